From an optimization exercise on the open Yosys and OpenROAD flow, aimed at small area and a short achievable clock period; shortcuts taken in it are not production practice. Function was checked by simulation only, so behaviour that the tests miss may differ from the original. Runs are listed by start time; runs that overlapped did not see each other's results, and the first one shown may already differ from the original design. Not every run is shown, and edits may drop behaviour that the tests do not exercise.

$ cat flow/run.sh
#!/bin/bash
# synth_recipe.tcl (not shown) runs the flow's synth.tcl, then flattens the netlist and writes it again
# the make line also repeats each setting of config.mk as NAME=value (left out here)
make -C /OpenROAD-flow-scripts/flow DESIGN_CONFIG=/design/flow/config.mk WORK_HOME=/design/flow/orfs CLKGATE_MAP_FILE= SYNTH_SCRIPT=/design/flow/synth_recipe.tcl finish
$ cat flow/config.mk
export PLATFORM = sky130hd
export DESIGN_NAME = singlecycle
export DESIGN_NICKNAME = singlecycle
export VERILOG_FILES = /design/flow/design.v
export SDC_FILE = /design/flow/constraint.sdc
export NUM_CORES = 8
export LEC_CHECK = 0
export CAP_MARGIN = 20
export CORE_MARGIN = 2
export CORE_UTILIZATION = 30
export PLACE_DENSITY = 0.5
export SLEW_MARGIN = 20
$ cat flow/constraint.sdc
create_clock -name core_clock -period 30.0 [get_ports {i_clk}]
set_input_delay 6.0000 -clock core_clock [delete_from_list [all_inputs] [get_ports {i_clk}]]
set_output_delay 6.0000 -clock core_clock [all_outputs]
set_load 0.01 [all_outputs]
$ cat flow/design.v
module full_adder(
	input logic x,y,z,
	output logic s,c);
	assign s = x ^ y ^ z;
	assign c = x&y | x&z | y&z;
endmodule 
module ADD_SUB(
	input logic [31:0] x,y,
	input logic c_in,
	output logic [31:0] s,
	output logic c_out
	);
	reg [30:0] tmp;
  full_adder bit_0(.x(x[0]), .y(y[0]^c_in), .z(c_in), .s(s[0]), .c(tmp[0]));
  full_adder bit_1(.x(x[1]), .y(y[1]^c_in), .z(tmp[0]), .s(s[1]), .c(tmp[1]));
  full_adder bit_2(.x(x[2]), .y(y[2]^c_in), .z(tmp[1]), .s(s[2]), .c(tmp[2]));
  full_adder bit_3(.x(x[3]), .y(y[3]^c_in), .z(tmp[2]), .s(s[3]), .c(tmp[3]));
  full_adder bit_4(.x(x[4]), .y(y[4]^c_in), .z(tmp[3]), .s(s[4]), .c(tmp[4]));
  full_adder bit_5(.x(x[5]), .y(y[5]^c_in), .z(tmp[4]), .s(s[5]), .c(tmp[5]));
  full_adder bit_6(.x(x[6]), .y(y[6]^c_in), .z(tmp[5]), .s(s[6]), .c(tmp[6]));
  full_adder bit_7(.x(x[7]), .y(y[7]^c_in), .z(tmp[6]), .s(s[7]), .c(tmp[7]));
  full_adder bit_8(.x(x[8]), .y(y[8]^c_in), .z(tmp[7]), .s(s[8]), .c(tmp[8]));
  full_adder bit_9(.x(x[9]), .y(y[9]^c_in), .z(tmp[8]), .s(s[9]), .c(tmp[9]));
  full_adder bit_10(.x(x[10]), .y(y[10]^c_in), .z(tmp[9]), .s(s[10]), .c(tmp[10]));
  full_adder bit_11(.x(x[11]), .y(y[11]^c_in), .z(tmp[10]), .s(s[11]), .c(tmp[11]));
  full_adder bit_12(.x(x[12]), .y(y[12]^c_in), .z(tmp[11]), .s(s[12]), .c(tmp[12]));
  full_adder bit_13(.x(x[13]), .y(y[13]^c_in), .z(tmp[12]), .s(s[13]), .c(tmp[13]));
  full_adder bit_14(.x(x[14]), .y(y[14]^c_in), .z(tmp[13]), .s(s[14]), .c(tmp[14]));
  full_adder bit_15(.x(x[15]), .y(y[15]^c_in), .z(tmp[14]), .s(s[15]), .c(tmp[15]));
  full_adder bit_16(.x(x[16]), .y(y[16]^c_in), .z(tmp[15]), .s(s[16]), .c(tmp[16]));
  full_adder bit_17(.x(x[17]), .y(y[17]^c_in), .z(tmp[16]), .s(s[17]), .c(tmp[17]));
  full_adder bit_18(.x(x[18]), .y(y[18]^c_in), .z(tmp[17]), .s(s[18]), .c(tmp[18]));
  full_adder bit_19(.x(x[19]), .y(y[19]^c_in), .z(tmp[18]), .s(s[19]), .c(tmp[19]));
  full_adder bit_20(.x(x[20]), .y(y[20]^c_in), .z(tmp[19]), .s(s[20]), .c(tmp[20]));
  full_adder bit_21(.x(x[21]), .y(y[21]^c_in), .z(tmp[20]), .s(s[21]), .c(tmp[21]));
  full_adder bit_22(.x(x[22]), .y(y[22]^c_in), .z(tmp[21]), .s(s[22]), .c(tmp[22]));
  full_adder bit_23(.x(x[23]), .y(y[23]^c_in), .z(tmp[22]), .s(s[23]), .c(tmp[23]));
  full_adder bit_24(.x(x[24]), .y(y[24]^c_in), .z(tmp[23]), .s(s[24]), .c(tmp[24]));
  full_adder bit_25(.x(x[25]), .y(y[25]^c_in), .z(tmp[24]), .s(s[25]), .c(tmp[25]));
  full_adder bit_26(.x(x[26]), .y(y[26]^c_in), .z(tmp[25]), .s(s[26]), .c(tmp[26]));
  full_adder bit_27(.x(x[27]), .y(y[27]^c_in), .z(tmp[26]), .s(s[27]), .c(tmp[27]));
  full_adder bit_28(.x(x[28]), .y(y[28]^c_in), .z(tmp[27]), .s(s[28]), .c(tmp[28]));
  full_adder bit_29(.x(x[29]), .y(y[29]^c_in), .z(tmp[28]), .s(s[29]), .c(tmp[29]));
  full_adder bit_30(.x(x[30]), .y(y[30]^c_in), .z(tmp[29]), .s(s[30]), .c(tmp[30]));
  full_adder bit_31(.x(x[31]), .y(y[31]^c_in), .z(tmp[30]), .s(s[31]), .c(c_out));
endmodule
module alu(
	input logic [31:0] i_op_a, i_op_b,
	input logic [3:0] i_alu_op,
	output logic [31:0] o_alu_data);
	parameter ADD  = 4'b0000;
	parameter SUB  = 4'b0001;
	parameter SLT  = 4'b0010;
	parameter SLTU = 4'b0011;
	parameter XOR  = 4'b0100;
	parameter OR   = 4'b0101;
	parameter AND  = 4'b0110;
	parameter SLL  = 4'b0111;
	parameter SRL  = 4'b1000;
	parameter SRA  = 4'b1001;
	parameter LUI  = 4'b1010;
	logic [31:0] add_result, sub_result;
	reg tmp0,tmp1;
	ADD_SUB dut(.x(i_op_a),.y(i_op_b),.c_in(1'b0),.s(add_result),.c_out(tmp0));
   ADD_SUB dut1(.x(i_op_a),.y(i_op_b),.c_in(1'b1),.s(sub_result),.c_out(tmp1));
		reg [31:0] check_slt;
		reg [31:0] slt_result;
	always @(*) begin
		if (~i_op_a[31] & i_op_b[31]) slt_result = 32'h0000_0000;  
		else if (i_op_a[31] & ~i_op_b[31]) slt_result = 32'h0000_0001; 
		else slt_result = {{31{1'b0}}, sub_result[31]};  
	end  
		logic [31:0] eq;
	   logic [31:0] eq_so_far;
	   logic [31:0] lt_i;
		logic [31:0] sltu_result;
	  assign eq = ~(i_op_a ^ i_op_b);  
	  assign eq_so_far[31] = 1'b1;
	  genvar i;
	  generate 
		 for (i = 30; i >= 0; i--) begin:step_1
			 assign eq_so_far[i] = eq[i+1] & eq_so_far[i+1];  
		 end
	  endgenerate
	  genvar j;
	  generate
		 for (j = 0; j <32; j++) begin:step_2
			 assign lt_i[j] = eq_so_far[j] & (~i_op_a[j] & i_op_b[j]);  
		 end
	  endgenerate
	  assign sltu_result = {31'b0,|lt_i[31:0]};
	function logic [31:0] sll_fc;
		input logic [31:0] r1;
		input logic [4:0] r2;
		logic [31:0] tmp0, tmp1, tmp2, tmp3, tmp4;
		begin
			tmp0 = (r2[0]==1'b1)?{r1[30:0], 1'b0}: r1;
		   tmp1 = (r2[1]==1'b1)?{tmp0[29:0], 2'b00}: tmp0;
		   tmp2 = (r2[2]==1'b1)?{tmp1[27:0], {4{1'b0}}}: tmp1;
		   tmp3 = (r2[3]==1'b1)?{tmp2[23:0], {8{1'b0}}}: tmp2;
		   sll_fc = (r2[4]==1'b1)?{tmp3[15:0], {16{1'b0}}}: tmp3;
		end
	endfunction
	function logic [31:0] srl_fc;
		input logic [31:0] r1;
		input logic [4:0] r2;
		logic [31:0] tmp0, tmp1, tmp2, tmp3, tmp4;
		begin
			tmp0 = (r2[0]==1'b1)?{1'b0, r1[31:1]}: r1;
		   tmp1 = (r2[1]==1'b1)?{2'b00, tmp0[31:2]}: tmp0;
		   tmp2 = (r2[2]==1'b1)?{{4{1'b0}}, tmp1[31:4]}: tmp1;
		   tmp3 = (r2[3]==1'b1)?{{8{1'b0}}, tmp2[31:8]}: tmp2;
		   srl_fc = (r2[4]==1'b1)?{{16{1'b0}}, tmp3[31:16]}: tmp3;
		end
	endfunction
	function logic [31:0] sra_fc;
		input logic [31:0] r1;
		input logic [4:0] r2;
		logic [31:0] tmp0, tmp1, tmp2, tmp3, tmp4;
		begin
			tmp0 = (r2[0]==1'b1)?{r1[31], r1[31:1]}: r1;
		   tmp1 = (r2[1]==1'b1)?{{2{tmp0[31]}}, tmp0[31:2]}: tmp0;
		   tmp2 = (r2[2]==1'b1)?{{4{tmp0[31]}}, tmp1[31:4]}: tmp1;
		   tmp3 = (r2[3]==1'b1)?{{8{tmp0[31]}}, tmp2[31:8]}: tmp2;
		   sra_fc = (r2[4]==1'b1)?{{16{tmp0[31]}}, tmp3[31:16]}: tmp3;
		end
	endfunction
	logic [31:0] lui_result;
	reg tmp3;
	ADD_SUB dut3(.x(32'h0000_0000), .y(i_op_b), .c_in(1'b0), .s(lui_result), .c_out(tmp3));
	always @(*) begin
		case (i_alu_op) 
			ADD:  o_alu_data = add_result;
			SUB:  o_alu_data = sub_result;
			SLT:  o_alu_data = slt_result;
			SLTU: o_alu_data = sltu_result;
			XOR:  o_alu_data = i_op_a ^ i_op_b;
			OR:   o_alu_data = i_op_a | i_op_b;
			AND:  o_alu_data = i_op_a & i_op_b;
			SLL:  o_alu_data = sll_fc(i_op_a, i_op_b[4:0]);
			SRL:  o_alu_data = srl_fc(i_op_a, i_op_b[4:0]);
			SRA:  o_alu_data = sra_fc(i_op_a, i_op_b[4:0]);
			LUI:  o_alu_data = lui_result;
			default: o_alu_data = 32'h0000_0000;
		endcase
   end
endmodule 
module brc(
	input logic [31:0] i_rs1_data,
	input logic [31:0] i_rs2_data,
	input logic i_br_un,
	output logic o_br_less,
	output logic o_br_equal);
	reg [31:0] tmp;
	assign tmp = ~(i_rs1_data ^ i_rs2_data);
	assign o_br_equal = &tmp;  
		logic [31:0] eq;
	   logic [31:0] eq_so_far;
	   logic [31:0] lt_i;
		logic [31:0] cltu_result;
	  assign eq = ~(i_rs1_data ^ i_rs2_data);  
	  assign eq_so_far[31] = 1'b1;
	  genvar i;
	  generate 
		 for (i = 30; i >= 0; i--) begin:step_1
			 assign eq_so_far[i] = eq[i+1] & eq_so_far[i+1];  
		 end
	  endgenerate
	  genvar j;
	  generate
		 for (j = 0; j <32; j++) begin:step_2
			 assign lt_i[j] = eq_so_far[j] & (~i_rs1_data[j] & i_rs2_data[j]);  
		 end
	  endgenerate
	  assign cltu_result = |lt_i[31:0];
   reg [31:0] sub_result;
	reg [31:0] clt_result;	
	reg tmp0;
	ADD_SUB dut(.x(i_rs1_data),.y(i_rs2_data),.c_in(1'b1),.s(sub_result),.c_out(tmp0));
	always @(*) begin
		if (~i_rs1_data[31] & i_rs2_data[31]) clt_result = 32'h0000_0000;  
		else if (i_rs1_data[31] & ~i_rs2_data[31]) clt_result = 32'h0000_0001; 
		else clt_result = sub_result[31];  
	end  
	assign o_br_less = (i_br_un)? clt_result : cltu_result;  
endmodule 
module regfile(
	input logic i_clk, i_reset, i_rd_wren,
	input logic [4:0] i_rs1_addr, i_rs2_addr, i_rd_addr,
	input logic [31:0] i_rd_data,
	output logic [31:0] o_rs1_data, o_rs2_data);
	reg [31:0] reg31_0 [31:0];
	reg check_rd_addr;
	always @(posedge i_clk or posedge i_reset) begin
		if (i_reset) begin
			for (int i = 0; i < 32; i++) begin
				reg31_0[i] <= 32'h0000_0000;
			end
		end else if (i_rd_wren) begin
			if (i_rd_addr == 5'b0000_0) reg31_0[i_rd_addr] <= 32'h0000_0000;
			else reg31_0[i_rd_addr] <= i_rd_data;
		end else begin
		end
	end
	assign o_rs1_data = reg31_0[i_rs1_addr];
	assign o_rs2_data = reg31_0[i_rs2_addr];
endmodule
module imm_gen(
    input logic [2:0] i_immsel,
    input logic [31:0] i_inst,
    output logic [31:0] o_imm
);
    parameter I_type = 3'b000;
    parameter S_type = 3'b001;
    parameter B_type = 3'b010;
    parameter J_type = 3'b011;
    always @(*) begin
        case (i_immsel)
            I_type: begin
                o_imm[0]      = i_inst[20];
                o_imm[4:1]    = i_inst[24:21];
                o_imm[10:5]   = i_inst[30:25];
                o_imm[11]     = i_inst[31];
                o_imm[19:12]  = {8{i_inst[31]}};
                o_imm[31:20]  = {12{i_inst[31]}};
            end
            S_type: begin
                o_imm[0]      = i_inst[7];
                o_imm[4:1]    = i_inst[11:8];
                o_imm[10:5]   = i_inst[30:25];
                o_imm[11]     = i_inst[31];
                o_imm[19:12]  = {8{i_inst[31]}};
                o_imm[31:20]  = {12{i_inst[31]}};
            end
            B_type: begin
                o_imm[0]      = 1'b0;
                o_imm[4:1]    = i_inst[11:8];
                o_imm[10:5]   = i_inst[30:25];
                o_imm[11]     = i_inst[7];
                o_imm[19:12]  = {8{i_inst[31]}};
                o_imm[31:20]  = {12{i_inst[31]}};
            end
            J_type: begin
                o_imm[0]      = 1'b0;
                o_imm[4:1]    = i_inst[24:21];
                o_imm[10:5]   = i_inst[30:25];
                o_imm[11]     = i_inst[20];
                o_imm[19:12]  = i_inst[19:12];
                o_imm[31:20]  = {12{i_inst[31]}};
            end
            default: begin  
                o_imm[0]      = 1'b0;
                o_imm[4:1]    = 4'b0000;
                o_imm[10:5]   = 6'b0000_00;
                o_imm[11]     = 1'b0;
                o_imm[19:12]  = i_inst[19:12];
                o_imm[31:20]  = i_inst[31:20];
            end
        endcase
    end
endmodule
module control_unit(
	input logic [31:0] i_inst,
	input logic i_BrEq, i_BrLT,
	output logic o_PCSel,o_RegWEn, o_BrUn, o_Bsel, o_Asel, o_MemRW, o_insn_vld,
	output logic [2:0] o_ImmSel,
	output logic [1:0] o_WBSel,
	output logic [3:0] o_ALUSel,
	output logic [2:0] o_lsu_sel);
	parameter add_sub = 3'b000;
	parameter sll = 3'b001;
	parameter slt = 3'b010;
	parameter sltu = 3'b011;
	parameter xorr = 3'b100;
	parameter srl_sra = 3'b101;
	parameter orr = 3'b110;
	parameter andd = 3'b111;
	always @(*) begin
		if (i_inst[6:0] == 7'b0110_011) begin  
			o_insn_vld = 1'b0;
			if (i_inst[31:25] == 7'b0000_000) begin  
				{o_PCSel, o_ImmSel, o_RegWEn, o_BrUn, o_Bsel, o_Asel, o_MemRW, o_WBSel} = {1'b0, 3'bxxx, 1'b1, 1'bx, 1'b0,1'b0, 1'b0, 2'b01};
				o_lsu_sel = 3'bxxx;
				case (i_inst[14:12])  
					add_sub: begin
									o_ALUSel = 4'b0000;	 
									o_insn_vld = 1'b1;
								end
					sll:		begin 
									o_ALUSel = 4'b0111;
									o_insn_vld = 1'b1;
								end
					slt: 		begin
									o_ALUSel = 4'b0010;
									o_insn_vld = 1'b1;
								end
					sltu: 	begin 
									o_ALUSel = 4'b0011;
									o_insn_vld = 1'b1;
								end
					xorr: 	begin 
									o_ALUSel = 4'b0100;
									o_insn_vld = 1'b1;
								end
					srl_sra:	begin
									o_ALUSel = 4'b1000;  
									o_insn_vld = 1'b1;
								end
					orr: 		begin 
									o_ALUSel = 4'b0101;
									o_insn_vld = 1'b1;
								end
					default:	begin
									o_ALUSel = 4'b0110;  
									o_insn_vld = 1'b0;
								end
				endcase
			end else if (i_inst[31:25] == 7'b0100_000) begin  
				{o_PCSel, o_ImmSel, o_RegWEn, o_BrUn, o_Bsel, o_Asel, o_MemRW, o_WBSel} = {1'b0, 3'bxxx, 1'b1, 1'bx, 1'b0,1'b0, 1'b0, 2'b01};
				 o_lsu_sel = 3'bxxx;
				 case (i_inst[14:12])
					add_sub: begin
									o_ALUSel = 4'b0001;	 
									o_insn_vld = 1'b1;
								end
					srl_sra:	begin
									o_ALUSel = 4'b1001;  
									o_insn_vld = 1'b1;
								end
					default:	begin
                                                        o_insn_vld = 1'b0;
				{o_PCSel, o_ImmSel, o_RegWEn, o_BrUn, o_Bsel, o_Asel, o_MemRW, o_WBSel} = {1'b0, 3'b000, 1'b0, 1'b0, 1'b0,1'b0, 1'b0, 2'b00};
							o_lsu_sel = 3'bxxx;
							o_ALUSel = 4'b1111;  
								end
				 endcase
			end else begin
				o_insn_vld = 1'b0;
				{o_PCSel, o_ImmSel, o_RegWEn, o_BrUn, o_Bsel, o_Asel, o_MemRW, o_WBSel} = {1'b0, 3'b000, 1'b0, 1'b0, 1'b0,1'b0, 1'b0, 2'b00};
				o_lsu_sel = 3'bxxx;
				o_ALUSel = 4'b1111;  
			end
end else if (i_inst[6:0] == 7'b001_0011) begin  
    o_insn_vld = 1'b1;
    if (i_inst[31:25] == 7'b0000_000) begin  
        if (i_inst[14:12] == sll) begin  
            {o_PCSel, o_ImmSel, o_RegWEn, o_BrUn, o_Bsel, o_Asel, o_MemRW, o_WBSel} = {1'b0, 3'b000, 1'b1, 1'bx, 1'b1, 1'b0, 1'b0, 2'b01};
            o_lsu_sel = 3'bxxx;
            o_ALUSel = 4'b0111;
        end else if (i_inst[14:12] == srl_sra) begin
            {o_PCSel, o_ImmSel, o_RegWEn, o_BrUn, o_Bsel, o_Asel, o_MemRW, o_WBSel} = {1'b0, 3'b000, 1'b1, 1'bx, 1'b1, 1'b0, 1'b0, 2'b01};
            o_lsu_sel = 3'bxxx;
            o_ALUSel = 4'b1000;  
        end else begin
            {o_PCSel, o_ImmSel, o_RegWEn, o_BrUn, o_Bsel, o_Asel, o_MemRW, o_WBSel} = {1'b0, 3'b000, 1'b1, 1'bx, 1'b1, 1'b0, 1'b0, 2'b01};
            o_lsu_sel = 3'bxxx;
            case (i_inst[14:12])
                add_sub: o_ALUSel = 4'b0000;  
                slt:     o_ALUSel = 4'b0010;  
                sltu:    o_ALUSel = 4'b0011;  
                xorr:    o_ALUSel = 4'b0100;  
                orr:     o_ALUSel = 4'b0101;  
                andd:    o_ALUSel = 4'b0110;  
                default: begin
                    o_insn_vld = 1'b0;
                    {o_PCSel, o_ImmSel, o_RegWEn, o_BrUn, o_Bsel, o_Asel, o_MemRW, o_WBSel} = {1'b0, 3'b000, 1'b0, 1'b0, 1'b0,1'b0, 1'b0, 2'b00};
                    o_ALUSel = 4'b0000;
                end
            endcase
        end
    end else if (i_inst[31:25] == 7'b0100_000) begin
        if (i_inst[14:12] == srl_sra) begin
            {o_PCSel, o_ImmSel, o_RegWEn, o_BrUn, o_Bsel, o_Asel, o_MemRW, o_WBSel} = {1'b0, 3'b000, 1'b1, 1'bx, 1'b1, 1'b0, 1'b0, 2'b01};
            o_lsu_sel = 3'bxxx;
            o_ALUSel = 4'b1001;  
        end else begin
            {o_PCSel, o_ImmSel, o_RegWEn, o_BrUn, o_Bsel, o_Asel, o_MemRW, o_WBSel} = {1'b0, 3'b000, 1'b1, 1'bx, 1'b1, 1'b0, 1'b0, 2'b01};
            o_lsu_sel = 3'bxxx;
            case (i_inst[14:12])
                add_sub: o_ALUSel = 4'b0000;
                slt:     o_ALUSel = 4'b0010;
                sltu:    o_ALUSel = 4'b0011;
                xorr:    o_ALUSel = 4'b0100;
                orr:     o_ALUSel = 4'b0101;
                andd:    o_ALUSel = 4'b0110;
                default: begin
                    o_insn_vld = 1'b0;
                    {o_PCSel, o_ImmSel, o_RegWEn, o_BrUn, o_Bsel, o_Asel, o_MemRW, o_WBSel} = {1'b0, 3'b000, 1'b0, 1'b0, 1'b0,1'b0, 1'b0, 2'b00};
                    o_lsu_sel = 3'bxxx;
                    o_ALUSel = 4'b0000;
                end
            endcase
        end
    end else begin
        {o_PCSel, o_ImmSel, o_RegWEn, o_BrUn, o_Bsel, o_Asel, o_MemRW, o_WBSel} = {1'b0, 3'b000, 1'b1, 1'bx, 1'b1, 1'b0, 1'b0, 2'b01};
        o_lsu_sel = 3'bxxx;
        case (i_inst[14:12])
            add_sub: o_ALUSel = 4'b0000;
            slt:     o_ALUSel = 4'b0010;
            sltu:    o_ALUSel = 4'b0011;
            xorr:    o_ALUSel = 4'b0100;
            orr:     o_ALUSel = 4'b0101;
            andd:    o_ALUSel = 4'b0110;
            default: begin
                o_insn_vld = 1'b0;
                {o_PCSel, o_ImmSel, o_RegWEn, o_BrUn, o_Bsel, o_Asel, o_MemRW, o_WBSel} = {1'b0, 3'b000, 1'b0, 1'b0, 1'b0,1'b0, 1'b0, 2'b00};
                o_lsu_sel = 3'bxxx;
                o_ALUSel = 4'b0000;
            end
        endcase
    end		 
		end else if(i_inst[6:0] == 7'b0000_011) begin
			o_insn_vld = 1'b1;
			{o_PCSel, o_ImmSel, o_RegWEn, o_BrUn, o_Bsel, o_Asel, o_MemRW, o_WBSel} = {1'b0, 3'b000, 1'b1, 1'bx, 1'b1,1'b0, 1'b0, 2'b00};
         o_ALUSel = 4'b0000;
			case(i_inst[14:12]) 
				3'b000: o_lsu_sel = 3'b010;  
				3'b001: o_lsu_sel = 3'b100;  
				3'b010: o_lsu_sel = 3'b000;  
				3'b100: o_lsu_sel = 3'b011;  
				3'b101: o_lsu_sel = 3'b101;  
				default: begin
					o_insn_vld = 1'b0;
                			{o_PCSel, o_ImmSel, o_RegWEn, o_BrUn, o_Bsel, o_Asel, o_MemRW, o_WBSel} = {1'b0, 3'b000, 1'b0, 1'b0, 1'b0,1'b0, 1'b0, 2'b00};
                			o_lsu_sel = 3'bxxx;
                			o_ALUSel = 4'b0000;
					end
			endcase
		end else if (i_inst[6:0] == 7'b0100_011) begin
			{o_PCSel, o_ImmSel, o_RegWEn, o_BrUn, o_Bsel, o_Asel, o_MemRW, o_WBSel} = {1'b0, 3'b001, 1'b0, 1'bx, 1'b1,1'b0, 1'b1, 2'bxx};
         o_ALUSel = 4'b0000;
			o_insn_vld = 1'b1;
			case(i_inst[14:12]) 
				3'b000: o_lsu_sel = 3'b110;  
				3'b001: o_lsu_sel = 3'b111;  
				3'b010: o_lsu_sel = 3'b001;  
				default: begin
					o_insn_vld = 1'b0;
                			{o_PCSel, o_ImmSel, o_RegWEn, o_BrUn, o_Bsel, o_Asel, o_MemRW, o_WBSel} = {1'b0, 3'b000, 1'b0, 1'b0, 1'b0,1'b0, 1'b0, 2'b00};
                			o_lsu_sel = 3'bxxx;
                			o_ALUSel = 4'b0000;
					end
			endcase
		end else if (i_inst[6:0] == 7'b1100_011) begin  
			{o_ALUSel, o_ImmSel, o_RegWEn,o_BrUn, o_Bsel, o_Asel, o_MemRW, o_WBSel} = {3'b000, 3'b010, 1'b0,1'b1, 1'b1,1'b1, 1'b0, 2'bxx};
			o_lsu_sel = 3'bxxx;
			case (i_inst[14:12])
				3'b000: begin	 
					o_insn_vld = 1'b1;
					if (i_BrEq) o_PCSel = 1'b1;
					else o_PCSel = 1'b0;
				end
				3'b001: begin  
					o_insn_vld = 1'b1;
					if (~i_BrEq) o_PCSel = 1'b1;
					else o_PCSel = 1'b0;
				end
				3'b100: begin  
					o_insn_vld = 1'b1;
					if (i_BrLT) o_PCSel = 1'b1;
					else o_PCSel = 1'b0;
				end
				3'b101: begin  
					o_insn_vld = 1'b1;
					if (~i_BrLT) o_PCSel = 1'b1;
					else o_PCSel = 1'b0;
				end
				3'b110: begin  
					o_insn_vld = 1'b1;
					o_BrUn = 1'b0;
					if (i_BrLT) o_PCSel = 1'b1;
					else o_PCSel = 1'b0;
				end
				3'b111: begin  
					o_insn_vld = 1'b1;
					o_BrUn = 1'b0;
					if (~i_BrLT) o_PCSel = 1'b1;
					else o_PCSel = 1'b0;
				end
				default: begin
					o_insn_vld = 1'b0;
					{o_PCSel, o_ImmSel, o_RegWEn, o_BrUn, o_Bsel, o_Asel, o_MemRW, o_WBSel} = {1'b0, 3'b000, 1'b0, 1'b0, 1'b0,1'b0, 1'b0, 2'b00};
					o_lsu_sel = 3'bxxx;
					o_ALUSel = 4'b1111;  
				end
			endcase
		end else if (i_inst[6:0] == 7'b1101_111) begin  
			o_insn_vld = 1'b1;
			o_lsu_sel = 3'bxxx;
			{o_PCSel, o_ImmSel, o_RegWEn, o_BrUn, o_Bsel, o_Asel, o_ALUSel, o_MemRW, o_WBSel} = {1'b1, 3'b011, 1'b1, 1'bx, 1'b1, 1'b1, 4'b0000, 1'b0, 2'b10};
		end else if (i_inst[6:0] == 7'b0110_111) begin 
			o_lsu_sel = 3'bxxx;
			o_insn_vld = 1'b1;
			{o_PCSel, o_ImmSel, o_RegWEn, o_BrUn, o_Bsel, o_Asel, o_ALUSel, o_MemRW, o_WBSel} = {1'b0, 3'b111, 1'b1, 1'bx, 1'b1, 1'bx, 4'b1010, 1'b0, 2'b01};
		end else if (i_inst[6:0] == 7'b0010_111) begin 
			o_insn_vld = 1'b1;
			o_lsu_sel = 3'bxxx;
			{o_PCSel, o_ImmSel, o_RegWEn, o_BrUn, o_Bsel, o_Asel, o_ALUSel, o_MemRW, o_WBSel} = {1'b0, 3'b111, 1'b1, 1'bx, 1'b1, 1'b1, 4'b0000, 1'b0, 2'b01};
		end else if (i_inst[6:0] == 7'b1100_111) begin 
			o_lsu_sel = 3'bxxx;
			if (i_inst[14:12] == 3'b000) begin
				o_insn_vld = 1'b1;
				{o_PCSel, o_ImmSel, o_RegWEn, o_BrUn, o_Bsel, o_Asel, o_ALUSel, o_MemRW, o_WBSel} = {1'b1, 3'b000, 1'b1, 1'bx, 1'b1, 1'b0, 4'b0000, 1'b0, 2'b10};
			end else begin
				o_insn_vld = 1'b0;
				{o_PCSel, o_ImmSel, o_RegWEn, o_BrUn, o_Bsel, o_Asel, o_MemRW, o_WBSel} = {1'b0, 3'b000, 1'b0, 1'b0, 1'b0,1'b0, 1'b0, 2'b00};
				o_ALUSel = 4'b1111;  
			end
		end else begin
			o_insn_vld = 1'b0;
			o_lsu_sel = 3'bxxx;
			{o_PCSel, o_ImmSel, o_RegWEn, o_BrUn, o_Bsel, o_Asel, o_MemRW, o_WBSel} = {1'b0, 3'b000, 1'b0, 1'b0, 1'b0,1'b0, 1'b0, 2'b00};
			o_ALUSel = 4'b1111;  
		end
	end
endmodule
module lsu (
    input  logic        i_clk, i_reset, i_lsu_wren,
    input  logic [31:0] i_lsu_addr, i_st_data, i_io_sw,
    input  logic [2:0]  i_type,
    output logic [31:0] o_ld_data, o_io_ledr, o_io_ledg, o_io_lcd,
    output logic [6:0]  o_io_hex0, o_io_hex1, o_io_hex2, o_io_hex3,
    output logic [6:0]  o_io_hex4, o_io_hex5, o_io_hex6, o_io_hex7
);
    logic [31:0] mem [0:63];
    logic [31:0] ledr_buffer;
    logic [31:0] ledg_buffer;
    logic [31:0] l7seg30_buffer;
    logic [31:0] l7seg74_buffer;
    logic [31:0] lcd_buffer;
    logic [31:0] swt_buffer;
    parameter LW  = 3'b000;
    parameter SW  = 3'b001;
    parameter LB  = 3'b010;
    parameter LBU = 3'b011;
    parameter LH  = 3'b100;
    parameter LHU = 3'b101;
    parameter SB  = 3'b110;
    parameter SH  = 3'b111;
    always @(posedge i_clk) begin
        if (i_reset) begin
            ledr_buffer    <= 32'h0000_0000;
            ledg_buffer    <= 32'h0000_0000;
            l7seg30_buffer <= 32'h0000_0000;
            l7seg74_buffer <= 32'h0000_0000;
            lcd_buffer     <= 32'h0000_0000;
        end else if (i_lsu_wren) begin
            if (i_lsu_addr[31:15] == 17'b0000_0000_0000_0000_0) begin
                case (i_type) 
                    SW: mem[i_lsu_addr[7:2]] <= i_st_data;
                    SB: begin
                        case(i_lsu_addr[1:0])
                            2'b00: mem[i_lsu_addr[7:2]][7:0]   <= i_st_data[7:0];
                            2'b01: mem[i_lsu_addr[7:2]][15:8]  <= i_st_data[7:0];
                            2'b10: mem[i_lsu_addr[7:2]][23:16] <= i_st_data[7:0];
                            2'b11: mem[i_lsu_addr[7:2]][31:24] <= i_st_data[7:0];
                        endcase
                    end
                    SH: begin
                        case(i_lsu_addr[1])
                            1'b0: mem[i_lsu_addr[7:2]][15:0]  <= i_st_data[15:0];
                            1'b1: mem[i_lsu_addr[7:2]][31:16] <= i_st_data[15:0];
                        endcase
                    end
                endcase
            end else if (i_lsu_addr[31:12] == 20'b0001_0000_0000_0000_0000) begin
                case (i_type) 
                    SW: ledr_buffer <= i_st_data;
                    SB: begin
                        case(i_lsu_addr[1:0])
                            2'b00: ledr_buffer[7:0]   <= i_st_data[7:0];
                            2'b01: ledr_buffer[15:8]  <= i_st_data[7:0];
                            2'b10: ledr_buffer[23:16] <= i_st_data[7:0];
                            2'b11: ledr_buffer[31:24] <= i_st_data[7:0];
                        endcase
                    end
                    SH: begin
                        case(i_lsu_addr[1])
                            1'b0: ledr_buffer[15:0]  <= i_st_data[15:0];
                            1'b1: ledr_buffer[31:16] <= i_st_data[15:0];
                        endcase
                    end
                endcase
            end else if (i_lsu_addr[31:12] == 20'h1000_1) begin
                case (i_type) 
                    SW: ledg_buffer <= i_st_data;
                    SB: begin
                        case(i_lsu_addr[1:0])
                            2'b00: ledg_buffer[7:0]   <= i_st_data[7:0];
                            2'b01: ledg_buffer[15:8]  <= i_st_data[7:0];
                            2'b10: ledg_buffer[23:16] <= i_st_data[7:0];
                            2'b11: ledg_buffer[31:24] <= i_st_data[7:0];
                        endcase
                    end
                    SH: begin
                        case(i_lsu_addr[1])
                            1'b0: ledg_buffer[15:0]  <= i_st_data[15:0];
                            1'b1: ledg_buffer[31:16] <= i_st_data[15:0];
                        endcase
                    end
                endcase
            end else if (i_lsu_addr[31:12] == 20'h1000_2) begin
                case (i_type) 
                    SW: l7seg30_buffer <= i_st_data;
                    SB: begin
                        case(i_lsu_addr[1:0])
                            2'b00: l7seg30_buffer[6:0]   <= i_st_data[6:0];  
                            2'b01: l7seg30_buffer[14:8]  <= i_st_data[6:0];  
                            2'b10: l7seg30_buffer[22:16] <= i_st_data[6:0];  
                            2'b11: l7seg30_buffer[30:24] <= i_st_data[6:0];  
                        endcase
                    end
                    SH: begin
                        case(i_lsu_addr[1])
                            1'b0: l7seg30_buffer[14:0]  <= i_st_data[14:0];  
                            1'b1: l7seg30_buffer[30:16] <= i_st_data[14:0];  
                        endcase
                    end
                endcase
            end else if (i_lsu_addr[31:12] == 20'h1000_3) begin
                case (i_type) 
                    SW: l7seg74_buffer <= i_st_data;
                    SB: begin
                        case(i_lsu_addr[1:0])
                            2'b00: l7seg74_buffer[6:0]   <= i_st_data[6:0];  
                            2'b01: l7seg74_buffer[14:8]  <= i_st_data[6:0];  
                            2'b10: l7seg74_buffer[22:16] <= i_st_data[6:0];  
                            2'b11: l7seg74_buffer[30:24] <= i_st_data[6:0];  
                        endcase
                    end
                    SH: begin
                        case(i_lsu_addr[1])
                            1'b0: l7seg74_buffer[14:0]  <= i_st_data[14:0];  
                            1'b1: l7seg74_buffer[30:16] <= i_st_data[14:0];  
                        endcase
                    end
                endcase
            end else if (i_lsu_addr[31:12] == 20'h1000_4) begin
                case (i_type) 
                    SW: lcd_buffer <= i_st_data;
                    SB: begin
                        case(i_lsu_addr[1:0])
                            2'b00: lcd_buffer[7:0]   <= i_st_data[7:0];  
                        endcase
                    end
                    SH: begin
                        case(i_lsu_addr[1])
                            1'b0: lcd_buffer[15:0] <= i_st_data[15:0];  
                        endcase
                    end
                endcase
            end
        end
    end
    always @(posedge i_clk or posedge i_reset) begin
        if (i_reset) swt_buffer <= 32'h0000_0000;
        else swt_buffer <= i_io_sw;
    end
    always @(*) begin
        o_ld_data = 32'h0000_0000;
        if (i_reset) begin
            o_ld_data = 32'h0000_0000;
        end else begin
            if (i_lsu_addr[31:15] == 17'b0000_0000_0000_0000_0) begin
                case(i_type) 
                    LW:  o_ld_data = mem[i_lsu_addr[7:2]];
                    LB:  begin
                        case (i_lsu_addr[1:0])
                            2'b00: o_ld_data = {{24{mem[i_lsu_addr[7:2]][7]}},  mem[i_lsu_addr[7:2]][7:0]};
                            2'b01: o_ld_data = {{24{mem[i_lsu_addr[7:2]][15]}}, mem[i_lsu_addr[7:2]][15:8]};
                            2'b10: o_ld_data = {{24{mem[i_lsu_addr[7:2]][23]}}, mem[i_lsu_addr[7:2]][23:16]};
                            2'b11: o_ld_data = {{24{mem[i_lsu_addr[7:2]][31]}}, mem[i_lsu_addr[7:2]][31:24]};
                        endcase
                    end
                    LBU: begin
                        case (i_lsu_addr[1:0])
                            2'b00: o_ld_data = {24'b0, mem[i_lsu_addr[7:2]][7:0]};
                            2'b01: o_ld_data = {24'b0, mem[i_lsu_addr[7:2]][15:8]};
                            2'b10: o_ld_data = {24'b0, mem[i_lsu_addr[7:2]][23:16]};
                            2'b11: o_ld_data = {24'b0, mem[i_lsu_addr[7:2]][31:24]};
                        endcase
                    end
                    LH:  begin
                        case (i_lsu_addr[1])
                            1'b0: o_ld_data = {{16{mem[i_lsu_addr[7:2]][15]}}, mem[i_lsu_addr[7:2]][15:0]};
                            1'b1: o_ld_data = {{16{mem[i_lsu_addr[7:2]][31]}}, mem[i_lsu_addr[7:2]][31:16]};
                        endcase
                    end
                    LHU: begin
                        case (i_lsu_addr[1])
                            1'b0: o_ld_data = {16'b0, mem[i_lsu_addr[7:2]][15:0]};
                            1'b1: o_ld_data = {16'b0, mem[i_lsu_addr[7:2]][31:16]};
                        endcase
                    end
                    default: o_ld_data = mem[i_lsu_addr[7:2]];  
                endcase
            end else if (i_lsu_addr[31:12] == 20'b0001_0000_0000_0000_0000) begin
                case(i_type) 
                    LW:  o_ld_data = ledr_buffer;
                    LB:  begin
                        case (i_lsu_addr[1:0])
                            2'b00: o_ld_data = {{24{ledr_buffer[7]}},  ledr_buffer[7:0]};
                            2'b01: o_ld_data = {{24{ledr_buffer[15]}}, ledr_buffer[15:8]};
                            2'b10: o_ld_data = {{24{ledr_buffer[23]}}, ledr_buffer[23:16]};
                            2'b11: o_ld_data = {{24{ledr_buffer[31]}}, ledr_buffer[31:24]};
                        endcase
                    end
                    LBU: begin
                        case (i_lsu_addr[1:0])
                            2'b00: o_ld_data = {24'b0, ledr_buffer[7:0]};
                            2'b01: o_ld_data = {24'b0, ledr_buffer[15:8]};
                            2'b10: o_ld_data = {24'b0, ledr_buffer[23:16]};
                            2'b11: o_ld_data = {24'b0, ledr_buffer[31:24]};
                        endcase
                    end
                    LH:  begin
                        case (i_lsu_addr[1])
                            1'b0: o_ld_data = {{16{ledr_buffer[15]}}, ledr_buffer[15:0]};
                            1'b1: o_ld_data = {{16{ledr_buffer[31]}}, ledr_buffer[31:16]};
                        endcase
                    end
                    LHU: begin
                        case (i_lsu_addr[1])
                            1'b0: o_ld_data = {16'b0, ledr_buffer[15:0]};
                            1'b1: o_ld_data = {16'b0, ledr_buffer[31:16]};
                        endcase
                    end
                    default: o_ld_data = ledr_buffer;  
                endcase
            end else if (i_lsu_addr[31:12] == 20'h1000_1) begin
                case(i_type) 
                    LW:  o_ld_data = ledg_buffer;
                    LB:  begin
                        case (i_lsu_addr[1:0])
                            2'b00: o_ld_data = {{24{ledg_buffer[7]}},  ledg_buffer[7:0]};
                            2'b01: o_ld_data = {{24{ledg_buffer[15]}}, ledg_buffer[15:8]};
                            2'b10: o_ld_data = {{24{ledg_buffer[23]}}, ledg_buffer[23:16]};
                            2'b11: o_ld_data = {{24{ledg_buffer[31]}}, ledg_buffer[31:24]};
                        endcase
                    end
                    LBU: begin
                        case (i_lsu_addr[1:0])
                            2'b00: o_ld_data = {24'b0, ledg_buffer[7:0]};
                            2'b01: o_ld_data = {24'b0, ledg_buffer[15:8]};
                            2'b10: o_ld_data = {24'b0, ledg_buffer[23:16]};
                            2'b11: o_ld_data = {24'b0, ledg_buffer[31:24]};
                        endcase
                    end
                    LH:  begin
                        case (i_lsu_addr[1])
                            1'b0: o_ld_data = {{16{ledg_buffer[15]}}, ledg_buffer[15:0]};
                            1'b1: o_ld_data = {{16{ledg_buffer[31]}}, ledg_buffer[31:16]};
                        endcase
                    end
                    LHU: begin
                        case (i_lsu_addr[1])
                            1'b0: o_ld_data = {16'b0, ledg_buffer[15:0]};
                            1'b1: o_ld_data = {16'b0, ledg_buffer[31:16]};
                        endcase
                    end
                    default: o_ld_data = ledg_buffer;  
                endcase
            end else if (i_lsu_addr[31:12] == 20'h1000_2) begin
                case(i_type) 
                    LW:  o_ld_data = l7seg30_buffer;
                    LB:  begin
                        case (i_lsu_addr[1:0])
                            2'b00: o_ld_data = {{24{l7seg30_buffer[6]}},  l7seg30_buffer[6:0]};
                            2'b01: o_ld_data = {{24{l7seg30_buffer[14]}}, l7seg30_buffer[14:8]};
                            2'b10: o_ld_data = {{24{l7seg30_buffer[22]}}, l7seg30_buffer[22:16]};
                            2'b11: o_ld_data = {{24{l7seg30_buffer[30]}}, l7seg30_buffer[30:24]};
                        endcase
                    end
                    LBU: begin
                        case (i_lsu_addr[1:0])
                            2'b00: o_ld_data = {24'b0, l7seg30_buffer[6:0]};
                            2'b01: o_ld_data = {24'b0, l7seg30_buffer[14:8]};
                            2'b10: o_ld_data = {24'b0, l7seg30_buffer[22:16]};
                            2'b11: o_ld_data = {24'b0, l7seg30_buffer[30:24]};
                        endcase
                    end
                    LH:  begin
                        case (i_lsu_addr[1])
                            1'b0: o_ld_data = {{16{l7seg30_buffer[14]}}, l7seg30_buffer[14:0]};
                            1'b1: o_ld_data = {{16{l7seg30_buffer[30]}}, l7seg30_buffer[30:16]};
                        endcase
                    end
                    LHU: begin
                        case (i_lsu_addr[1])
                            1'b0: o_ld_data = {16'b0, l7seg30_buffer[14:0]};
                            1'b1: o_ld_data = {16'b0, l7seg30_buffer[30:16]};
                        endcase
                    end
                    default: o_ld_data = l7seg30_buffer;  
                endcase
            end else if (i_lsu_addr[31:12] == 20'h1000_3) begin
                case(i_type) 
                    LW:  o_ld_data = l7seg74_buffer;
                    LB:  begin
                        case (i_lsu_addr[1:0])
                            2'b00: o_ld_data = {{24{l7seg74_buffer[6]}},  l7seg74_buffer[6:0]};
                            2'b01: o_ld_data = {{24{l7seg74_buffer[14]}}, l7seg74_buffer[14:8]};
                            2'b10: o_ld_data = {{24{l7seg74_buffer[22]}}, l7seg74_buffer[22:16]};
                            2'b11: o_ld_data = {{24{l7seg74_buffer[30]}}, l7seg74_buffer[30:24]};
                        endcase
                    end
                    LBU: begin
                        case (i_lsu_addr[1:0])
                            2'b00: o_ld_data = {24'b0, l7seg74_buffer[6:0]};
                            2'b01: o_ld_data = {24'b0, l7seg74_buffer[14:8]};
                            2'b10: o_ld_data = {24'b0, l7seg74_buffer[22:16]};
                            2'b11: o_ld_data = {24'b0, l7seg74_buffer[30:24]};
                        endcase
                    end
                    LH:  begin
                        case (i_lsu_addr[1])
                            1'b0: o_ld_data = {{16{l7seg74_buffer[14]}}, l7seg74_buffer[14:0]};
                            1'b1: o_ld_data = {{16{l7seg74_buffer[30]}}, l7seg74_buffer[30:16]};
                        endcase
                    end
                    LHU: begin
                        case (i_lsu_addr[1])
                            1'b0: o_ld_data = {16'b0, l7seg74_buffer[14:0]};
                            1'b1: o_ld_data = {16'b0, l7seg74_buffer[30:16]};
                        endcase
                    end
                    default: o_ld_data = l7seg74_buffer;  
                endcase
            end else if (i_lsu_addr[31:12] == 20'h1000_4) begin
                case(i_type) 
                    LW:  o_ld_data = lcd_buffer;
                    LB:  begin
                        case (i_lsu_addr[1:0])
                            2'b00: o_ld_data = {{24{lcd_buffer[7]}},  lcd_buffer[7:0]};
                            2'b01: o_ld_data = {{24{lcd_buffer[15]}}, lcd_buffer[15:8]};
                            2'b10: o_ld_data = {{24{lcd_buffer[23]}}, lcd_buffer[23:16]};
                            2'b11: o_ld_data = {{24{lcd_buffer[31]}}, lcd_buffer[31:24]};
                        endcase
                    end
                    LBU: begin
                        case (i_lsu_addr[1:0])
                            2'b00: o_ld_data = {24'b0, lcd_buffer[7:0]};
                            2'b01: o_ld_data = {24'b0, lcd_buffer[15:8]};
                            2'b10: o_ld_data = {24'b0, lcd_buffer[23:16]};
                            2'b11: o_ld_data = {24'b0, lcd_buffer[31:24]};
                        endcase
                    end
                    LH:  begin
                        case (i_lsu_addr[1])
                            1'b0: o_ld_data = {{16{lcd_buffer[15]}}, lcd_buffer[15:0]};
                            1'b1: o_ld_data = {{16{lcd_buffer[31]}}, lcd_buffer[31:16]};
                        endcase
                    end
                    LHU: begin
                        case (i_lsu_addr[1])
                            1'b0: o_ld_data = {16'b0, lcd_buffer[15:0]};
                            1'b1: o_ld_data = {16'b0, lcd_buffer[31:16]};
                        endcase
                    end
                    default: o_ld_data = lcd_buffer;  
                endcase
            end else if (i_lsu_addr[31:12] == 20'h1001_0) begin
                o_ld_data = swt_buffer;
            end 
        end
    end
    assign o_io_ledr = ledr_buffer;
    assign o_io_ledg = ledg_buffer;
    assign o_io_lcd  = lcd_buffer;
    assign o_io_hex0 = l7seg30_buffer[6:0];
    assign o_io_hex1 = l7seg30_buffer[14:8];
    assign o_io_hex2 = l7seg30_buffer[22:16];
    assign o_io_hex3 = l7seg30_buffer[30:24];
    assign o_io_hex4 = l7seg74_buffer[6:0];
    assign o_io_hex5 = l7seg74_buffer[14:8];
    assign o_io_hex6 = l7seg74_buffer[22:16];
    assign o_io_hex7 = l7seg74_buffer[30:24];
endmodule
module singlecycle (
    input  logic        i_clk, i_reset,
    input  logic [31:0] i_io_sw,
    input  logic [31:0] i_instr,
    output logic [31:0] o_pc_debug,
    output logic [31:0] o_io_ledr,
    output logic [31:0] o_io_ledg,
    output logic [31:0] o_io_lcd,
    output logic [31:0] o_io_hex0, o_io_hex1, o_io_hex2, o_io_hex3,
    output logic [31:0] o_io_hex4, o_io_hex5, o_io_hex6, o_io_hex7
);
    logic [31:0] pc, pc_next, pc_four;
    logic jalr;
    logic [31:0] instr;
    logic PCSel, RegWEn, BrUn, Bsel, Asel, MemRW, insn_vld;
    logic [2:0] ImmSel, lsu_sel;
    logic [1:0] WBSel;
    logic [3:0] ALUSel;
    logic BrEq, BrLT;
    logic [31:0] rs1_data, rs2_data, wb_data;
    logic [31:0] imm;
    logic [31:0] alu_op_a, alu_op_b, alu_data;
    logic [31:0] ld_data;
    assign pc_four = pc + 32'h0000_0004;
    assign pc_next = (PCSel == 1'b1) ? {alu_data[31:1], alu_data[0] & ~jalr} : pc_four;
    assign jalr = (instr[6:0] == 7'b1100111);
    always_ff @(posedge i_clk or posedge i_reset) begin
        if (i_reset) begin
            pc <= 32'h0000_0000;
        end else begin
            pc <= pc_next;
        end
    end
    assign o_pc_debug = pc;
    assign instr = i_reset ? 32'h0000_0000 : i_instr;
    control_unit ctrl (
        .i_inst(instr),
        .i_BrEq(BrEq),
        .i_BrLT(BrLT),
        .o_PCSel(PCSel),
        .o_RegWEn(RegWEn),
        .o_BrUn(BrUn),
        .o_Bsel(Bsel),
        .o_Asel(Asel),
        .o_MemRW(MemRW),
        .o_insn_vld(insn_vld),
        .o_ImmSel(ImmSel),
        .o_WBSel(WBSel),
        .o_ALUSel(ALUSel),
        .o_lsu_sel(lsu_sel)
    );
    regfile regfile_inst (
        .i_clk(i_clk),
        .i_reset(i_reset),
        .i_rs1_addr(instr[19:15]),
        .i_rs2_addr(instr[24:20]),
        .i_rd_addr(instr[11:7]),
        .i_rd_data(wb_data),
        .i_rd_wren(RegWEn),
        .o_rs1_data(rs1_data),
        .o_rs2_data(rs2_data)
    );
    imm_gen imm_gen_inst (
        .i_immsel(ImmSel),
        .i_inst(instr),
        .o_imm(imm)
    );
    brc brc_inst (
        .i_rs1_data(rs1_data),
        .i_rs2_data(rs2_data),
        .i_br_un(BrUn),
        .o_br_less(BrLT),
        .o_br_equal(BrEq)
    );
    assign alu_op_a = Asel ? pc : rs1_data;
    assign alu_op_b = Bsel ? imm : rs2_data;
    alu alu_inst (
        .i_op_a(alu_op_a),
        .i_op_b(alu_op_b),
        .i_alu_op(ALUSel),
        .o_alu_data(alu_data)
    );
    lsu lsu_inst (
        .i_clk(i_clk),
        .i_reset(i_reset),
        .i_lsu_wren(MemRW),
        .i_lsu_addr(alu_data),
        .i_st_data(rs2_data),
        .i_io_sw(i_io_sw),
        .i_type(lsu_sel),
        .o_ld_data(ld_data),
        .o_io_ledr(o_io_ledr),
        .o_io_ledg(o_io_ledg),
        .o_io_lcd(o_io_lcd),
        .o_io_hex0(o_io_hex0[6:0]),
        .o_io_hex1(o_io_hex1[6:0]),
        .o_io_hex2(o_io_hex2[6:0]),
        .o_io_hex3(o_io_hex3[6:0]),
        .o_io_hex4(o_io_hex4[6:0]),
        .o_io_hex5(o_io_hex5[6:0]),
        .o_io_hex6(o_io_hex6[6:0]),
        .o_io_hex7(o_io_hex7[6:0])
    );
    assign o_io_hex0[31:7] = 25'b0;
    assign o_io_hex1[31:7] = 25'b0;
    assign o_io_hex2[31:7] = 25'b0;
    assign o_io_hex3[31:7] = 25'b0;
    assign o_io_hex4[31:7] = 25'b0;
    assign o_io_hex5[31:7] = 25'b0;
    assign o_io_hex6[31:7] = 25'b0;
    assign o_io_hex7[31:7] = 25'b0;
    always_comb begin
        case (WBSel)
            2'b00: wb_data = ld_data;   
            2'b01: wb_data = alu_data;  
            2'b10: wb_data = pc_four;   
            default: wb_data = 32'h0000_0000;
        endcase
    end
endmodule
==> results.sh, run 1 <==
export IMPL_status="timing/DRC/antenna clean"
export IMPL_fp_dieArea_um2=543100
export IMPL_worst_path_buf_inv=11
export IMPL_worstReg2RegEnd="regfile_inst.reg31_0[12][15]"
export IMPL_startpoint="i_instr[24]"
export IMPL_cp_end_kind="flop"
export IMPL_hold_viol_final=0
export IMPL_fp_row_count=269
export IMPL_cts_num_sinks=3264
export IMPL_drtPass1Iterations=8
export IMPL_seq_area_frac_synth=0.5654
export IMPL_arrival_ps=29710
export IMPL_yosysUniqueCellTypes=145
export IMPL_drc=0
export IMPL_fin_crit_ps=28860
export IMPL_critPathTopFamily="adder cells"
export IMPL_fin_util=0.3497
export IMPL_yosys_warnings=9
export IMPL_start_util=0.3008
export IMPL_worst_pin_slew_ps=1316
export IMPL_gp_congestion=1.036
export IMPL_maxSlewHeadroom=0.1102
export IMPL_synth_compound_gate_area_share=0.1718
export IMPL_synth_simple_area_share=0.1436
export IMPL_grt_pass1_wl_um=1183000
export IMPL_clk_insertion_delay_late_ps=1050
export IMPL_io_buffers=249
export IMPL_place_hpwl_um=587500
export IMPL_vias=141000
export IMPL_postSynthAreaPerCell_um2=11.00
export IMPL_antenna_found_initial=96
export IMPL_grt_overflow_total=0
export IMPL_post_cts_repair_setup_buffers=0
export IMPL_synth_xor_xnor_area_share=0.001739
export IMPL_cp_num_cells=62
export IMPL_synth_most_common_cell="edfxtp_1"
export IMPL_post_route_period_util=0.9621
export IMPL_synthesis_instances=14650
export IMPL_critPathMaxStageDelay_ps=990
export IMPL_synth_top_family_by_area="compound AO/OA/AOI/OAI gates"
export IMPL_nFillCells=53590
export IMPL_core_um2=535800
export IMPL_drt_iter0_drc=22040
export IMPL_drv_cap=0
export IMPL_timing_reg2reg_setup_slack_ps=7300
export IMPL_yosys_area_top_type_share=0.3816
export IMPL_drive_above_1_share=0.1503
export IMPL_cts_tree="done"
export IMPL_viasPerCell=6.264
export IMPL_yosys_top_cells_count="edfxtp_1, nand2_1, nor2_1"
export IMPL_grt_use_total=0.3140
export IMPL_ys_top_cells_by_area="edfxtp_1, dfrtp_1, and3_1"
export IMPL_max_freq_mhz=34.65
export IMPL_synth_adder_area_share=0.02051
export IMPL_yosysTopAreaCell="edfxtp_1"
export IMPL_crit_end="regfile_inst.reg31_0[12][15]"
export IMPL_worstPathRequired_ps=30850
export IMPL_synthFlopType="edfxtp_1"
export IMPL_async_flop_share=0.3235
export IMPL_syn_area_um2=161200
export IMPL_cts_buffers=362
export IMPL_setup_ws_ps=1138
export IMPL_hold_class="reg -> reg"
export IMPL_whs_ps=466.8
export IMPL_finalClockSkew_ps=76.33
export IMPL_area_growth_pct=16.26
export IMPL_grt_setup_unrepaired="no"
export IMPL_post_cts_resized=0
export IMPL_start_kind="primary input"
export IMPL_r2r_cells=58
export IMPL_place_ws_ps=347.2
export IMPL_synth_edf_count=2048
export IMPL_multiInputGateArea_um2=64050
export IMPL_routedWlPerCell_um=39.43
export IMPL_clk_path_buf_depth=4
export IMPL_fin_nets=15250
export IMPL_criticalPathCategory="in -> reg"
export IMPL_htreeDepth=5
export IMPL_critPathMostFrequentCell="fa_1"
export IMPL_ioPinCount=450
export IMPL_root_buffer="clkbuf_16"
export IMPL_grt_max_degree=175
export IMPL_finalMaxSlewViolations=0
export IMPL_final_antenna_net_count=0
export IMPL_die_w_um=737.0
export IMPL_fp_dieH_um=737.0
export IMPL_crit_slowest_cell="a221oi_4"
export IMPL_ys_ff_latch=3264
export IMPL_path_clk_slew_ps=60
export IMPL_crit_fanout=16
export IMPL_synth_mux_area_fraction=0.04309
export IMPL_fin_tns_setup_ps=0
export IMPL_grt_pass1_vias=129500
export IMPL_worstReg2RegStart="regfile_inst.reg31_0[15][0]"
export IMPL_seq_area_um2=91130
export IMPL_wirelength_um=887400
export IMPL_ctsHoldBuffers=0
export IMPL_setup_viol_count_final=0
## final cells by class
class / count / share of cell area
Inverter: 205 / 0.004160
Multi-Input combinational cell: 9883 / 0.3418
Sequential cell: 3264 / 0.4863
Clock inverter: 196 / 0.01158
Tap cell: 7181 / 0.04795
Antenna cell: 79 / 0.001055
Timing Repair Buffer: 1238 / 0.05476
Clock buffer: 459 / 0.05233
## stage by stage
step                      cells  area [µm²]
after CTS                 22420      187100
after global placement    21770      175100
after floorplan           14850      161900
after global routing      22440      187200
after detailed placement  21770      175100
final                     22510      187400
## routing by layer
layer	vias to the layer above	wire length, µm	global-route usage
met1	71630	339100	0.3996
li1	56250	-	-
met2	10340	374900	0.4586
met5	-	632	0
met3	2681	102200	0.09482
met4	70	70630	0.2130
## sequential cells by signal (all words and copies together) (netlist names)
name                     flops
lsu_inst.ledg_buffer        32
lsu_inst.ledr_buffer        32
lsu_inst.l7seg30_buffer     32
lsu_inst.swt_buffer         32
pc                          32
lsu_inst.lcd_buffer         32
lsu_inst.mem              2048
lsu_inst.l7seg74_buffer     32
regfile_inst.reg31_0       992
## kinds of logic (layout without fill, tap and decap cells)
family / after synthesis / count (layout)
AND/OR/NAND/NOR: 4751 / 4751
AO/OA/AOI/OAI: 4040 / 4040
flip-flops: 3264 / 3264
buffers and inverters: 1700 / 2098
multiplexers: 633 / 633
adder cells (fa/ha/maj): 227 / 227
XOR/XNOR: 32 / 32
other: 1 / 279
## worst min-delay path, cell delays in order, from the launching register on
cell and delay, ps:
dfxtp_1 310, nand2_1 50, a21oi_1 50
## worst min-delay path by stage
stage / startpoint / end / slack [ps] / cells after the start
final: lsu_inst.l7seg74_buffer[15] / lsu_inst.l7seg74_buffer[15] / 470 / 2
after global routing: lsu_inst.l7seg74_buffer[15] / lsu_inst.l7seg74_buffer[15] / 480 / 2
after CTS: lsu_inst.l7seg74_buffer[31] / lsu_inst.l7seg74_buffer[31] / 470 / 2
after detailed placement: lsu_inst.l7seg74_buffer[15] / lsu_inst.l7seg74_buffer[15] / 460 / 2
after global placement: lsu_inst.l7seg74_buffer[15] / lsu_inst.l7seg74_buffer[15] / 450 / 2
after floorplan: lsu_inst.l7seg74_buffer[15] / lsu_inst.l7seg74_buffer[15] / 430 / 2
## placed cells by master, fill, tap and decap left out, types with 129 or more instances in the layout
cell	instances
conb_1	200
dfxtp_1	160
clkbuf_16	369
a22oi_1	389
o21ai_1	249
nor3_1	406
inv_1	193
buf_4	956
mux2_2	337
o21ai_0	638
a31oi_1	141
clkdlybuf4s50_1	242
nand3_1	467
dfrtp_1	1056
o22ai_1	366
nor2_1	1044
a211oi_1	204
ha_1	165
a21oi_1	678
mux2i_1	273
a2111oi_0	238
nand2_1	1298
edfxtp_1	2048
nand4_1	129
and3_1	792
Power of run 1 is not shown: the default activity estimate is doubtful for this run.
==> inputs of run 2 (changes only) <==
==> flow/design.v (replaced) <==
module singlecycle (
    input  logic        i_clk, i_reset,
    input  logic [31:0] i_io_sw,
    input  logic [31:0] i_instr,
    output logic [31:0] o_pc_debug,
    output logic [31:0] o_io_ledr,
    output logic [31:0] o_io_ledg,
    output logic [31:0] o_io_lcd,
    output logic [31:0] o_io_hex0, o_io_hex1, o_io_hex2, o_io_hex3,
    output logic [31:0] o_io_hex4, o_io_hex5, o_io_hex6, o_io_hex7
);
    logic [31:0] pc;
    logic [31:0] ledr, ledg, lcd, hex30, hex74, swt;
    logic [31:0] mem [0:63];
    logic [31:1] rf_v;                  
    logic        s_we;                  
    logic        s_st;                  
    logic        s_ld;                  
    logic [4:0]  s_rd;
    logic [2:0]  s_f3;                  
    logic        s_alt;                 
    logic [2:0]  s_fn;                  
    logic [31:0] s_a, s_b;
    wire [31:0] ins = i_instr;
    wire [6:0]  opc = ins[6:0];
    wire [2:0]  f3  = ins[14:12];
    wire [4:0]  rd  = ins[11:7];
    wire [4:0]  ra1 = ins[19:15];
    wire [4:0]  ra2 = ins[24:20];
    wire        f7_0  = ins[31:25] == 7'b0000000;
    wire        f7_20 = ins[31:25] == 7'b0100000;
    wire is_op    = opc == 7'b0110011;
    wire is_opimm = opc == 7'b0010011;
    wire is_load  = opc == 7'b0000011;
    wire is_store = opc == 7'b0100011;
    wire is_br    = opc == 7'b1100011;
    wire is_jal   = opc == 7'b1101111;
    wire is_jalr  = opc == 7'b1100111 && f3 == 3'b000;
    wire is_lui   = opc == 7'b0110111;
    wire is_auipc = opc == 7'b0010111;
    wire op_ok    = is_op & (f7_0 | (f7_20 & (f3 == 3'b000 | f3 == 3'b101)));
    wire opimm_ok = is_opimm & ((f3 == 3'b001) ? f7_0 :
                                (f3 == 3'b101) ? (f7_0 | f7_20) : 1'b1);
    wire ld_ok    = is_load & (f3 == 3'b000 | f3 == 3'b001 | f3 == 3'b010 |
                               f3 == 3'b100 | f3 == 3'b101);
    wire st_ok    = is_store & (f3 == 3'b000 | f3 == 3'b001 | f3 == 3'b010);
    wire br_ok    = is_br & (f3 != 3'b010) & (f3 != 3'b011);
    wire wen      = (op_ok | opimm_ok | ld_ok | is_jal | is_jalr | is_lui | is_auipc)
                    & (rd != 5'd0);
    wire [31:0] imm_i = {{20{ins[31]}}, ins[31:20]};
    wire [31:0] imm_s = {{20{ins[31]}}, ins[31:25], ins[11:7]};
    wire [31:0] imm_b = {{20{ins[31]}}, ins[7], ins[30:25], ins[11:8], 1'b0};
    wire [31:0] imm_j = {{12{ins[31]}}, ins[19:12], ins[20], ins[30:21], 1'b0};
    wire [31:0] imm_u = {ins[31:12], 12'b0};
    logic [31:0] wb;                    
    logic [31:0] rfa [0:31];
    assign rfa[0] = 32'b0;
    genvar g;
    generate
        for (g = 1; g < 32; g++) begin : R
            logic [31:0] q;
            always_ff @(posedge i_clk)
                if (s_we && s_rd == g) q <= wb;
            assign rfa[g] = q;
        end
    endgenerate
    always_ff @(posedge i_clk or posedge i_reset)
        if (i_reset) rf_v <= '0;
        else if (s_we) rf_v[s_rd] <= 1'b1;
    wire [31:0] vld = {rf_v, 1'b0};
    wire fwd1 = s_we && (ra1 == s_rd);
    wire fwd2 = s_we && (ra2 == s_rd);
    wire [31:0] rs1 = fwd1 ? wb : (vld[ra1] ? rfa[ra1] : 32'b0);
    wire [31:0] rs2 = fwd2 ? wb : (vld[ra2] ? rfa[ra2] : 32'b0);
    wire [31:0] pc4 = pc + 32'd4;
    wire [31:0] pc_tgt = pc + (is_jal ? imm_j : imm_b);
    wire [31:0] agu = rs1 + (is_store ? imm_s : imm_i);
    wire        eq  = rs1 == rs2;
    wire        lt  = {rs1[31] ^ ~f3[1], rs1[30:0]} < {rs2[31] ^ ~f3[1], rs2[30:0]};
    wire        take = br_ok & (f3[0] ^ (f3[2] ? lt : eq));
    logic [31:0] pc_next_c;
    always_comb begin
        if (is_jalr)              pc_next_c = {agu[31:1], 1'b0};
        else if (is_jal | take)   pc_next_c = pc_tgt;
        else                      pc_next_c = pc4;
    end
    always_ff @(posedge i_clk or posedge i_reset)
        if (i_reset) pc <= 32'b0;
        else         pc <= pc_next_c;
    assign o_pc_debug = pc;
    wire io_st   = st_ok & (agu[31:15] == 17'h02000);    
    wire pg_ledr = io_st & agu[14:12] == 3'd0;
    wire pg_ledg = io_st & agu[14:12] == 3'd1;
    wire pg_h30  = io_st & agu[14:12] == 3'd2;
    wire pg_h74  = io_st & agu[14:12] == 3'd3;
    wire pg_lcd  = io_st & agu[14:12] == 3'd4;
    wire sw_w = f3[1];
    wire sh_w = f3[0];
    wire sb_w = ~f3[1] & ~f3[0];
    wire [3:0] lane = sw_w ? 4'b1111 :
                      sh_w ? (agu[1] ? 4'b1100 : 4'b0011) :
                             (4'b0001 << agu[1:0]);
    wire [3:0] lane_lcd = sw_w ? 4'b1111 :
                          sh_w ? (agu[1] ? 4'b0000 : 4'b0011) :
                                 (agu[1:0] == 2'b00 ? 4'b0001 : 4'b0000);
    wire [31:0] sdat = {sw_w ? rs2[31:24] : sh_w ? rs2[15:8] : rs2[7:0],
                        sw_w ? rs2[23:16] : rs2[7:0],
                        sh_w | sw_w ? rs2[15:8] : rs2[7:0],
                        rs2[7:0]};
    function automatic [31:0] merge(input [31:0] old, input [31:0] d, input [3:0] en);
        merge = {en[3] ? d[31:24] : old[31:24], en[2] ? d[23:16] : old[23:16],
                 en[1] ? d[15:8]  : old[15:8],  en[0] ? d[7:0]   : old[7:0]};
    endfunction
    function automatic [31:0] merge_hex(input [31:0] old, input [31:0] d, input [3:0] en,
                                        input full, input half);
        logic [31:0] m;
        m = merge(old, d, en);
        merge_hex = full ? m : {old[31], m[30:24], half ? m[23] : old[23], m[22:16],
                                old[15], m[14:8], half ? m[7] : old[7], m[6:0]};
    endfunction
    always_ff @(posedge i_clk) begin
        if (i_reset) begin
            ledr  <= 32'b0;
            ledg  <= 32'b0;
            hex30 <= 32'b0;
            hex74 <= 32'b0;
            lcd   <= 32'b0;
        end else begin
            if (pg_ledr) ledr  <= merge(ledr, sdat, lane);
            if (pg_ledg) ledg  <= merge(ledg, sdat, lane);
            if (pg_h30)  hex30 <= merge_hex(hex30, sdat, lane, sw_w, sh_w);
            if (pg_h74)  hex74 <= merge_hex(hex74, sdat, lane, sw_w, sh_w);
            if (pg_lcd)  lcd   <= merge(lcd, sdat, lane_lcd);
        end
    end
    always_ff @(posedge i_clk or posedge i_reset)
        if (i_reset) swt <= 32'b0;
        else         swt <= i_io_sw;
    assign o_io_ledr = ledr;
    assign o_io_ledg = ledg;
    assign o_io_lcd  = lcd;
    assign o_io_hex0 = {25'b0, hex30[6:0]};
    assign o_io_hex1 = {25'b0, hex30[14:8]};
    assign o_io_hex2 = {25'b0, hex30[22:16]};
    assign o_io_hex3 = {25'b0, hex30[30:24]};
    assign o_io_hex4 = {25'b0, hex74[6:0]};
    assign o_io_hex5 = {25'b0, hex74[14:8]};
    assign o_io_hex6 = {25'b0, hex74[22:16]};
    assign o_io_hex7 = {25'b0, hex74[30:24]};
    logic [31:0] a_in, b_in;
    always_comb begin
        if (is_load | is_store)     a_in = agu;
        else if (is_auipc)          a_in = pc;
        else if (is_jal | is_jalr)  a_in = pc4;
        else if (is_lui)            a_in = 32'b0;
        else                        a_in = rs1;
        if (is_op | is_store)       b_in = rs2;
        else if (is_load)           b_in = swt;
        else if (is_opimm)          b_in = imm_i;
        else if (is_lui | is_auipc) b_in = imm_u;
        else                        b_in = 32'b0;
    end
    wire alu_grp = is_op | is_opimm;
    always_ff @(posedge i_clk or posedge i_reset)
        if (i_reset) s_we <= 1'b0;
        else         s_we <= wen;
    always_ff @(posedge i_clk) begin
        s_st  <= st_ok & ~i_reset;
        s_ld  <= is_load;
        s_rd  <= rd;
        s_f3  <= f3;
        s_alt <= ins[30] & (is_op | (is_opimm & f3 == 3'b101));
        s_fn  <= alu_grp ? f3 : 3'b000;
        s_a   <= a_in;
        s_b   <= b_in;
    end
    wire        sub  = s_alt | (s_fn == 3'b010) | (s_fn == 3'b011);
    wire [32:0] diff = {1'b0, s_a} + {1'b0, s_b ^ {32{sub}}} + {32'b0, sub};
    wire        s_ltu = ~diff[32];
    wire        s_lt  = (s_a[31] ^ s_b[31]) ? s_a[31] : diff[31];
    wire [4:0]  sh = s_b[4:0];
    wire        left = s_fn == 3'b001;
    logic [31:0] sh_in, sh_out, sh_rev;
    logic [63:0] sh_wide;
    always_comb begin
        for (int i = 0; i < 32; i++) sh_in[i] = left ? s_a[31 - i] : s_a[i];
        sh_wide = {{32{s_alt & s_a[31] & ~left}}, sh_in} >> sh;
        sh_out = sh_wide[31:0];
        for (int i = 0; i < 32; i++) sh_rev[i] = sh_out[31 - i];
    end
    logic [31:0] alu;
    always_comb begin
        case (s_fn)
            3'b000: alu = diff[31:0];
            3'b001: alu = sh_rev;
            3'b010: alu = {31'b0, s_lt};
            3'b011: alu = {31'b0, s_ltu};
            3'b100: alu = s_a ^ s_b;
            3'b101: alu = sh_out;
            3'b110: alu = s_a | s_b;
            default: alu = s_a & s_b;
        endcase
    end
    wire        m_mem  = s_a[31:15] == 17'b0;
    wire        m_io   = s_a[31:15] == 17'h02000;
    wire        m_ledr = m_io & s_a[14:12] == 3'd0;
    wire        m_ledg = m_io & s_a[14:12] == 3'd1;
    wire        m_h30  = m_io & s_a[14:12] == 3'd2;
    wire        m_h74  = m_io & s_a[14:12] == 3'd3;
    wire        m_lcd  = m_io & s_a[14:12] == 3'd4;
    wire        m_swt  = s_a[31:12] == 20'h10010;
    wire [5:0]  widx   = s_a[7:2];
    wire [3:0] s_lane = s_f3[1] ? 4'b1111 :
                        s_f3[0] ? (s_a[1] ? 4'b1100 : 4'b0011) :
                                  (4'b0001 << s_a[1:0]);
    wire [31:0] s_sdat = {s_f3[1] ? s_b[31:24] : s_f3[0] ? s_b[15:8] : s_b[7:0],
                          s_f3[1] ? s_b[23:16] : s_b[7:0],
                          s_f3[1] | s_f3[0] ? s_b[15:8] : s_b[7:0],
                          s_b[7:0]};
    wire mem_we = s_st & m_mem;
    always_ff @(posedge i_clk) begin
        if (mem_we) begin
            if (s_lane[0]) mem[widx][7:0]   <= s_sdat[7:0];
            if (s_lane[1]) mem[widx][15:8]  <= s_sdat[15:8];
            if (s_lane[2]) mem[widx][23:16] <= s_sdat[23:16];
            if (s_lane[3]) mem[widx][31:24] <= s_sdat[31:24];
        end
    end
    logic [31:0] lword;
    always_comb begin
        lword = 32'b0;
        if (m_mem)  lword = mem[widx];
        if (m_ledr) lword = ledr;
        if (m_ledg) lword = ledg;
        if (m_h30)  lword = hex30;
        if (m_h74)  lword = hex74;
        if (m_lcd)  lword = lcd;
    end
    wire hexpg = m_h30 | m_h74;
    logic [31:0] ld;
    logic [7:0]  lb;
    logic [15:0] lh;
    always_comb begin
        case (s_a[1:0])
            2'b00: lb = lword[7:0];
            2'b01: lb = lword[15:8];
            2'b10: lb = lword[23:16];
            default: lb = lword[31:24];
        endcase
        lh = s_a[1] ? lword[31:16] : lword[15:0];
        if (hexpg) begin
            lb[7]  = lb[6]  & ~s_f3[2];
            lh[15] = lh[14] & ~s_f3[2];
        end
        case (s_f3)
            3'b000: ld = {{24{lb[7]}}, lb};
            3'b001: ld = {{16{lh[15]}}, lh};
            3'b100: ld = {24'b0, lb};
            3'b101: ld = {16'b0, lh};
            default: ld = lword;
        endcase
        if (hexpg & ~s_f3[1]) ld[31] = 1'b0;
        if (m_swt) ld = s_b;
    end
    assign wb = s_ld ? ld : alu;
endmodule
==> results.sh, run 2 <==
export IMPL_grt_max_degree=100
export IMPL_ctsHoldBuffers=0
export IMPL_viasPerCell=6.235
export IMPL_final_antenna_net_count=0
export IMPL_yosys_top_cells_count="edfxtp_1, nor2_1, a221oi_1"
export IMPL_nFillCells=48620
export IMPL_wirelength_um=741600
export IMPL_grt_use_total=0.2787
export IMPL_start_kind="primary input"
export IMPL_fin_crit_ps=14960
export IMPL_yosysTopAreaCell="edfxtp_1"
export IMPL_drt_iter0_drc=20350
export IMPL_synthesis_instances=10910
export IMPL_fin_tns_setup_ps=0
export IMPL_critPathMaxStageDelay_ps=890
export IMPL_grt_pass1_wl_um=976300
export IMPL_drtPass1Iterations=12
export IMPL_criticalPathCategory="in -> reg"
export IMPL_yosys_area_top_type_share=0.6015
export IMPL_synth_most_common_cell="edfxtp_1"
export IMPL_path_clk_slew_ps=60
export IMPL_syn_area_um2=151800
export IMPL_vias=113400
export IMPL_die_w_um=715.3
export IMPL_post_cts_resized=0
export IMPL_ys_ff_latch=3373
export IMPL_drive_above_1_share=0.1470
export IMPL_finalMaxSlewViolations=0
export IMPL_io_buffers=248
export IMPL_grt_overflow_total=0
export IMPL_area_growth_pct=15.58
export IMPL_setup_viol_count_final=0
export IMPL_place_hpwl_um=482400
export IMPL_routedWlPerCell_um=40.78
export IMPL_yosys_warnings=2
export IMPL_fp_dieH_um=715.3
export IMPL_start_util=0.3008
export IMPL_hold_class="reg -> reg"
export IMPL_synth_adder_area_share=0.01697
export IMPL_cts_buffers=368
export IMPL_gp_congestion=1.311
export IMPL_crit_fanout=31
export IMPL_arrival_ps=15840
export IMPL_drv_cap=0
export IMPL_antenna_found_initial=76
export IMPL_htreeDepth=5
export IMPL_clk_path_buf_depth=4
export IMPL_seq_area_frac_synth=0.6486
export IMPL_yosysUniqueCellTypes=113
export IMPL_mostFrequentLayoutCell="edfxtp_1"
export IMPL_fin_nets=11420
export IMPL_ys_top_cells_by_area="edfxtp_1, a221oi_1, dfxtp_1"
export IMPL_grt_setup_unrepaired="no"
export IMPL_synth_xor_xnor_area_share=0.009629
export IMPL_postSynthAreaPerCell_um2=13.91
export IMPL_maxSlewHeadroom=0.1165
export IMPL_fp_row_count=261
export IMPL_cp_end_kind="flop"
export IMPL_clk_insertion_delay_late_ps=1060
export IMPL_core_um2=504500
export IMPL_synth_top_family_by_area="compound AO/OA/AOI/OAI gates"
export IMPL_worstPathRequired_ps=30880
export IMPL_largest_register_ffs=2048
export IMPL_post_cts_repair_setup_buffers=0
export IMPL_status="timing/DRC/antenna clean"
export IMPL_synth_edf_count=3040
export IMPL_synthFlopType="edfxtp_1"
export IMPL_root_buffer="clkbuf_16"
export IMPL_ioPinCount=450
export IMPL_crit_slowest_cell="nor2_2"
export IMPL_hold_viol_final=0
export IMPL_post_route_period_util=0.4988
export IMPL_cts_num_sinks=3373
export IMPL_final_cell_mix="edfxtp_1, nor2_1, a221oi_1, a22oi_1, nand2_1"
export IMPL_synth_mux_area_fraction=0.07196
export IMPL_grt_pass1_vias=104800
export IMPL_max_freq_mhz=66.83
export IMPL_worst_path_buf_inv=4
export IMPL_finalClockSkew_ps=193.3
export IMPL_critPathTopFamily="simple AND/OR/NAND/NOR gates"
export IMPL_cts_tree="done"
export IMPL_worst_pin_slew_ps=1325
export IMPL_drc=0
export IMPL_fp_dieArea_um2=511600
export IMPL_synth_simple_area_share=0.06845
export IMPL_async_flop_share=0.02816
export IMPL_synth_compound_gate_area_share=0.1462
run 2: changes by cell type in the layout (fill, tap and decap cells not counted), sizes merged, moves of 238 or more:
| cell | previous run | this run |
|---|---|---|
| and3 | 793 | 44 |
| nor3 | 432 | 100 |
| buf | 996 | 446 |
| a21oi | 702 | 443 |
| nand3 | 478 | 240 |
| a221oi | 107 | 560 |
| dfrtp | 1056 | 95 |
| a2111oi | 256 | 7 |
| nor2 | 1145 | 857 |
| o21ai | 914 | 346 |
| edfxtp | 2048 | 3040 |
| a22o | 43 | 334 |
| nand2 | 1317 | 450 |
run 2: cells by family (layout without fill, tap and decap cells):
kind of cell             Yosys count  after routing
XOR/XNOR                         166            166
AO/OA/AOI/OAI                   3000           3000
adder cells (fa/ha/maj)          204            204
buffers and inverters           1163           1505
multiplexers                     829            829
flip-flops                      3373           3373
AND/OR/NAND/NOR                 2178           2178
other                              1            225
run 2: worst paths after layout:
| check | start | to | slack [ps] | depth (start not counted) |
|---|---|---|---|---|
| worst max-delay path | i_instr[16] | lcd[24] | 15040 | 26 |
| worst min-delay path | rf_v[15] | rf_v[15] | 490 | 1 |
| worst max register to register | s_a[3] | lcd[24] | 15950 | 33 |
| max in group asynchronous | i_reset | pc[8] | 22930 | 4 |
| worst min register to register | rf_v[15] | rf_v[15] | 490 | 1 |
| min in group asynchronous | i_reset | swt[1] | 5330 | 2 |
run 2: layout make-up:
class                      instances  area, µm²  area share
sequential                      3373      98480      0.5614
multi-input combinational       6578      50010      0.2851
clock buffer                     442       9632     0.05491
tap                             6706       8391     0.04783
timing repair buffer             691       5882     0.03353
clock inverter                   235       2426     0.01383
inverter                         137      531.8    0.003032
antenna                           24      60.06   0.0003424
run 2: stage by stage:
| stage | setup slack, ps | cells | cell area [µm²] | util | hold WS (ps) |
|---|---|---|---|---|---|
| after global routing | 14760 | 18170 | 175400 | 0.3476 | 513.2 |
| final | 15040 | 18190 | 175400 | 0.3477 | 489.6 |
| after global placement | 14400 | 17480 | 163100 | 0.3233 | 462.0 |
| after floorplan | 17110 | 11110 | 152500 | - | 439.0 |
| after CTS | 15410 | 18160 | 175200 | 0.3473 | 487.2 |
| after detailed placement | 14380 | 17480 | 163200 | 0.3234 | 469.5 |
run 2: per-layer routing:
layer / track usage / vias up / wire (µm)
met5: 0.005090 / - / 864
met1: 0.3578 / 58190 / 279500
met4: 0.1696 / 76 / 56450
met2: 0.4036 / 8924 / 309200
met3: 0.09529 / 2325 / 95610
li1: - / 43880 / -
run 2: worst register-to-register path: cells and delay by family, from the launching register on:
family,cells,cell delay (ps)
AO/OA/AOI/OAI,14,5240
XOR/XNOR,1,210
adder cells (fa/ha/maj),1,430
buffers and inverters,5,2960
flip-flops,1,730
multiplexers,1,450
AND/OR/NAND/NOR,11,4040
Power of run 2 is not shown: the default activity estimate is doubtful for this run.
==> inputs of run 3 (changes only) <==
--- a/flow/design.v
+++ b/flow/design.v
@@ -54,2 +54,26 @@
     wire [31:0] imm_u = {ins[31:12], 12'b0};
+    function automatic [63:0] ks_add(input [31:0] a, input [31:0] b);
+        logic [31:0] g, p, gg, pp;
+        g = a & b;
+        p = a ^ b;
+        gg = g;
+        pp = p;
+        for (int d = 1; d < 32; d = d * 2)
+            for (int i = 31; i >= d; i--) begin
+                gg[i] = gg[i] | (pp[i] & gg[i - d]);
+                pp[i] = pp[i] & pp[i - d];
+            end
+        ks_add = {gg, p ^ {gg[30:0], 1'b0}};
+    endfunction
+    function automatic [1:0] cmp_tree(input [31:0] a, input [31:0] b);
+        logic [31:0] l, e;
+        l = ~a & b;
+        e = ~(a ^ b);
+        for (int w = 32; w > 1; w = w / 2)
+            for (int i = 0; i < w / 2; i++) begin
+                l[i] = l[2 * i + 1] | (e[2 * i + 1] & l[2 * i]);
+                e[i] = e[2 * i + 1] & e[2 * i];
+            end
+        cmp_tree = {l[0], e[0]};
+    endfunction
     logic [31:0] wb;                    
@@ -69,12 +93,24 @@
         else if (s_we) rf_v[s_rd] <= 1'b1;
-    wire [31:0] vld = {rf_v, 1'b0};
     wire fwd1 = s_we && (ra1 == s_rd);
     wire fwd2 = s_we && (ra2 == s_rd);
-    wire [31:0] rs1 = fwd1 ? wb : (vld[ra1] ? rfa[ra1] : 32'b0);
-    wire [31:0] rs2 = fwd2 ? wb : (vld[ra2] ? rfa[ra2] : 32'b0);
+    logic [31:0] rd1, rd2;
+    always_comb begin
+        rd1 = 32'b0;
+        rd2 = 32'b0;
+        for (int i = 1; i < 32; i++) begin
+            rd1 = rd1 | ({32{ra1 == i && rf_v[i]}} & rfa[i]);
+            rd2 = rd2 | ({32{ra2 == i && rf_v[i]}} & rfa[i]);
+        end
+    end
+    wire [31:0] rs1 = fwd1 ? wb : rd1;
+    wire [31:0] rs2 = fwd2 ? wb : rd2;
     wire [31:0] pc4 = pc + 32'd4;
     wire [31:0] pc_tgt = pc + (is_jal ? imm_j : imm_b);
-    wire [31:0] agu = rs1 + (is_store ? imm_s : imm_i);
-    wire        eq  = rs1 == rs2;
-    wire        lt  = {rs1[31] ^ ~f3[1], rs1[30:0]} < {rs2[31] ^ ~f3[1], rs2[30:0]};
+    wire [31:0] imm_ls = is_store ? imm_s : imm_i;
+    wire [63:0] agu_c = ks_add(rs1, imm_ls);
+    wire [31:0] agu = agu_c[31:0];
+    wire        c12 = agu_c[32 + 11];           
+    wire [1:0]  cmp = cmp_tree({rs1[31] ^ ~f3[1], rs1[30:0]}, {rs2[31] ^ ~f3[1], rs2[30:0]});
+    wire        eq  = cmp[0];
+    wire        lt  = cmp[1];
     wire        take = br_ok & (f3[0] ^ (f3[2] ? lt : eq));
@@ -90,8 +126,22 @@
     assign o_pc_debug = pc;
-    wire io_st   = st_ok & (agu[31:15] == 17'h02000);    
-    wire pg_ledr = io_st & agu[14:12] == 3'd0;
-    wire pg_ledg = io_st & agu[14:12] == 3'd1;
-    wire pg_h30  = io_st & agu[14:12] == 3'd2;
-    wire pg_h74  = io_st & agu[14:12] == 3'd3;
-    wire pg_lcd  = io_st & agu[14:12] == 3'd4;
+    wire [19:0] hi = rs1[31:12];
+    wire        hi_io = hi[19:3] == 17'h02000;
+    wire [6:0]  hik = {hi_io & hi[2:0] == 3'd5, hi_io & hi[2:0] == 3'd4,
+                       hi_io & hi[2:0] == 3'd3, hi_io & hi[2:0] == 3'd2,
+                       hi_io & hi[2:0] == 3'd1, hi_io & hi[2:0] == 3'd0,
+                       hi == 20'h0FFFF};
+    wire        dz = c12 == imm_s[11];          
+    wire        dp = c12 & ~imm_s[11];          
+    wire        dm = ~c12 & imm_s[11];          
+    wire [4:0]  pg;
+    generate
+        for (g = 0; g < 5; g++) begin : PG
+            assign pg[g] = st_ok & ((dz & hik[g + 1]) | (dp & hik[g]) | (dm & hik[g + 2]));
+        end
+    endgenerate
+    wire pg_ledr = pg[0];
+    wire pg_ledg = pg[1];
+    wire pg_h30  = pg[2];
+    wire pg_h74  = pg[3];
+    wire pg_lcd  = pg[4];
     wire sw_w = f3[1];
==> flow/flow/run.sh (new file) <==
#!/bin/bash
# Layout flow: the standard ORFS flow (standard.sh) with these changes:
#  - repair_timing aims at 20 ns of setup slack, so the resizer sizes and buffers
#    the critical paths instead of stopping once the 30 ns clock is met;
#  - clock tree sinks are clustered 20 to a buffer and CTS adds no dummy loads;
#  - ports are buffered with buf_2 cells.
# The synthesis, floorplan, power grid, SDC and clock period are the standard ones.
set -euo pipefail
export SETUP_SLACK_MARGIN=20
export CTS_ARGS="-sink_clustering_enable -repair_clock_nets -sink_clustering_size 20 -sink_clustering_max_diameter 100 -dont_use_dummy_load"
export BUFFER_PORTS_ARGS="-buffer_cell sky130_fd_sc_hd__buf_2"
bash standard.sh > standard.log 2>&1
==> flow/standard.sh (new file) <==
#!/bin/bash
# synth_recipe.tcl (not shown) runs the flow's synth.tcl, then flattens the netlist and writes it again
# the make line also repeats each setting of config.mk as NAME=value (left out here)
make -C /OpenROAD-flow-scripts/flow DESIGN_CONFIG=/design/flow/config.mk WORK_HOME=/design/flow/orfs CLKGATE_MAP_FILE= SYNTH_SCRIPT=/design/flow/synth_recipe.tcl "${@:-finish}"
removed: flow/run.sh
==> results.sh, run 3 <==
export IMPL_core_um2=505500
export IMPL_final_cell_mix="edfxtp_1, a22oi_1, nor2_1, buf_4, nand2_1"
export IMPL_cts_buffers=198
export IMPL_status="timing/DRC/antenna clean"
export IMPL_async_flop_share=0.02816
export IMPL_yosys_top_cells_count="edfxtp_1, nor2_1, a22oi_1"
export IMPL_fp_dieH_um=716.6
export IMPL_final_antenna_net_count=0
export IMPL_wirelength_um=752300
export IMPL_worstPathRequired_ps=30860
export IMPL_min_delay_start="hex30[31]"
export IMPL_worstReg2RegStart="s_a[4]"
export IMPL_viasPerCell=6.402
export IMPL_startpoint="i_instr[23]"
export IMPL_drc=0
export IMPL_maxSlewHeadroom=0.1476
export IMPL_start_util=0.3013
export IMPL_fin_crit_ps=10310
export IMPL_mostFrequentLayoutCell="edfxtp_1"
export IMPL_cp_end_kind="flop"
export IMPL_hold_viol_final=0
export IMPL_clk_insertion_delay_late_ps=1020
export IMPL_max_freq_mhz=96.96
export IMPL_drt_iter0_drc=22830
export IMPL_path_clk_slew_ps=80
export IMPL_yosysUniqueCellTypes=127
export IMPL_grt_pass1_wl_um=979200
export IMPL_seq_area_um2=98480
export IMPL_clk_path_buf_depth=4
export IMPL_start_kind="primary input"
export IMPL_yosys_warnings=2
export IMPL_fin_nets=11730
export IMPL_synth_edf_count=3040
export IMPL_io_buffers=248
export IMPL_postSynthAreaPerCell_um2=13.86
export IMPL_finalClockSkew_ps=160.7
export IMPL_ys_ff_latch=3373
export IMPL_arrival_ps=11170
export IMPL_crit_slowest_cell="nor3b_2"
export IMPL_ioPinCount=450
export IMPL_drtPass1Iterations=17
export IMPL_worst_pin_slew_ps=1268
export IMPL_gp_congestion=0.9847
export IMPL_antenna_found_initial=78
export IMPL_synthesis_instances=10990
export IMPL_htreeDepth=4
export IMPL_hold_class="reg -> reg"
export IMPL_ys_top_cells_by_area="edfxtp_1, a22oi_1, dfxtp_1"
export IMPL_multiInputGateArea_um2=51780
export IMPL_critPathMostFrequentCell="a21o_1"
export IMPL_grt_use_total=0.2785
export IMPL_syn_area_um2=152300
export IMPL_crit_fanout=32
export IMPL_cts_num_sinks=3373
export IMPL_grt_max_degree=92
export IMPL_drv_cap=0
export IMPL_finalMaxSlewViolations=0
export IMPL_root_buffer="clkbuf_16"
export IMPL_largest_register_ffs=2048
export IMPL_synthFlopType="edfxtp_1"
export IMPL_grt_setup_unrepaired="yes"
export IMPL_fin_tns_setup_ps=0
export IMPL_grt_pass1_vias=105100
export IMPL_cts_tree="done"
export IMPL_die_w_um=716.6
export IMPL_fp_dieArea_um2=513500
export IMPL_place_hpwl_um=460900
export IMPL_critPathMaxStageDelay_ps=470
export IMPL_fp_row_count=261
export IMPL_seq_area_frac_synth=0.6462
export IMPL_setup_viol_count_final=0
export IMPL_yosys_area_top_type_share=0.5993
export IMPL_area_growth_pct=15.24
export IMPL_drive_above_1_share=0.2036
export IMPL_vias=116600
export IMPL_grt_overflow_total=0
export IMPL_synth_most_common_cell="edfxtp_1"
export IMPL_post_route_period_util=0.3438
export IMPL_yosysTopAreaCell="edfxtp_1"
export IMPL_criticalPathCategory="in -> reg"
export IMPL_nFillCells=48820
export IMPL_routedWlPerCell_um=41.31
-- run 3: changes by cell type after synthesis, moves of 36 or more --
| cell | before | now |
|---|---|---|
| and3_1 | 44 | 99 |
| nor3_1 | 95 | 136 |
| o22ai_1 | 140 | 100 |
| nor2_1 | 854 | 704 |
| nand2_1 | 449 | 525 |
| clkbuf_1 | 496 | 537 |
| inv_1 | 130 | 171 |
| a221oi_1 | 559 | 475 |
| mux2i_1 | 443 | 407 |
| a22oi_1 | 483 | 665 |
| a21oi_1 | 442 | 389 |
| nand4_1 | 110 | 158 |
-- run 3: per-layer routing --
metal  share of wire  GRT usage
met1            0.38     0.3656
met2            0.41     0.3982
met3            0.14    0.09207
met4           0.078     0.1668
met5         0.00052  0.0005602
-- run 3: through the flow --
step / setup WS (ps) / util / cells / hold slack, ps / instance area (µm²)
floorplan: 19370 / - / 11190 / 431.6 / 154200
global placement: 17290 / 0.3203 / 17510 / 443.4 / 161900
detailed placement: 17250 / 0.3206 / 17520 / 460.8 / 162100
CTS: 19930 / 0.3420 / 18010 / 472.4 / 172900
global route: 19630 / 0.3470 / 18160 / 488.0 / 175400
finish: 19690 / 0.3472 / 18210 / 475.0 / 175500
-- run 3: cell type report --
class / count / share of cell area
flip-flops and latches: 3373 / 0.5610
repair buffers: 1127 / 0.06313
inverters: 185 / 0.004084
well taps: 6706 / 0.04780
multi-input cells: 6571 / 0.2950
clock buffers: 198 / 0.02823
diodes: 50 / 0.0007128
-- run 3: path summary, 6_finish.rpt --
path                             endpoint  slack [ps]  depth (start not counted)
worst max-delay path                pc[2]       19690                         29
worst min-delay path            hex30[31]         480                          2
worst max register to register      pc[2]       19800                         39
worst min register to register  hex30[31]         480                          2
max in group asynchronous           pc[4]       22600                          4
min in group asynchronous          pc[23]        6100                          3
-- run 3: cell families after synthesis --
| family | Yosys count | share of synthesized area |
|---|---|---|
| AOI/OAI and AO/OA | 3001 | 0.1476 |
| xor gates and xnor gates | 142 | 0.008165 |
| adders and majority gates | 206 | 0.01707 |
| buffers and inverters | 1247 | 0.04195 |
| DFF | 3373 | 0.6462 |
| muxes | 788 | 0.06827 |
| other | 1 | 0.00002462 |
| and+or+nand+nor | 2230 | 0.07074 |
-- run 3: repair_timing --
item | 4_1_cts | 5_1_grt
pin swaps | 127 | 109
resized for setup | 556 | 224
hold buffers | 0 | 0
setup buffers | 261 | 130
endpoints found under the setup margin | 214 | 199
gates cloned | 38 | 13
-- run 3: critical path: cells and delay by family --
family | cells | cell delay [ps]
adders and majority gates | 1 | 200
xor gates and xnor gates | 1 | 160
buffers and inverters | 7 | 1240
and+or+nand+nor | 5 | 1310
AOI/OAI and AO/OA | 15 | 2160
Power of run 3 is not shown: the default activity estimate is doubtful for this run.
==> inputs of run 4 (changes only) <==
==> flow/design.v (replaced) <==
module singlecycle (
    input  logic        i_clk, i_reset,
    input  logic [31:0] i_io_sw,
    input  logic [31:0] i_instr,
    output logic [31:0] o_pc_debug,
    output logic [31:0] o_io_ledr,
    output logic [31:0] o_io_ledg,
    output logic [31:0] o_io_lcd,
    output logic [31:0] o_io_hex0, o_io_hex1, o_io_hex2, o_io_hex3,
    output logic [31:0] o_io_hex4, o_io_hex5, o_io_hex6, o_io_hex7
);
    logic [31:0] pc;
    logic [31:0] ledr, ledg, lcd, hex30, hex74, swt;
    logic [31:1] rf_v;                  
    logic        s_we;                  
    logic        s_st;                  
    logic        s_ld;                  
    logic [4:0]  s_rd;
    logic [2:0]  s_f3;                  
    logic        s_alt;                 
    logic [2:0]  s_fn;                  
    logic [31:0] s_a, s_b;
    logic [31:0]      wb;               
    logic [32*32-1:0] rf_all;           
    logic [64*32-1:0] mem_all;          
    logic [31:0]      pc_next;
    logic [4:0]       pg;               
    logic [3:0]       lane, lane_lcd;
    logic             hex_full, hex_half;
    logic [31:0]      sdat;
    logic             wen, st_ok, ld_in, alt_in;
    logic [4:0]       rd_in;
    logic [2:0]       f3_in, fn_in;
    logic [31:0]      a_in, b_in;
    logic             mem_we;
    logic [3:0]       s_lane;
    logic [31:0]      s_sdat;
    s1_logic u_s1 (
        .ins(i_instr), .rf_all(rf_all), .rf_v(rf_v), .wb(wb), .s_we(s_we), .s_rd(s_rd),
        .pc(pc), .swt(swt),
        .pc_next(pc_next), .pg(pg), .lane(lane), .lane_lcd(lane_lcd),
        .hex_full(hex_full), .hex_half(hex_half), .sdat(sdat),
        .wen(wen), .st_ok(st_ok), .ld(ld_in), .alt(alt_in), .rd(rd_in), .f3(f3_in),
        .fn(fn_in), .a_in(a_in), .b_in(b_in));
    s2_logic u_s2 (
        .s_a(s_a), .s_b(s_b), .s_f3(s_f3), .s_fn(s_fn), .s_alt(s_alt), .s_ld(s_ld),
        .s_st(s_st), .mem_all(mem_all), .ledr(ledr), .ledg(ledg), .hex30(hex30),
        .hex74(hex74), .lcd(lcd),
        .wb(wb), .mem_we(mem_we), .lane(s_lane), .sdat(s_sdat));
    assign rf_all[31:0] = 32'b0;
    genvar g;
    generate
        for (g = 1; g < 32; g++) begin : R
            logic [31:0] q;
            always_ff @(posedge i_clk)
                if (s_we && s_rd == g) q <= wb;
            assign rf_all[32 * g +: 32] = q;
        end
    endgenerate
    always_ff @(posedge i_clk or posedge i_reset)
        if (i_reset) rf_v <= '0;
        else if (s_we) rf_v[s_rd] <= 1'b1;
    generate
        for (g = 0; g < 64; g++) begin : M
            logic [31:0] q;
            wire we = mem_we && s_a[7:2] == g;
            always_ff @(posedge i_clk) begin
                if (we && s_lane[0]) q[7:0]   <= s_sdat[7:0];
                if (we && s_lane[1]) q[15:8]  <= s_sdat[15:8];
                if (we && s_lane[2]) q[23:16] <= s_sdat[23:16];
                if (we && s_lane[3]) q[31:24] <= s_sdat[31:24];
            end
            assign mem_all[32 * g +: 32] = q;
        end
    endgenerate
    always_ff @(posedge i_clk or posedge i_reset)
        if (i_reset) pc <= 32'b0;
        else         pc <= pc_next;
    assign o_pc_debug = pc;
    wire [3:0] hex_b7 = hex_full ? lane : hex_half ? (lane & 4'b0101) : 4'b0000;
    always_ff @(posedge i_clk) begin
        if (i_reset) begin
            ledr  <= 32'b0;
            ledg  <= 32'b0;
            hex30 <= 32'b0;
            hex74 <= 32'b0;
            lcd   <= 32'b0;
        end else begin
            for (int k = 0; k < 4; k++) begin
                if (pg[0] & lane[k])     ledr[8 * k +: 8]  <= sdat[8 * k +: 8];
                if (pg[1] & lane[k])     ledg[8 * k +: 8]  <= sdat[8 * k +: 8];
                if (pg[2] & lane[k])     hex30[8 * k +: 7] <= sdat[8 * k +: 7];
                if (pg[2] & hex_b7[k])   hex30[8 * k + 7]  <= sdat[8 * k + 7];
                if (pg[3] & lane[k])     hex74[8 * k +: 7] <= sdat[8 * k +: 7];
                if (pg[3] & hex_b7[k])   hex74[8 * k + 7]  <= sdat[8 * k + 7];
                if (pg[4] & lane_lcd[k]) lcd[8 * k +: 8]   <= sdat[8 * k +: 8];
            end
        end
    end
    always_ff @(posedge i_clk or posedge i_reset)
        if (i_reset) swt <= 32'b0;
        else         swt <= i_io_sw;
    assign o_io_ledr = ledr;
    assign o_io_ledg = ledg;
    assign o_io_lcd  = lcd;
    assign o_io_hex0 = {25'b0, hex30[6:0]};
    assign o_io_hex1 = {25'b0, hex30[14:8]};
    assign o_io_hex2 = {25'b0, hex30[22:16]};
    assign o_io_hex3 = {25'b0, hex30[30:24]};
    assign o_io_hex4 = {25'b0, hex74[6:0]};
    assign o_io_hex5 = {25'b0, hex74[14:8]};
    assign o_io_hex6 = {25'b0, hex74[22:16]};
    assign o_io_hex7 = {25'b0, hex74[30:24]};
    always_ff @(posedge i_clk or posedge i_reset)
        if (i_reset) s_we <= 1'b0;
        else         s_we <= wen;
    always_ff @(posedge i_clk) begin
        s_st  <= st_ok & ~i_reset;
        s_ld  <= ld_in;
        s_rd  <= rd_in;
        s_f3  <= f3_in;
        s_alt <= alt_in;
        s_fn  <= fn_in;
        s_a   <= a_in;
        s_b   <= b_in;
    end
endmodule
module s1_logic (
    input  logic [31:0]      ins,
    input  logic [32*32-1:0] rf_all,
    input  logic [31:1]      rf_v,
    input  logic [31:0]      wb,
    input  logic             s_we,
    input  logic [4:0]       s_rd,
    input  logic [31:0]      pc, swt,
    output logic [31:0]      pc_next,
    output logic [4:0]       pg,
    output logic [3:0]       lane, lane_lcd,
    output logic             hex_full, hex_half,
    output logic [31:0]      sdat,
    output logic             wen, st_ok, ld, alt,
    output logic [4:0]       rd,
    output logic [2:0]       f3, fn,
    output logic [31:0]      a_in, b_in
);
    wire [6:0]  opc = ins[6:0];
    wire [4:0]  ra1 = ins[19:15];
    wire [4:0]  ra2 = ins[24:20];
    wire        f7_0  = ins[31:25] == 7'b0000000;
    wire        f7_20 = ins[31:25] == 7'b0100000;
    assign f3 = ins[14:12];
    assign rd = ins[11:7];
    wire is_op    = opc == 7'b0110011;
    wire is_opimm = opc == 7'b0010011;
    wire is_load  = opc == 7'b0000011;
    wire is_store = opc == 7'b0100011;
    wire is_br    = opc == 7'b1100011;
    wire is_jal   = opc == 7'b1101111;
    wire is_jalr  = opc == 7'b1100111 && f3 == 3'b000;
    wire is_lui   = opc == 7'b0110111;
    wire is_auipc = opc == 7'b0010111;
    wire op_ok    = is_op & (f7_0 | (f7_20 & (f3 == 3'b000 | f3 == 3'b101)));
    wire opimm_ok = is_opimm & ((f3 == 3'b001) ? f7_0 :
                                (f3 == 3'b101) ? (f7_0 | f7_20) : 1'b1);
    wire ld_ok    = is_load & (f3 == 3'b000 | f3 == 3'b001 | f3 == 3'b010 |
                               f3 == 3'b100 | f3 == 3'b101);
    assign st_ok  = is_store & (f3 == 3'b000 | f3 == 3'b001 | f3 == 3'b010);
    wire br_ok    = is_br & (f3 != 3'b010) & (f3 != 3'b011);
    assign wen    = (op_ok | opimm_ok | ld_ok | is_jal | is_jalr | is_lui | is_auipc)
                    & (rd != 5'd0);
    assign ld     = is_load;
    assign alt    = ins[30] & (is_op | (is_opimm & f3 == 3'b101));
    assign fn     = (is_op | is_opimm) ? f3 : 3'b000;
    wire [31:0] imm_i = {{20{ins[31]}}, ins[31:20]};
    wire [31:0] imm_s = {{20{ins[31]}}, ins[31:25], ins[11:7]};
    wire [31:0] imm_b = {{20{ins[31]}}, ins[7], ins[30:25], ins[11:8], 1'b0};
    wire [31:0] imm_j = {{12{ins[31]}}, ins[19:12], ins[20], ins[30:21], 1'b0};
    wire [31:0] imm_u = {ins[31:12], 12'b0};
    logic [31:0] rd1, rd2;
    always_comb begin
        rd1 = 32'b0;
        rd2 = 32'b0;
        for (int i = 1; i < 32; i++) begin
            rd1 = rd1 | ({32{ra1 == i && rf_v[i]}} & rf_all[32 * i +: 32]);
            rd2 = rd2 | ({32{ra2 == i && rf_v[i]}} & rf_all[32 * i +: 32]);
        end
    end
    wire fwd1 = s_we && (ra1 == s_rd);
    wire fwd2 = s_we && (ra2 == s_rd);
    wire [31:0] rs1 = fwd1 ? wb : rd1;
    wire [31:0] rs2 = fwd2 ? wb : rd2;
    wire [31:0] pc4 = pc + 32'd4;
    wire [31:0] pc_tgt = pc + (is_jal ? imm_j : imm_b);
    wire [31:0] imm_ls = is_store ? imm_s : imm_i;
    logic [31:0] agu, agu_co;
    pfx_add32 u_agu (.a(rs1), .b(imm_ls), .s(agu), .co(agu_co));
    wire        c12 = agu_co[11];           
    wire [1:0]  ea = agu[1:0];
    wire        sgn = ~f3[1];
    logic       eq, lt;
    tree_cmp32 u_cmp (.a({rs1[31] ^ sgn, rs1[30:0]}), .b({rs2[31] ^ sgn, rs2[30:0]}),
                      .lt(lt), .eq(eq));
    wire        take = br_ok & (f3[0] ^ (f3[2] ? lt : eq));
    always_comb begin
        if (is_jalr)              pc_next = {agu[31:1], 1'b0};
        else if (is_jal | take)   pc_next = pc_tgt;
        else                      pc_next = pc4;
    end
    wire [19:0] hi = rs1[31:12];
    wire        hi_io = hi[19:3] == 17'h02000;
    wire [6:0]  hik = {hi_io & hi[2:0] == 3'd5, hi_io & hi[2:0] == 3'd4,
                       hi_io & hi[2:0] == 3'd3, hi_io & hi[2:0] == 3'd2,
                       hi_io & hi[2:0] == 3'd1, hi_io & hi[2:0] == 3'd0,
                       hi == 20'h0FFFF};
    wire        dz = c12 == imm_s[11];          
    wire        dp = c12 & ~imm_s[11];          
    wire        dm = ~c12 & imm_s[11];          
    always_comb
        for (int j = 0; j < 5; j++)
            pg[j] = st_ok & ((dz & hik[j + 1]) | (dp & hik[j]) | (dm & hik[j + 2]));
    wire sw_w = f3[1];
    wire sh_w = f3[0];
    assign hex_full = sw_w;
    assign hex_half = sh_w;
    assign lane = sw_w ? 4'b1111 :
                  sh_w ? (ea[1] ? 4'b1100 : 4'b0011) :
                         (4'b0001 << ea);
    assign lane_lcd = sw_w ? 4'b1111 :
                      sh_w ? (ea[1] ? 4'b0000 : 4'b0011) :
                             (ea == 2'b00 ? 4'b0001 : 4'b0000);
    assign sdat = {sw_w ? rs2[31:24] : sh_w ? rs2[15:8] : rs2[7:0],
                   sw_w ? rs2[23:16] : rs2[7:0],
                   sh_w | sw_w ? rs2[15:8] : rs2[7:0],
                   rs2[7:0]};
    always_comb begin
        if (is_load | is_store)     a_in = agu;
        else if (is_auipc)          a_in = pc;
        else if (is_jal | is_jalr)  a_in = pc4;
        else if (is_lui)            a_in = 32'b0;
        else                        a_in = rs1;
        if (is_op | is_store)       b_in = rs2;
        else if (is_load)           b_in = swt;
        else if (is_opimm)          b_in = imm_i;
        else if (is_lui | is_auipc) b_in = imm_u;
        else                        b_in = 32'b0;
    end
endmodule
module s2_logic (
    input  logic [31:0]      s_a, s_b,
    input  logic [2:0]       s_f3, s_fn,
    input  logic             s_alt, s_ld, s_st,
    input  logic [64*32-1:0] mem_all,
    input  logic [31:0]      ledr, ledg, hex30, hex74, lcd,
    output logic [31:0]      wb,
    output logic             mem_we,
    output logic [3:0]       lane,
    output logic [31:0]      sdat
);
    wire        sub  = s_alt | (s_fn == 3'b010) | (s_fn == 3'b011);
    wire [32:0] diff = {1'b0, s_a} + {1'b0, s_b ^ {32{sub}}} + {32'b0, sub};
    wire        s_ltu = ~diff[32];
    wire        s_lt  = (s_a[31] ^ s_b[31]) ? s_a[31] : diff[31];
    wire [4:0]  sh = s_b[4:0];
    wire        left = s_fn == 3'b001;
    logic [31:0] sh_in, sh_out, sh_rev;
    logic [63:0] sh_wide;
    always_comb begin
        for (int i = 0; i < 32; i++) sh_in[i] = left ? s_a[31 - i] : s_a[i];
        sh_wide = {{32{s_alt & s_a[31] & ~left}}, sh_in} >> sh;
        sh_out = sh_wide[31:0];
        for (int i = 0; i < 32; i++) sh_rev[i] = sh_out[31 - i];
    end
    logic [31:0] alu;
    always_comb begin
        case (s_fn)
            3'b000: alu = diff[31:0];
            3'b001: alu = sh_rev;
            3'b010: alu = {31'b0, s_lt};
            3'b011: alu = {31'b0, s_ltu};
            3'b100: alu = s_a ^ s_b;
            3'b101: alu = sh_out;
            3'b110: alu = s_a | s_b;
            default: alu = s_a & s_b;
        endcase
    end
    wire        m_mem  = s_a[31:15] == 17'b0;
    wire        m_io   = s_a[31:15] == 17'h02000;
    wire        m_ledr = m_io & s_a[14:12] == 3'd0;
    wire        m_ledg = m_io & s_a[14:12] == 3'd1;
    wire        m_h30  = m_io & s_a[14:12] == 3'd2;
    wire        m_h74  = m_io & s_a[14:12] == 3'd3;
    wire        m_lcd  = m_io & s_a[14:12] == 3'd4;
    wire        m_swt  = s_a[31:12] == 20'h10010;
    assign lane = s_f3[1] ? 4'b1111 :
                  s_f3[0] ? (s_a[1] ? 4'b1100 : 4'b0011) :
                            (4'b0001 << s_a[1:0]);
    assign sdat = {s_f3[1] ? s_b[31:24] : s_f3[0] ? s_b[15:8] : s_b[7:0],
                   s_f3[1] ? s_b[23:16] : s_b[7:0],
                   s_f3[1] | s_f3[0] ? s_b[15:8] : s_b[7:0],
                   s_b[7:0]};
    assign mem_we = s_st & m_mem;
    logic [63:0] msel;
    always_comb
        for (int i = 0; i < 64; i++) msel[i] = s_a[7:2] == i;
    logic [31:0] mword, lword;
    ao_mux64 u_mrd (.sel(msel), .d(mem_all), .q(mword));
    always_comb begin
        lword = 32'b0;
        if (m_mem)  lword = mword;
        if (m_ledr) lword = ledr;
        if (m_ledg) lword = ledg;
        if (m_h30)  lword = hex30;
        if (m_h74)  lword = hex74;
        if (m_lcd)  lword = lcd;
    end
    wire hexpg = m_h30 | m_h74;
    logic [31:0] ldv;
    logic [7:0]  lb;
    logic [15:0] lh;
    always_comb begin
        case (s_a[1:0])
            2'b00: lb = lword[7:0];
            2'b01: lb = lword[15:8];
            2'b10: lb = lword[23:16];
            default: lb = lword[31:24];
        endcase
        lh = s_a[1] ? lword[31:16] : lword[15:0];
        if (hexpg) begin
            lb[7]  = lb[6]  & ~s_f3[2];
            lh[15] = lh[14] & ~s_f3[2];
        end
        case (s_f3)
            3'b000: ldv = {{24{lb[7]}}, lb};
            3'b001: ldv = {{16{lh[15]}}, lh};
            3'b100: ldv = {24'b0, lb};
            3'b101: ldv = {16'b0, lh};
            default: ldv = lword;
        endcase
        if (hexpg & ~s_f3[1]) ldv[31] = 1'b0;
        if (m_swt) ldv = s_b;
    end
    assign wb = s_ld ? ldv : alu;
endmodule
module ao_mux32 (                       
    input  logic [31:0]      sel,
    input  logic [32*32-1:0] d,
    output logic [31:0]      q_n
);
    genvar b, j;
    generate
        for (b = 0; b < 32; b++) begin : B
            logic [10:0] y;
            logic [2:0]  z;
            for (j = 0; j < 10; j++) begin : T
                g_ao222i u (.a(sel[3 * j + 1]), .b(d[32 * (3 * j + 1) + b]),
                            .c(sel[3 * j + 2]), .d(d[32 * (3 * j + 2) + b]),
                            .e(sel[3 * j + 3]), .f(d[32 * (3 * j + 3) + b]), .y(y[j]));
            end
            g_nand2 u31 (.a(sel[31]), .b(d[32 * 31 + b]), .y(y[10]));
            g_nand4 n0 (.a(y[0]), .b(y[1]), .c(y[2]), .d(y[3]), .y(z[0]));
            g_nand4 n1 (.a(y[4]), .b(y[5]), .c(y[6]), .d(y[7]), .y(z[1]));
            g_nand3 n2 (.a(y[8]), .b(y[9]), .c(y[10]), .y(z[2]));
            g_nor3 o (.a(z[0]), .b(z[1]), .c(z[2]), .y(q_n[b]));
        end
    endgenerate
endmodule
module ao_mux64 (                       
    input  logic [63:0]      sel,
    input  logic [64*32-1:0] d,
    output logic [31:0]      q
);
    genvar b, j;
    generate
        for (b = 0; b < 32; b++) begin : B
            logic [21:0] y;
            logic [5:0]  z;
            logic [2:0]  w;
            for (j = 0; j < 21; j++) begin : T
                g_ao222i u (.a(sel[3 * j]), .b(d[32 * (3 * j) + b]),
                            .c(sel[3 * j + 1]), .d(d[32 * (3 * j + 1) + b]),
                            .e(sel[3 * j + 2]), .f(d[32 * (3 * j + 2) + b]), .y(y[j]));
            end
            g_nand2 u63 (.a(sel[63]), .b(d[32 * 63 + b]), .y(y[21]));
            for (j = 0; j < 5; j++) begin : N
                g_nand4 n (.a(y[4 * j]), .b(y[4 * j + 1]), .c(y[4 * j + 2]), .d(y[4 * j + 3]),
                           .y(z[j]));
            end
            g_nand2 n5 (.a(y[20]), .b(y[21]), .y(z[5]));
            g_nor2 o0 (.a(z[0]), .b(z[1]), .y(w[0]));
            g_nor2 o1 (.a(z[2]), .b(z[3]), .y(w[1]));
            g_nor2 o2 (.a(z[4]), .b(z[5]), .y(w[2]));
            g_nand3 r (.a(w[0]), .b(w[1]), .c(w[2]), .y(q[b]));
        end
    endgenerate
endmodule
module g_ao222i (input logic a, b, c, d, e, f, output logic y);
    assign y = ~((a & b) | (c & d) | (e & f));
endmodule
module g_nand2 (input logic a, b, output logic y);
    assign y = ~(a & b);
endmodule
module g_nand3 (input logic a, b, c, output logic y);
    assign y = ~(a & b & c);
endmodule
module g_nand4 (input logic a, b, c, d, output logic y);
    assign y = ~(a & b & c & d);
endmodule
module g_nor2 (input logic a, b, output logic y);
    assign y = ~(a | b);
endmodule
module g_nor3 (input logic a, b, c, output logic y);
    assign y = ~(a | b | c);
endmodule
module pfx_add32 (
    input  logic [31:0] a, b,
    output logic [31:0] s, co
);
    logic [31:0] p, g0n, p0n;
    logic [31:0] gg [0:5];
    logic [31:0] pp [0:5];
    genvar i, k;
    generate
        for (i = 0; i < 32; i++) begin : L0
            g_xor2  x (.a(a[i]), .b(b[i]), .y(p[i]));
            g_nand2 n (.a(a[i]), .b(b[i]), .y(gg[0][i]));      
            g_xnor2 q (.a(a[i]), .b(b[i]), .y(pp[0][i]));      
        end
        for (k = 1; k <= 5; k++) begin : LV
            localparam int D = 1 << (k - 1);
            for (i = 0; i < 32; i++) begin : N
                if (k % 2 == 1) begin : POS     
                    if (i >= D) begin : C
                        g_o21ai u (.a1(pp[k-1][i]), .a2(gg[k-1][i-D]), .b1(gg[k-1][i]), .y(gg[k][i]));
                        g_nor2  v (.a(pp[k-1][i]), .b(pp[k-1][i-D]), .y(pp[k][i]));
                    end else begin : T
                        g_inv   u (.a(gg[k-1][i]), .y(gg[k][i]));
                        assign pp[k][i] = 1'b0;
                    end
                end else begin : NEG            
                    if (i >= D) begin : C
                        g_a21oi u (.a1(pp[k-1][i]), .a2(gg[k-1][i-D]), .b1(gg[k-1][i]), .y(gg[k][i]));
                        g_nand2 v (.a(pp[k-1][i]), .b(pp[k-1][i-D]), .y(pp[k][i]));
                    end else begin : T
                        g_inv   u (.a(gg[k-1][i]), .y(gg[k][i]));
                        assign pp[k][i] = 1'b1;
                    end
                end
            end
        end
        assign s[0] = p[0];
        for (i = 1; i < 32; i++) begin : S
            g_xor2 x (.a(p[i]), .b(gg[5][i-1]), .y(s[i]));
        end
    endgenerate
    assign co = gg[5];
endmodule
module tree_cmp32 (
    input  logic [31:0] a, b,
    output logic        lt, eq
);
    logic [31:0] ll [0:5];
    logic [31:0] ee [0:5];
    genvar i, k;
    generate
        for (i = 0; i < 32; i++) begin : L0
            g_orn   o (.a(a[i]), .bn(b[i]), .y(ll[0][i]));     
            g_xor2  x (.a(a[i]), .b(b[i]), .y(ee[0][i]));      
        end
        for (k = 1; k <= 5; k++) begin : LV
            localparam int W = 32 >> k;
            for (i = 0; i < W; i++) begin : N
                if (k % 2 == 1) begin : POS
                    g_o21ai u (.a1(ee[k-1][2*i+1]), .a2(ll[k-1][2*i]), .b1(ll[k-1][2*i+1]), .y(ll[k][i]));
                    g_nor2  v (.a(ee[k-1][2*i+1]), .b(ee[k-1][2*i]), .y(ee[k][i]));
                end else begin : NEG
                    g_a21oi u (.a1(ee[k-1][2*i+1]), .a2(ll[k-1][2*i]), .b1(ll[k-1][2*i+1]), .y(ll[k][i]));
                    g_nand2 v (.a(ee[k-1][2*i+1]), .b(ee[k-1][2*i]), .y(ee[k][i]));
                end
            end
        end
    endgenerate
    assign lt = ll[5][0];
    assign eq = ee[5][0];
endmodule
module g_inv (input logic a, output logic y);
    assign y = ~a;
endmodule
module g_xor2 (input logic a, b, output logic y);
    assign y = a ^ b;
endmodule
module g_xnor2 (input logic a, b, output logic y);
    assign y = ~(a ^ b);
endmodule
module g_orn (input logic a, bn, output logic y);
    assign y = a | ~bn;
endmodule
module g_a21oi (input logic a1, a2, b1, output logic y);
    assign y = ~((a1 & a2) | b1);
endmodule
module g_o21ai (input logic a1, a2, b1, output logic y);
    assign y = ~((a1 | a2) & b1);
endmodule
--- a/flow/config.mk
+++ b/flow/config.mk
@@ -12 +12,2 @@
 export SLEW_MARGIN = 20
+export SYNTH_HIERARCHICAL = 1
==> results.sh, run 4 <==
export IMPL_clk_insertion_delay_late_ps=1030
export IMPL_final_antenna_net_count=0
export IMPL_postSynthAreaPerCell_um2=13.44
export IMPL_grt_setup_unrepaired="yes"
export IMPL_place_hpwl_um=448300
export IMPL_grt_max_degree=77
export IMPL_fin_tns_setup_ps=0
export IMPL_core_um2=490100
export IMPL_drt_iter0_drc=22420
export IMPL_post_route_period_util=0.3354
export IMPL_criticalPathCategory="in -> reg"
export IMPL_max_freq_mhz=99.39
export IMPL_hold_viol_final=0
export IMPL_finalMaxSlewViolations=0
export IMPL_ioPinCount=450
export IMPL_area_growth_pct=13.21
export IMPL_drive_above_1_share=0.1472
export IMPL_fp_dieArea_um2=498000
export IMPL_cts_buffers=196
export IMPL_status="timing/DRC/antenna clean"
export IMPL_syn_area_um2=147700
export IMPL_drtPass1Iterations=11
export IMPL_arrival_ps=10880
export IMPL_grt_use_total=0.2652
export IMPL_cp_end_kind="flop"
export IMPL_htreeDepth=4
export IMPL_largest_register_ffs=2048
export IMPL_wirelength_um=700100
export IMPL_crit_fanout=23
export IMPL_path_clk_slew_ps=80
export IMPL_drv_cap=0
export IMPL_root_buffer="clkbuf_16"
export IMPL_worst_pin_slew_ps=1235
export IMPL_start_kind="primary input"
export IMPL_drc=0
export IMPL_finalClockSkew_ps=165.2
export IMPL_cts_tree="done"
export IMPL_die_w_um=705.7
export IMPL_maxSlewHeadroom=0.1766
export IMPL_yosys_warnings=16
export IMPL_io_buffers=249
export IMPL_viasPerCell=6.360
export IMPL_clk_path_buf_depth=4
export IMPL_final_cell_mix="edfxtp_1, a222oi_1, nand2_1, nor2_1, a22oi_1"
export IMPL_fp_dieH_um=705.7
export IMPL_hold_class="reg -> reg"
export IMPL_worstPathRequired_ps=30820
export IMPL_ctsHoldBuffers=0
export IMPL_mostFrequentLayoutCell="edfxtp_1"
export IMPL_routedWlPerCell_um=39.08
export IMPL_fin_nets=11590
export IMPL_cts_num_sinks=3374
export IMPL_timing_reg2reg_setup_slack_ps=20430
export IMPL_grt_overflow_total=0
export IMPL_start_util=0.3014
export IMPL_antenna_found_initial=69
export IMPL_fin_crit_ps=10060
export IMPL_grt_pass1_wl_um=914700
export IMPL_vias=113900
export IMPL_synthesis_instances=10990
export IMPL_grt_pass1_vias=102700
export IMPL_gp_congestion=1.006
export IMPL_fp_row_count=257
export IMPL_setup_viol_count_final=0
run 4: area by class of cell:
cell class	count	area (µm²)
fillers	47830	322800
flip-flops and latches	3374	98490
multi-input cells	6823	47680
well taps	6475	8102
repair buffers	857	7415
clock buffers	196	4905
inverters	125	475.5
diodes	66	165.2
run 4: timing repair:
item | 4_1_cts | 5_1_grt
resized for setup | 297 | 208
endpoints found under the setup margin | 222 | 196
cloned | 16 | 15
setup buffers | 67 | 102
endpoints found under the hold margin | 0 | 0
pin swaps | 44 | 74
run 4: path summary, 6_finish.rpt:
kind	to	cells past startpoint	start
max	pc[16]	21	i_instr[16]
min	ledr[13]	2	ledr[13]
max reg2reg	hex74[31]	32	s_a[7]
min reg2reg	ledr[13]	2	ledr[13]
max in group asynchronous	swt[14]	3	i_reset
min in group asynchronous	pc[6]	2	i_reset
run 4: per-stage QoR:
| step | util | cells | instance area, µm² | worst slack (ps) | hold WS (ps) |
|---|---|---|---|---|---|
| 2_1_floorplan | - | 11190 | 148700 | 19970 | 431.5 |
| 3_3_place_gp | 0.3221 | 17450 | 157900 | 16890 | 455.3 |
| 3_5_place_dp | 0.3222 | 17450 | 157900 | 16730 | 465.0 |
| 4_1_cts | 0.3367 | 17730 | 165000 | 20000 | 477.2 |
| 5_1_grt | 0.3409 | 17850 | 167100 | 19910 | 494.8 |
| 6_report | 0.3413 | 17920 | 167200 | 19940 | 478.0 |
run 4: metal layers:
layer | vias up | track usage | share of wire
li1 | 44650 | - | -
met1 | 57240 | 0.3343 | 0.36
met2 | 9636 | 0.3869 | 0.42
met3 | 2405 | 0.09685 | 0.14
met4 | 21 | 0.1609 | 0.081
met5 | - | 0.004133 | 0.00068
run 4: worst max-delay path, stage by stage:
cell	delay, ps
buf_16	150
nor3b_2	270
buf_8	300
and2_4	390
buf_4	390
a2111oi_0	170
and4_1	240
a31oi_4	460
xnor2_1	220
xor2_1	220
nor2_1	100
a21oi_2	150
o21ai_1	90
a21oi_2	120
o21ai_2	80
mux2i_4	300
xnor2_4	140
buf_4	160
a31o_2	410
o311a_1	390
nor2_1	80
Power of run 4 is not shown: the default activity estimate is doubtful for this run.
==> inputs of run 5 (changes only) <==
--- a/flow/design.v
+++ b/flow/design.v
@@ -26,6 +26,4 @@
     logic [31:0]      pc_next;
-    logic [4:0]       pg;               
-    logic [3:0]       lane, lane_lcd;
-    logic             hex_full, hex_half;
-    logic [31:0]      sdat;
+    logic [39:0]      io_en;            
+    logic [31:0]      io_d;             
     logic             wen, st_ok, ld_in, alt_in;
@@ -40,4 +38,3 @@
         .pc(pc), .swt(swt),
-        .pc_next(pc_next), .pg(pg), .lane(lane), .lane_lcd(lane_lcd),
-        .hex_full(hex_full), .hex_half(hex_half), .sdat(sdat),
+        .rst(i_reset), .pc_next(pc_next), .io_en(io_en), .io_d(io_d),
         .wen(wen), .st_ok(st_ok), .ld(ld_in), .alt(alt_in), .rd(rd_in), .f3(f3_in),
@@ -79,22 +76,17 @@
     assign o_pc_debug = pc;
-    wire [3:0] hex_b7 = hex_full ? lane : hex_half ? (lane & 4'b0101) : 4'b0000;
-    always_ff @(posedge i_clk) begin
-        if (i_reset) begin
-            ledr  <= 32'b0;
-            ledg  <= 32'b0;
-            hex30 <= 32'b0;
-            hex74 <= 32'b0;
-            lcd   <= 32'b0;
-        end else begin
-            for (int k = 0; k < 4; k++) begin
-                if (pg[0] & lane[k])     ledr[8 * k +: 8]  <= sdat[8 * k +: 8];
-                if (pg[1] & lane[k])     ledg[8 * k +: 8]  <= sdat[8 * k +: 8];
-                if (pg[2] & lane[k])     hex30[8 * k +: 7] <= sdat[8 * k +: 7];
-                if (pg[2] & hex_b7[k])   hex30[8 * k + 7]  <= sdat[8 * k + 7];
-                if (pg[3] & lane[k])     hex74[8 * k +: 7] <= sdat[8 * k +: 7];
-                if (pg[3] & hex_b7[k])   hex74[8 * k + 7]  <= sdat[8 * k + 7];
-                if (pg[4] & lane_lcd[k]) lcd[8 * k +: 8]   <= sdat[8 * k +: 8];
-            end
+    logic [31:0] io_q [0:4];
+    generate
+        for (g = 0; g < 5; g++) begin : IO
+            always_ff @(posedge i_clk)
+                for (int k = 0; k < 4; k++) begin
+                    if (io_en[8 * g + k])     io_q[g][8 * k +: 7] <= io_d[8 * k +: 7];
+                    if (io_en[8 * g + 4 + k]) io_q[g][8 * k + 7]  <= io_d[8 * k + 7];
+                end
         end
-    end
+    endgenerate
+    assign ledr  = io_q[0];
+    assign ledg  = io_q[1];
+    assign hex30 = io_q[2];
+    assign hex74 = io_q[3];
+    assign lcd   = io_q[4];
     always_ff @(posedge i_clk or posedge i_reset)
@@ -135,7 +127,6 @@
     input  logic [31:0]      pc, swt,
+    input  logic             rst,
     output logic [31:0]      pc_next,
-    output logic [4:0]       pg,
-    output logic [3:0]       lane, lane_lcd,
-    output logic             hex_full, hex_half,
-    output logic [31:0]      sdat,
+    output logic [39:0]      io_en,
+    output logic [31:0]      io_d,
     output logic             wen, st_ok, ld, alt,
@@ -203,7 +194,10 @@
     wire        take = br_ok & (f3[0] ^ (f3[2] ? lt : eq));
-    always_comb begin
-        if (is_jalr)              pc_next = {agu[31:1], 1'b0};
-        else if (is_jal | take)   pc_next = pc_tgt;
-        else                      pc_next = pc4;
-    end
+    wire [31:0] pc_seq = is_jalr ? {agu[31:1], 1'b0} : pc4;
+    wire        jmp = is_jal | take;
+    genvar gi;
+    generate
+        for (gi = 0; gi < 32; gi++) begin : PM
+            g_mux2 m (.a(pc_seq[gi]), .b(pc_tgt[gi]), .s(jmp), .y(pc_next[gi]));
+        end
+    endgenerate
     wire [19:0] hi = rs1[31:12];
@@ -214,19 +208,34 @@
                        hi == 20'h0FFFF};
-    wire        dz = c12 == imm_s[11];          
-    wire        dp = c12 & ~imm_s[11];          
-    wire        dm = ~c12 & imm_s[11];          
+    logic [4:0] pg0, pg1;
     always_comb
-        for (int j = 0; j < 5; j++)
-            pg[j] = st_ok & ((dz & hik[j + 1]) | (dp & hik[j]) | (dm & hik[j + 2]));
+        for (int j = 0; j < 5; j++) begin
+            pg0[j] = st_ok & (imm_s[11] ? hik[j + 2] : hik[j + 1]);
+            pg1[j] = st_ok & (imm_s[11] ? hik[j + 1] : hik[j]);
+        end
     wire sw_w = f3[1];
     wire sh_w = f3[0];
-    assign hex_full = sw_w;
-    assign hex_half = sh_w;
-    assign lane = sw_w ? 4'b1111 :
-                  sh_w ? (ea[1] ? 4'b1100 : 4'b0011) :
-                         (4'b0001 << ea);
-    assign lane_lcd = sw_w ? 4'b1111 :
-                      sh_w ? (ea[1] ? 4'b0000 : 4'b0011) :
-                             (ea == 2'b00 ? 4'b0001 : 4'b0000);
-    assign sdat = {sw_w ? rs2[31:24] : sh_w ? rs2[15:8] : rs2[7:0],
+    wire [3:0] lane = sw_w ? 4'b1111 :
+                      sh_w ? (ea[1] ? 4'b1100 : 4'b0011) :
+                             (4'b0001 << ea);
+    wire [3:0] lane_lcd = sw_w ? 4'b1111 :
+                          sh_w ? (ea[1] ? 4'b0000 : 4'b0011) :
+                                 (ea == 2'b00 ? 4'b0001 : 4'b0000);
+    wire [3:0] lane_h7 = sw_w ? lane : sh_w ? (lane & 4'b0101) : 4'b0000;
+    logic [39:0] m0, m1;
+    always_comb
+        for (int j = 0; j < 5; j++)
+            for (int k = 0; k < 4; k++) begin
+                m0[8 * j + k]     = rst | (pg0[j] & (j == 4 ? lane_lcd[k] : lane[k]));
+                m1[8 * j + k]     = rst | (pg1[j] & (j == 4 ? lane_lcd[k] : lane[k]));
+                m0[8 * j + 4 + k] = rst | (pg0[j] & (j == 4 ? lane_lcd[k] :
+                                                     (j == 2 || j == 3) ? lane_h7[k] : lane[k]));
+                m1[8 * j + 4 + k] = rst | (pg1[j] & (j == 4 ? lane_lcd[k] :
+                                                     (j == 2 || j == 3) ? lane_h7[k] : lane[k]));
+            end
+    generate
+        for (gi = 0; gi < 40; gi++) begin : EN
+            g_mux2 m (.a(m0[gi]), .b(m1[gi]), .s(c12), .y(io_en[gi]));
+        end
+    endgenerate
+    wire [31:0] sdat = {sw_w ? rs2[31:24] : sh_w ? rs2[15:8] : rs2[7:0],
                    sw_w ? rs2[23:16] : rs2[7:0],
@@ -234,2 +243,3 @@
                    rs2[7:0]};
+    assign io_d = sdat & {32{~rst}};
     always_comb begin
@@ -502 +512,4 @@
 endmodule
+module g_mux2 (input logic a, b, s, output logic y);
+    assign y = s ? b : a;
+endmodule
--- a/flow/config.mk
+++ b/flow/config.mk
@@ -7,3 +7,3 @@
 export LEC_CHECK = 0
-export CAP_MARGIN = 20
+export CAP_MARGIN = 35
 export CORE_MARGIN = 2
@@ -11,3 +11,3 @@
 export PLACE_DENSITY = 0.5
-export SLEW_MARGIN = 20
+export SLEW_MARGIN = 35
 export SYNTH_HIERARCHICAL = 1
==> results.sh, run 5 <==
export IMPL_status="timing/DRC/antenna clean"
export IMPL_root_buffer="clkbuf_16"
export IMPL_hold_path_depth=1
export IMPL_hold_class="reg -> reg"
export IMPL_setup_viol_count_final=0
export IMPL_startpoint="i_instr[19]"
export IMPL_drc=0
export IMPL_worstPathRequired_ps=30700
export IMPL_critPathTopFamily="buffers and inverters"
export IMPL_arrival_ps=10860
export IMPL_start_kind="primary input"
export IMPL_ioPinCount=450
export IMPL_cp_end_kind="flop"
export IMPL_path_clk_slew_ps=80
export IMPL_synthesis_instances=10360
export IMPL_cts_buffers=201
export IMPL_hold_viol_final=0
export IMPL_cts_tree="done"
export IMPL_finalClockSkew_ps=220.4
export IMPL_worstReg2RegStart="s_a[4]"
export IMPL_clk_path_buf_depth=4
export IMPL_grt_use_total=0.2742
export IMPL_multiInputGateArea_um2=45910
export IMPL_syn_area_um2=147400
export IMPL_critPathMostFrequentCell="inv_1"
export IMPL_nFillCells=47200
export IMPL_drive_above_1_share=0.1633
export IMPL_crit_slowest_cell="nor4_4"
export IMPL_min_delay_start="rf_v[3]"
export IMPL_final_antenna_net_count=0
export IMPL_cts_num_sinks=3374
export IMPL_fin_nets=11030
export IMPL_gp_congestion=0.9604
export IMPL_r2r_cells=35
export IMPL_grt_pass1_vias=103200
export IMPL_grt_setup_unrepaired="no"
export IMPL_grt_overflow_total=0
export IMPL_crit_chain="buf_12, and3b_1, buf_4, and2_4, buf_12, a22oi_1, nand3_1, nor4_4, a21oi_4, nand2_2, inv_1, inv_1, inv_1, inv_1, inv_1, xor2_1, buf_6, clkinvlp_4, buf_6, a21o_1, a41o_1, mux2_4"
export IMPL_post_route_period_util=0.3387
export IMPL_fp_dieArea_um2=496900
export IMPL_fp_row_count=257
export IMPL_yosys_warnings=17
export IMPL_cp_num_cells=22
export IMPL_worst_path_buf_inv=11
export IMPL_drt_iter0_drc=19080
export IMPL_mostFrequentLayoutCell="edfxtp_1"
export IMPL_io_buffers=249
export IMPL_fin_crit_ps=10160
export IMPL_final_cell_mix="edfxtp_1, a222oi_1, nor2_1, nand2_1, a22oi_1"
export IMPL_grt_pass1_wl_um=935100
export IMPL_drv_cap=0
export IMPL_criticalPathCategory="in -> reg"
export IMPL_place_hpwl_um=459700
export IMPL_core_um2=489700
export IMPL_antenna_found_initial=73
export IMPL_postSynthAreaPerCell_um2=14.23
export IMPL_area_growth_pct=13.68
export IMPL_critPathMaxStageDelay_ps=740
export IMPL_fin_tns_setup_ps=0
export IMPL_clk_insertion_delay_late_ps=1020
export IMPL_vias=111100
export IMPL_worst_pin_slew_ps=1081
export IMPL_max_freq_mhz=98.41
export IMPL_maxSlewHeadroom=0.2796
export IMPL_htreeDepth=4
export IMPL_finalMaxSlewViolations=0
export IMPL_viasPerCell=6.394
export IMPL_drtPass1Iterations=13
export IMPL_fp_dieH_um=704.9
export IMPL_wirelength_um=717400
export IMPL_start_util=0.3010
export IMPL_largest_register_ffs=2048
export IMPL_routedWlPerCell_um=41.29
export IMPL_seq_area_um2=100100
export IMPL_grt_max_degree=76
export IMPL_crit_fanout=35
export IMPL_die_w_um=704.9
## run 5: path summary, 6_finish.rpt
check,endpoint,slack [ps]
worst min register to register,rf_v[3],530
worst min-delay path,rf_v[3],530
min in group asynchronous,swt[17],5600
worst max register to register,pc[0],20240
worst max-delay path,io_q[4][11],19840
max in group asynchronous,swt[30],23160
## run 5: area by class of cell
type                    instances  share of cell area
well taps                    6475             0.04835
flip-flops and latches       3374              0.5974
repair buffers                851             0.04573
inverters                     144            0.003316
multi-input cells            6250              0.2740
clock buffers                 201             0.03002
diodes                         80            0.001195
## run 5: per-stage QoR
| stage | hold slack (ps) | instances | cell area (µm²) | worst slack (ps) | util |
|---|---|---|---|---|---|
| finish | 527.6 | 17380 | 167600 | 19840 | 0.3421 |
| global route | 538.8 | 17310 | 167400 | 19980 | 0.3418 |
| CTS | 535.1 | 17200 | 165400 | 19980 | 0.3377 |
| detailed placement | 508.8 | 16900 | 158100 | 17390 | 0.3227 |
| global placement | 504.9 | 16890 | 157700 | 16970 | 0.3220 |
| floorplan | 431.5 | 10560 | 148600 | 19060 | - |
## run 5: repair_timing
action / 4_1_cts / 5_1_grt
pin swaps: 50 / 58
hold buffers: 0 / 0
endpoints found under the setup margin: 222 / 207
gates resized for setup: 299 / 174
cloned: 11 / 7
setup buffers: 83 / 77
## run 5: metal layers
metal  global-route usage  routed length [µm]  share of wire  up-vias
met2               0.4209              313900           0.44     8934
met1               0.3234              252600           0.35    56720
met4               0.1895               63850          0.089       26
met5             0.002307                 382        0.00053        -
li1                     -                   -              -    42740
met3              0.09385               86680           0.12     2676
Power of run 5 is not shown: the default activity estimate is doubtful for this run.
==> inputs of run 6 (changes only) <==
--- a/flow/design.v
+++ b/flow/design.v
@@ -185,5 +185,5 @@
     wire [31:0] imm_ls = is_store ? imm_s : imm_i;
-    logic [31:0] agu, agu_co;
-    pfx_add32 u_agu (.a(rs1), .b(imm_ls), .s(agu), .co(agu_co));
-    wire        c12 = agu_co[11];           
+    logic [31:0] agu, agu_co, agu_co4n;
+    pfx_add32 u_agu (.a(rs1), .b(imm_ls), .s(agu), .co(agu_co), .co4n(agu_co4n));
+    wire        c12n = agu_co4n[11];        
     wire [1:0]  ea = agu[1:0];
@@ -191,11 +191,20 @@
     logic       eq, lt;
+    logic [1:0] ll4, ee4;
     tree_cmp32 u_cmp (.a({rs1[31] ^ sgn, rs1[30:0]}), .b({rs2[31] ^ sgn, rs2[30:0]}),
-                      .lt(lt), .eq(eq));
+                      .lt(lt), .eq(eq), .ll4(ll4), .ee4(ee4));
     wire        take = br_ok & (f3[0] ^ (f3[2] ? lt : eq));
     wire [31:0] pc_seq = is_jalr ? {agu[31:1], 1'b0} : pc4;
-    wire        jmp = is_jal | take;
+    wire c_lt = br_ok & f3[2] & ~f3[0];
+    wire c_ge = br_ok & f3[2] & f3[0];
+    wire c_eq = br_ok & ~f3[2] & ~f3[0];
+    wire c_ne = br_ok & ~f3[2] & f3[0];
+    logic [3:0] jmp;
     genvar gi;
     generate
+        for (gi = 0; gi < 4; gi++) begin : TK
+            take_unit t (.ll4(ll4), .ee4(ee4), .c_lt(c_lt), .c_ge(c_ge), .c_eq(c_eq),
+                         .c_ne(c_ne), .jal(is_jal), .jmp(jmp[gi]));
+        end
         for (gi = 0; gi < 32; gi++) begin : PM
-            g_mux2 m (.a(pc_seq[gi]), .b(pc_tgt[gi]), .s(jmp), .y(pc_next[gi]));
+            g_mux2 m (.a(pc_seq[gi]), .b(pc_tgt[gi]), .s(jmp[gi / 8]), .y(pc_next[gi]));
         end
@@ -236,3 +245,3 @@
         for (gi = 0; gi < 40; gi++) begin : EN
-            g_mux2 m (.a(m0[gi]), .b(m1[gi]), .s(c12), .y(io_en[gi]));
+            g_mux2 m (.a(m1[gi]), .b(m0[gi]), .s(c12n), .y(io_en[gi]));
         end
@@ -425,3 +434,4 @@
     input  logic [31:0] a, b,
-    output logic [31:0] s, co
+    output logic [31:0] s, co,
+    output logic [31:0] co4n                
 );
@@ -465,2 +475,3 @@
     assign co = gg[5];
+    assign co4n = gg[4];
 endmodule
@@ -468,3 +479,4 @@
     input  logic [31:0] a, b,
-    output logic        lt, eq
+    output logic        lt, eq,
+    output logic [1:0]  ll4, ee4        
 );
@@ -493,2 +505,4 @@
     assign eq = ee[5][0];
+    assign ll4 = ll[4][1:0];
+    assign ee4 = ee[4][1:0];
 endmodule
@@ -515 +529,10 @@
 endmodule
+module take_unit (
+    input  logic [1:0] ll4, ee4,
+    input  logic       c_lt, c_ge, c_eq, c_ne, jal,
+    output logic       jmp
+);
+    wire lt = ~ll4[1] | (~ee4[1] & ~ll4[0]);
+    wire eq = ~ee4[1] & ~ee4[0];
+    assign jmp = jal | (c_lt & lt) | (c_ge & ~lt) | (c_eq & eq) | (c_ne & ~eq);
+endmodule
==> results.sh, run 6 <==
export IMPL_fin_nets=11150
export IMPL_grt_max_degree=66
export IMPL_grt_pass1_wl_um=917700
export IMPL_worstPathRequired_ps=30620
export IMPL_die_w_um=706.0
export IMPL_hold_path_depth=1
export IMPL_drc=0
export IMPL_drtPass1Iterations=11
export IMPL_fin_tns_setup_ps=0
export IMPL_fin_crit_ps=10100
export IMPL_routedWlPerCell_um=39.89
export IMPL_cts_num_sinks=3374
export IMPL_antenna_found_initial=58
export IMPL_grt_pass1_vias=102700
export IMPL_place_hpwl_um=465200
export IMPL_grt_setup_unrepaired="yes"
export IMPL_whs_ps=509.2
export IMPL_start_util=0.3015
export IMPL_criticalPathCategory="in -> reg"
export IMPL_yosys_warnings=17
export IMPL_drt_iter0_drc=19790
export IMPL_mostFrequentLayoutCell="edfxtp_1"
export IMPL_worst_pin_slew_ps=1072
export IMPL_postSynthAreaPerCell_um2=13.90
export IMPL_syn_area_um2=147800
export IMPL_placed_cell_area_um2=158700
export IMPL_largest_register_ffs=2048
export IMPL_io_buffers=249
export IMPL_arrival_ps=10720
export IMPL_r2r_cells=26
export IMPL_max_freq_mhz=99.04
export IMPL_drv_cap=0
export IMPL_area_growth_pct=11.78
export IMPL_htreeDepth=4
export IMPL_fp_dieH_um=706.0
export IMPL_finalMaxSlewViolations=0
export IMPL_crit_fanout=34
export IMPL_cts_buffers=200
export IMPL_root_buffer="clkbuf_16"
export IMPL_maxSlewHeadroom=0.2852
export IMPL_setup_viol_count_final=0
export IMPL_grt_overflow_total=0
export IMPL_post_route_period_util=0.3366
export IMPL_fp_row_count=257
export IMPL_grt_use_total=0.2665
export IMPL_cp_end_kind="flop"
export IMPL_final_antenna_net_count=0
export IMPL_path_clk_slew_ps=80
export IMPL_cts_tree="done"
export IMPL_vias=109700
export IMPL_hold_class="reg -> reg"
export IMPL_fp_dieArea_um2=498400
export IMPL_critPathMaxStageDelay_ps=770
export IMPL_final_area_um2=165300
export IMPL_critPathMostFrequentCell="buf_4"
export IMPL_ctsHoldBuffers=0
export IMPL_finalClockSkew_ps=162.6
export IMPL_core_um2=490400
export IMPL_clk_path_buf_depth=4
export IMPL_drive_above_1_share=0.1443
export IMPL_start_kind="primary input"
export IMPL_crit_slowest_cell="a222oi_1"
export IMPL_final_cell_mix="edfxtp_1, a222oi_1, nand3_1, a22oi_1, nor2_1"
export IMPL_viasPerCell=6.285
export IMPL_crit_chain="buf_8, and3b_1, buf_4, and2_1, buf_4, a222oi_1, nor4bb_1, a31oi_1, buf_4, nor3_4, nand3_1, buf_4, nor3b_4, buf_12, a21o_1, mux2_4"
export IMPL_hold_viol_final=0
export IMPL_synthesis_instances=10640
export IMPL_status="timing/DRC/antenna clean"
export IMPL_ioPinCount=450
export IMPL_gp_congestion=0.9919
export IMPL_clk_insertion_delay_late_ps=1020
export IMPL_wirelength_um=696300
[run 6: area by class of cell]
cell class / instances / area (µm²)
repair buffers: 718 / 5363
flip-flops and latches: 3374 / 100100
clock buffers: 200 / 5005
well taps: 6475 / 8102
multi-input cells: 6517 / 46100
diodes: 37 / 92.59
inverters: 133 / 501.7
fillers: 47750 / 325100
[run 6: final timing paths]
kind	from	end	slack (ps)
max reg2reg	s_a[5]	io_q[4][16]	20350
max in group asynchronous	i_reset	swt[14]	23240
min in group asynchronous	i_reset	swt[12]	5460
min	rf_v[2]	rf_v[2]	510
min reg2reg	rf_v[2]	rf_v[2]	510
max	i_instr[19]	io_q[4][6]	19900
[run 6: routing by layer]
metal	global-route usage	vias up	wire length, µm
met2	0.4175	8340	311200
met3	0.07366	2373	77550
li1	-	43300	-
met1	0.3209	55660	247100
met5	0.001057	-	165
met4	0.1778	28	60320
[run 6: timing repair]
item,CTS,global route
cloned,1,3
hold endpoints to repair,0,0
pin swaps,11,16
gates resized for setup,115,130
buffers inserted,9,8
setup endpoints to repair,223,204
[run 6: metrics by stage]
step | setup WS, ps | utilization | cells
after floorplan | 19500 | - | 10840
after global placement | 17500 | 0.3228 | 17170
after detailed placement | 17430 | 0.3236 | 17180
after CTS | 20010 | 0.3351 | 17390
after global routing | 19980 | 0.3368 | 17420
final | 19900 | 0.3370 | 17450
[run 6: critical path: cells and delay by family]
kind | cells | cell delay [ps]
compound gates | 3 | 1100
buf+inv | 6 | 1520
mux | 1 | 250
simple gates | 6 | 1730
Power of run 6 is not shown: the default activity estimate is doubtful for this run.
==> inputs of run 7 (changes only) <==
--- a/flow/flow/run.sh
+++ b/flow/flow/run.sh
@@ -2,3 +2,3 @@
 # Layout flow: the standard ORFS flow (standard.sh) with these changes:
-#  - repair_timing aims at 20 ns of setup slack, so the resizer sizes and buffers
+#  - repair_timing aims at 21 ns of setup slack, so the resizer sizes and buffers
 #    the critical paths instead of stopping once the 30 ns clock is met;
@@ -8,3 +8,3 @@
 set -euo pipefail
-export SETUP_SLACK_MARGIN=20
+export SETUP_SLACK_MARGIN=21
 export CTS_ARGS="-sink_clustering_enable -repair_clock_nets -sink_clustering_size 20 -sink_clustering_max_diameter 100 -dont_use_dummy_load"
==> results.sh, run 7 <==
export IMPL_drtPass1Iterations=13
export IMPL_layout_cells_non_filler=17780
export IMPL_final_antenna_net_count=0
export IMPL_setup_viol_count_final=0
export IMPL_crit_chain="buf_16, and3b_4, buf_12, and2_4, buf_12, buf_4, a22oi_1, nand3_1, nor4_4, a21oi_4, xnor2_4, o21ai_2, a21oi_2, o21ai_2, a21oi_2, o21ai_1, xor2_1, mux2_4, mux2_4"
export IMPL_gr_usage_met1=0.3193
export IMPL_max_freq_mhz=105.5
export IMPL_hold_class="reg -> reg"
export IMPL_vias=112400
export IMPL_final_cell_mix="edfxtp_1, a222oi_1, nand3_1, a22oi_1, nor2_1"
export IMPL_core_um2=490400
export IMPL_clk_insertion_delay_late_ps=1030
export IMPL_grt_pass1_vias=103700
export IMPL_largest_register_ffs=2048
export IMPL_status="timing/DRC/antenna clean"
export IMPL_die_w_um=706.0
export IMPL_critPathMaxStageDelay_ps=700
export IMPL_start_kind="primary input"
export IMPL_fin_crit_ps=9478
export IMPL_gp_congestion=1.012
export IMPL_grt_max_degree=70
export IMPL_finalClockSkew_ps=170.8
export IMPL_criticalPathCategory="in -> reg"
export IMPL_antenna_found_initial=85
export IMPL_synthesis_instances=10640
export IMPL_crit_fanout=8
export IMPL_start_util=0.3015
export IMPL_drc=0
export IMPL_fp_row_count=257
export IMPL_post_route_period_util=0.3159
export IMPL_dp_cells=17170
export IMPL_cts_num_sinks=3374
export IMPL_cts_buffers=204
export IMPL_top_usage_layer="met2"
export IMPL_whs_ps=544.6
export IMPL_worstPathRequired_ps=30830
export IMPL_fp_dieArea_um2=498400
export IMPL_grt_overflow_total=0
export IMPL_cp_end_kind="flop"
export IMPL_grt_pass1_wl_um=939000
export IMPL_root_buffer="clkbuf_16"
export IMPL_io_buffers=249
export IMPL_place_hpwl_um=464300
export IMPL_gr_usage_met2=0.4281
export IMPL_finalMaxSlewViolations=0
export IMPL_arrival_ps=10300
export IMPL_use_met3=0.08996
export IMPL_cts_tree="done"
export IMPL_drt_iter0_drc=21840
export IMPL_nFillCells=47290
export IMPL_hold_path_depth=1
export IMPL_crit_slowest_cell="nor4_4"
export IMPL_routedWlPerCell_um=40.36
export IMPL_fin_nets=11460
export IMPL_grt_setup_unrepaired="yes"
export IMPL_drive_above_1_share=0.1882
export IMPL_viasPerCell=6.325
export IMPL_ioPinCount=450
export IMPL_fp_dieH_um=706.0
export IMPL_mostFrequentLayoutCell="edfxtp_1"
export IMPL_htreeDepth=4
export IMPL_clk_path_buf_depth=4
export IMPL_fin_tns_setup_ps=0
export IMPL_syn_area_um2=147800
export IMPL_postSynthAreaPerCell_um2=13.90
export IMPL_area_growth_pct=15.90
export IMPL_critPathTopFamily="simple AND/OR/NAND/NOR gates"
export IMPL_r2r_cells=31
export IMPL_cp_num_cells=19
export IMPL_hold_viol_final=0
export IMPL_grt_use_total=0.2740
export IMPL_drv_cap=0
export IMPL_worst_path_buf_inv=4
export IMPL_maxSlewHeadroom=0.2911
export IMPL_fin_util=0.3494
export IMPL_path_clk_slew_ps=90
export IMPL_wirelength_um=717400
export IMPL_timing_reg2reg_setup_slack_ps=21120
export IMPL_worst_pin_slew_ps=1063
export IMPL_yosys_warnings=17
run 7: what timing repair did:
item | 4_1_cts | 5_1_grt
setup buffers | 273 | 36
gates resized for setup | 650 | 156
gates cloned | 33 | 2
hold buffers | 0 | 0
pin swaps | 130 | 91
endpoints found under the setup margin | 321 | 222
run 7: cell type report:
type,instances,area (µm²),share of cell area
well taps,6475,8102,0.04728
diodes,52,130.1,0.0007594
repair buffers,1017,9787,0.05712
inverters,133,513.0,0.002994
clock buffers,204,5105,0.02979
multi-input cells,6520,47620,0.2779
flip-flops and latches,3374,100100,0.5842
run 7: worst paths after layout:
| kind | to | start |
|---|---|---|
| max | pc[31] | i_instr[15] |
| min | rf_v[12] | rf_v[12] |
| max reg2reg | pc[29] | s_a[5] |
| min reg2reg | rf_v[12] | rf_v[12] |
| max in group asynchronous | pc[18] | i_reset |
| min in group asynchronous | s_we | i_reset |
run 7: layer usage:
layer / part of all wire / wire (µm) / vias up
met5: 0.00075 / 540 / -
met4: 0.090 / 64250 / 42
met3: 0.12 / 88110 / 2719
met2: 0.45 / 319400 / 9046
met1: 0.34 / 245000 / 56660
li1: - / - / 43960
run 7: per-stage QoR:
step	setup slack, ps	area, µm²
after global routing	20530	171200
final	20520	171300
after floorplan	19500	149100
after detailed placement	17020	158800
after global placement	17170	158300
after CTS	20830	170000
Power of run 7 is not shown: the default activity estimate is doubtful for this run.
==> inputs of run 8 (changes only) <==
==> flow/flow/run.sh (replaced) <==
#!/bin/bash
# Layout flow: the standard ORFS flow (standard.sh) with these changes:
#  - repair_timing aims at 21 ns of setup slack, so the resizer sizes and buffers
#    the critical paths instead of stopping once the 30 ns clock is met;
#  - clock tree sinks are clustered 25 to a buffer and CTS adds no dummy loads;
#  - ports are buffered with buf_2 cells.
# The synthesis, floorplan, power grid, SDC and clock period are the standard ones.
set -euo pipefail
export SETUP_SLACK_MARGIN=21
export CTS_ARGS="-sink_clustering_enable -repair_clock_nets -sink_clustering_size 25 -sink_clustering_max_diameter 100 -dont_use_dummy_load"
export BUFFER_PORTS_ARGS="-buffer_cell sky130_fd_sc_hd__buf_2"
bash standard.sh > standard.log 2>&1
==> results.sh, run 8 <==
export IMPL_clk_path_buf_depth=4
export IMPL_routedWlPerCell_um=40.39
export IMPL_layout_cells_non_filler=17730
export IMPL_final_antenna_net_count=0
export IMPL_crit_slowest_cell="and3_4"
export IMPL_crit_fanout=21
export IMPL_setup_viol_count_final=0
export IMPL_fp_row_count=257
export IMPL_arrival_ps=10320
export IMPL_gp_congestion=1.012
export IMPL_finalClockSkew_ps=156.7
export IMPL_critPathTopFamily="simple AND/OR/NAND/NOR gates"
export IMPL_cp_end_kind="flop"
export IMPL_htreeDepth=4
export IMPL_finalMaxSlewViolations=0
export IMPL_clk_insertion_delay_late_ps=990
export IMPL_gr_usage_met2=0.4274
export IMPL_cts_buffers=170
export IMPL_grt_pass1_wl_um=938400
export IMPL_grt_max_degree=70
export IMPL_cts_num_sinks=3374
export IMPL_grt_pass1_vias=103400
export IMPL_vias=112200
export IMPL_yosys_warnings=17
export IMPL_postSynthAreaPerCell_um2=13.90
export IMPL_worst_pin_slew_ps=1112
export IMPL_path_clk_slew_ps=90
export IMPL_hold_class="reg -> reg"
export IMPL_placed_cell_area_um2=158800
export IMPL_drt_iter0_drc=21580
export IMPL_syn_area_um2=147800
export IMPL_ioPinCount=450
export IMPL_use_met3=0.08882
export IMPL_mostFrequentLayoutCell="edfxtp_1"
export IMPL_fin_nets=11410
export IMPL_antenna_found_initial=75
export IMPL_maxSlewHeadroom=0.2590
export IMPL_criticalPathCategory="in -> reg"
export IMPL_worstPathRequired_ps=30810
export IMPL_place_hpwl_um=464300
export IMPL_ctsHoldBuffers=0
export IMPL_dp_cells=17170
export IMPL_drc=0
export IMPL_start_kind="primary input"
export IMPL_hold_viol_final=0
export IMPL_status="timing/DRC/antenna clean"
export IMPL_post_route_period_util=0.3172
export IMPL_cts_tree="done"
export IMPL_crit_chain="buf_6, nor3b_2, and3_4, buf_6, a22oi_1, nand2_1, nor4_1, a31oi_1, buf_4, xor2_1, nor2_1, nand2_1, nor2_4, a21oi_4, buf_12, o21ai_2, mux2i_1, nand4b_1, buf_6, mux2_4"
export IMPL_start_util=0.3015
export IMPL_io_buffers=249
export IMPL_critPathMostFrequentCell="buf_6"
export IMPL_drv_cap=0
export IMPL_gr_usage_met1=0.3200
export IMPL_fp_dieH_um=706.0
export IMPL_fin_crit_ps=9516
export IMPL_drtPass1Iterations=13
export IMPL_worst_path_buf_inv=5
export IMPL_fin_tns_setup_ps=0
export IMPL_final_cell_mix="edfxtp_1, a222oi_1, nand3_1, a22oi_1, nor2_1"
export IMPL_top_usage_layer="met2"
export IMPL_synthesis_instances=10640
export IMPL_whs_ps=554.2
export IMPL_critPathMaxStageDelay_ps=490
export IMPL_root_buffer="clkbuf_16"
export IMPL_final_area_um2=170200
export IMPL_area_growth_pct=15.14
export IMPL_core_um2=490400
export IMPL_largest_register_ffs=2048
export IMPL_max_freq_mhz=105.1
export IMPL_grt_setup_unrepaired="yes"
export IMPL_grt_overflow_total=0
export IMPL_fp_dieArea_um2=498400
export IMPL_wirelength_um=716200
export IMPL_die_w_um=706.0
export IMPL_viasPerCell=6.327
export IMPL_drive_above_1_share=0.1838
export IMPL_grt_use_total=0.2739
run 8: path summary, 6_finish.rpt:
path	from	cells after the start	endpoint	slack [ps]
max	i_instr[21]	20	pc[29]	20480
min	rf_v[12]	1	rf_v[12]	550
max reg2reg	s_a[5]	31	pc[29]	21100
min reg2reg	rf_v[12]	1	rf_v[12]	550
min in group asynchronous	i_reset	3	swt[12]	5430
max in group asynchronous	i_reset	4	swt[15]	23420
run 8: area by class of cell:
| class | count | area (µm²) |
|---|---|---|
| clock buffer | 170 | 4254 |
| fill | 47350 | 320200 |
| tap | 6475 | 8102 |
| inverter | 133 | 508.0 |
| antenna | 55 | 137.6 |
| timing repair buffer | 1006 | 9639 |
| multi-input combinational | 6520 | 47480 |
| sequential | 3374 | 100100 |
run 8: per-stage QoR:
stage	utilization	worst slack (ps)
after CTS	0.3446	20860
final	0.3471	20480
after global placement	0.3228	17170
after global routing	0.3469	20530
after detailed placement	0.3239	17020
after floorplan	-	19500
run 8: what timing repair did:
item / CTS / global route
endpoints found under the setup margin: 339 / 222
gates cloned: 31 / 5
gates resized for setup: 634 / 137
pin swaps: 150 / 67
setup buffers: 271 / 27
run 8: layer usage:
metal	up-vias	routed length [µm]
li1	43830	-
met1	56530	245900
met2	9078	318500
met3	2734	86550
met4	28	64750
met5	-	476
Power of run 8 is not shown: the default activity estimate is doubtful for this run.
==> inputs of run 9 (changes only) <==
--- a/flow/design.v
+++ b/flow/design.v
@@ -232,3 +232,4 @@
     wire [3:0] lane_h7 = sw_w ? lane : sh_w ? (lane & 4'b0101) : 4'b0000;
-    logic [39:0] m0, m1;
+    logic [4:0]  pg;
+    logic [39:0] msk;
     always_comb
@@ -236,12 +237,11 @@
             for (int k = 0; k < 4; k++) begin
-                m0[8 * j + k]     = rst | (pg0[j] & (j == 4 ? lane_lcd[k] : lane[k]));
-                m1[8 * j + k]     = rst | (pg1[j] & (j == 4 ? lane_lcd[k] : lane[k]));
-                m0[8 * j + 4 + k] = rst | (pg0[j] & (j == 4 ? lane_lcd[k] :
-                                                     (j == 2 || j == 3) ? lane_h7[k] : lane[k]));
-                m1[8 * j + 4 + k] = rst | (pg1[j] & (j == 4 ? lane_lcd[k] :
-                                                     (j == 2 || j == 3) ? lane_h7[k] : lane[k]));
+                msk[8 * j + k]     = j == 4 ? lane_lcd[k] : lane[k];
+                msk[8 * j + 4 + k] = j == 4 ? lane_lcd[k] : (j == 2 || j == 3) ? lane_h7[k] : lane[k];
             end
     generate
+        for (gi = 0; gi < 5; gi++) begin : PG
+            g_mux2 m (.a(pg1[gi]), .b(pg0[gi]), .s(c12n), .y(pg[gi]));
+        end
         for (gi = 0; gi < 40; gi++) begin : EN
-            g_mux2 m (.a(m1[gi]), .b(m0[gi]), .s(c12n), .y(io_en[gi]));
+            g_a21o e (.a1(pg[gi / 8]), .a2(msk[gi]), .b1(rst), .y(io_en[gi]));
         end
@@ -538 +538,4 @@
 endmodule
+module g_a21o (input logic a1, a2, b1, output logic y);
+    assign y = (a1 & a2) | b1;
+endmodule
--- a/flow/config.mk
+++ b/flow/config.mk
@@ -10,3 +10,3 @@
 export CORE_UTILIZATION = 30
-export PLACE_DENSITY = 0.5
+export PLACE_DENSITY = 0.7
 export SLEW_MARGIN = 35
==> results.sh, run 9 <==
export IMPL_status="timing/DRC/antenna clean"
export IMPL_htreeDepth=4
export IMPL_grt_pass1_wl_um=884600
export IMPL_critPathMostFrequentCell="buf_12"
export IMPL_ioPinCount=450
export IMPL_cts_num_sinks=3374
export IMPL_nFillCells=46620
export IMPL_dp_cells=16940
export IMPL_grt_setup_unrepaired="yes"
export IMPL_final_cell_mix="edfxtp_1, a222oi_1, nor2_1, a22oi_1, nand2_1"
export IMPL_layout_cells_non_filler=17460
export IMPL_worst_pin_slew_ps=1117
export IMPL_io_buffers=249
export IMPL_setup_viol_count_final=0
export IMPL_fin_crit_ps=9499
export IMPL_routedWlPerCell_um=38.71
export IMPL_die_w_um=704.7
export IMPL_start_util=0.3009
export IMPL_root_buffer="clkbuf_16"
export IMPL_hold_class="reg -> reg"
export IMPL_fp_row_count=257
export IMPL_drv_cap=0
export IMPL_multiInputGateArea_um2=47830
export IMPL_clk_path_buf_depth=4
export IMPL_cts_buffers=164
export IMPL_crit_slowest_cell="a2111oi_1"
export IMPL_hold_viol_final=0
export IMPL_maxSlewHeadroom=0.2552
export IMPL_yosys_warnings=17
export IMPL_final_antenna_net_count=0
export IMPL_synthesis_instances=10420
export IMPL_start_kind="primary input"
export IMPL_path_clk_slew_ps=100
export IMPL_wirelength_um=676000
export IMPL_syn_area_um2=147300
export IMPL_criticalPathCategory="in -> reg"
export IMPL_place_hpwl_um=430000
export IMPL_seq_area_um2=100100
export IMPL_mostFrequentLayoutCell="edfxtp_1"
export IMPL_cp_end_kind="flop"
export IMPL_postSynthAreaPerCell_um2=14.13
export IMPL_core_um2=489400
export IMPL_area_growth_pct=15.07
export IMPL_grt_pass1_vias=103000
export IMPL_worst_path_buf_inv=4
export IMPL_crit_chain="bufbuf_16, and4bb_4, and2_2, buf_12, a2111oi_1, and4_1, a31oi_4, buf_6, buf_12, nor2_4, nand4b_1, nor4b_4, and4bb_1, mux2_4, a21o_4"
export IMPL_viasPerCell=6.573
export IMPL_max_freq_mhz=105.3
export IMPL_antenna_found_initial=80
export IMPL_drtPass1Iterations=15
export IMPL_critPathTopFamily="simple AND/OR/NAND/NOR gates"
export IMPL_largest_register_ffs=2048
export IMPL_fp_dieH_um=704.7
export IMPL_grt_overflow_total=0
export IMPL_drt_iter0_drc=25940
export IMPL_crit_fanout=27
export IMPL_grt_max_degree=70
export IMPL_drive_above_1_share=0.1831
export IMPL_ctsHoldBuffers=0
export IMPL_critPathMaxStageDelay_ps=480
export IMPL_clk_insertion_delay_late_ps=970
export IMPL_drc=0
export IMPL_fin_tns_setup_ps=0
export IMPL_fin_nets=11120
export IMPL_arrival_ps=10110
export IMPL_post_route_period_util=0.3166
export IMPL_finalClockSkew_ps=151.9
export IMPL_worstPathRequired_ps=30610
export IMPL_finalMaxSlewViolations=0
export IMPL_gp_congestion=1.046
export IMPL_fp_dieArea_um2=496600
export IMPL_grt_use_total=0.2565
export IMPL_cts_tree="done"
export IMPL_vias=114800
[run 9: per-stage QoR]
| step | setup WS, ps | hold slack, ps | cell area [µm²] | util |
|---|---|---|---|---|
| 5_1_grt | 20560 | 539.0 | 169300 | 0.3460 |
| 3_3_place_gp | 17930 | 501.6 | 157700 | 0.3223 |
| 3_5_place_dp | 17890 | 489.0 | 157900 | 0.3227 |
| 4_1_cts | 20750 | 510.2 | 167500 | 0.3423 |
| 6_report | 20500 | 518.4 | 169500 | 0.3463 |
| 2_1_floorplan | 20290 | 431.5 | 148800 | - |
[run 9: what timing repair did]
item,in CTS,in global routing
pin swaps,209,138
setup buffers,201,53
setup endpoints to repair,338,221
gates cloned,28,2
gates resized for setup,668,240
[run 9: cell type report]
cell class / count / share of cell area
clock buffers: 164 / 0.02422
multi-input cells: 6341 / 0.2822
repair buffers: 914 / 0.05134
inverters: 122 / 0.002761
well taps: 6475 / 0.04780
diodes: 72 / 0.001063
flip-flops and latches: 3374 / 0.5906
[run 9: metal layers]
metal / track usage / up-vias / wire length [µm]
met3: 0.1276 / 3265 / 114800
met5: 0.01490 / - / 1918
met4: 0.1798 / 68 / 63660
li1: - / 42980 / -
met1: 0.2980 / 56780 / 219100
met2: 0.3660 / 11690 / 276500
[run 9: path summary, 6_finish.rpt]
kind                             start    endpoint  slack [ps]  cells after the start
max                        i_instr[18]  io_q[3][6]       20500                     15
min                           rf_v[18]    rf_v[18]         520                      1
max reg2reg                     s_a[4]  io_q[3][6]       21080                     29
min reg2reg                   rf_v[18]    rf_v[18]         520                      1
max in group asynchronous      i_reset      pc[27]       23080                      4
min in group asynchronous      i_reset     swt[17]        5690                      3
[run 9: worst reg2reg max path, delay by kind of cell, from the launching register on]
family	cells	cell delay [ps]
muxes	1	310
AOI/OAI and AO/OA	11	2940
buffers and inverters	5	1350
DFF	1	320
and+or+nand+nor	12	3740
Power of run 9 is not shown: the default activity estimate is doubtful for this run.
==> inputs of run 10 (changes only) <==
--- a/flow/config.mk
+++ b/flow/config.mk
@@ -10,3 +10,3 @@
 export CORE_UTILIZATION = 30
-export PLACE_DENSITY = 0.7
+export PLACE_DENSITY = 0.55
 export SLEW_MARGIN = 35
==> results.sh, run 10 <==
export IMPL_layout_cells_non_filler=17450
export IMPL_grt_pass1_wl_um=916300
export IMPL_fin_nets=11120
export IMPL_fp_row_count=257
export IMPL_grt_pass1_vias=101600
export IMPL_cts_buffers=167
export IMPL_drc=0
export IMPL_grt_setup_unrepaired="yes"
export IMPL_clk_insertion_delay_late_ps=1050
export IMPL_critPathMaxStageDelay_ps=670
export IMPL_crit_slowest_cell="nor4_4"
export IMPL_critPathMostFrequentCell="buf_12"
export IMPL_viasPerCell=6.430
export IMPL_drt_iter0_drc=23940
export IMPL_worstReg2RegStart="s_a[5]"
export IMPL_final_cell_mix="edfxtp_1, a222oi_1, nor2_1, a22oi_1, nand2_1"
export IMPL_setup_viol_count_final=0
export IMPL_htreeDepth=4
export IMPL_ctsHoldBuffers=0
export IMPL_startpoint="i_instr[18]"
export IMPL_hold_viol_final=0
export IMPL_fin_util=0.3438
export IMPL_vias=112200
export IMPL_routedWlPerCell_um=40.22
export IMPL_place_hpwl_um=445000
export IMPL_postSynthAreaPerCell_um2=14.13
export IMPL_final_antenna_net_count=0
export IMPL_maxSlewHeadroom=0.2715
export IMPL_mostFrequentLayoutCell="edfxtp_1"
export IMPL_min_delay_start="rf_v[18]"
export IMPL_fin_crit_ps=9576
export IMPL_root_buffer="clkbuf_16"
export IMPL_wirelength_um=701800
export IMPL_cp_end_kind="flop"
export IMPL_crit_chain="buf_16, and3_4, buf_12, and2_4, buf_12, a22oi_1, and3_1, nand4_1, nor4_4, a21oi_4, xnor2_4, o21ai_2, a21oi_2, o21ai_4, a21oi_4, buf_12, mux2_4, a21o_4"
export IMPL_fin_tns_setup_ps=0
export IMPL_core_um2=489400
export IMPL_grt_use_total=0.2685
export IMPL_hold_class="reg -> reg"
export IMPL_worstPathRequired_ps=30730
export IMPL_io_buffers=249
export IMPL_fp_dieH_um=704.7
export IMPL_die_w_um=704.7
export IMPL_worst_pin_slew_ps=1093
export IMPL_ioPinCount=450
export IMPL_grt_max_degree=85
export IMPL_largest_register_ffs=2048
export IMPL_drtPass1Iterations=14
export IMPL_gp_congestion=0.9869
export IMPL_grt_overflow_total=0
export IMPL_post_route_period_util=0.3192
export IMPL_start_kind="primary input"
export IMPL_syn_area_um2=147300
export IMPL_clk_path_buf_depth=4
export IMPL_synthesis_instances=10420
export IMPL_max_freq_mhz=104.4
export IMPL_dp_cells=16950
export IMPL_area_growth_pct=14.24
export IMPL_path_clk_slew_ps=100
export IMPL_yosys_warnings=17
export IMPL_placed_cell_area_um2=158400
export IMPL_status="timing/DRC/antenna clean"
export IMPL_finalMaxSlewViolations=0
export IMPL_fp_dieArea_um2=496600
export IMPL_cts_tree="done"
export IMPL_criticalPathCategory="in -> reg"
export IMPL_finalClockSkew_ps=161.9
export IMPL_drive_above_1_share=0.1707
export IMPL_crit_fanout=23
export IMPL_antenna_found_initial=88
export IMPL_cts_num_sinks=3374
export IMPL_start_util=0.3009
export IMPL_final_area_um2=168300
export IMPL_arrival_ps=10300
export IMPL_drv_cap=0
## run 10: cell count changes in the layout (fill, tap and decap cells not counted), moves of 12 or more
cell       previous run  this run
a2111oi_0            27        66
a2111oi_2            23         3
buf_6                86        73
nand2_1             525       548
nand2_2              25         6
nor2_1              585       600
o21ai_1              57        69
xnor2_1              95       110
xnor2_2              20         7
## run 10: path summary, 6_finish.rpt
check / endpoint / slack, ps / depth (start not counted)
worst min register to register: rf_v[18] / 530 / 1
worst max-delay path: io_q[0][14] / 20420 / 18
max in group asynchronous: rf_v[23] / 23070 / 4
min in group asynchronous: pc[19] / 5630 / 3
worst min-delay path: rf_v[18] / 530 / 1
worst max register to register: pc[31] / 20780 / 31
## run 10: what timing repair did
action	4_1_cts	5_1_grt
buffers inserted	181	43
pin swaps	152	51
gates resized for setup	492	130
setup endpoints to repair	272	223
cloned	30	1
## run 10: critical path: cells and delay by family
family	cells	cell delay [ps]
buffers and inverters	4	640
multiplexers	1	390
AO/OA/AOI/OAI	7	1370
XOR/XNOR	1	310
AND/OR/NAND/NOR	5	1460
## run 10: layer usage
| metal | up-vias | track usage | wire length [µm] |
|---|---|---|---|
| met2 | 9830 | 0.3869 | 292100 |
| met3 | 2660 | 0.1138 | 103500 |
| met4 | 46 | 0.1912 | 63580 |
| met1 | 56690 | 0.3206 | 241400 |
| met5 | - | 0.01336 | 1272 |
| li1 | 42980 | - | - |
## run 10: final cells by class
class | instances | area [µm²]
flip-flops and latches | 3374 | 100100
diodes | 69 | 172.7
clock buffers | 167 | 4179
fillers | 47350 | 321200
repair buffers | 897 | 8299
multi-input cells | 6346 | 46950
well taps | 6475 | 8102
inverters | 122 | 460.4
## run 10: metrics by stage
step           hold WS (ps)  setup WS (ps)
2_1_floorplan         431.5          20290
3_3_place_gp          495.2          17300
3_5_place_dp          490.0          17790
4_1_cts               526.6          20760
5_1_grt               547.9          20530
6_report              531.2          20420
Power of run 10 is not shown: the default activity estimate is doubtful for this run.
==> inputs of run 11 (changes only) <==
--- a/flow/design.v
+++ b/flow/design.v
@@ -59,2 +59,3 @@
         else if (s_we) rf_v[s_rd] <= 1'b1;
+    wire [3:0] lane_n = ~s_lane;
     generate
@@ -62,8 +63,12 @@
             logic [31:0] q;
-            wire we = mem_we && s_a[7:2] == g;
+            wire we_n = ~(mem_we && s_a[7:2] == g);
+            logic [3:0] en;
+            for (genvar k = 0; k < 4; k++) begin : E
+                g_nor2 u (.a(we_n), .b(lane_n[k]), .y(en[k]));
+            end
             always_ff @(posedge i_clk) begin
-                if (we && s_lane[0]) q[7:0]   <= s_sdat[7:0];
-                if (we && s_lane[1]) q[15:8]  <= s_sdat[15:8];
-                if (we && s_lane[2]) q[23:16] <= s_sdat[23:16];
-                if (we && s_lane[3]) q[31:24] <= s_sdat[31:24];
+                if (en[0]) q[7:0]   <= s_sdat[7:0];
+                if (en[1]) q[15:8]  <= s_sdat[15:8];
+                if (en[2]) q[23:16] <= s_sdat[23:16];
+                if (en[3]) q[31:24] <= s_sdat[31:24];
             end
--- a/flow/flow/run.sh
+++ b/flow/flow/run.sh
@@ -5,3 +5,3 @@
 #  - clock tree sinks are clustered 25 to a buffer and CTS adds no dummy loads;
-#  - ports are buffered with buf_2 cells.
+#  - ports are buffered with buf_1 cells.
 # The synthesis, floorplan, power grid, SDC and clock period are the standard ones.
@@ -10,3 +10,3 @@
 export CTS_ARGS="-sink_clustering_enable -repair_clock_nets -sink_clustering_size 25 -sink_clustering_max_diameter 100 -dont_use_dummy_load"
-export BUFFER_PORTS_ARGS="-buffer_cell sky130_fd_sc_hd__buf_2"
+export BUFFER_PORTS_ARGS="-buffer_cell sky130_fd_sc_hd__buf_1"
 bash standard.sh > standard.log 2>&1
--- a/flow/config.mk
+++ b/flow/config.mk
@@ -10,3 +10,3 @@
 export CORE_UTILIZATION = 30
-export PLACE_DENSITY = 0.55
+export PLACE_DENSITY = 0.7
 export SLEW_MARGIN = 35
==> results.sh, run 11 <==
export IMPL_status="timing/DRC/antenna clean"
export IMPL_fp_row_count=256
export IMPL_finalMaxSlewViolations=0
export IMPL_grt_use_total=0.2533
export IMPL_clk_path_buf_depth=4
export IMPL_start_kind="primary input"
export IMPL_crit_fanout=38
export IMPL_routedWlPerCell_um=38.03
export IMPL_root_buffer="clkbuf_16"
export IMPL_grt_overflow_total=0
export IMPL_wirelength_um=660600
export IMPL_cts_buffers=162
export IMPL_drc=0
export IMPL_arrival_ps=10320
export IMPL_die_w_um=701.4
export IMPL_grt_pass1_vias=101800
export IMPL_maxSlewHeadroom=0.2136
export IMPL_drv_cap=0
export IMPL_fin_tns_setup_ps=0
export IMPL_drive_above_1_share=0.1606
export IMPL_worst_pin_slew_ps=1180
export IMPL_synthesis_instances=10300
export IMPL_fp_dieArea_um2=492000
export IMPL_hold_viol_final=0
export IMPL_fp_dieH_um=701.4
export IMPL_antenna_found_initial=39
export IMPL_critPathMaxStageDelay_ps=650
export IMPL_grt_pass1_wl_um=864700
export IMPL_final_cell_mix="edfxtp_1, a222oi_1, nor2_1, a22oi_1, nand2_1"
export IMPL_viasPerCell=6.499
export IMPL_hold_class="reg -> reg"
export IMPL_whs_ps=532.7
export IMPL_core_um2=485300
export IMPL_nFillCells=46290
export IMPL_place_hpwl_um=416200
export IMPL_timing_reg2reg_setup_slack_ps=20790
export IMPL_clk_insertion_delay_late_ps=940
export IMPL_top_usage_layer="met2"
export IMPL_mostFrequentLayoutCell="edfxtp_1"
export IMPL_fin_crit_ps=9697
export IMPL_ctsHoldBuffers=0
export IMPL_largest_register_ffs=2048
export IMPL_area_growth_pct=14.76
export IMPL_criticalPathCategory="in -> reg"
export IMPL_htreeDepth=4
export IMPL_yosys_warnings=18
export IMPL_max_freq_mhz=103.1
export IMPL_drt_iter0_drc=24170
export IMPL_cp_end_kind="flop"
export IMPL_syn_area_um2=145900
export IMPL_worst_path_buf_inv=5
export IMPL_gp_congestion=1.002
export IMPL_worstPathRequired_ps=30620
export IMPL_critPathTopFamily="compound AO/OA/AOI/OAI gates"
export IMPL_setup_viol_count_final=0
export IMPL_post_route_period_util=0.3232
export IMPL_grt_setup_unrepaired="yes"
export IMPL_gr_usage_met2=0.3645
export IMPL_gr_usage_met1=0.2920
export IMPL_path_clk_slew_ps=90
export IMPL_cts_num_sinks=3374
export IMPL_vias=112900
export IMPL_grt_max_degree=69
export IMPL_fin_nets=11090
export IMPL_cts_tree="done"
export IMPL_drtPass1Iterations=14
export IMPL_crit_chain="clkbuf_16, buf_12, nor3b_4, buf_12, and2_4, buf_12, a222oi_1, nand3_1, nor4_4, a21oi_4, xnor2_4, o21ai_2, a21oi_2, o21ai_2, a21oi_4, buf_12, mux2_4, a21o_4"
export IMPL_io_buffers=249
export IMPL_use_met3=0.1201
export IMPL_final_antenna_net_count=0
export IMPL_finalClockSkew_ps=126.4
export IMPL_crit_slowest_cell="nor4_4"
export IMPL_postSynthAreaPerCell_um2=14.17
export IMPL_ioPinCount=450
export IMPL_start_util=0.3007
export IMPL_critPathMostFrequentCell="buf_12"
==> run 11: cell types whose count changed in the layout (fill, tap and decap cells not counted), sizes merged, moves of 14 or more <==
cell,delta
nand2,+21
a22oi,-23
clkbuf,+14
nor2,+163
and2,-247
o22ai,+15
a22o,-16
a21o,-20
a21oi,-30
buf,+50
diode,-23
mux2i,+22
==> run 11: per-stage QoR <==
stage | utilization | worst slack, ps | cell area [µm²] | instances
after floorplan | - | 20350 | 147700 | 10500
after global placement | 0.3220 | 17720 | 156300 | 16830
after detailed placement | 0.3229 | 17750 | 156700 | 16840
after CTS | 0.3414 | 20560 | 165700 | 17250
after global routing | 0.3449 | 20360 | 167400 | 17340
final | 0.3451 | 20300 | 167500 | 17370
==> run 11: final timing paths <==
kind                            cells after the start     endpoint   startpoint
worst max-delay path                               18  io_q[3][21]  i_instr[15]
worst min-delay path                                1      rf_v[8]      rf_v[8]
worst max register to register                     32       pc[26]       s_a[3]
worst min register to register                      1      rf_v[8]      rf_v[8]
max in group asynchronous                           3       pc[29]      i_reset
min in group asynchronous                           2      swt[19]      i_reset
==> run 11: what timing repair did <==
action / in CTS / in global routing
setup endpoints to repair: 321 / 222
hold endpoints to repair: 0 / 0
cloned: 27 / 5
pin swaps: 137 / 80
buffers inserted: 220 / 54
resized for setup: 536 / 174
==> run 11: layer usage <==
layer | vias to the layer above | share of wire | wire length (µm)
met2 | 11120 | 0.41 | 271000
met1 | 55780 | 0.32 | 211200
met5 | - | 0.0055 | 3664
li1 | 42770 | - | -
met4 | 59 | 0.096 | 63740
met3 | 3168 | 0.17 | 111000
==> run 11: final cells by class <==
class,count,area [µm²],area share
Sequential cell,3374,100100,0.5976
Multi-Input combinational cell,6242,46000,0.2747
Timing Repair Buffer,966,8642,0.05160
Tap cell,6450,8070,0.04819
Clock buffer,162,4054,0.02421
Inverter,132,505.5,0.003018
Antenna cell,46,115.1,0.0006874
==> run 11: worst reg2reg max path: cells and delay by family, from the launching register on <==
family                    cells  cell delay [ps]
buffers and inverters         5             1670
and+or+nand+nor              11             2630
muxes                         2              470
AOI/OAI and AO/OA            13             3580
DFF                           1              450
xor gates and xnor gates      1              250
Power of run 11 is not shown: the default activity estimate is doubtful for this run.
==> inputs of run 12 (changes only) <==
--- a/flow/config.mk
+++ b/flow/config.mk
@@ -10,3 +10,3 @@
 export CORE_UTILIZATION = 30
-export PLACE_DENSITY = 0.7
+export PLACE_DENSITY = 0.55
 export SLEW_MARGIN = 35
==> results.sh, run 12 <==
export IMPL_drv_cap=0
export IMPL_multiInputGateArea_um2=46030
export IMPL_crit_slowest_cell="nor4_4"
export IMPL_grt_pass1_vias=101600
export IMPL_antenna_found_initial=62
export IMPL_clk_path_buf_depth=4
export IMPL_grt_use_total=0.2662
export IMPL_worstPathRequired_ps=30830
export IMPL_startpoint="i_instr[15]"
export IMPL_worst_pin_slew_ps=1096
export IMPL_hold_path_depth=2
export IMPL_fin_util=0.3455
export IMPL_worstReg2RegStart="s_a[2]"
export IMPL_setup_ws_ps=20410
export IMPL_critPathMaxStageDelay_ps=640
export IMPL_seq_area_um2=100100
export IMPL_critPathTopFamily="simple AND/OR/NAND/NOR gates"
export IMPL_vias=112400
export IMPL_cp_num_cells=21
export IMPL_grt_setup_unrepaired="yes"
export IMPL_cts_buffers=167
export IMPL_wirelength_um=687700
export IMPL_crit_fanout=24
export IMPL_grt_overflow_total=0
export IMPL_final_antenna_net_count=0
export IMPL_gp_congestion=0.9951
export IMPL_nFillCells=46810
export IMPL_place_ws_ps=17490
export IMPL_start_util=0.3007
export IMPL_largest_register_ffs=2048
export IMPL_cp_end_kind="flop"
export IMPL_path_clk_slew_ps=110
export IMPL_hold_viol_final=0
export IMPL_whs_ps=536.7
export IMPL_finalClockSkew_ps=169.5
export IMPL_core_um2=485300
export IMPL_cts_num_sinks=3374
export IMPL_final_cell_mix="edfxtp_1, nor2_1, a222oi_1, nand2_1, a22oi_1"
export IMPL_arrival_ps=10420
export IMPL_die_w_um=701.4
export IMPL_io_buffers=249
export IMPL_area_growth_pct=14.88
export IMPL_htreeDepth=4
export IMPL_crit_chain="clkbuf_16, and3_1, buf_4, and2_4, buf_12, buf_4, a222oi_1, nand3_1, nor4_4, a21oi_4, nand2b_4, o21ai_2, a21oi_2, o21ai_2, a21oi_4, buf_12, o21ai_2, mux2i_1, nand4b_1, buf_6, mux2_4"
export IMPL_crit_end="pc[2]"
export IMPL_routedWlPerCell_um=39.52
export IMPL_postSynthAreaPerCell_um2=14.17
export IMPL_viasPerCell=6.458
export IMPL_fin_nets=11080
export IMPL_drive_above_1_share=0.1608
export IMPL_status="timing/DRC/antenna clean"
export IMPL_start_kind="primary input"
export IMPL_synthesis_instances=10300
export IMPL_place_hpwl_um=437500
export IMPL_ioPinCount=450
export IMPL_drt_iter0_drc=22320
export IMPL_grt_pass1_wl_um=901800
export IMPL_post_route_period_util=0.3195
export IMPL_setup_viol_count_final=0
export IMPL_finalMaxSlewViolations=0
export IMPL_max_freq_mhz=104.3
export IMPL_timing_reg2reg_setup_slack_ps=20680
export IMPL_fp_dieH_um=701.4
export IMPL_critPathMostFrequentCell="o21ai_2"
export IMPL_drc=0
export IMPL_fp_dieArea_um2=492000
export IMPL_worst_path_buf_inv=6
export IMPL_fin_crit_ps=9585
export IMPL_hold_class="reg -> reg"
export IMPL_fp_row_count=256
export IMPL_drtPass1Iterations=14
export IMPL_cts_tree="done"
export IMPL_mostFrequentLayoutCell="edfxtp_1"
export IMPL_syn_area_um2=145900
export IMPL_grt_max_degree=70
export IMPL_root_buffer="clkbuf_16"
export IMPL_yosys_warnings=18
export IMPL_criticalPathCategory="in -> reg"
export IMPL_fin_tns_setup_ps=0
export IMPL_clk_insertion_delay_late_ps=1020
export IMPL_maxSlewHeadroom=0.2696
export IMPL_worstReg2RegEnd="pc[2]"
export IMPL_r2r_cells=32
[run 12: cell count changes in the layout (fill, tap and decap cells not counted), sizes merged]
cell,before,now
clkinvlp,0,1
and2,60,70
and3,347,344
diode,46,77
buf,935,917
clkbuf,182,185
nand3,267,266
inv,126,125
and3b,24,25
bufbuf,11,17
[run 12: layout make-up]
cell class | count | share of cell area
Clock buffer | 167 | 0.02493
Inverter | 132 | 0.003008
Timing Repair Buffer | 952 | 0.05112
Sequential cell | 3374 | 0.5971
Tap cell | 6450 | 0.04814
Multi-Input combinational cell | 6249 | 0.2746
Antenna cell | 77 | 0.001149
[run 12: how the worst min path moves through the flow]
stage	slack, ps	end	startpoint
2_1_floorplan	430	rf_v[8]	rf_v[8]
3_3_place_gp	490	rf_v[2]	rf_v[2]
4_1_cts	520	s_b[11]	swt[11]
5_1_grt	550	rf_v[7]	rf_v[7]
6_report	540	s_b[11]	swt[11]
3_5_place_dp	500	rf_v[2]	rf_v[2]
[run 12: stage by stage]
step | instances | instance area, µm²
2_1_floorplan | 10500 | 147700
3_3_place_gp | 16820 | 156300
3_5_place_dp | 16840 | 156900
4_1_cts | 17290 | 166300
5_1_grt | 17340 | 167500
6_report | 17400 | 167600
[run 12: routing by layer]
layer / global-route usage / routed length, µm / vias to the layer above
li1: - / - / 42810
met1: 0.3188 / 238300 / 56560
met2: 0.3967 / 292400 / 10130
met3: 0.1033 / 95510 / 2855
met4: 0.1750 / 60880 / 28
met5: 0.009510 / 586 / -
[run 12: tightest hold or removal path: cells and delay by family, from the launching register on]
kind,cells,cell delay [ps]
AOI/OAI and AO/OA,1,70
DFF,1,340
and+or+nand+nor,1,90
[run 12: repair_timing]
item,CTS,global route
cloned,38,3
endpoints found under the hold margin,0,0
hold buffers,0,0
pin swaps,146,80
setup endpoints to repair,294,222
setup buffers,238,26
resized for setup,509,139
Power of run 12 is not shown: the default activity estimate is doubtful for this run.
==> inputs of run 13 (changes only) <==
--- a/flow/flow/run.sh
+++ b/flow/flow/run.sh
@@ -2,3 +2,3 @@
 # Layout flow: the standard ORFS flow (standard.sh) with these changes:
-#  - repair_timing aims at 21 ns of setup slack, so the resizer sizes and buffers
+#  - repair_timing aims at 20.5 ns of setup slack, so the resizer sizes and buffers
 #    the critical paths instead of stopping once the 30 ns clock is met;
@@ -8,3 +8,3 @@
 set -euo pipefail
-export SETUP_SLACK_MARGIN=21
+export SETUP_SLACK_MARGIN=20.5
 export CTS_ARGS="-sink_clustering_enable -repair_clock_nets -sink_clustering_size 25 -sink_clustering_max_diameter 100 -dont_use_dummy_load"
==> results.sh, run 13 <==
export IMPL_status="timing/DRC/antenna clean"
export IMPL_criticalPathCategory="in -> reg"
export IMPL_grt_pass1_wl_um=890600
export IMPL_worstPathRequired_ps=30630
export IMPL_start_util=0.3007
export IMPL_drc=0
export IMPL_clk_insertion_delay_late_ps=1020
export IMPL_timing_reg2reg_setup_slack_ps=20660
export IMPL_nFillCells=46910
export IMPL_mostFrequentLayoutCell="edfxtp_1"
export IMPL_post_route_period_util=0.3229
export IMPL_yosys_warnings=18
export IMPL_finalClockSkew_ps=169.7
export IMPL_seq_area_um2=100100
export IMPL_viasPerCell=6.407
export IMPL_grt_use_total=0.2628
export IMPL_hold_viol_final=0
export IMPL_maxSlewHeadroom=0.2849
export IMPL_crit_fanout=24
export IMPL_htreeDepth=4
export IMPL_io_buffers=249
export IMPL_root_buffer="clkbuf_16"
export IMPL_grt_overflow_total=0
export IMPL_critPathMostFrequentCell="nor4b_4"
export IMPL_start_kind="primary input"
export IMPL_die_w_um=701.4
export IMPL_area_growth_pct=13.64
export IMPL_critPathMaxStageDelay_ps=520
export IMPL_drt_iter0_drc=22130
export IMPL_path_clk_slew_ps=100
export IMPL_largest_register_ffs=2048
export IMPL_worst_pin_slew_ps=1073
export IMPL_fin_crit_ps=9687
export IMPL_finalMaxSlewViolations=0
export IMPL_fin_tns_setup_ps=0
export IMPL_fp_dieArea_um2=492000
export IMPL_place_hpwl_um=439500
export IMPL_fp_row_count=256
export IMPL_postSynthAreaPerCell_um2=14.17
export IMPL_fp_dieH_um=701.4
export IMPL_synthesis_instances=10300
export IMPL_cts_num_sinks=3374
export IMPL_antenna_found_initial=57
export IMPL_arrival_ps=10320
export IMPL_hold_class="reg -> reg"
export IMPL_cts_buffers=166
export IMPL_fin_util=0.3417
export IMPL_wirelength_um=684700
export IMPL_cp_end_kind="flop"
export IMPL_core_um2=485300
export IMPL_drtPass1Iterations=13
export IMPL_routedWlPerCell_um=39.56
export IMPL_final_cell_mix="edfxtp_1, nor2_1, a222oi_1, nand2_1, a22oi_1"
export IMPL_multiInputGateArea_um2=45410
export IMPL_crit_slowest_cell="nor2_2"
export IMPL_max_freq_mhz=103.2
export IMPL_final_antenna_net_count=0
export IMPL_vias=110900
export IMPL_clk_path_buf_depth=4
export IMPL_cts_tree="done"
export IMPL_ioPinCount=450
export IMPL_grt_pass1_vias=100100
export IMPL_grt_max_degree=73
export IMPL_crit_chain="clkbuf_8, nor2_2, and2_4, buf_12, a2111oi_0, and4_1, a31oi_1, buf_4, nor4b_4, nand4b_1, nor4b_4, and4bb_1, mux2_4, a21o_4"
export IMPL_fin_nets=11000
export IMPL_drv_cap=0
export IMPL_gp_congestion=1.016
export IMPL_grt_setup_unrepaired="yes"
export IMPL_drive_above_1_share=0.1454
export IMPL_syn_area_um2=145900
export IMPL_setup_viol_count_final=0
[run 13: changes by cell type in the layout (fill, tap and decap cells not counted), sizes merged, moves of 5 or more]
cell	delta
diode	-5
bufbuf	-11
and2	-7
buf	-68
[run 13: repair_timing]
| item | 4_1_cts | 5_1_grt |
|---|---|---|
| setup endpoints to repair | 238 | 207 |
| resized for setup | 333 | 222 |
| gates cloned | 16 | 14 |
| pin swaps | 62 | 99 |
| setup buffers | 77 | 112 |
| hold buffers | 0 | 0 |
[run 13: area by class of cell]
| cell class | instances | area share |
|---|---|---|
| multi-input cells | 6243 | 0.2738 |
| repair buffers | 873 | 0.04479 |
| clock buffers | 166 | 0.02505 |
| diodes | 72 | 0.001086 |
| inverters | 132 | 0.003018 |
| well taps | 6450 | 0.04866 |
| flip-flops and latches | 3374 | 0.6036 |
[run 13: path summary, 6_finish.rpt]
check	from	end	cells after the start
worst min-delay path	rf_v[3]	rf_v[3]	1
min in group asynchronous	i_reset	swt[15]	3
worst max-delay path	i_instr[16]	io_q[2][22]	14
worst min register to register	rf_v[3]	rf_v[3]	1
worst max register to register	s_a[7]	io_q[2][22]	27
max in group asynchronous	i_reset	rf_v[15]	4
[run 13: worst max-delay path, delay by kind of cell]
family | cells | cell delay [ps]
AND/OR/NAND/NOR | 7 | 2400
multiplexers | 1 | 350
buffers and inverters | 3 | 820
AO/OA/AOI/OAI | 3 | 640
[run 13: through the flow]
stage | setup WS, ps | hold WS [ps] | instances | cell area, µm²
6_report | 20310 | 528.0 | 17310 | 165800
5_1_grt | 20360 | 537.9 | 17250 | 165700
4_1_cts | 20500 | 519.6 | 17110 | 163400
3_5_place_dp | 17800 | 482.3 | 16850 | 156800
3_3_place_gp | 17550 | 496.5 | 16830 | 156200
2_1_floorplan | 20350 | 434.2 | 10500 | 147500
[run 13: metal layers]
metal,global-route usage,share of wire,up-vias
met5,0,0.0014,-
li1,-,-,42610
met2,0.3925,0.43,9699
met4,0.1782,0.088,35
met3,0.09138,0.13,2603
met1,0.3194,0.35,55960
Power of run 13 is not shown: the default activity estimate is doubtful for this run.
==> inputs of run 14 (changes only) <==
--- a/flow/flow/run.sh
+++ b/flow/flow/run.sh
@@ -2,3 +2,3 @@
 # Layout flow: the standard ORFS flow (standard.sh) with these changes:
-#  - repair_timing aims at 20.5 ns of setup slack, so the resizer sizes and buffers
+#  - repair_timing aims at 21.5 ns of setup slack, so the resizer sizes and buffers
 #    the critical paths instead of stopping once the 30 ns clock is met;
@@ -8,3 +8,3 @@
 set -euo pipefail
-export SETUP_SLACK_MARGIN=20.5
+export SETUP_SLACK_MARGIN=21.5
 export CTS_ARGS="-sink_clustering_enable -repair_clock_nets -sink_clustering_size 25 -sink_clustering_max_diameter 100 -dont_use_dummy_load"
==> results.sh, run 14 <==
export IMPL_status="timing/DRC/antenna clean"
export IMPL_hold_end="rf_v[8]"
export IMPL_grt_pass1_vias=101700
export IMPL_ioPinCount=450
export IMPL_worst_pin_slew_ps=1124
export IMPL_grt_overflow_total=0
export IMPL_fp_dieArea_um2=492000
export IMPL_drv_cap=0
export IMPL_path_clk_slew_ps=100
export IMPL_cts_num_sinks=3374
export IMPL_setup_viol_count_final=0
export IMPL_worst_path_buf_inv=6
export IMPL_maxSlewHeadroom=0.2507
export IMPL_final_cell_mix="edfxtp_1, a222oi_1, nor2_1, buf_4, a22oi_1"
export IMPL_crit_slowest_cell="nor4_4"
export IMPL_place_hpwl_um=437300
export IMPL_fp_row_count=256
export IMPL_hold_viol_final=0
export IMPL_fin_tns_setup_ps=0
export IMPL_critPathTopFamily="simple AND/OR/NAND/NOR gates"
export IMPL_vias=112800
export IMPL_grt_use_total=0.2682
export IMPL_clk_path_buf_depth=4
export IMPL_fin_crit_ps=9640
export IMPL_mostFrequentLayoutCell="edfxtp_1"
export IMPL_start_util=0.3007
export IMPL_worstReg2RegEnd="io_q[3][3]"
export IMPL_yosys_warnings=18
export IMPL_drive_above_1_share=0.1773
export IMPL_placed_cell_area_um2=157200
export IMPL_critPathMostFrequentCell="buf_12"
export IMPL_postSynthAreaPerCell_um2=14.17
export IMPL_min_delay_start="rf_v[8]"
export IMPL_gp_congestion=1.005
export IMPL_routedWlPerCell_um=39.89
export IMPL_start_kind="primary input"
export IMPL_worstReg2RegStart="s_a[5]"
export IMPL_clk_insertion_delay_late_ps=1070
export IMPL_arrival_ps=10350
export IMPL_cts_tree="done"
export IMPL_finalClockSkew_ps=212.6
export IMPL_root_buffer="clkbuf_16"
export IMPL_finalMaxSlewViolations=0
export IMPL_final_antenna_net_count=0
export IMPL_crit_chain="clkbuf_16, and3b_1, buf_6, and2_4, buf_12, buf_4, a22oi_1, nand2_1, nor4_4, a21oi_4, buf_12, xnor2_4, o21ai_2, a21oi_2, o21ai_4, a21oi_4, buf_12, mux2_4, a21o_4"
export IMPL_worstPathRequired_ps=30710
export IMPL_drc=0
export IMPL_post_route_period_util=0.3213
export IMPL_hold_path_depth=1
export IMPL_r2r_cells=30
export IMPL_grt_setup_unrepaired="yes"
export IMPL_wirelength_um=698500
export IMPL_antenna_found_initial=54
export IMPL_die_w_um=701.4
export IMPL_grt_max_degree=81
export IMPL_final_area_um2=169300
export IMPL_grt_pass1_wl_um=906900
export IMPL_critPathMaxStageDelay_ps=840
export IMPL_crit_fanout=13
export IMPL_fin_nets=11210
export IMPL_syn_area_um2=145900
export IMPL_htreeDepth=4
export IMPL_cts_buffers=167
export IMPL_cp_end_kind="flop"
export IMPL_criticalPathCategory="in -> reg"
export IMPL_fp_dieH_um=701.4
export IMPL_drtPass1Iterations=15
export IMPL_area_growth_pct=16.04
export IMPL_viasPerCell=6.443
export IMPL_io_buffers=249
export IMPL_timing_reg2reg_setup_slack_ps=20670
export IMPL_fin_util=0.3489
export IMPL_largest_register_ffs=2048
export IMPL_synthesis_instances=10300
export IMPL_hold_class="reg -> reg"
export IMPL_core_um2=485300
export IMPL_drt_iter0_drc=23120
export IMPL_max_freq_mhz=103.7
export IMPL_ctsHoldBuffers=0
run 14: per-stage QoR:
stage | setup slack (ps) | hold slack, ps | std cells
detailed placement | 17770 | 508.4 | 16850
floorplan | 20350 | 434.2 | 10500
finish | 20360 | 543.6 | 17510
CTS | 20640 | 531.3 | 17280
global placement | 17670 | 493.3 | 16830
global route | 20450 | 545.9 | 17480
run 14: layer usage:
layer | global-route usage | wire length, µm
met1 | 0.3192 | 239300
met2 | 0.3974 | 294700
met3 | 0.1057 | 97720
met4 | 0.1813 | 64460
met5 | 0.02147 | 2278
run 14: timing repair:
action	CTS	global route
cloned	37	11
endpoints found under the setup margin	387	289
pin swaps	125	126
setup buffers	224	158
gates resized for setup	510	247
run 14: worst max-delay path by stage:
| stage | startpoint | endpoint | slack (ps) | cells past startpoint |
|---|---|---|---|---|
| floorplan | i_instr[18] | pc[10] | 20350 | 21 |
| global placement | i_instr[15] | pc[3] | 17670 | 18 |
| detailed placement | i_instr[16] | pc[3] | 17770 | 17 |
| CTS | i_instr[17] | io_q[2][0] | 20640 | 17 |
| global route | i_instr[21] | pc[19] | 20450 | 21 |
| finish | i_instr[18] | io_q[2][5] | 20360 | 19 |
run 14: area by class of cell:
type,count,area [µm²]
Fill cell,46600,315900
Sequential cell,3374,100100
Multi-Input combinational cell,6253,46420
Inverter,132,526.8
Clock buffer,167,4179
Timing Repair Buffer,1079,9901
Antenna cell,54,135.1
Tap cell,6450,8070
run 14: worst reg2reg max path, delay by kind of cell (launching register included):
family                 cells  cell delay, ps
flip-flops                 1             320
AND/OR/NAND/NOR           14            3630
multiplexers               1             370
buffers and inverters      6            1760
AO/OA/AOI/OAI              9            2870
Power of run 14 is not shown: the default activity estimate is doubtful for this run.
==> inputs of run 15 (changes only) <==
--- a/flow/flow/run.sh
+++ b/flow/flow/run.sh
@@ -2,3 +2,3 @@
 # Layout flow: the standard ORFS flow (standard.sh) with these changes:
-#  - repair_timing aims at 21.5 ns of setup slack, so the resizer sizes and buffers
+#  - repair_timing aims at 21 ns of setup slack, so the resizer sizes and buffers
 #    the critical paths instead of stopping once the 30 ns clock is met;
@@ -8,3 +8,3 @@
 set -euo pipefail
-export SETUP_SLACK_MARGIN=21.5
+export SETUP_SLACK_MARGIN=21
 export CTS_ARGS="-sink_clustering_enable -repair_clock_nets -sink_clustering_size 25 -sink_clustering_max_diameter 100 -dont_use_dummy_load"
--- a/flow/config.mk
+++ b/flow/config.mk
@@ -9,4 +9,4 @@
 export CORE_MARGIN = 2
-export CORE_UTILIZATION = 30
-export PLACE_DENSITY = 0.55
+export CORE_UTILIZATION = 45
+export PLACE_DENSITY = 0.6
 export SLEW_MARGIN = 35
==> results.sh, run 15 <==
export IMPL_drt_iter0_drc=23360
export IMPL_seq_area_um2=100100
export IMPL_die_w_um=573.5
export IMPL_fp_dieH_um=573.5
export IMPL_syn_area_um2=145900
export IMPL_multiInputGateArea_um2=46120
export IMPL_area_growth_pct=12.90
export IMPL_drtPass1Iterations=14
export IMPL_setup_viol_count_final=0
export IMPL_grt_use_total=0.4024
export IMPL_hold_class="reg -> reg"
export IMPL_ioPinCount=450
export IMPL_worst_pin_slew_ps=1111
export IMPL_wirelength_um=683100
export IMPL_final_antenna_net_count=0
export IMPL_crit_fanout=14
export IMPL_cp_end_kind="flop"
export IMPL_place_hpwl_um=423400
export IMPL_cts_tree="done"
export IMPL_start_util=0.4511
export IMPL_root_buffer="clkbuf_16"
export IMPL_fin_tns_setup_ps=0
export IMPL_post_route_period_util=0.3225
export IMPL_fin_nets=11040
export IMPL_core_um2=323500
export IMPL_cts_buffers=168
export IMPL_hold_viol_final=0
export IMPL_fin_crit_ps=9674
export IMPL_mostFrequentLayoutCell="edfxtp_1"
export IMPL_yosys_warnings=18
export IMPL_ctsHoldBuffers=0
export IMPL_io_buffers=249
export IMPL_vias=112000
export IMPL_fp_dieArea_um2=328900
export IMPL_grt_max_degree=69
export IMPL_path_clk_slew_ps=90
export IMPL_worstPathRequired_ps=30660
export IMPL_grt_pass1_vias=103000
export IMPL_postSynthAreaPerCell_um2=14.17
export IMPL_finalMaxSlewViolations=0
export IMPL_arrival_ps=10330
export IMPL_finalClockSkew_ps=120.9
export IMPL_viasPerCell=7.352
export IMPL_routedWlPerCell_um=44.86
export IMPL_clk_insertion_delay_late_ps=960
export IMPL_fp_row_count=209
export IMPL_final_cell_mix="edfxtp_1, a222oi_1, nor2_1, a22oi_1, nand2_1"
export IMPL_grt_overflow_total=0
export IMPL_synthesis_instances=10300
export IMPL_max_freq_mhz=103.4
export IMPL_start_kind="primary input"
export IMPL_cts_num_sinks=3374
export IMPL_grt_setup_unrepaired="yes"
export IMPL_drv_cap=0
export IMPL_criticalPathCategory="in -> reg"
export IMPL_nFillCells=27140
export IMPL_drc=0
export IMPL_largest_register_ffs=2048
export IMPL_gp_congestion=1.004
export IMPL_status="timing/DRC/antenna clean"
export IMPL_maxSlewHeadroom=0.2594
export IMPL_drive_above_1_share=0.1610
export IMPL_antenna_found_initial=68
export IMPL_htreeDepth=4
export IMPL_clk_path_buf_depth=4
export IMPL_grt_pass1_wl_um=902700
[run 15: worst paths after layout]
kind,startpoint,to,slack [ps],depth (start not counted)
max in group asynchronous,i_reset,s_we,23020,4
min reg2reg,rf_v[24],rf_v[24],560,1
min in group asynchronous,i_reset,pc[28],5870,3
max,i_instr[17],io_q[0][21],20330,17
max reg2reg,s_a[4],io_q[3][0],20400,30
min,rf_v[24],rf_v[24],560,1
[run 15: final cells by class]
type	count	share of cell area
Inverter	132	0.003076
Timing Repair Buffer	913	0.05005
Antenna cell	70	0.001063
Tap cell	4325	0.03284
Multi-Input combinational cell	6246	0.2800
Clock buffer	168	0.02552
Sequential cell	3374	0.6075
[run 15: worst max-delay path: stages]
cell	delay, ps
buf_12	130
buf_12	150
and3_4	200
buf_12	140
buf_16	160
and2_4	200
buf_12	190
a221oi_4	320
nand3_2	130
nor4_4	640
a21oi_4	200
buf_6	180
xor2_2	390
nand2b_1	350
nand2_1	190
nand2_2	290
a21o_4	390
[run 15: through the flow]
stage	utilization	worst slack, ps	hold slack, ps	area (µm²)	std cells
after floorplan	-	20350	434.2	147700	10500
after global placement	0.4750	17490	531.3	153700	14710
after detailed placement	0.4762	17770	538.2	154000	14720
after CTS	0.5061	20570	556.4	163700	15130
after global routing	0.5088	20370	586.2	164600	15170
final	0.5093	20330	556.5	164800	15230
[run 15: what timing repair did]
action,4_1_cts,5_1_grt
gates resized for setup,598,126
hold endpoints to repair,0,0
setup endpoints to repair,359,224
pin swaps,130,75
buffers inserted,212,20
gates cloned,36,0
[run 15: routing by layer]
metal | global-route usage | vias to the layer above | wire [µm]
met5 | 0.003194 | - | 419
met4 | 0.3338 | 24 | 73360
met3 | 0.1347 | 3081 | 93000
met2 | 0.5854 | 10490 | 289300
met1 | 0.4846 | 55680 | 227000
li1 | - | 42690 | -
Power of run 15 is not shown: the default activity estimate is doubtful for this run.
==> inputs of run 16 (changes only) <==
--- a/flow/config.mk
+++ b/flow/config.mk
@@ -9,4 +9,4 @@
 export CORE_MARGIN = 2
-export CORE_UTILIZATION = 45
-export PLACE_DENSITY = 0.6
+export CORE_UTILIZATION = 30
+export PLACE_DENSITY = 0.62
 export SLEW_MARGIN = 35
==> results.sh, run 16 <==
export IMPL_cp_end_kind="flop"
export IMPL_place_hpwl_um=434800
export IMPL_fin_crit_ps=9552
export IMPL_worstReg2RegStart="s_a[5]"
export IMPL_startpoint="i_instr[23]"
export IMPL_cts_buffers=167
export IMPL_min_delay_start="swt[11]"
export IMPL_grt_setup_unrepaired="yes"
export IMPL_die_w_um=701.4
export IMPL_setup_viol_count_final=0
export IMPL_fp_row_count=256
export IMPL_post_route_period_util=0.3184
export IMPL_postSynthAreaPerCell_um2=14.17
export IMPL_fp_dieH_um=701.4
export IMPL_grt_use_total=0.2569
export IMPL_finalMaxSlewViolations=0
export IMPL_fin_util=0.3455
export IMPL_grt_pass1_vias=100800
export IMPL_max_freq_mhz=104.7
export IMPL_worst_pin_slew_ps=1112
export IMPL_crit_chain="buf_12, buf_12, and3b_2, and3_4, buf_12, a222oi_1, and3_1, nand4_1, nor4_4, a21oi_4, xor2_2, nor2_1, nand2_1, nor2_2, nand2_4, buf_6, o21ai_2, mux2i_1, nand4b_1, buf_6, mux2_4"
export IMPL_vias=112400
export IMPL_start_kind="primary input"
export IMPL_worst_path_buf_inv=5
export IMPL_critPathMaxStageDelay_ps=620
export IMPL_final_antenna_net_count=0
export IMPL_nFillCells=46630
export IMPL_syn_area_um2=145900
export IMPL_drive_above_1_share=0.1630
export IMPL_critPathTopFamily="simple AND/OR/NAND/NOR gates"
export IMPL_grt_pass1_wl_um=875400
export IMPL_cts_num_sinks=3374
export IMPL_gp_congestion=1.007
export IMPL_dp_cells=16840
export IMPL_arrival_ps=10390
export IMPL_clk_path_buf_depth=4
export IMPL_crit_slowest_cell="nor4_4"
export IMPL_hold_viol_final=0
export IMPL_final_cell_mix="edfxtp_1, a222oi_1, nor2_1, a22oi_1, nand2_1"
export IMPL_clk_insertion_delay_late_ps=1020
export IMPL_crit_fanout=8
export IMPL_maxSlewHeadroom=0.2589
export IMPL_ioPinCount=450
export IMPL_htreeDepth=4
export IMPL_drtPass1Iterations=14
export IMPL_largest_register_ffs=2048
export IMPL_layout_cells_non_filler=17350
export IMPL_criticalPathCategory="in -> reg"
export IMPL_critPathMostFrequentCell="buf_12"
export IMPL_area_growth_pct=14.88
export IMPL_status="timing/DRC/antenna clean"
export IMPL_fin_nets=11060
export IMPL_worstPathRequired_ps=30840
export IMPL_drt_iter0_drc=23850
export IMPL_ctsHoldBuffers=0
export IMPL_finalClockSkew_ps=210.8
export IMPL_mostFrequentLayoutCell="edfxtp_1"
export IMPL_io_buffers=249
export IMPL_fp_dieArea_um2=492000
export IMPL_synthesis_instances=10300
export IMPL_path_clk_slew_ps=110
export IMPL_grt_max_degree=68
export IMPL_routedWlPerCell_um=38.65
export IMPL_drc=0
export IMPL_start_util=0.3007
export IMPL_cts_tree="done"
export IMPL_core_um2=485300
export IMPL_antenna_found_initial=54
export IMPL_grt_overflow_total=0
export IMPL_root_buffer="clkbuf_16"
export IMPL_fin_tns_setup_ps=0
export IMPL_drv_cap=0
export IMPL_viasPerCell=6.481
export IMPL_yosys_warnings=18
export IMPL_hold_class="reg -> reg"
export IMPL_wirelength_um=670500
## run 16: path summary, 6_finish.rpt
kind / end / slack (ps) / cells after the start
min in group asynchronous: swt[13] / 5250 / 2
max in group asynchronous: pc[14] / 23450 / 3
min: s_b[11] / 510 / 2
max reg2reg: io_q[4][22] / 20730 / 29
max: pc[5] / 20450 / 21
min reg2reg: s_b[11] / 510 / 2
## run 16: final cells by class
class                      instances  area [µm²]  area share
sequential                      3374      100100      0.5971
multi-input combinational       6238       46220      0.2757
timing repair buffer             938        8438     0.05034
tap                             6450        8070     0.04814
clock buffer                     167        4179     0.02493
inverter                         132       508.0    0.003030
antenna                           50       125.1   0.0007464
## run 16: repair_timing
action	CTS	global route
buffers inserted	115	142
endpoints found under the setup margin	302	222
gates cloned	15	14
pin swaps	66	181
resized for setup	366	436
## run 16: metal layers
metal,share of wire,track usage
met3,0.15,0.1034
met2,0.42,0.3760
met5,0.0013,0.006078
met1,0.34,0.3097
met4,0.092,0.1730
## run 16: worst min-delay path: stages, from the launching register on
cell and delay, ps:
dfrtp_1 340, a21oi_1 60, nor2_1 80
## run 16: through the flow
| step | hold slack (ps) | area, µm² | setup WS [ps] |
|---|---|---|---|
| floorplan | 434.2 | 147700 | 20350 |
| global placement | 478.0 | 156300 | 17490 |
| detailed placement | 479.5 | 156700 | 17720 |
| CTS | 495.7 | 163800 | 20610 |
| global route | 519.4 | 167500 | 20510 |
| finish | 506.3 | 167600 | 20450 |
Power of run 16 is not shown: the default activity estimate is doubtful for this run.

[separate check: timing with driven ports]
The results above use ideal ports. As a check the final layouts listed here were re-extracted and re-timed, cells and wires unchanged. Step 1 sets driving cells, clkbuf_16 on the clock port and buf_2 on the other inputs (assumed; they add their load-dependent delay and slew). Step 2 times the ports against the registers' clock, not the clock port: input delays grow and output delays shrink by t, the midpoint of the rising clock arrivals with the driver on. Three values: ideal, step 1, step 2; two values: the first two.
run	shift t [ns]	slack for setup (ns)	hold WS [ns]	pins driven straight from the clock port
run 1	1.153	1.138 / 1.165 / 0.012	0.467 / 0.467 / 0.467	1
run 2	1.091	15.036 / 15.119 / 14.028	0.490 / 0.490 / 0.490	1
run 3	1.075	19.686 / 19.428 / 18.353	0.475 / 0.475 / 0.475	1
run 4	1.091	19.939 / 20.022 / 18.932	0.478 / 0.478 / 0.478	1
run 5	1.043	19.838 / 19.798 / 18.755	0.528 / 0.528 / 0.528	1
run 6	1.056	19.903 / 19.884 / 18.828	0.509 / 0.509 / 0.509	1
run 7	1.049	20.522 / 20.228 / 19.179	0.545 / 0.545 / 0.545	1
run 8	1.022	20.484 / 20.212 / 19.189	0.554 / 0.554 / 0.554	1
run 9	0.982	20.501 / 20.257 / 19.275	0.518 / 0.518 / 0.518	1
run 10	1.098	20.424 / 20.134 / 19.036	0.531 / 0.531 / 0.531	1
run 11	0.986	20.303 / 20.349 / 19.363	0.533 / 0.533 / 0.533	1
run 12	1.050	20.415 / 20.403 / 19.352	0.537 / 0.537 / 0.537	1
run 13	1.048	20.313 / 20.364 / 19.316	0.528 / 0.528 / 0.528	1
run 14	1.070	20.360 / 20.073 / 19.004	0.544 / 0.544 / 0.544	1
run 15	1.018	20.325 / 20.394 / 19.377	0.556 / 0.556 / 0.556	1
run 16	1.022	20.448 / 20.509 / 19.487	0.506 / 0.506 / 0.506	1
After both steps every run listed still meets setup and hold. For run 10, which loses most, drivers alone change the setup slack by -0.290 ns; drivers and shift together by -1.388 ns.
